From an optimization exercise on the open Yosys and OpenROAD flow, aimed at small area; shortcuts taken in it are not production practice. At most, simulation tests tie the RTL to the original design; equivalence was not proved. Order is by start time. A run may have started before the one above it ended, and the first run may already hold edits. The series may have gaps, and a smaller design here may also do less where the tests do not look. Function not checked in runs 1, 7, 8, 11 and 12: the RTL went through the layout flow alone. The clock port is modelled as an ideal driver; clocking choices that lean on that would not hold on a real chip. Power is estimated from default activity; no workload was simulated.

`flow/constraint.sdc`:
```
create_clock -name core_clock -period 6.0 [get_ports {bb_clk_in}]
set_input_delay 1.2000 -clock core_clock [delete_from_list [all_inputs] [get_ports {bb_clk_in}]]
set_output_delay 1.2000 -clock core_clock [all_outputs]
set_load 0.01 [all_outputs]
```
`flow/run.sh`:
```
#!/bin/bash
# synth_recipe.tcl (not shown) runs the flow's synth.tcl, then flattens the netlist and writes it again
# the make line also repeats each setting of config.mk as NAME=value (left out here)
make -C /OpenROAD-flow-scripts/flow DESIGN_CONFIG=/design/flow/config.mk WORK_HOME=/design/flow/orfs CLKGATE_MAP_FILE= SYNTH_SCRIPT=/design/flow/synth_recipe.tcl finish
```
`flow/design.v`:
```
module xci2_buf (
    input wire a,
    output wire y
);
assign y = a;    
endmodule
module strobe_generator #(
    parameter STROBE_PERIOD = 3  
) (
    input wire clk,
    input wire rst_l,
    output reg strobe
);
localparam COUNTER_WIDTH = $clog2(STROBE_PERIOD);
reg [COUNTER_WIDTH-1:0] counter;
always @(posedge clk or negedge rst_l) begin
    if (!rst_l) begin
        counter <= 0;
        strobe <= 1'b0;
    end else begin
        if (counter >= STROBE_PERIOD - 1) begin
            counter <= 0;
            strobe <= 1'b1;
        end else begin
            counter <= counter + 1;
            strobe <= 1'b0;
        end
    end
end
endmodule
module codegen #(
	parameter DATA_WIDTH = 8
) (
	input  wire clk,
	input  wire rst_l,
	output reg ready,
	input wire start,
	output wire [DATA_WIDTH-1:0] data
);
reg [DATA_WIDTH-1:0] increment;
always @(posedge clk or negedge rst_l) begin
	if (!rst_l) begin
		increment <= '0;
		ready <= 0;
	end
	else begin
		if (start)
			if (increment < 8'hff) begin
				increment <= increment + 1;
				ready <= 0;
			end
			else	
				ready <= 1;
	end
end
assign data = increment;
endmodule
module psevdo_ram_block (
    input [8:0] DIn,          
    input [7:0] RADDR,        
    input [7:0] WADDR,       
    input RDB,               
    input WRB,                
    input RCLKS,              
    input WCLKS,              
    input DC_in0,             
    input DC_in1,             
    input DC_in2,            
    output wire [8:0] DO1,    
    output wire [8:0] DO2      
);
reg [8:0] memory_block0 [0:255];
reg [8:0] read_data01;
reg [8:0] read_data23;
always @(posedge WCLKS) begin
    if (!WRB) begin
        memory_block0[WADDR] <= DIn;
    end
end
always @(posedge RCLKS) begin
    if (!RDB) begin
		read_data01 <= memory_block0[RADDR];
		read_data23 <= '0;
	end
end
assign DO1 = read_data01;  
assign DO2 = read_data23;
endmodule
module slave_device(
	input  wire 	   clk,
	input  wire 	   rst_l,
	input  wire 	   ram_rd_rq,
	input  wire [15:0] rd_addr,
	output reg  [7:0]  data_o,
	input  wire 	   new_msg,
	output reg 		   ready
);
wire [7:0] data_gen_by_fpga;
wire [7:0] data_inf;
wire [7:0] data_ram;
reg [15:0] data_h;
wire [8:0] DOut1;
reg RDB;
reg [7:0] raddr;
wire        fifo_read_clk; 
wire 	    fifo_write_clk;
wire 	    full1;
wire	    empty1;
wire 	    eqth1;
wire	    geqt1;
wire 	    full2;
wire	    empty2;
wire 	    eqth2;
wire 	    geqth2;
wire RDB_buf, WRB_buf;
codegen #(.DATA_WIDTH(8)) codegen_inst (
	.clk(clk),
	.rst_l(rst_l),
	.data(data_inf),
	.start(1'b1),
	.ready(ready_inf)
);
reg [15:0] rd_addr_reg;
reg [7:0]  data_o_next;
reg        RDB_next;
always @(posedge clk or negedge rst_l) begin : rd_addr_pipeline
    if (!rst_l) begin
        rd_addr_reg <= '0;
        data_o <= '0;
        RDB <= 1;
    end else begin
        rd_addr_reg <= rd_addr;  
        data_o <= data_o_next;   
        RDB <= RDB_next;         
    end
end
reg [7:0] raddr_reg;
always @(posedge clk or negedge rst_l) begin :  rd_addr_pipeline_minus1
    if (!rst_l) 
        raddr_reg <= '0;
    else
        raddr_reg <= rd_addr[7:0] - 1;  
end
always @(posedge clk or negedge rst_l) begin : header_increment
	if (!rst_l) 
		data_h <= '0;
	else
		data_h <= (ram_rd_rq && rd_addr_reg == 0) ? data_h + 1 : data_h;
end
always @(*) begin : package_coding
    case (rd_addr_reg)  
        16'h0: begin
            data_o_next = data_h[15:8];
            RDB_next = 1;
			raddr <= 0;
        end
        16'h1: begin
            data_o_next = data_h[7:0];
            RDB_next = !ram_rd_rq;
			raddr = raddr_reg;
        end
        default: begin
            data_o_next = data_ram;
            RDB_next = !ram_rd_rq;
			raddr = raddr_reg;
        end
    endcase
end
xci2_buf buf3 (
	.a(RDB),
	.y(RDB_buf)
);
xci2_buf buf4a (
	.a(ready_inf),
	.y(WRB_buf)
);
xci2_buf buf7 (
	.a(clk),
	.y(fifo_write_clk)
);
xci2_buf buf8 (
	.a(clk),
	.y(fifo_read_clk)
);
genvar i;
generate
    for (i = 0; i < 8; i = i + 1) begin : data_buf_gen
            xci2_buf buf_inst0 (
                .a(DOut1[i]),       
                .y(data_ram[i])     
            );
    end
endgenerate
	psevdo_ram_block ram0 (
	.DIn({1'b0,data_inf}),
	.RADDR(raddr),
	.WADDR(data_inf),
	.RDB(RDB_buf),
	.WRB(WRB_buf),
	.RCLKS(fifo_read_clk),
	.WCLKS(fifo_write_clk),
	.DC_in0(0),
	.DC_in1(0),
	.DC_in2(0),
	.DO1(DOut1),
	.DO2()
	);
endmodule
module crc16(clk, clk_en, reset, clr, d, data_out);
input clk, clk_en, reset, clr; 
input [7:0] d; 
output [15:0] data_out;
wire [15:0] xor_out; 
reg [15:0] r;
wire [15:0] temr;
assign temr[0] = d[4] ^ d[0];
assign temr[1] = d[5] ^ d[1];
assign temr[2] = d[6] ^ d[2];
assign temr[3] = d[7] ^ d[3];
assign temr[4] = r[12] ^ r[8];
assign temr[5] = r[13] ^ r[9];
assign temr[6] = r[14] ^ r[10];
assign temr[7] = r[15] ^ r[11];
assign temr[8] = d[4] ^ r[12];
assign temr[9] = d[5] ^ r[13];
assign temr[10] = d[6] ^ r[14];
assign temr[11] = d[7] ^ r[15];
assign temr[12] = temr[0] ^ temr[4];
assign temr[13] = temr[1] ^ temr[5];
assign temr[14] = temr[2] ^ temr[6];
assign temr[15] = temr[3] ^ temr[7];
assign xor_out[0] = temr[12];
assign xor_out[1] = temr[13];
assign xor_out[2] = temr[14];
assign xor_out[3] = temr[15];
assign xor_out[4] = temr[8];
assign xor_out[5] = temr[9] ^  temr[12];
assign xor_out[6] = temr[10] ^  temr[13];
assign xor_out[7] = temr[11] ^  temr[14];
assign xor_out[8] = temr[15] ^ r[0];
assign xor_out[9] = temr[8] ^ r[1];
assign xor_out[10] = temr[9] ^ r[2];
assign xor_out[11] = temr[10] ^ r[3];
assign xor_out[12] = temr[11] ^ temr[12] ^ r[4];
assign xor_out[13] = temr[13] ^ r[5];
assign xor_out[14] = temr[14] ^ r[6];
assign xor_out[15] = temr[15] ^ r[7];
always @(posedge clk or negedge reset) 
begin
	if (~reset)  							 
		begin
			r <= 16'h0;
		end
	else if (!clr) 
		r <= 16'hffff;  
	else if (clk_en)
		r <= xor_out;
end
assign data_out = r; 
endmodule
module rs_coder(
CLK,
CLK_EN,
RESET,
WR_DATA, 
WR_EN,
OUT,
CODING,
FULL,
TIME_OUT
);
parameter 	PARITY_BIT = "ON",	 
			STOP_BIT = 1,		 
			WAIT_END = 1,		 
			FIRST_BIT = "MSB";	 
localparam BIT_COUNT = (PARITY_BIT == "ON") ? ((STOP_BIT == 1) ? 10 : 11) : ((STOP_BIT == 1) ? 9 : 10);
input 			CLK; 
input 			CLK_EN;
input 			RESET;
input [7:0]		WR_DATA;
input 			WR_EN;
output			OUT;  
output			CODING;
output			FULL;
output			TIME_OUT;
reg			CODING;
reg	[3:0]	count;
reg			FULL;
reg	[7:0]	reg_data_in;	
reg	[9:0]	shift_data;
wire		parity;
reg			TIME_OUT;	
reg			OUT;
initial  
begin
    if ((PARITY_BIT != "ON") && (PARITY_BIT != "OFF"))  
    begin
        $display("Error: Параметр PARITY_BIT должен быть ON или OFF");
    end
    if ((STOP_BIT != 1) && (STOP_BIT != 2))  
    begin
        $display("Error: Параметр STOP_BIT должен быть 1 или 2");
    end
    if ((PARITY_BIT == "OFF") && (STOP_BIT == 1))  
    	begin
			if ((WAIT_END < 1) || (WAIT_END > 9))
       			$display("Error: Параметр WAIT_END должен быть от 1 до 9");
    	end
	else
		begin
			if ((WAIT_END < 1) || (WAIT_END > 10))
       			$display("Error: Параметр WAIT_END должен быть от 1 до 10");
		end
    if ((FIRST_BIT != "MSB") && (FIRST_BIT != "LSB"))  
    begin
        $display("Error: Параметр FIRST_BIT должен быть MSB или LSB");
    end
end
always @(posedge CLK or negedge RESET)
begin 
	if (~RESET)  							 
		CODING <= 1'b0;
	else 
		if (CLK_EN)
				if (FULL) 	
						CODING <= 1'b1;
				else
				if (TIME_OUT & (count[3:0] == WAIT_END)) 	
						CODING <= 1'b0;		
end		
always @(posedge CLK)
begin 
		if (CLK_EN)
			if (CODING)	
				begin
					if (count[3:0] == BIT_COUNT)
							count[3:0] <= 4'b0;
					else
							count[3:0] <= count[3:0] + 1'b1;
				end
			else
				count[3:0] <= 4'b0;
end		
always @(posedge CLK or negedge RESET)
begin 
	if (~RESET)  							 
		FULL <= 1'b0;
	else 
		if (CLK_EN)
				if ((count[3:0] == 0) & CODING) 	
						FULL <= 1'b0;
				else if (WR_EN & ~TIME_OUT) 	
						FULL <= 1'b1;
end		
always @(posedge CLK)
begin 
		if (CLK_EN & WR_EN & ~FULL)
				reg_data_in[7:0] <= WR_DATA[7:0];
end	
always @(posedge CLK or negedge RESET)
begin 
	if (~RESET)  							 
		shift_data[9:0] <= 10'b1111111111;
	else 
		if (CLK_EN)
			if ((count[3:0] == 0) & FULL & CODING)	
						shift_data[9:0] <= (FIRST_BIT == "MSB") ? 
												({1'b0, 	reg_data_in[7:0], ((PARITY_BIT == "ON") ? (~parity) : 1'b1)})	 
												:
												({1'b0, 	reg_data_in[0], 												 
														reg_data_in[1], 
														reg_data_in[2], 
														reg_data_in[3], 
														reg_data_in[4], 
														reg_data_in[5], 
														reg_data_in[6], 
														reg_data_in[7], 
														((PARITY_BIT == "ON") ? (~parity) : 1'b1)});
			else
						shift_data[9:0] <= {shift_data[8:0], 1'b1};					
end		
assign	parity = ^reg_data_in[7:0];
always @(posedge CLK)
begin 	
	if (CLK_EN)	
		if (CODING)
			begin
				if ((count[3:0] == BIT_COUNT) & ~TIME_OUT)
					begin
						TIME_OUT <= ~(FULL | WR_EN);
					end
				else if ((count[3:0] == WAIT_END) & TIME_OUT)
					begin
						TIME_OUT <= 1'b0;
					end
			end
		else	TIME_OUT <= 1'b0;
end	
always @(posedge CLK or negedge RESET)
begin 
		if (!RESET)
			begin
				OUT <= 1'b1;
			end
		else
			begin
				if (CLK_EN)
					if (CODING)	
						OUT <= shift_data[9];
					else
						OUT <= 1'b1;	
			end	
end		
endmodule
module rs_decoder_4(
CLK, 
CLK_EN, 
RESET, 
IN,
DATA_OUT, 
DECODING, 
RD_EN, 
END_MESSAGE, 
ERROR);
parameter 	PARITY_BIT = "ON",	 
			STOP_BIT = 1,		 
			FIRST_BIT = "MSB",	 
			WAIT_END = 1;  
localparam BIT_NUMBER = (PARITY_BIT == "ON") ? ((STOP_BIT == 1) ? 10 : 11) : ((STOP_BIT == 1) ? 9 : 10);
localparam BIT_NUMBER_NEW_WORD = BIT_NUMBER + WAIT_END;
localparam TAKT_SAMPLE = 0;  
localparam TAKT_CHECK = 1;  
input 			CLK; 
input 			CLK_EN;
input 			RESET;
input			IN;  
output [7:0]	DATA_OUT;
output			DECODING;
output			RD_EN;
output			END_MESSAGE;
output			ERROR;
reg				IN_DFF;
reg				spad_dff;
wire 			spad;
reg	[1:0]	fsm_state;
parameter	FSM_WAITING_NEW_MSG 	= 6'b00,
			FSM_START_BIT_CHECK		= 6'b01,
			FSM_RECEIVING_WORD 		= 6'b10,
			FSM_WAITING_NEW_WORD 	= 6'b11;
reg [7:0]	DATA_OUT;
reg			DECODING;
reg			RD_EN; 
reg			END_MESSAGE; 
reg			ERROR;
reg [1:0]	takt_count;
reg [4:0]	bit_count;
reg			dot;
reg			shift_en;
reg			error_bit;
wire		parity;
initial  
begin
    if ((PARITY_BIT != "ON") && (PARITY_BIT != "OFF"))  
    begin
        $display("Error: Параметр PARITY_BIT должен быть ON или OFF");
    end
    if ((STOP_BIT != 1) && (STOP_BIT != 2))  
    begin
        $display("Error: Параметр STOP_BIT должен быть 1 или 2");
    end
    if ((FIRST_BIT != "MSB") && (FIRST_BIT != "LSB"))  
    begin
        $display("Error: Параметр FIRST_BIT должен быть MSB или LSB");
    end
	if ((WAIT_END < 1) || (WAIT_END > 19))
	begin
       	$display("Error: Параметр WAIT_END должен быть от 1 до 19");
    end
end
always @(posedge CLK)
begin 
	if (CLK_EN)	IN_DFF <= IN;
end		
always @(posedge CLK)
begin 
	if (CLK_EN)	spad_dff <= IN_DFF;
end		
assign spad = ({spad_dff, IN_DFF} == 2'b10);
always @ (posedge CLK or negedge RESET)
begin
	if (~RESET) 
		begin
			fsm_state  <= FSM_WAITING_NEW_MSG;
			DECODING <= 1'b0;
			RD_EN <= 1'b0; 
			END_MESSAGE <= 1'b0; 
			ERROR <= 1'b0;
     	end 
	else if (CLK_EN) begin
       case(fsm_state)
	 FSM_WAITING_NEW_MSG : 
		begin
			takt_count <= 2'b00;
			bit_count <= 5'b00000;
			DECODING <= 1'b0;
			RD_EN <= 1'b0; 
			END_MESSAGE <= 1'b0; 
			ERROR <= 1'b0;
			if (spad)	fsm_state  <= FSM_START_BIT_CHECK;
	 	end
	 FSM_START_BIT_CHECK : 
		begin
			takt_count <= takt_count + 1'b1;
			if (takt_count == TAKT_SAMPLE) 	dot <= IN_DFF;
			if (takt_count == TAKT_CHECK)
				begin
					bit_count <= bit_count + 1'b1;  
					if (error_bit)	
						begin
							if (DECODING)	END_MESSAGE <= 1'b1;
							fsm_state  <= FSM_WAITING_NEW_MSG;
						end
					else			fsm_state  <= FSM_RECEIVING_WORD;
				end			
	 	end
	 FSM_RECEIVING_WORD : 
		begin
			DECODING <= 1'b1;
			takt_count <= takt_count + 1'b1;
			if (takt_count == TAKT_CHECK)	bit_count <= bit_count + 1'b1;  
			if (takt_count == TAKT_SAMPLE) 	dot <= IN_DFF;
			if ((takt_count == TAKT_CHECK) & shift_en)	
				begin
					DATA_OUT[7:0] <= (FIRST_BIT == "MSB") ? ({DATA_OUT[6:0], dot}) : ({dot, DATA_OUT[7:1]});
				end
			if (takt_count == TAKT_CHECK)
				begin
					if (error_bit)
						begin
							ERROR <= 1'b1;
							fsm_state  <= FSM_WAITING_NEW_MSG;
						end
					else if (bit_count == BIT_NUMBER)
						begin
							RD_EN <= 1'b1;
							fsm_state  <= FSM_WAITING_NEW_WORD;
						end
				end
	 	end
	 FSM_WAITING_NEW_WORD :
		begin 
			RD_EN <= 1'b0;
			if (takt_count == TAKT_SAMPLE) dot <= IN_DFF;
			if (spad)
				begin
					takt_count <= 2'b00;
					bit_count <= 5'b00000;
					fsm_state  <= FSM_START_BIT_CHECK;
				end
			else if ((bit_count == BIT_NUMBER_NEW_WORD) && (takt_count == TAKT_CHECK))
				begin
					takt_count <= takt_count + 1'b1;
					if (takt_count == TAKT_CHECK)	bit_count <= bit_count + 1'b1;  
					END_MESSAGE <= 1'b1;
					fsm_state  <= FSM_WAITING_NEW_MSG;
				end
			else
				begin
					takt_count <= takt_count + 1'b1;
					if (takt_count == TAKT_CHECK)	bit_count <= bit_count + 1'b1;  
				end
	 	end	
	default: 				fsm_state  <= FSM_WAITING_NEW_MSG;
       endcase
	end
end
always @(*)
begin
case (bit_count)
	5'd0: 											 
		begin
			shift_en = 1'b0;
			if (dot)		error_bit = 1'b1;
			else			error_bit = 1'b0;
		end
	5'd1, 5'd2, 5'd3, 5'd4, 5'd5, 5'd6, 5'd7, 5'd8:  
		begin
			shift_en = 1'b1;
			error_bit = 1'b0;
		end
	5'd9: 											 
		begin
			shift_en = 1'b0;
			if (dot)		error_bit = (PARITY_BIT == "ON") ? ( parity) : 1'b0;
			else			error_bit = (PARITY_BIT == "ON") ? (~parity) : 1'b1;
		end
	5'd10, 5'd11: 									 
		begin
			shift_en = 1'b0;
			if (dot)		error_bit = 1'b0;
			else			error_bit = 1'b1;
		end		
	default :										 
		begin
			shift_en = 1'b0;
		 	error_bit = 1'b1;	
		end
endcase
end
assign parity = ^DATA_OUT[7:0];
endmodule
module mod_hi_speed_protocol_coder(
CLK, 
RESET,
CLK_EN_RS, 
TX_STR,
TX_FLAG,
TX_BYTE_NUMBER,
TX_RAM_REQ_RD,
TX_RAM_RDY_RD,
TX_RAM_ADDR_OUT,
TX_RAM_DATA_IN,
CODING,
OUT,
test
);
parameter QUARTZ = 24;
parameter [7:0] MARKER_BYTE = 8'hb6;
input 			CLK; 
input 			RESET;
input 			CLK_EN_RS;
input 			TX_STR;
input [7:0] 	TX_FLAG;
input [15:0]	TX_BYTE_NUMBER;
output 			TX_RAM_REQ_RD;
input 			TX_RAM_RDY_RD;
output [15:0]	TX_RAM_ADDR_OUT;
input  [7:0]	TX_RAM_DATA_IN;
output 			CODING;
output 			OUT;
output [31:0] test;
wire		rs_coder_CODING;
wire		rs_coder_FULL;
wire		rs_coder_TIME_OUT;
reg [7:0]	coder_data_in;
wire [15:0]	crc16_coder_data_out;
reg			coder_wr_in_dff;
reg	[3:0]	fsm_state;
parameter	FSM_IDLE 			= 4'd0,
			FSM_TX_MARKER 		= 4'd1,
			FSM_TX_MARKER_END 	= 4'd2,
			FSM_TX_DATA1 		= 4'd3,
			FSM_TX_DATA2 		= 4'd4,
			FSM_TX_DATA_END		= 4'd5,
            FSM_TX_CRC     		= 4'd6,
            FSM_TX_CRC_END    	= 4'd7;
reg			crc_en;
reg	[1:0]	flag_tx_count;
reg	[15:0]	tx_count;
reg	[15:0]	TX_RAM_ADDR_OUT;
reg			CODING;
reg	[7:0]	reg_tx_flag;
reg	[15:0]	reg_tx_byte_number;
reg			coder_wr_in;
reg			TX_RAM_REQ_RD;
reg	[7:0]	reg_data;
rs_coder #(.PARITY_BIT("ON"), .STOP_BIT(1), .WAIT_END(1), .FIRST_BIT("LSB")) rs_coder_inst(
.CLK			(CLK),
.CLK_EN			(CLK_EN_RS),
.RESET			(RESET), 
.WR_DATA		(coder_data_in[7:0]),
.WR_EN			(coder_wr_in),
.OUT			(OUT),
.CODING			(rs_coder_CODING),
.FULL			(rs_coder_FULL),
.TIME_OUT		(rs_coder_TIME_OUT)
);
always @(*) 
begin
	case (flag_tx_count[1:0])
		2'd0	: 	begin  
						case (tx_count[15:0])
							16'd0	: 	coder_data_in[7:0] = MARKER_BYTE[7:0];
							16'd1	: 	coder_data_in[7:0] = reg_tx_flag[7:0];
							16'd2	: 	coder_data_in[7:0] = reg_tx_byte_number[15:8];
							default : 	coder_data_in[7:0] = reg_tx_byte_number[7:0];
						endcase
					end
		2'd1	: 	begin  
						coder_data_in[7:0] = reg_data[7:0];
					end
		default	: 	begin  
						case (tx_count[15:0])
							16'd0	: 	coder_data_in[7:0] = crc16_coder_data_out[15:8];
							default : 	coder_data_in[7:0] = crc16_coder_data_out[7:0];
						endcase
					end
	endcase
end
wire crc_clk_en = CLK_EN_RS & coder_wr_in & crc_en;
crc16 crc16_coder(
.clk		(CLK), 
.clk_en		(crc_clk_en), 
.reset		(RESET),
.clr		(CODING), 
.d			(coder_data_in[7:0]),	 
.data_out	(crc16_coder_data_out[15:0])   
);
assign test[31:0] = {4'b0, CLK, CLK_EN_RS & coder_wr_in & crc_en, RESET, CODING, coder_data_in[7:0], crc16_coder_data_out[15:0]};
always @ (posedge CLK or negedge RESET)
begin
	if (~RESET) 
		begin
			coder_wr_in_dff <= 1'b0;
     	end
	else if (CLK_EN_RS)
		begin
			coder_wr_in_dff <= coder_wr_in;
		end
end
always @ (posedge CLK or negedge RESET)
begin
	if (~RESET) 
		begin
			crc_en <= 1'b0;
			flag_tx_count[1:0] <= 2'd0;
			tx_count[15:0] <= 16'd0;
			TX_RAM_ADDR_OUT[15:0] <= 16'd0;
			CODING <= 1'b0;
			reg_tx_flag[7:0] <= 8'd0;
			reg_tx_byte_number[15:0] <= 16'd0;
			coder_wr_in <= 1'b0;
			TX_RAM_REQ_RD <= 1'b0;
			reg_data[7:0] <= 8'd0;
			fsm_state  <= FSM_IDLE;
     	end
	else begin
       case(fsm_state)
	 FSM_IDLE : 
		begin	
	 		crc_en <= 1'b1;
			flag_tx_count[1:0] <= 2'd0;
			tx_count[15:0] <= 16'd0;
			TX_RAM_ADDR_OUT[15:0] <= 16'd0;
			coder_wr_in <= 1'b0;
			TX_RAM_REQ_RD <= 1'b0;
			reg_data[7:0] <= 8'd0;
			if (TX_STR & ~CODING)
				begin
					CODING <= 1'b1;
					reg_tx_flag[7:0] <= TX_FLAG[7:0];
					reg_tx_byte_number[15:0] <= TX_BYTE_NUMBER[15:0];
					fsm_state  <= FSM_TX_MARKER;
				end
			else
				begin
					CODING <= 1'b0;
				end
	 	end
	 FSM_TX_MARKER :
		begin
			if (CLK_EN_RS)
				begin
					coder_wr_in <= ~coder_wr_in & ~rs_coder_FULL;
					if (coder_wr_in_dff)	tx_count[15:0] <= tx_count[15:0] + 1'b1;
					if (coder_wr_in & (tx_count[15:0] == 16'd3))	
						begin
							fsm_state  <= FSM_TX_MARKER_END;
						end
				end
	 	end
	 FSM_TX_MARKER_END :
		begin
			if (CLK_EN_RS)
				begin
					flag_tx_count[1:0] <= flag_tx_count[1:0] + 1'b1;
					tx_count[15:0] <= 16'h0;
					if (reg_tx_byte_number[15:0] == 16'd0)	fsm_state  <= FSM_TX_DATA_END;
					else									
						begin
							TX_RAM_REQ_RD <= 1'b1;
							fsm_state  <= FSM_TX_DATA1;
						end
				end
	 	end
	 FSM_TX_DATA1 :
		begin
			if (TX_RAM_RDY_RD)
				begin
					TX_RAM_REQ_RD <= 1'b0;
					reg_data[7:0] <= TX_RAM_DATA_IN[7:0];
					tx_count[15:0] <= tx_count[15:0] + 1'b1;
					TX_RAM_ADDR_OUT[15:0] <= TX_RAM_ADDR_OUT[15:0] + 1'b1;
					fsm_state  <= FSM_TX_DATA2;
				end
			else
				begin
					TX_RAM_REQ_RD <= 1'b1;
				end
	 	end
	 FSM_TX_DATA2 :
		begin
			if (CLK_EN_RS)
				begin
					coder_wr_in <= ~coder_wr_in & ~rs_coder_FULL;
					if (coder_wr_in)
						begin
							if (tx_count[15:0] == reg_tx_byte_number[15:0])		fsm_state  <= FSM_TX_DATA_END;
							else									
								begin
									TX_RAM_REQ_RD <= 1'b1;
									fsm_state  <= FSM_TX_DATA1;
								end
						end
				end
	 	end
	 FSM_TX_DATA_END :
		begin
			if (CLK_EN_RS)
				begin
					flag_tx_count[1:0] <= flag_tx_count[1:0] + 1'b1;
					tx_count[15:0] <= 16'd0;
					crc_en <= 1'b0;
					fsm_state  <= FSM_TX_CRC;
				end
	 	end
	 FSM_TX_CRC :
		begin
			if (CLK_EN_RS)
				begin
					coder_wr_in <= ~coder_wr_in & ~rs_coder_FULL;
					if (coder_wr_in_dff)	tx_count[15:0] <= tx_count[15:0] + 1'b1;
					if (coder_wr_in & (tx_count[15:0] == 16'd1))
						begin
							fsm_state  <= FSM_TX_CRC_END;
						end
				end
	 	end
	 FSM_TX_CRC_END :
		begin
			if (CLK_EN_RS)
				begin
					if (~rs_coder_CODING) fsm_state  <= FSM_IDLE;
				end
	 	end		 	
	default : 				fsm_state  <= FSM_IDLE;
       endcase
	end
end
endmodule
module mod_hi_speed_protocol_decoder(
CLK, 
RESET,
CLK_EN_RS, 
IN,
RX_FLAG,
RX_BYTE_NUMBER,
RX_FLAG_BYTE_NUMBER_RD_EN,
RX_RAM_REQ_WR,
RX_RAM_RDY_WR,
RX_RAM_ADDR_OUT,
RX_RAM_DATA_OUT,
DECODING,
RX_END_MESSAGE,
RX_MESSAGE_RIGHT
);
parameter QUARTZ = 24;
parameter [7:0] MARKER_BYTE = 8'ha5;
input 			CLK; 
input 			RESET;
input 			CLK_EN_RS;
input 			IN;
output [7:0]	RX_FLAG;
output [15:0]	RX_BYTE_NUMBER;
output			RX_FLAG_BYTE_NUMBER_RD_EN;
output			RX_RAM_REQ_WR;
input			RX_RAM_RDY_WR;
output [15:0]	RX_RAM_ADDR_OUT;
output [7:0]	RX_RAM_DATA_OUT;
output 			DECODING;
output 			RX_END_MESSAGE;
output 			RX_MESSAGE_RIGHT;
wire [7:0]	rs_decoder_data_out;
wire		rs_decoder_decoding;
wire		rs_decoder_rd_en;
wire		rs_decoder_end_message;
wire		rs_decoder_error;
wire [15:0]	crc16_decoder_data_out;
reg [1:0]	rs_decoder_decoding_dff;
reg			rs_decoder_decoding_front;
reg	[3:0]	fsm_state;
parameter	FSM_IDLE 			= 4'd0,
			FSM_RX_MARKER 		= 4'd1,
			FSM_RX_MARKER_END 	= 4'd2,
			FSM_RX_DATA1 		= 4'd3,
			FSM_RX_DATA2 		= 4'd4,
			FSM_RX_DATA_END		= 4'd5,
            FSM_RX_CRC     		= 4'd6,
            FSM_RX_CRC_END    	= 4'd7;
reg [15:0]	rx_count;
reg			RX_END_MESSAGE;
reg			RX_MESSAGE_RIGHT;
reg [7:0]	RX_FLAG;
reg [15:0]	RX_BYTE_NUMBER;
reg			RX_FLAG_BYTE_NUMBER_RD_EN;
reg			RX_RAM_REQ_WR;
reg [15:0]	RX_RAM_ADDR_OUT;
reg [7:0]	RX_RAM_DATA_OUT;	
reg			DECODING;
reg			crc_en;
reg [15:0]	reg_crc;		
rs_decoder_4 #(.PARITY_BIT("ON"), .STOP_BIT(1), .WAIT_END(1), .FIRST_BIT("LSB")) rs_decoder_4_inst(
.CLK			(CLK),
.CLK_EN			(CLK_EN_RS),
.RESET			(RESET), 
.IN				(IN),
.DATA_OUT		(rs_decoder_data_out[7:0]),
.DECODING		(rs_decoder_decoding),
.RD_EN			(rs_decoder_rd_en),
.END_MESSAGE	(rs_decoder_end_message),
.ERROR			(rs_decoder_error)
);
wire crc_clk_en = CLK_EN_RS & rs_decoder_rd_en & crc_en;
crc16 crc16_decoder(
.clk		(CLK), 
.clk_en		(crc_clk_en), 
.reset		(RESET),
.clr		(DECODING), 
.d			(rs_decoder_data_out[7:0]),		 
.data_out	(crc16_decoder_data_out[15:0])   
);
always @ (posedge CLK or negedge RESET)
begin
	if (~RESET) 
		begin
			rs_decoder_decoding_dff[1:0] <= 2'b0;
			rs_decoder_decoding_front <= 1'b0;
     	end
	else
		begin
			rs_decoder_decoding_dff[1:0] <= {rs_decoder_decoding_dff[0], rs_decoder_decoding};
			rs_decoder_decoding_front <= (rs_decoder_decoding_dff[1:0] == 2'b01);
		end
end
always @ (posedge CLK or negedge RESET)
begin
	if (~RESET) 
		begin
			rx_count[15:0] <= 16'b0;
			RX_END_MESSAGE <= 1'b0;
			RX_MESSAGE_RIGHT <= 1'b0;
			RX_FLAG[7:0] <= 8'b0;
			RX_BYTE_NUMBER[15:0] <= 16'b0;
			RX_FLAG_BYTE_NUMBER_RD_EN <= 1'b0;
			RX_RAM_REQ_WR <= 1'b0;
			RX_RAM_ADDR_OUT[15:0] <= 16'b0;
			RX_RAM_DATA_OUT[7:0] <= 8'b0;	
			reg_crc[15:0] <= 16'b0;
			DECODING <= 1'b0;
			crc_en <= 1'b0;
			fsm_state  <= FSM_IDLE;
     	end
	else begin
       case(fsm_state)
	 FSM_IDLE : 
		begin	
			rx_count[15:0] <= 16'b0;
			RX_END_MESSAGE <= 1'b0;
			RX_MESSAGE_RIGHT <= 1'b0;
			RX_FLAG[7:0] <= 8'b0;
			RX_BYTE_NUMBER[15:0] <= 16'b0;
			RX_FLAG_BYTE_NUMBER_RD_EN <= 1'b0;
			RX_RAM_REQ_WR <= 1'b0;
			RX_RAM_ADDR_OUT[15:0] <= 16'b0;
			RX_RAM_DATA_OUT[7:0] <= 8'b0;								
			reg_crc[15:0] <= 16'b0;
			if (rs_decoder_decoding_front & ~DECODING)
				begin
					DECODING <= 1'b1;
					crc_en <= 1'b1;
					fsm_state  <= FSM_RX_MARKER;
				end
			else
				begin
					DECODING <= 1'b0;
					crc_en <= 1'b0;
				end
	 	end
	 FSM_RX_MARKER :
		begin
			if (CLK_EN_RS)
				begin
					if (rs_decoder_error)
						begin
							RX_END_MESSAGE <= 1'b1;
							RX_MESSAGE_RIGHT <= 1'b0;
							fsm_state  <= FSM_IDLE;
						end
					else if (rs_decoder_end_message)
						begin
							RX_END_MESSAGE <= 1'b1;
							RX_MESSAGE_RIGHT <= 1'b0;
							fsm_state  <= FSM_IDLE;
						end
					else if (rs_decoder_rd_en)
						begin
							rx_count[15:0] <= rx_count[15:0] + 1'b1;
							case (rx_count[15:0])
								16'd0 : begin
											if (rs_decoder_data_out[7:0] != MARKER_BYTE[7:0])
												begin
													RX_END_MESSAGE <= 1'b1;
													RX_MESSAGE_RIGHT <= 1'b0;
													fsm_state  <= FSM_IDLE;
												end
										end
								16'd1 : begin
											RX_FLAG[7:0] <= rs_decoder_data_out[7:0];
										end
								16'd2 : begin
											RX_BYTE_NUMBER[15:8] <= rs_decoder_data_out[7:0];
										end
								16'd3 : begin
											RX_BYTE_NUMBER[7:0] <= rs_decoder_data_out[7:0];
											RX_FLAG_BYTE_NUMBER_RD_EN <= 1'b1;
											fsm_state  <= FSM_RX_MARKER_END;
										end	
								default : ;
							endcase
						end
				end
	 	end
	 FSM_RX_MARKER_END :
		begin
			rx_count[15:0] <= 16'b0;
			RX_FLAG_BYTE_NUMBER_RD_EN <= 1'b0;
			if (RX_BYTE_NUMBER[15:0] == 16'b0)	fsm_state  <= FSM_RX_DATA_END;
			else								fsm_state  <= FSM_RX_DATA1;
	 	end
	 FSM_RX_DATA1 :
		begin
			if (CLK_EN_RS)
				begin
					if (rs_decoder_error)
						begin
							RX_END_MESSAGE <= 1'b1;
							RX_MESSAGE_RIGHT <= 1'b0;
							fsm_state  <= FSM_IDLE;
						end
					else if (rs_decoder_end_message)
						begin
							RX_END_MESSAGE <= 1'b1;
							RX_MESSAGE_RIGHT <= 1'b0;
							fsm_state  <= FSM_IDLE;
						end
					else if (rs_decoder_rd_en)
						begin
							rx_count[15:0] <= rx_count[15:0] + 1'b1;
							RX_RAM_REQ_WR <= 1'b1;
							RX_RAM_DATA_OUT[7:0] <= rs_decoder_data_out[7:0];
							fsm_state  <= FSM_RX_DATA2;
						end
				end
	 	end
	 FSM_RX_DATA2 :
		begin
			if (rs_decoder_rd_en | rs_decoder_end_message)
				begin
					RX_END_MESSAGE <= 1'b1;
					RX_MESSAGE_RIGHT <= 1'b0;
					fsm_state  <= FSM_IDLE;				
				end
			else if (RX_RAM_RDY_WR)
				begin
					RX_RAM_REQ_WR <= 1'b0;
					RX_RAM_ADDR_OUT[15:0] <= RX_RAM_ADDR_OUT[15:0] + 1'b1;
					if (rx_count[15:0] == RX_BYTE_NUMBER[15:0])	fsm_state  <= FSM_RX_DATA_END;
					else										fsm_state  <= FSM_RX_DATA1;
				end
	 	end
	 FSM_RX_DATA_END :
		begin
			rx_count[15:0] <= 16'b0;
			crc_en <= 1'b0;
			fsm_state  <= FSM_RX_CRC;
	 	end
	 FSM_RX_CRC :
		begin
			if (CLK_EN_RS)
				begin
					if (rs_decoder_error)
						begin
							RX_END_MESSAGE <= 1'b1;
							RX_MESSAGE_RIGHT <= 1'b0;
							fsm_state  <= FSM_IDLE;
						end
					else if (rs_decoder_end_message)
						begin
							RX_END_MESSAGE <= 1'b1;
							RX_MESSAGE_RIGHT <= 1'b0;
							fsm_state  <= FSM_IDLE;
						end
					else if (rs_decoder_rd_en)
						begin
							rx_count[15:0] <= rx_count[15:0] + 1'b1;
							case (rx_count[15:0])
								16'd0 : begin
											reg_crc[15:8] <= rs_decoder_data_out[7:0];
										end
								16'd1 : begin
											reg_crc[7:0] <= rs_decoder_data_out[7:0];
											fsm_state  <= FSM_RX_CRC_END;
										end	
								default : ;
							endcase
						end
				end
	 	end
	 FSM_RX_CRC_END :
		begin
			if (reg_crc[15:0] == crc16_decoder_data_out[15:0])
				begin
					RX_END_MESSAGE <= 1'b1;
					RX_MESSAGE_RIGHT <= 1'b1;
					fsm_state  <= FSM_IDLE;
				end
			else
				begin
					RX_END_MESSAGE <= 1'b1;
					RX_MESSAGE_RIGHT <= 1'b0;
					fsm_state  <= FSM_IDLE;
				end
	 	end		 	
	default : 				fsm_state  <= FSM_IDLE;
       endcase
	end
end
endmodule
module mod_hi_speed_protocol_rx(
CLK, 
RESET,
CODING,
DECODING,
BIT_SR,
BIT_BUSY,
CLK_EN_RS_DECODER,
RX_FLAG,
RX_BYTE_NUMBER,
RX_FLAG_BYTE_NUMBER_RD_EN,
RX_RAM_REQ_WR,
RX_RAM_RDY_WR,
RX_RAM_ADDR_OUT,
RX_RAM_DATA_OUT,
RX_END_MESSAGE,
RX_MESSAGE_RIGHT,
RX_END_MESSAGE_LINE,
CLK_EN_RS_CODER,
TX_RAM_REQ_RD,
TX_RAM_RDY_RD,
TX_RAM_ADDR_OUT,
TX_RAM_DATA_IN,
FLAG_DATA_OUT,
COM1,
COM2,
DATA1,
DATA2
);
parameter QUARTZ = 24;
parameter MARKER_BYTE_CODER = 8'ha5;
parameter MARKER_BYTE_DECODER = 8'ha5;
input 			CLK; 
input 			RESET;
output 			CODING;
output 			DECODING;
input 			BIT_SR;  
input 			BIT_BUSY;  
input 			CLK_EN_RS_DECODER;
output  [7:0]	RX_FLAG;
output  [15:0]	RX_BYTE_NUMBER;
output			RX_FLAG_BYTE_NUMBER_RD_EN;
output			RX_RAM_REQ_WR;
input			RX_RAM_RDY_WR;
output [15:0]	RX_RAM_ADDR_OUT;
output [7:0]	RX_RAM_DATA_OUT;
output			RX_END_MESSAGE;
output			RX_MESSAGE_RIGHT;
output			RX_END_MESSAGE_LINE;
input 			CLK_EN_RS_CODER;
output 			TX_RAM_REQ_RD;
input 			TX_RAM_RDY_RD;
output [15:0]	TX_RAM_ADDR_OUT;
input  [7:0]	TX_RAM_DATA_IN;
output 			FLAG_DATA_OUT;
output			DATA1;
output			DATA2;
input 			COM1;
input 			COM2;
reg			r_data1_1takt_en;
reg			r_data2_1takt_en;
reg			r_data1_4takt_en;
reg [3:0]	r_data1_4takt_dff;
reg			r_data2_4takt_en;
reg [3:0]	r_data2_4takt_dff;
wire			mod_hi_speed_protocol_decoder_DECODING;
wire			mod_hi_speed_protocol_coder_CODING;
wire			mod_hi_speed_protocol_coder_OUT;
reg [15:0]		in_TX_BYTE_NUMBER;
reg	[3:0]	fsm_rx_state;
parameter	FSM_RX_IDLE 				= 4'd0,
			FSM_RX_WAIT_FOR_DECODING 	= 4'd1,
			FSM_RX_RX 					= 4'd2;
reg	[4:0]	wait_rx_for_decoding_count;
reg			DECODING;
reg	[3:0]	fsm_tx_state;
parameter	FSM_TX_IDLE 				= 4'd0,
			FSM_TX_WAIT_FOR_DECODING 	= 4'd1,
			FSM_TX_RX 					= 4'd2,
			FSM_TX_PAUSE 				= 4'd3,
			FSM_TX_TX 					= 4'd4,
			FSM_TX_TX1					= 4'd5,
            FSM_TX_END     				= 4'd6;
reg	[4:0]	wait_tx_for_decoding_count;
reg			reg_BIT_SR;
reg			reg_BIT_BUSY;
reg			flag_data_out;
reg			flag_error;
reg			reg_TX_STR;
reg			RX_END_MESSAGE_LINE;
reg			CODING;
always @ (posedge CLK or negedge RESET)
begin
	if (~RESET) 
		begin
			r_data1_1takt_en <= 1'b0;
			r_data2_1takt_en <= 1'b0;
			r_data1_4takt_en <= 1'b0;
			r_data1_4takt_dff[3:0] <= 4'b0;
			r_data2_4takt_en <= 1'b0;
			r_data2_4takt_dff[3:0] <= 4'b0;
     	end 
	else 
		begin 
			r_data1_1takt_en <= COM1;
			r_data2_1takt_en <= COM2;
			r_data1_4takt_en <= r_data1_4takt_dff[3];
			r_data1_4takt_dff[3:0] <= {r_data1_4takt_dff[2:0], COM1};
			r_data2_4takt_en <= r_data2_4takt_dff[3];
			r_data2_4takt_dff[3:0] <= {r_data2_4takt_dff[2:0], COM2};
		end		
end
mod_hi_speed_protocol_decoder #(.MARKER_BYTE(MARKER_BYTE_DECODER)) mod_hi_speed_protocol_decoder_inst(
.CLK						(CLK), 
.RESET						(RESET),
.CLK_EN_RS					(CLK_EN_RS_DECODER), 
.IN							(RX_END_MESSAGE_LINE ? r_data2_4takt_en : r_data1_4takt_en),
.RX_FLAG					(RX_FLAG[7:0]),
.RX_BYTE_NUMBER				(RX_BYTE_NUMBER[15:0]),
.RX_FLAG_BYTE_NUMBER_RD_EN	(RX_FLAG_BYTE_NUMBER_RD_EN),
.RX_RAM_REQ_WR				(RX_RAM_REQ_WR),
.RX_RAM_RDY_WR				(RX_RAM_RDY_WR),
.RX_RAM_ADDR_OUT			(RX_RAM_ADDR_OUT[15:0]),
.RX_RAM_DATA_OUT			(RX_RAM_DATA_OUT[7:0]),
.DECODING					(mod_hi_speed_protocol_decoder_DECODING),
.RX_END_MESSAGE				(RX_END_MESSAGE),
.RX_MESSAGE_RIGHT			(RX_MESSAGE_RIGHT)
);
mod_hi_speed_protocol_coder #(.MARKER_BYTE(MARKER_BYTE_CODER)) mod_hi_speed_protocol_coder_inst(
.CLK					(CLK), 
.RESET					(RESET),
.CLK_EN_RS				(CLK_EN_RS_CODER), 
.TX_STR					(reg_TX_STR),
.TX_FLAG				({3'b0, flag_data_out, 1'b0, BIT_BUSY, BIT_SR, flag_error}),
.TX_BYTE_NUMBER			(in_TX_BYTE_NUMBER[15:0]),
.TX_RAM_REQ_RD			(TX_RAM_REQ_RD),
.TX_RAM_RDY_RD			(TX_RAM_RDY_RD),
.TX_RAM_ADDR_OUT		(TX_RAM_ADDR_OUT[15:0]),
.TX_RAM_DATA_IN			(TX_RAM_DATA_IN[7:0]),
.CODING					(mod_hi_speed_protocol_coder_CODING),
.OUT					(mod_hi_speed_protocol_coder_OUT)
);
always @(*)
begin 
	case (flag_data_out)
		1'b0 : begin  
					in_TX_BYTE_NUMBER[15:0] = 16'h00;
				end
		default : 	begin  
						in_TX_BYTE_NUMBER[15:0] = 16'd2032;  
					end
	endcase
end
always @ (posedge CLK or negedge RESET)
begin
	if (~RESET) 
		begin
			wait_rx_for_decoding_count[4:0] <= 5'b0;
			RX_END_MESSAGE_LINE <= 1'b0;
			DECODING <= 1'b0;
			fsm_rx_state  <= FSM_RX_IDLE;
     	end 
	else begin
       case(fsm_rx_state)
	 FSM_RX_IDLE : 
		begin	
			wait_rx_for_decoding_count[4:0] <= 5'b0;
			if (~DECODING)
				begin
					if (CLK_EN_RS_DECODER)
						begin
							if (r_data1_1takt_en == 1'b0)
								begin
									RX_END_MESSAGE_LINE <= 1'b0;
									DECODING <= 1'b1;
									fsm_rx_state  <= FSM_RX_WAIT_FOR_DECODING;
								end
							else if (r_data2_1takt_en == 1'b0)
								begin
									RX_END_MESSAGE_LINE <= 1'b1;
									DECODING <= 1'b1;
									fsm_rx_state  <= FSM_RX_WAIT_FOR_DECODING;
								end
						end
				end
			else
				begin
					DECODING <= 1'b0;
				end
	 	end
	 FSM_RX_WAIT_FOR_DECODING :
		begin
			if (CLK_EN_RS_DECODER)
				begin
					wait_rx_for_decoding_count[4:0] <= wait_rx_for_decoding_count[4:0] + 1'b1;
					if (mod_hi_speed_protocol_decoder_DECODING)
						begin
							fsm_rx_state  <= FSM_RX_RX;
						end
					else if (wait_rx_for_decoding_count[4:0] == 5'd31)
						begin
							fsm_rx_state  <= FSM_RX_IDLE;
						end
				end
	 	end
	 FSM_RX_RX :
		begin
			if (RX_END_MESSAGE)
				begin
					fsm_rx_state  <= FSM_RX_IDLE;						
				end
	 	end
	default : 				fsm_rx_state  <= FSM_RX_IDLE;
       endcase
	end
end
always @ (posedge CLK or negedge RESET)
begin
	if (~RESET) 
		begin
			wait_tx_for_decoding_count[4:0] <= 5'b0;
			reg_BIT_SR <= 1'b0;
			reg_BIT_BUSY <= 1'b0;
			flag_data_out <= 1'b0;
			flag_error <= 1'b0;
			reg_TX_STR <= 1'b0;
			CODING <= 1'b0;
			fsm_tx_state  <= FSM_TX_IDLE;
     	end 
	else begin
       case(fsm_tx_state)
	 FSM_TX_IDLE : 
		begin	
			wait_tx_for_decoding_count[4:0] <= 5'b0;
			reg_BIT_SR <= 1'b0;
			reg_BIT_BUSY <= 1'b0;
			flag_data_out <= 1'b0;
			flag_error <= 1'b0;
			reg_TX_STR <= 1'b0;
			if (~CODING)
				begin
					if (CLK_EN_RS_DECODER)
						begin
							if (r_data1_1takt_en == 1'b0)
								begin
									fsm_tx_state  <= FSM_TX_WAIT_FOR_DECODING;
								end
							else if (r_data2_1takt_en == 1'b0)
								begin
									fsm_tx_state  <= FSM_TX_WAIT_FOR_DECODING;
								end
						end
				end
			else
				begin
					CODING <= 1'b0;
				end
	 	end
	 FSM_TX_WAIT_FOR_DECODING :
		begin
			if (CLK_EN_RS_DECODER)
				begin
					wait_tx_for_decoding_count[4:0] <= wait_tx_for_decoding_count[4:0] + 1'b1;
					if (mod_hi_speed_protocol_decoder_DECODING)
						begin
							reg_BIT_SR <= BIT_SR;
							reg_BIT_BUSY <= BIT_BUSY;
							fsm_tx_state  <= FSM_TX_RX;
						end
					else if (wait_tx_for_decoding_count[4:0] == 5'd31)
						begin
							fsm_tx_state  <= FSM_TX_IDLE;
						end
				end
	 	end
	 FSM_TX_RX :  
		begin
			if (RX_END_MESSAGE)
				begin
					flag_error <= ~RX_MESSAGE_RIGHT;
					case (RX_FLAG[7:0])
						8'h02 :  
								begin
									CODING <= 1'b1;
									fsm_tx_state  <= FSM_TX_PAUSE;
								end
						8'h03 :  
								begin
									CODING <= 1'b1;
									fsm_tx_state  <= FSM_TX_PAUSE;
								end
						8'h04 :  
								begin
									CODING <= 1'b1;
									flag_data_out <= RX_MESSAGE_RIGHT & reg_BIT_SR & ~reg_BIT_BUSY;   
									fsm_tx_state  <= FSM_TX_PAUSE;
								end
						default :  
								begin
									fsm_tx_state  <= FSM_TX_IDLE;
								end
					endcase
				end
	 	end
	 FSM_TX_PAUSE :
		begin
			fsm_tx_state  <= FSM_TX_TX;
	 	end	 
	 FSM_TX_TX :
		begin
			reg_TX_STR <= 1'b1;
			fsm_tx_state  <= FSM_TX_TX1;
	 	end	
	 FSM_TX_TX1 :
		begin
			reg_TX_STR <= 1'b0;
			if (mod_hi_speed_protocol_coder_CODING) fsm_tx_state <= FSM_TX_END;
	 	end	
	 FSM_TX_END :
		begin
			if (~mod_hi_speed_protocol_coder_CODING) fsm_tx_state <= FSM_TX_IDLE;
	 	end
	default : 				fsm_tx_state  <= FSM_TX_IDLE;
       endcase
	end
end
assign DATA1 = mod_hi_speed_protocol_coder_OUT;
assign DATA2 = mod_hi_speed_protocol_coder_OUT;
assign FLAG_DATA_OUT = flag_data_out;
endmodule
module top (
    input  wire bb_clk_in,
    input  wire rst_h,
    output wire DATA1,
    output wire DATA2,
    input  wire COM1,
    input  wire COM2
);
wire [7:0]  RX_FLAG;
wire [15:0] RX_BYTE_NUMBER;
wire 	   RX_FLAG_BYTE_NUMBER_RD_EN;
wire 		RX_RAM_REQ_WR;
wire 		RX_RAM_RDY_WR = 1'b1;
wire  [15:0]	RX_RAM_ADDR_OUT;
wire  [7:0]	RX_RAM_DATA_OUT;
wire 		RX_END_MESSAGE;
wire 		RX_MESSAGE_RIGHT;
wire 		RX_END_MESSAGE_LINE;
wire         FLAG_DATA_OUT;
wire CODING;
wire DECODING;
wire clk = bb_clk_in;
wire strobe_1mhz;
wire strobe_4mhz;
wire rst_l = !rst_h;
wire rst_s;
wire [15:0] rd_addr;   
wire       ram_rd_rq;
wire       ready;
wire [7:0] data_o;
assign data_mem_out = data_o[0];
strobe_generator #(.STROBE_PERIOD(2)) strobegen_1mhz (
    .clk(clk),
    .rst_l(rst_l),
    .strobe(strobe_1mhz)
);
strobe_generator #(.STROBE_PERIOD(3)) strobegen_4mhz (
    .clk(clk),
    .rst_l(rst_l),
    .strobe(strobe_4mhz)
);
slave_device slave_device_inst (
    .clk(clk),            
    .rst_l(rst_l),        
    .ram_rd_rq(ram_rd_rq),
    .rd_addr(rd_addr),    
    .data_o(data_o)           
);
mod_hi_speed_protocol_rx #(
    .QUARTZ(24),
    .MARKER_BYTE_CODER(8'hb6),
    .MARKER_BYTE_DECODER(8'ha5)
) hi_speed_protocol_rx_inst (
    .CLK(clk),
    .RESET(rst_l),
    .CODING(CODING),
    .DECODING(DECODING),
    .BIT_SR(1'b1),
    .BIT_BUSY(1'b0),
    .CLK_EN_RS_DECODER(strobe_4mhz),
    .RX_FLAG(RX_FLAG),
    .RX_BYTE_NUMBER(RX_BYTE_NUMBER),
    .RX_FLAG_BYTE_NUMBER_RD_EN(RX_FLAG_BYTE_NUMBER_RD_EN),
    .RX_RAM_REQ_WR(RX_RAM_REQ_WR),
    .RX_RAM_RDY_WR(RX_RAM_RDY_WR),
    .RX_RAM_ADDR_OUT(RX_RAM_ADDR_OUT),
    .RX_RAM_DATA_OUT(RX_RAM_DATA_OUT),
    .RX_END_MESSAGE(RX_END_MESSAGE),
    .RX_MESSAGE_RIGHT(RX_MESSAGE_RIGHT),
    .RX_END_MESSAGE_LINE(RX_END_MESSAGE_LINE),
    .CLK_EN_RS_CODER(strobe_1mhz),
    .TX_RAM_REQ_RD(ram_rd_rq),
    .TX_RAM_RDY_RD(1'b1),
    .TX_RAM_ADDR_OUT(rd_addr),
    .TX_RAM_DATA_IN(data_o),
    .FLAG_DATA_OUT(FLAG_DATA_OUT),
    .COM1(COM1),
    .COM2(COM2),
    .DATA1(DATA1),
    .DATA2(DATA2)
);
endmodule
```
`flow/config.mk`:
```
export PLATFORM = sky130hd
export DESIGN_NAME = top
export DESIGN_NICKNAME = top
export VERILOG_FILES = /design/flow/design.v
export SDC_FILE = /design/flow/constraint.sdc
export NUM_CORES = 4
export LEC_CHECK = 0
export CAP_MARGIN = 20
export CORE_MARGIN = 2
export CORE_UTILIZATION = 30
export SLEW_MARGIN = 20
```
==> results of run 1 <==
cells by family after synthesis:
logic type / count (synthesis)
buf+inv: 578
xor+xnor: 135
simple gates: 1424
compound gates: 1507
mux: 624
fa+ha+maj: 39
flops: 2352
cell usage after synthesis, types with 121 or more instances:
cell | instances | area (µm²)
o21ai_0 | 222 | 1110
o221ai_1 | 147 | 1290
a31oi_1 | 121 | 757
inv_1 | 129 | 484
clkbuf_1 | 280 | 1050
edfxtp_1 | 2087 | 62700
o211ai_1 | 147 | 1100
dfrtp_1 | 253 | 6330
mux2_2 | 221 | 2490
mux2i_1 | 315 | 3150
a21oi_1 | 312 | 1560
nand2_1 | 217 | 815
nor2_1 | 786 | 2950
layout make-up:
cell class / count / share of cell area, %
Timing Repair Buffer: 132 / 1.14
Antenna cell: 1 / 0.00227
Sequential cell: 2352 / 62.9
Clock inverter: 157 / 1.38
Inverter: 132 / 0.456
Clock buffer: 290 / 5.65
Tap cell: 4325 / 4.90
Multi-Input combinational cell: 3729 / 23.6
final timing paths:
check / from / endpoint / slack (ns) / cells past startpoint
worst min register to register: hi_speed_protocol_rx_inst.r_data1_4takt_dff[1]$_DFF_PP0_ / hi_speed_protocol_rx_inst.r_data1_4takt_dff[2]$_DFF_PP0_ / 0.35 / 0
worst max-delay path: slave_device_inst.rd_addr_reg[9]$_DFF_PP0_ / slave_device_inst.ram0.read_data01[6]$_DFFE_PN_ / 1.29 / 10
min in group asynchronous: rst_h / asynchronous set/reset pin / 0.93 / 3
worst max register to register: slave_device_inst.rd_addr_reg[9]$_DFF_PP0_ / slave_device_inst.ram0.read_data01[6]$_DFFE_PN_ / 1.29 / 10
worst min-delay path: hi_speed_protocol_rx_inst.r_data1_4takt_dff[1]$_DFF_PP0_ / hi_speed_protocol_rx_inst.r_data1_4takt_dff[2]$_DFF_PP0_ / 0.35 / 0
max in group asynchronous: rst_h / asynchronous set/reset pin / 3.99 / 4
routing by layer:
layer	vias to the layer above	part of all wire (%)	GRT usage, %	wire (µm)
li1	25700	-	-	-
met1	30300	41	21.7	111000
met2	3037	46	25.1	124000
met3	553	9.3	3.25	25400
met4	4	4.0	6.26	10900
met5	-	0.0085	0	23
through the flow:
stage	hold WS [ns]	utilization (%)	cells	worst slack, ns
after floorplan	0.331	-	6659	0.682
final	0.349	34.1	11100	1.29
after CTS	0.352	34.0	11100	1.36
after global placement	0.335	31.7	10700	1.43
after detailed placement	0.340	31.7	10700	1.40
after global routing	0.355	34.1	11100	1.14
==> out/results.txt, run 1 <==
Outcome - complete, no violations
Mapped cell area - 97600 µm²
Congestion Overflow GR - 0
Max Clk Rate - 212 MHz
CTS resizes - 0
CTS tree - done
Slew HR - 16.8%
Number of buffers created by CTS - 238
CP max stage cell - a221oi_1
Slew Viols, Final - 0
Post-synthesis sequential area ratio - 71.0%
Number of global-route vias before repair - 58.2k
Post-route setup TNS - 0 ns
Commonest non-fill, non-tap cell in the layout - edfxtp_1
Most frequent CP cell - a211oi_1
Syn Area/Cell - 14.7 µm²
Setup Viol. Count Final - 0
Critical Path Max Stage Delay - 0.66 ns
Initial antenna violation count - 9
Critical path type - reg -> reg
Later-pin clock latency in the skew report - 0.91 ns
Fillcell total - 30.9k
Total Wirelength - 272000 µm
CP Launch Type - register
Vias per cell - 5.36
Synth Instances - 6659
Core box area - 324000 µm²
FFs w/ async S/R, synth - 11.3%
Max FFs per register - 2048
Synthesis Warnings - 16
Clock skew - 0.0987 ns
Clk pin slew, worst setup/hold paths - 0.07 ns
# Post-CTS Setup Buffers - 0
Hold WC Path Type - reg -> reg
Die Wd - 574 µm
Crit path DAT - 5.34 ns
Num ports - 6
Placed Area - 103000 µm²
Post-Synth Simple-Gate Area - 6.49%
Global-route wire length before repair - 398000 µm
Synth Area in Adders - 0.500%
Area Growth Syn to Fin - 13.0%
Vias - 59.6k
Family with the most delay on the worst path - compound AO/OA/AOI/OAI gates
Final period util - 78.5%
Nets@finish - 6628
DIE AREA - 330000 µm²
Final RePlAce weighted congestion - 0.906
Final Critical Period - 4.71 ns
Final ANT Viol Nets - 0
Chip height - 574 µm
Worst path bufs/invs - 2
CP endpoint kind - register
CTS max path bufs - 3
Avg WL per Cell - 24.5 µm
Main synth FF type - edfxtp_1
Multiplexer share of the synthesized area - 7.81%
Total GRT Usage - 16.0%
Compound-Gate Fraction of Synth Area - 10.4%
Syn Nets - 6702
IO Port Bufs - 5
Max_cap viols - 0
Finished Cell Area - 110000 µm²
Final Hold Viols - 0
Reg area - 69400 µm²
Multi-input gate area - 26000 µm²
CTS Sinks - 2352
Synth Area in XOR/XNOR - 1.34%
HPWL after DPL - 163000 µm
Root buf cell - clkbuf_16
DR pass1 iterations - 7
Largest family of logic cells by synthesized area - compound AO/OA/AOI/OAI gates
Layout cells sized above 1 - 12.6%
H-tree Lvls - 4
Register bit total from synthesis - 2352
DR iter-0 viols - 7538
Row cnt - 209
Post-synth EDFFs - 2087
Hold_buf cts - 0
Worst-margin pin slew - 1.25 ns
Initial core utilization - 30.1%
Distinct cells, synth - 87
Worst-path maximum fanout - 79
Most frequent cells in the layout - 2087 x edfxtp_1, 782 x nor2_1, 315 x mux2i_1, 312 x a21oi_1, 241 x dfrtp_1
RSZ-0062 raised after global routing - no
Drc violations - 0
Worst Path Required - 6.63 ns
Largest net degree at the start of global routing - 189
Crit path cell chain - nor4_1, nand4_1, buf_12, nand3_2, buf_4, o22ai_1, a211oi_1, a211oi_1, a221oi_1, o32ai_1
Power of run 1 is not shown: the default activity estimate is doubtful for this run.
==> inputs of run 2 (changes only) <==
--- a/flow/design.v
+++ b/flow/design.v
@@ -28,64 +28,6 @@
     end
 end
 endmodule
-module codegen #(
-	parameter DATA_WIDTH = 8
-) (
-	input  wire clk,
-	input  wire rst_l,
-	output reg ready,
-	input wire start,
-	output wire [DATA_WIDTH-1:0] data
-);
-reg [DATA_WIDTH-1:0] increment;
-always @(posedge clk or negedge rst_l) begin
-	if (!rst_l) begin
-		increment <= '0;
-		ready <= 0;
-	end
-	else begin
-		if (start)
-			if (increment < 8'hff) begin
-				increment <= increment + 1;
-				ready <= 0;
-			end
-			else	
-				ready <= 1;
-	end
-end
-assign data = increment;
-endmodule
-module psevdo_ram_block (
-    input [8:0] DIn,          
-    input [7:0] RADDR,        
-    input [7:0] WADDR,       
-    input RDB,               
-    input WRB,                
-    input RCLKS,              
-    input WCLKS,              
-    input DC_in0,             
-    input DC_in1,             
-    input DC_in2,            
-    output wire [8:0] DO1,    
-    output wire [8:0] DO2      
-);
-reg [8:0] memory_block0 [0:255];
-reg [8:0] read_data01;
-reg [8:0] read_data23;
-always @(posedge WCLKS) begin
-    if (!WRB) begin
-        memory_block0[WADDR] <= DIn;
-    end
-end
-always @(posedge RCLKS) begin
-    if (!RDB) begin
-		read_data01 <= memory_block0[RADDR];
-		read_data23 <= '0;
-	end
-end
-assign DO1 = read_data01;  
-assign DO2 = read_data23;
-endmodule
 module slave_device(
 	input  wire 	   clk,
 	input  wire 	   rst_l,
@@ -113,13 +55,6 @@
 wire 	    eqth2;
 wire 	    geqth2;
 wire RDB_buf, WRB_buf;
-codegen #(.DATA_WIDTH(8)) codegen_inst (
-	.clk(clk),
-	.rst_l(rst_l),
-	.data(data_inf),
-	.start(1'b1),
-	.ready(ready_inf)
-);
 reg [15:0] rd_addr_reg;
 reg [7:0]  data_o_next;
 reg        RDB_next;
@@ -170,10 +105,6 @@
 	.a(RDB),
 	.y(RDB_buf)
 );
-xci2_buf buf4a (
-	.a(ready_inf),
-	.y(WRB_buf)
-);
 xci2_buf buf7 (
 	.a(clk),
 	.y(fifo_write_clk)
@@ -191,20 +122,12 @@
             );
     end
 endgenerate
-	psevdo_ram_block ram0 (
-	.DIn({1'b0,data_inf}),
-	.RADDR(raddr),
-	.WADDR(data_inf),
-	.RDB(RDB_buf),
-	.WRB(WRB_buf),
-	.RCLKS(fifo_read_clk),
-	.WCLKS(fifo_write_clk),
-	.DC_in0(0),
-	.DC_in1(0),
-	.DC_in2(0),
-	.DO1(DOut1),
-	.DO2()
-	);
+reg [7:0] read_data01;
+always @(posedge clk) begin
+    if (!RDB)
+        read_data01 <= raddr;
+end
+assign DOut1 = {1'b0, read_data01};
 endmodule
 module crc16(clk, clk_en, reset, clr, d, data_out);
 input clk, clk_en, reset, clr; 
@@ -247,12 +170,12 @@
 assign xor_out[15] = temr[15] ^ r[7];
 always @(posedge clk or negedge reset) 
 begin
-	if (~reset)  							 
+	if (~reset)  							
 		begin
 			r <= 16'h0;
 		end
 	else if (!clr) 
-		r <= 16'hffff;  
+		r <= 16'hffff; 
 	else if (clk_en)
 		r <= xor_out;
 end
@@ -295,30 +218,30 @@
 begin
     if ((PARITY_BIT != "ON") && (PARITY_BIT != "OFF"))  
     begin
-        $display("Error: Параметр PARITY_BIT должен быть ON или OFF");
+        $display("Error:  PARITY_BIT   ON  OFF");
     end
     if ((STOP_BIT != 1) && (STOP_BIT != 2))  
     begin
-        $display("Error: Параметр STOP_BIT должен быть 1 или 2");
+        $display("Error:  STOP_BIT   1  2");
     end
     if ((PARITY_BIT == "OFF") && (STOP_BIT == 1))  
     	begin
 			if ((WAIT_END < 1) || (WAIT_END > 9))
-       			$display("Error: Параметр WAIT_END должен быть от 1 до 9");
+       			$display("Error:  WAIT_END    1  9");
     	end
 	else
 		begin
 			if ((WAIT_END < 1) || (WAIT_END > 10))
-       			$display("Error: Параметр WAIT_END должен быть от 1 до 10");
+       			$display("Error:  WAIT_END    1  10");
 		end
     if ((FIRST_BIT != "MSB") && (FIRST_BIT != "LSB"))  
     begin
-        $display("Error: Параметр FIRST_BIT должен быть MSB или LSB");
+        $display("Error:  FIRST_BIT   MSB  LSB");
     end
 end
 always @(posedge CLK or negedge RESET)
 begin 
-	if (~RESET)  							 
+	if (~RESET)  							
 		CODING <= 1'b0;
 	else 
 		if (CLK_EN)
@@ -343,7 +266,7 @@
 end		
 always @(posedge CLK or negedge RESET)
 begin 
-	if (~RESET)  							 
+	if (~RESET)  							
 		FULL <= 1'b0;
 	else 
 		if (CLK_EN)
@@ -359,7 +282,7 @@
 end	
 always @(posedge CLK or negedge RESET)
 begin 
-	if (~RESET)  							 
+	if (~RESET)  							
 		shift_data[9:0] <= 10'b1111111111;
 	else 
 		if (CLK_EN)
@@ -462,19 +385,19 @@
 begin
     if ((PARITY_BIT != "ON") && (PARITY_BIT != "OFF"))  
     begin
-        $display("Error: Параметр PARITY_BIT должен быть ON или OFF");
+        $display("Error:  PARITY_BIT   ON  OFF");
     end
     if ((STOP_BIT != 1) && (STOP_BIT != 2))  
     begin
-        $display("Error: Параметр STOP_BIT должен быть 1 или 2");
+        $display("Error:  STOP_BIT   1  2");
     end
     if ((FIRST_BIT != "MSB") && (FIRST_BIT != "LSB"))  
     begin
-        $display("Error: Параметр FIRST_BIT должен быть MSB или LSB");
+        $display("Error:  FIRST_BIT   MSB  LSB");
     end
 	if ((WAIT_END < 1) || (WAIT_END > 19))
 	begin
-       	$display("Error: Параметр WAIT_END должен быть от 1 до 19");
+       	$display("Error:  WAIT_END    1  19");
     end
 end
 always @(posedge CLK)
@@ -678,7 +601,7 @@
 always @(*) 
 begin
 	case (flag_tx_count[1:0])
-		2'd0	: 	begin  
+		2'd0	: 	begin 
 						case (tx_count[15:0])
 							16'd0	: 	coder_data_in[7:0] = MARKER_BYTE[7:0];
 							16'd1	: 	coder_data_in[7:0] = reg_tx_flag[7:0];
@@ -686,7 +609,7 @@
 							default : 	coder_data_in[7:0] = reg_tx_byte_number[7:0];
 						endcase
 					end
-		2'd1	: 	begin  
+		2'd1	: 	begin 
 						coder_data_in[7:0] = reg_data[7:0];
 					end
 		default	: 	begin  
@@ -1281,10 +1204,10 @@
 always @(*)
 begin 
 	case (flag_data_out)
-		1'b0 : begin  
+		1'b0 : begin 
 					in_TX_BYTE_NUMBER[15:0] = 16'h00;
 				end
-		default : 	begin  
+		default : 	begin 
 						in_TX_BYTE_NUMBER[15:0] = 16'd2032;  
 					end
 	endcase
@@ -1417,17 +1340,17 @@
 				begin
 					flag_error <= ~RX_MESSAGE_RIGHT;
 					case (RX_FLAG[7:0])
-						8'h02 :  
+						8'h02 : 
 								begin
 									CODING <= 1'b1;
 									fsm_tx_state  <= FSM_TX_PAUSE;
 								end
-						8'h03 :  
+						8'h03 : 
 								begin
 									CODING <= 1'b1;
 									fsm_tx_state  <= FSM_TX_PAUSE;
 								end
-						8'h04 :  
+						8'h04 : 
 								begin
 									CODING <= 1'b1;
 									flag_data_out <= RX_MESSAGE_RIGHT & reg_BIT_SR & ~reg_BIT_BUSY;   
==> out/results.txt, run 2 <==
Outcome - complete, no violations
Most common cell in the netlist - dfrtp_1
Layout cells sized above 1 - 10.5%
CTS resizes - 0
RSZ-0062 raised after global routing - no
Final period util - 54.4%
CTS tree - done
Peak supply drop - 169 µV
IO Port Bufs - 5
Finished Layout Cells - 2091
Vias - 10.3k
Dpl cells - 2031
Total Wirelength - 31600 µm
Worst-path maximum fanout - 18
Synth Area in XOR/XNOR - 8.10%
Fillcell total - 4882
Area Growth Syn to Fin - 12.2%
Most frequent cells in the layout - 244 x dfrtp_1, 132 x nand2_1, 111 x nor2_1, 75 x o21ai_0, 67 x xnor2_1
Root buf cell - clkbuf_16
Synth Instances - 1417
Crit path DAT - 3.64 ns
Synth top area share - 41.2%
Later-pin clock latency in the skew report - 0.54 ns
DR pass1 iterations - 5
Number of buffers created by CTS - 34
Initial core utilization - 30.3%
CTS Sinks - 295
Max_cap viols - 0
Largest family of logic cells by synthesized area - simple AND/OR/NAND/NOR gates
R2R cell count - 10
Critical Path Max Stage Delay - 0.78 ns
Family with the most delay on the worst path - simple AND/OR/NAND/NOR gates
Min-delay src - hi_speed_protocol_rx_inst.r_data1_4takt_dff[3]$_DFF_PP0_
Post-synth top area cell - dfrtp_1
Core box area - 48800 µm²
Distinct cells, synth - 88
Initial antenna violation count - 0
Setup Viol. Count Final - 0
Compound-Gate Fraction of Synth Area - 13.2%
Multiplexer share of the synthesized area - 5.66%
Internal - 4160 µW
Max Clk Rate - 307 MHz
Main synth FF type - dfrtp_1
Worst-margin pin slew - 1.04 ns
Clk pin slew, worst setup/hold paths - 0.06 ns
Syn Area/Cell - 10.5 µm²
Total GRT Usage - 12.8%
Synth Area in Adders - 2.96%
PD cells - 368 nW/µm²
Congestion Overflow GR - 0
Hold WC Path Type - reg -> reg
Hold_buf cts - 0
Final Critical Period - 3.26 ns
Num ports - 6
Critical path type - reg -> reg
CP Launch Type - register
Post-route setup TNS - 0 ns
WP depth - 10
CTS max path bufs - 3
Final ANT Viol Nets - 0
Largest net degree at the start of global routing - 149
Post-synthesis sequential area ratio - 51.3%
Sw Pwr - 1960 µW
Global-route wire length before repair - 53400 µm
Post-Synth Simple-Gate Area - 15.6%
HPWL after DPL - 21500 µm
Setup slack, reg-to-reg - 2.74 ns
H-tree Lvls - 2
Mapped cell area - 14800 µm²
Register bit total from synthesis - 295
Top cells by area, synth - dfrtp_1 41%, edfxtp_1 7.9%, xnor2_1 4.0%
DR iter-0 viols - 728
Switching share of power - 32.0%
CP max stage cell - and4_1
DIE AREA - 51200 µm²
Worst path bufs/invs - 1
# Post-CTS Setup Buffers - 0
Post-synth EDFFs - 39
Final RePlAce weighted congestion - 0.847
Seq pwr share - 40.7%
FFs w/ async S/R, synth - 86.8%
Comb pwr share - 24.9%
Vias per cell - 4.94
Number of global-route vias before repair - 10.2k
Row cnt - 81
Drc violations - 0
Syn Nets - 1456
Final Hold Viols - 0
Commonest non-fill, non-tap cell in the layout - dfrtp_1
Clock power frac - 34.4%
Die Wd - 226 µm
Diode count - 0
Slew HR - 30.0%
Avg WL per Cell - 15.1 µm
CP endpoint kind - register
Clock skew - 0.0199 ns
Nets@finish - 1442
Post-synth top cells - 244 x dfrtp_1, 132 x nand2_1, 111 x nor2_1, 75 x o21ai_0, 67 x xnor2_1
Crit path cell chain - inv_1, ha_1, nor4b_2, and4_1, nor2_2, a221oi_1, a2bb2oi_4, xnor2_2, xor2_1, o21ai_1
Worst Path Required - 6.38 ns
Static Leak - 0.00682 µW
Synthesis Warnings - 10
Chip height - 226 µm
Slew Viols, Final - 0
-- run 2: cell types whose count changed after synthesis, moves of 88 or more --
cell / delta
a21oi_1: -251
a31oi_1: -105
buf_2: -99
clkbuf_1: -227
edfxtp_1: -2048
mux2_2: -176
mux2i_1: -283
mux4_2: -88
nor2_1: -675
o211ai_1: -135
o21ai_0: -147
o221ai_1: -146
o22ai_1: -95
-- run 2: worst reg2reg max path, cell delays in order (launching register included) --
cell	delay, ns
dfrtp_1	0.41
inv_1	0.13
ha_1	0.23
nor4b_2	0.30
and4_1	0.78
nor2_2	0.18
a221oi_1	0.42
a2bb2oi_4	0.14
xnor2_2	0.26
xor2_1	0.18
o21ai_1	0.08
-- run 2: through the flow --
stage          setup WS (ns)  cell area [µm²]  power, µW  hold WS [ns]  utilization (%)
2_1_floorplan           1.44            14800       3740         0.331                -
3_3_place_gp            2.81            15500       4000         0.334             31.7
3_5_place_dp            2.64            15500       4050         0.336             31.7
4_1_cts                 2.76            16600       6190         0.352             34.0
5_1_grt                 2.47            16600       6480         0.357             34.0
6_report                2.74            16600       6120         0.348             34.0
-- run 2: final cells by class --
type                            instances  area [µm²]  area share [%]
Inverter                               55         210            1.26
Multi-Input combinational cell       1003        6740            40.6
Timing Repair Buffer                   14         130           0.783
Clock buffer                           49         980            5.90
Tap cell                              664         831            5.00
Clock inverter                         11         135           0.813
Sequential cell                       295        7590            45.7
-- run 2: worst min-delay path by stage --
stage          depth (start not counted)                                                        to
5_1_grt                                0      hi_speed_protocol_rx_inst.r_data1_4takt_en$_DFF_PP0_
6_report                               0      hi_speed_protocol_rx_inst.r_data1_4takt_en$_DFF_PP0_
3_5_place_dp                           0  hi_speed_protocol_rx_inst.r_data1_4takt_dff[3]$_DFF_PP0_
2_1_floorplan                          0  hi_speed_protocol_rx_inst.r_data1_4takt_dff[2]$_DFF_PP0_
3_3_place_gp                           0  hi_speed_protocol_rx_inst.r_data1_4takt_dff[2]$_DFF_PP0_
4_1_cts                                0      hi_speed_protocol_rx_inst.r_data2_4takt_en$_DFF_PP0_
-- run 2: power groups by stage --
stage / Sequential, µW / Combinational, µW / Clock [µW]
finish: 2490 / 1520 / 2110
CTS: 2490 / 1530 / 2160
floorplan: 2390 / 1350 / 0
global route: 2530 / 1700 / 2250
detailed placement: 2530 / 1520 / 0
global placement: 2520 / 1490 / 0
-- run 2: cell families after synthesis --
logic type	count (synthesis)
xor+xnor	132
compound gates	291
flops	295
buf+inv	119
fa+ha+maj	35
mux	78
simple gates	467
-- run 2: metal layers --
metal  vias up  global-route usage (%)  routed length, µm
met3        49                    2.28               1120
li1       5009                       -                  -
met1      5123                    17.5              14900
met2       148                    20.5              14800
met4         0                    3.86                756
met5         -                       0                  0
==> inputs of run 3 (changes only) <==
==> flow/design.v (replaced) <==
module top (
    input  wire bb_clk_in,
    input  wire rst_h,
    output wire DATA1,
    output wire DATA2,
    input  wire COM1,
    input  wire COM2
);
wire clk = bb_clk_in;
function [15:0] crc_upd;
    input [15:0] r;
    input [7:0]  d;
    reg   [15:0] t;
    begin
        t[0]  = d[4] ^ d[0];
        t[1]  = d[5] ^ d[1];
        t[2]  = d[6] ^ d[2];
        t[3]  = d[7] ^ d[3];
        t[4]  = r[12] ^ r[8];
        t[5]  = r[13] ^ r[9];
        t[6]  = r[14] ^ r[10];
        t[7]  = r[15] ^ r[11];
        t[8]  = d[4] ^ r[12];
        t[9]  = d[5] ^ r[13];
        t[10] = d[6] ^ r[14];
        t[11] = d[7] ^ r[15];
        t[12] = t[0] ^ t[4];
        t[13] = t[1] ^ t[5];
        t[14] = t[2] ^ t[6];
        t[15] = t[3] ^ t[7];
        crc_upd[0]  = t[12];
        crc_upd[1]  = t[13];
        crc_upd[2]  = t[14];
        crc_upd[3]  = t[15];
        crc_upd[4]  = t[8];
        crc_upd[5]  = t[9] ^ t[12];
        crc_upd[6]  = t[10] ^ t[13];
        crc_upd[7]  = t[11] ^ t[14];
        crc_upd[8]  = t[15] ^ r[0];
        crc_upd[9]  = t[8] ^ r[1];
        crc_upd[10] = t[9] ^ r[2];
        crc_upd[11] = t[10] ^ r[3];
        crc_upd[12] = t[11] ^ t[12] ^ r[4];
        crc_upd[13] = t[13] ^ r[5];
        crc_upd[14] = t[14] ^ r[6];
        crc_upd[15] = t[15] ^ r[7];
    end
endfunction
reg       q2;
reg [1:0] c3;    
always @(posedge clk or posedge rst_h)
    if (rst_h) begin
        q2 <= 1'b0;
        c3 <= 2'd3;
    end else begin
        q2 <= ~q2;
        c3 <= {c3 == 2'd1, ~(c3[1] ^ c3[0])};
    end
wire s2  = ~q2;
wire s3  = (c3 == 2'd0);
wire smp = (c3 == 2'd1);
reg r1, r2;          
reg a1, a2, b1, b2;  
always @(posedge clk) begin
    r1 <= COM1;
    r2 <= COM2;
    if (smp) begin
        a1 <= COM1;
        a2 <= COM2;
        b1 <= a1;
        b2 <= a2;
    end
end
reg line;    
wire rx_in = line ? b2 : b1;
reg       in_q, in_qq;
reg [1:0] rsd;       
reg       rdec;      
reg       rfail;     
reg [1:0] takt;
reg [3:0] bitc;
reg [7:0] rbyte;
reg       rpar;
wire spad = in_qq & ~in_q;
wire dot  = in_qq;
wire rerr = (bitc == 4'd0)  ? dot :
            (bitc == 4'd9)  ? ~(dot ^ rpar) :
            (bitc == 4'd10) ? ~dot : 1'b0;
wire shift_en = (bitc != 4'd0) && (bitc < 4'd9);
wire rd_en = (rsd == 2'd3) && (takt == 2'd2) && (bitc == 4'd11);
always @(posedge clk or posedge rst_h)
    if (rst_h) begin
        rsd   <= 2'd0;
        rdec  <= 1'b0;
        rfail <= 1'b0;
    end else if (s3) begin
        case (rsd)
        2'd0: begin
            rdec  <= 1'b0;
            rfail <= 1'b0;
            if (spad) rsd <= 2'd1;
        end
        2'd1: if (takt == 2'd1) begin
            if (rerr) begin
                rfail <= rdec;
                rsd   <= 2'd0;
            end else
                rsd <= 2'd2;
        end
        2'd2: begin
            if (takt == 2'd3) rdec <= 1'b1;
            if (takt == 2'd1) begin
                if (rerr) begin
                    rfail <= 1'b1;
                    rsd   <= 2'd0;
                end else if (bitc == 4'd10)
                    rsd <= 2'd3;
            end
        end
        default: begin
            if (spad) rsd <= 2'd1;
            else if (bitc == 4'd11 && takt == 2'd1) begin
                rfail <= 1'b1;
                rsd   <= 2'd0;
            end
        end
        endcase
    end
always @(posedge clk)
    if (s3) begin
        in_q  <= rx_in;
        in_qq <= in_q;
        if (rsd == 2'd0 || (rsd == 2'd3 && spad)) begin
            takt <= 2'd0;
            bitc <= 4'd0;
        end else begin
            takt <= takt + 2'd1;
            if (takt == 2'd1) bitc <= bitc + 4'd1;
        end
        if (rsd == 2'd2 && takt == 2'd1 && shift_en) begin
            rbyte <= {dot, rbyte[7:1]};
            rpar  <= rpar ^ dot;
        end
        if (rsd == 2'd1) rpar <= 1'b0;
    end
localparam D_IDLE = 3'd0, D_HDR = 3'd1, D_BODY = 3'd2, D_CHECK = 3'd3, D_OK = 3'd4, D_BAD = 3'd5;
reg [2:0]  dst;
reg [1:0]  idx;
reg [15:0] rem;
reg [1:0]  cls;      
reg [15:0] rcrc;
wire front   = s3 && (rsd == 2'd2) && (takt == 2'd3) && !rdec;
wire rx_byte = s3 && rd_en;
wire rx_done = (dst == D_OK) || (dst == D_BAD);
wire rx_ok   = (dst == D_OK);
wire rx_busy = (dst != D_IDLE);
always @(posedge clk or posedge rst_h)
    if (rst_h)
        dst <= D_IDLE;
    else case (dst)
        D_IDLE: if (front) dst <= D_HDR;
        D_HDR: if (s3) begin
            if (rfail) dst <= D_BAD;
            else if (rd_en) begin
                if (idx == 2'd0 && rbyte != 8'ha5) dst <= D_BAD;
                else if (idx == 2'd3) dst <= D_BODY;
            end
        end
        D_BODY: if (s3) begin
            if (rfail) dst <= D_BAD;
            else if (rd_en && rem == 16'd0 && idx == 2'd1) dst <= D_CHECK;
        end
        D_CHECK: dst <= (rcrc == 16'd0) ? D_OK : D_BAD;
        default: dst <= D_IDLE;
    endcase
always @(posedge clk)
    if (dst == D_IDLE) begin
        idx  <= 2'd0;
        cls  <= 2'd0;
        rcrc <= 16'hffff;
    end else if ((dst == D_HDR || dst == D_BODY) && rx_byte) begin
        rcrc <= crc_upd(rcrc, rbyte);
        if (dst == D_HDR || rem == 16'd0) idx <= idx + 2'd1;
        if (dst == D_HDR) begin
            if (idx == 2'd1) cls <= {rbyte == 8'h04, rbyte[7:1] == 7'h01};
            if (idx == 2'd2) rem[15:8] <= rbyte;
            if (idx == 2'd3) rem[7:0] <= rbyte;
        end else if (rem != 16'd0)
            rem <= rem - 16'd1;
    end
reg [1:0] rxs;       
reg [4:0] rcnt;
always @(posedge clk or posedge rst_h)
    if (rst_h) begin
        rxs  <= 2'd0;
        line <= 1'b0;
    end else case (rxs)
        2'd0: if (s3 && (!r1 || !r2)) begin
            line <= r1;
            rxs  <= 2'd2;
        end
        2'd1: rxs <= 2'd0;
        2'd2: if (s3) begin
            if (rx_busy) rxs <= 2'd3;
            else if (rcnt == 5'd31) rxs <= 2'd1;
        end
        default: if (rx_done) rxs <= 2'd1;
    endcase
always @(posedge clk)
    if (rxs != 2'd2) rcnt <= 5'd0;
    else if (s3) rcnt <= rcnt + 5'd1;
localparam T_IDLE = 4'd0, T_WAIT = 4'd1, T_RX = 4'd2, T_P1 = 4'd3, T_P2 = 4'd4, T_P3 = 4'd5,
           T_SEND = 4'd6, T_CEND = 4'd7, T_F1 = 4'd8, T_F2 = 4'd9, T_F3 = 4'd10;
reg [3:0]  txs;
reg [4:0]  tcnt;
reg        ferr, fdat;
reg        wr_in;
reg [10:0] M;        
reg [15:0] tcrc;
reg [15:0] pcnt;     
reg        coding, full, out, tmo, acc;
reg [3:0]  count;
wire hdr    = (M[10:4] == 7'h7f);
wire crcreg = (M[10:4] == 7'h7e) && (M[3:1] == 3'b111);
wire crc_hi = fdat ? (M == 11'h7ee) : (M == 11'h7fe);
reg [7:0] tbyte;
always @* begin
    if (hdr) begin
        case (M[2:0])
            3'd3:    tbyte = fdat ? 8'h12 : {7'h01, ferr};
            3'd4:    tbyte = fdat ? 8'h07 : 8'h00;
            3'd5:    tbyte = fdat ? 8'hf0 : 8'h00;
            3'd6:    tbyte = fdat ? pcnt[15:8] : tcrc[15:8];
            3'd7:    tbyte = fdat ? pcnt[7:0]  : tcrc[7:0];
            default: tbyte = 8'hb6;
        endcase
    end else if (crcreg)
        tbyte = M[0] ? tcrc[7:0] : tcrc[15:8];
    else
        tbyte = M[7:0];
end
wire load = s2 && coding && full && (count == 4'd0);
reg  sel;
always @* begin
    case (count)
        4'd0:    sel = 1'b1;
        4'd1:    sel = tmo;
        4'd2:    sel = tbyte[0];
        4'd3:    sel = tbyte[1];
        4'd4:    sel = tbyte[2];
        4'd5:    sel = tbyte[3];
        4'd6:    sel = tbyte[4];
        4'd7:    sel = tbyte[5];
        4'd8:    sel = tbyte[6];
        4'd9:    sel = tbyte[7];
        default: sel = acc;
    endcase
end
always @(posedge clk or posedge rst_h)
    if (rst_h)
        txs <= T_IDLE;
    else case (txs)
        T_IDLE: if (s3 && (!r1 || !r2)) txs <= T_WAIT;
        T_WAIT: if (s3) begin
            if (rx_busy) txs <= T_RX;
            else if (tcnt == 5'd31) txs <= T_IDLE;
        end
        T_RX: if (rx_done) txs <= (cls != 2'd0) ? T_P1 : T_IDLE;
        T_SEND: if (s2 && wr_in && crc_hi) txs <= T_CEND;
        T_CEND: if (s2 && !coding) txs <= T_F1;
        T_F3: txs <= T_IDLE;
        default: txs <= txs + 4'd1;
    endcase
always @(posedge clk) begin
    if (txs != T_WAIT) tcnt <= 5'd0;
    else if (s3) tcnt <= tcnt + 5'd1;
    if (txs == T_RX && rx_done) begin
        ferr <= !rx_ok;
        fdat <= rx_ok && cls[1];
    end
end
always @(posedge clk or posedge rst_h)
    if (rst_h)
        wr_in <= 1'b0;
    else if (txs != T_SEND)
        wr_in <= 1'b0;
    else if (s2)
        wr_in <= !wr_in && !full;
always @(posedge clk)
    if (txs == T_P3) begin
        M    <= 11'h7f9;
        tcrc <= 16'ha80c;    
    end else if (load) begin
        M <= M + 11'd1;
        if (!crc_hi) tcrc <= crc_upd(tcrc, tbyte);
    end
always @(posedge clk or posedge rst_h)
    if (rst_h)
        pcnt <= 16'd0;
    else if (load && fdat && M == 11'h7fe)
        pcnt <= pcnt + 16'd1;
always @(posedge clk or posedge rst_h)
    if (rst_h) begin
        coding <= 1'b0;
        full   <= 1'b0;
        out    <= 1'b1;
    end else if (s2) begin
        if (full) coding <= 1'b1;
        else if (tmo && count == 4'd1) coding <= 1'b0;
        if (count == 4'd0 && coding) full <= 1'b0;
        else if (wr_in && !tmo) full <= 1'b1;
        out <= coding ? sel : 1'b1;
    end
always @(posedge clk)
    if (s2) begin
        count <= !coding ? 4'd0 : (count == 4'd10) ? 4'd0 : count + 4'd1;
        tmo   <= coding && ((count == 4'd10) ? !(full || wr_in) : tmo);
        acc   <= (count < 4'd2) ? 1'b1 : acc ^ sel;
    end
assign DATA1 = out;
assign DATA2 = out;
endmodule
==> out/results.txt, run 3 <==
Dpl cells - 1132
H-tree Lvls - 4
Compound-Gate Fraction of Synth Area - 14.2%
Distinct cells, synth - 82
Syn Area/Cell - 9.65 µm²
Chip height - 167 µm
Clk pin slew, worst setup/hold paths - 0.06 ns
Slew HR - 37.5%
Crit path launch - M[0]$_SDFFE_PN1P_
Largest family of logic cells by synthesized area - simple AND/OR/NAND/NOR gates
Synth Area in Adders - 6.11%
Total Wirelength - 17000 µm
CP Launch Type - register
CP endpoint kind - register
Max Clk Rate - 299 MHz
Post-synth top area cell - edfxtp_1
HPWL after DPL - 12300 µm
Initial core utilization - 30.6%
Worst-margin pin slew - 0.935 ns
Core box area - 26100 µm²
Commonest non-fill, non-tap cell in the layout - nand2_1
Critical path type - reg -> reg
Total GRT Usage - 12.6%
Register bit total from synthesis - 141
Drc violations - 0
Post-Synth Simple-Gate Area - 17.5%
Critical Path Max Stage Delay - 0.68 ns
Outcome - complete, no violations
Worst-path maximum fanout - 13
Crit path DAT - 3.53 ns
Top cells by area, synth - edfxtp_1 17%, dfxtp_1 15%, dfrtp_1 11%
Num ports - 6
CTS tree - done
Row cnt - 59
Nets@finish - 859
Number of buffers created by CTS - 17
Final Hold Viols - 0
Worst path bufs/invs - 1
Congestion Overflow GR - 0
Hold_buf cts - 0
Post-synth EDFFs - 45
Crit path cell chain - inv_1, ha_1, o31ai_1, a211oi_2, a221oi_2, a2bb2oi_1, a31oi_1, or3_4, mux2i_1
Vias per cell - 5.01
Final Critical Period - 3.35 ns
Max_cap viols - 0
Peak supply drop - 248 µV
Largest net degree at the start of global routing - 38
DR iter-0 viols - 432
Layout cells sized above 1 - 7.60%
DR pass1 iterations - 5
R2R cell count - 9
IO Port Bufs - 5
Root buf cell - clkbuf_16
Most frequent cells in the layout - 79 x nand2_1, 69 x nor2_1, 59 x dfxtp_1, 53 x xnor2_1, 50 x a21oi_1
Post-route setup TNS - 0 ns
Synth top area share - 16.9%
Post-synth top cells - 79 x nand2_1, 70 x nor2_1, 59 x dfxtp_1, 53 x xnor2_1, 50 x a21oi_1
RSZ-0062 raised after global routing - no
Most common cell in the netlist - nand2_1
WP depth - 9
Family with the most delay on the worst path - compound AO/OA/AOI/OAI gates
Worst Path Required - 6.18 ns
Synthesis Warnings - 1
# Post-CTS Setup Buffers - 0
Setup Viol. Count Final - 0
Setup slack, reg-to-reg - 2.65 ns
Area Growth Syn to Fin - 11.5%
CTS max path bufs - 2
Main synth FF type - dfxtp_1
Vias - 5828
Mapped cell area - 7980 µm²
Diode count - 0
Initial antenna violation count - 0
Global-route wire length before repair - 28500 µm
Post-synthesis sequential area ratio - 43.4%
Finished Layout Cells - 1164
Synth Area in XOR/XNOR - 10.8%
Syn Nets - 870
Reg2reg end - acc$_SDFFCE_PN1N_
Final RePlAce weighted congestion - 0.921
CTS resizes - 0
Final period util - 55.8%
Synth Instances - 827
CTS Sinks - 141
Number of global-route vias before repair - 5599
Avg WL per Cell - 14.6 µm
PD cells - 316 nW/µm²
Static Leak - 0.00361 µW
FFs w/ async S/R, synth - 26.2%
Clock skew - 0.00684 ns
Multiplexer share of the synthesized area - 4.03%
Die Wd - 167 µm
CP max stage cell - dfxtp_1
Final ANT Viol Nets - 0
CP endpoint - acc$_SDFFCE_PN1N_
Hold WC Path Type - reg -> reg
Later-pin clock latency in the skew report - 0.43 ns
Slew Viols, Final - 0
Worst r2r src - M[0]$_SDFFE_PN1P_
DIE AREA - 27900 µm²
[run 3: power by group]
| group | internal (µW) | leakage, µW | switching (µW) |
|---|---|---|---|
| sequential | 1070 | 0.00144 | 135 |
| combinational | 253 | 0.00189 | 297 |
| clock | 619 | 0.000286 | 439 |
[run 3: how the worst min path moves through the flow]
stage	from	cells after the start	end
5_1_grt	a2$_DFFE_PP_	0	b2$_DFFE_PP_
3_3_place_gp	a1$_DFFE_PP_	0	b1$_DFFE_PP_
3_5_place_dp	a2$_DFFE_PP_	0	b2$_DFFE_PP_
2_1_floorplan	a1$_DFFE_PP_	0	b1$_DFFE_PP_
4_1_cts	a1$_DFFE_PP_	0	b1$_DFFE_PP_
6_report	a1$_DFFE_PP_	0	b1$_DFFE_PP_
[run 3: metal layers]
layer,vias up,global-route usage [%],routed length [µm],share of wire (%)
met5,-,0,0,0
met1,2765,17.1,8300,49
li1,2918,-,-,-
met2,104,19.0,7610,45
met3,41,2.88,633,3.7
met4,0,6.03,492,2.9
[run 3: kinds of logic (layout without fill, tap and decap cells)]
group | Yosys count | count (layout)
adder cells (fa/ha/maj) | 39 | 39
flip-flops | 141 | 141
XOR/XNOR | 92 | 92
multiplexers | 31 | 31
AND/OR/NAND/NOR | 282 | 282
AO/OA/AOI/OAI | 164 | 164
buffers and inverters | 78 | 80
[run 3: area by class of cell]
cell class | count | area, µm²
Inverter | 41 | 154
Fill cell | 2601 | 17200
Clock buffer | 17 | 425
Multi-Input combinational cell | 608 | 4210
Timing Repair Buffer | 7 | 65.1
Sequential cell | 141 | 3460
Tap cell | 335 | 419
Clock inverter | 15 | 161
[run 3: worst reg2reg max path, cell delays in order, from the launching register on]
cell	delay (ns)
dfxtp_1	0.68
inv_1	0.27
ha_1	0.33
o31ai_1	0.48
a211oi_2	0.19
a221oi_2	0.34
a2bb2oi_1	0.20
a31oi_1	0.09
or3_4	0.40
mux2i_1	0.12
[run 3: metrics by stage]
step / utilization [%] / hold slack (ns) / cell area (µm²) / setup WS [ns] / total power (µW)
CTS: 34.1 / 0.420 / 8890 / 2.68 / 2840
global placement: 31.9 / 0.407 / 8300 / 2.82 / 1770
global route: 34.1 / 0.431 / 8900 / 2.43 / 2960
floorplan: - / 0.400 / 7980 / 3.17 / 1650
finish: 34.1 / 0.419 / 8900 / 2.65 / 2820
detailed placement: 31.9 / 0.405 / 8300 / 2.69 / 1780
==> inputs of run 4 (changes only) <==
--- a/flow/design.v
+++ b/flow/design.v
@@ -60,19 +60,18 @@
 wire s3  = (c3 == 2'd0);
 wire smp = (c3 == 2'd1);
 reg r1, r2;          
-reg a1, a2, b1, b2;  
+reg a1, a2;      
+reg rx_in;       
+reg line;        
 always @(posedge clk) begin
     r1 <= COM1;
     r2 <= COM2;
     if (smp) begin
         a1 <= COM1;
         a2 <= COM2;
-        b1 <= a1;
-        b2 <= a2;
+        rx_in <= line ? a2 : a1;
     end
 end
-reg line;    
-wire rx_in = line ? b2 : b1;
 reg       in_q, in_qq;
 reg [1:0] rsd;       
 reg       rdec;      
@@ -102,7 +101,7 @@
         end
         2'd1: if (takt == 2'd1) begin
             if (rerr) begin
-                rfail <= rdec;
+                rfail <= 1'b1;
                 rsd   <= 2'd0;
             end else
                 rsd <= 2'd2;
@@ -149,6 +148,8 @@
 reg [15:0] rem;
 reg [1:0]  cls;      
 reg [15:0] rcrc;
+wire rx_crc_step = s3 && (rsd == 2'd2) && (bitc == 4'd9 || bitc == 4'd10);
+wire rx_crc_bit  = rbyte[{bitc[0], takt[1], ~takt[0]}];
 wire front   = s3 && (rsd == 2'd2) && (takt == 2'd3) && !rdec;
 wire rx_byte = s3 && rd_en;
 wire rx_done = (dst == D_OK) || (dst == D_BAD);
@@ -174,12 +175,15 @@
         default: dst <= D_IDLE;
     endcase
 always @(posedge clk)
+    if (dst == D_IDLE)
+        rcrc <= 16'hffff;
+    else if ((dst == D_HDR || dst == D_BODY) && rx_crc_step)
+        rcrc <= {rcrc[14:0], 1'b0} ^ ((rcrc[15] ^ rx_crc_bit) ? 16'h1021 : 16'h0000);
+always @(posedge clk)
     if (dst == D_IDLE) begin
         idx  <= 2'd0;
         cls  <= 2'd0;
-        rcrc <= 16'hffff;
     end else if ((dst == D_HDR || dst == D_BODY) && rx_byte) begin
-        rcrc <= crc_upd(rcrc, rbyte);
         if (dst == D_HDR || rem == 16'd0) idx <= idx + 2'd1;
         if (dst == D_HDR) begin
             if (idx == 2'd1) cls <= {rbyte == 8'h04, rbyte[7:1] == 7'h01};
@@ -216,13 +220,13 @@
 reg        ferr, fdat;
 reg        wr_in;
 reg [10:0] M;        
-reg [15:0] tcrc;
 reg [15:0] pcnt;     
 reg        coding, full, out, tmo, acc;
 reg [3:0]  count;
 wire hdr    = (M[10:4] == 7'h7f);
 wire crcreg = (M[10:4] == 7'h7e) && (M[3:1] == 3'b111);
 wire crc_hi = fdat ? (M == 11'h7ee) : (M == 11'h7fe);
+wire is_crc = crcreg || (hdr && M[2] && M[1] && !fdat);
 reg [7:0] tbyte;
 always @* begin
     if (hdr) begin
@@ -230,29 +234,47 @@
             3'd3:    tbyte = fdat ? 8'h12 : {7'h01, ferr};
             3'd4:    tbyte = fdat ? 8'h07 : 8'h00;
             3'd5:    tbyte = fdat ? 8'hf0 : 8'h00;
-            3'd6:    tbyte = fdat ? pcnt[15:8] : tcrc[15:8];
-            3'd7:    tbyte = fdat ? pcnt[7:0]  : tcrc[7:0];
+            3'd6:    tbyte = pcnt[15:8];
+            3'd7:    tbyte = pcnt[7:0];
             default: tbyte = 8'hb6;
         endcase
-    end else if (crcreg)
-        tbyte = M[0] ? tcrc[7:0] : tcrc[15:8];
-    else
+    end else
         tbyte = M[7:0];
 end
+wire [2:0] bi = count[2:0] - 3'd2;   
+wire [3:0] cj = {~M[0], bi};
+reg [15:0] gmask;
+reg        kbit, sbit0, sbit1;
+always @* begin
+    case (cj)
+        4'd0: begin gmask = 16'he091; kbit = 1'b0; sbit0 = 1'b0; sbit1 = 1'b0; end
+        4'd1: begin gmask = 16'hc122; kbit = 1'b1; sbit0 = 1'b0; sbit1 = 1'b0; end
+        4'd2: begin gmask = 16'h8245; kbit = 1'b1; sbit0 = 1'b0; sbit1 = 1'b0; end
+        4'd3: begin gmask = 16'h048b; kbit = 1'b1; sbit0 = 1'b1; sbit1 = 1'b1; end
+        4'd4: begin gmask = 16'h0916; kbit = 1'b1; sbit0 = 1'b0; sbit1 = 1'b1; end
+        4'd5: begin gmask = 16'hf2bd; kbit = 1'b1; sbit0 = 1'b1; sbit1 = 1'b0; end
+        4'd6: begin gmask = 16'he57a; kbit = 1'b1; sbit0 = 1'b1; sbit1 = 1'b1; end
+        4'd7: begin gmask = 16'hcaf4; kbit = 1'b0; sbit0 = 1'b1; sbit1 = 1'b1; end
+        4'd8: begin gmask = 16'h95e9; kbit = 1'b1; sbit0 = 1'b0; sbit1 = 1'b1; end
+        4'd9: begin gmask = 16'h2bd3; kbit = 1'b1; sbit0 = 1'b0; sbit1 = 1'b1; end
+        4'd10: begin gmask = 16'h57a6; kbit = 1'b1; sbit0 = 1'b1; sbit1 = 1'b0; end
+        4'd11: begin gmask = 16'haf4c; kbit = 1'b0; sbit0 = 1'b1; sbit1 = 1'b1; end
+        4'd12: begin gmask = 16'hbe09; kbit = 1'b0; sbit0 = 1'b1; sbit1 = 1'b0; end
+        4'd13: begin gmask = 16'h7c12; kbit = 1'b1; sbit0 = 1'b1; sbit1 = 1'b0; end
+        4'd14: begin gmask = 16'hf824; kbit = 1'b0; sbit0 = 1'b0; sbit1 = 1'b0; end
+        4'd15: begin gmask = 16'hf048; kbit = 1'b1; sbit0 = 1'b0; sbit1 = 1'b0; end
+    endcase
+end
+wire crcbit = fdat ? ((^(pcnt & gmask)) ^ kbit) : (ferr ? sbit1 : sbit0);
+wire dbit   = is_crc ? crcbit : tbyte[bi];
 wire load = s2 && coding && full && (count == 4'd0);
 reg  sel;
 always @* begin
     case (count)
         4'd0:    sel = 1'b1;
         4'd1:    sel = tmo;
-        4'd2:    sel = tbyte[0];
-        4'd3:    sel = tbyte[1];
-        4'd4:    sel = tbyte[2];
-        4'd5:    sel = tbyte[3];
-        4'd6:    sel = tbyte[4];
-        4'd7:    sel = tbyte[5];
-        4'd8:    sel = tbyte[6];
-        4'd9:    sel = tbyte[7];
+        4'd2, 4'd3, 4'd4, 4'd5, 4'd6, 4'd7, 4'd8, 4'd9:
+                 sel = dbit;
         default: sel = acc;
     endcase
 end
@@ -287,18 +309,17 @@
     else if (s2)
         wr_in <= !wr_in && !full;
 always @(posedge clk)
-    if (txs == T_P3) begin
-        M    <= 11'h7f9;
-        tcrc <= 16'ha80c;    
-    end else if (load) begin
+    if (txs == T_P3)
+        M <= 11'h7f9;
+    else if (load)
         M <= M + 11'd1;
-        if (!crc_hi) tcrc <= crc_upd(tcrc, tbyte);
-    end
 always @(posedge clk or posedge rst_h)
     if (rst_h)
         pcnt <= 16'd0;
-    else if (load && fdat && M == 11'h7fe)
-        pcnt <= pcnt + 16'd1;
+    else begin
+        if (load && fdat && M == 11'h7fd) pcnt[7:0] <= pcnt[7:0] + 8'd1;
+        if (txs == T_F1 && fdat && pcnt[7:0] == 8'd0) pcnt[15:8] <= pcnt[15:8] + 8'd1;
+    end
 always @(posedge clk or posedge rst_h)
     if (rst_h) begin
         coding <= 1'b0;
==> out/results.txt, run 4 <==
R2R cell count - 12
IO Port Bufs - 5
Post-Route Utilization - 34.4%
HPWL after DPL - 11400 µm
DP Worst Slack - 1.92 ns
Outcome - complete, no violations
Reg area - 3110 µm²
Later-pin clock latency in the skew report - 0.42 ns
Crit path launch - count[1]$_SDFFCE_PP0N_
CP endpoint kind - register
Synth Instances - 781
Register bit total from synthesis - 124
Synth top area share - 18.0%
Final Hold Viols - 0
Slew Viols, Final - 0
Crit path cell chain - ha_1, nand2b_1, nor3b_1, o21ai_1, xnor2_1, xnor2_1, xnor3_1, xnor2_1, a21oi_1, o32ai_2, mux2_4, o31ai_1
Post-route setup TNS - 0 ns
Final ANT Viol Nets - 0
Synthesis Warnings - 1
Layout cells sized above 1 - 7.49%
Root buf cell - clkbuf_16
Total GRT Usage - 12.7%
Total Wirelength - 15900 µm
Core box area - 24200 µm²
PD cells - 310 nW/µm²
CTS max path bufs - 2
Crit path DAT - 4.40 ns
Diode count - 0
Syn Area/Cell - 9.41 µm²
Number of global-route vias before repair - 5419
Critical Path Max Stage Delay - 1.06 ns
FFs w/ async S/R, synth - 29.8%
Number of buffers created by CTS - 17
Vias - 5637
Clk pin slew, worst setup/hold paths - 0.06 ns
Worst-margin pin slew - 0.945 ns
Multi-input gate area - 3960 µm²
Most frequent cells in the layout - 82 x nand2_1, 71 x nor2_1, 54 x a21oi_1, 44 x ha_1, 44 x edfxtp_1
Initial antenna violation count - 0
Worst-path maximum fanout - 32
Num ports - 6
Worst r2r src - count[1]$_SDFFCE_PP0N_
Most frequent CP cell - xnor2_1
H-tree Lvls - 4
Distinct cells, synth - 74
Critical path type - reg -> reg
DR pass1 iterations - 5
Main synth FF type - edfxtp_1
RSZ-0062 raised after global routing - no
Final period util - 69.2%
Max_cap viols - 0
Final RePlAce weighted congestion - 0.950
Worst Path Required - 6.25 ns
Row cnt - 57
CP Launch Type - register
Setup slack, reg-to-reg - 1.85 ns
Post-synth top cells - 82 x nand2_1, 71 x nor2_1, 54 x a21oi_1, 44 x edfxtp_1, 44 x ha_1
Syn Nets - 829
Clock skew - 0.0142 ns
CTS tree - done
Largest net degree at the start of global routing - 38
Avg WL per Cell - 14.3 µm
Post-synth top area cell - edfxtp_1
CP max stage cell - ha_1
Final Critical Period - 4.15 ns
Post-synthesis sequential area ratio - 42.3%
Fillcell total - 2478
Worst setup margin - 1.85 ns
Hold_buf cts - 0
CTS resizes - 0
Top cells by area, synth - edfxtp_1 18%, dfxtp_1 12%, dfrtp_1 12%
Slew HR - 37.0%
CP endpoint - acc$_SDFFCE_PN1N_
Max Clk Rate - 241 MHz
Global-route wire length before repair - 26800 µm
Area Growth Syn to Fin - 13.2%
Reg2reg end - acc$_SDFFCE_PN1N_
Die Wd - 161 µm
Mapped cell area - 7350 µm²
DR iter-0 viols - 482
Setup Viol. Count Final - 0
Nets@finish - 823
Hold WC Path Type - reg -> reg
Chip height - 161 µm
Drc violations - 0
# Post-CTS Setup Buffers - 0
Congestion Overflow GR - 0
Static Leak - 0.00317 µW
Peak supply drop - 252 µV
Vias per cell - 5.07
Commonest non-fill, non-tap cell in the layout - nand2_1
DIE AREA - 25800 µm²
Most common cell in the netlist - nand2_1
CTS Sinks - 124
Post-synth EDFFs - 44
Initial core utilization - 30.4%
==> run 4: changes by cell type in the layout (fill, tap and decap cells not counted), sizes merged, moves of 5 or more <==
cell,before,now
xor2,34,24
xnor2,57,40
nand2b,6,13
o21ai,26,44
o211ai,14,3
nand3,33,19
inv,48,36
dfxtp,59,43
mux2,9,4
nor2b,7,14
o22ai,6,0
ha,39,44
==> run 4: kinds of logic after synthesis <==
family	after synthesis	synth area share [%]
xor+xnor	65	8.04
simple gates	285	19.0
buf+inv	69	3.95
flops	124	42.3
compound gates	164	14.3
fa+ha+maj	44	7.49
mux	30	4.89
==> run 4: worst max-delay path, delay by kind of cell, from the launching register on <==
kind	cells	cell delay (ns)
AOI/OAI and AO/OA	4	0.60
xor gates and xnor gates	4	0.93
adders and majority gates	1	1.06
DFF	1	0.70
muxes	1	0.33
and+or+nand+nor	2	0.37
==> run 4: worst min path at each step <==
| stage | start | endpoint | slack [ns] | depth (start not counted) |
|---|---|---|---|---|
| 3_5_place_dp | rx_in$_DFFE_PP_ | in_q$_DFFE_PP_ | 0.43 | 0 |
| 3_3_place_gp | rx_in$_DFFE_PP_ | in_q$_DFFE_PP_ | 0.43 | 0 |
| 6_report | rx_in$_DFFE_PP_ | in_q$_DFFE_PP_ | 0.45 | 0 |
| 5_1_grt | rx_in$_DFFE_PP_ | in_q$_DFFE_PP_ | 0.44 | 0 |
| 4_1_cts | rx_in$_DFFE_PP_ | in_q$_DFFE_PP_ | 0.44 | 0 |
| 2_1_floorplan | rx_in$_DFFE_PP_ | in_q$_DFFE_PP_ | 0.40 | 0 |
==> run 4: per-layer routing <==
metal  global-route usage [%]  part of all wire [%]  up-vias
li1                         -                     -     2776
met1                     17.3                    48     2707
met2                     20.1                    46      129
met3                     2.43                   4.5       25
met4                     5.12                   2.0        0
met5                        0                     0        -
==> run 4: through the flow <==
stage | power (µW) | hold slack, ns | cell area, µm² | cells
3_5_place_dp | 1510 | 0.427 | 7680 | 1080
5_1_grt | 2720 | 0.444 | 8320 | 1112
3_3_place_gp | 1500 | 0.432 | 7680 | 1080
2_1_floorplan | 1390 | 0.400 | 7350 | 781
4_1_cts | 2600 | 0.441 | 8310 | 1112
6_report | 2580 | 0.451 | 8320 | 1112
==> run 4: power breakdown <==
part | switching, µW | leakage (µW) | internal [µW] | total (µW)
clock | 367 | 0.000302 | 718 | 1080
sequential | 87.8 | 0.00125 | 937 | 1020
combinational | 291 | 0.00162 | 182 | 472
==> run 4: cell type report <==
class,count,share of cell area [%]
multi-input cells,588,47.7
flip-flops and latches,124,37.4
clock buffers,21,5.55
well taps,324,4.87
clock inverters,11,2.02
inverters,36,1.62
repair buffers,8,0.872
==> inputs of run 5 (changes only) <==
--- a/flow/config.mk
+++ b/flow/config.mk
@@ -8,4 +8,5 @@
 export CAP_MARGIN = 20
 export CORE_MARGIN = 2
 export CORE_UTILIZATION = 30
+export CTS_BUF_LIST = sky130_fd_sc_hd__clkbuf_8
 export SLEW_MARGIN = 20
==> out/results.txt, run 5 <==
Outcome - complete, no violations
Synth Instances - 781
Most frequent cells in the layout - 82 x nand2_1, 71 x nor2_1, 54 x a21oi_1, 44 x ha_1, 44 x edfxtp_1
Clock skew - 0.0154 ns
Final Hold Viols - 0
IO Port Bufs - 5
Slew HR - 37.4%
Multi-input gate area - 3960 µm²
Post-synth top area cell - edfxtp_1
Most frequent CP cell - xnor2_1
Critical Path Max Stage Delay - 1.06 ns
Core box area - 24200 µm²
CTS tree - done
Final ANT Viol Nets - 0
Synth top area share - 18.0%
Final period util - 69.4%
Final RePlAce weighted congestion - 0.950
Worst setup margin - 1.84 ns
Worst Path Required - 6.27 ns
Post-synth top cells - 82 x nand2_1, 71 x nor2_1, 54 x a21oi_1, 44 x edfxtp_1, 44 x ha_1
Vias - 5604
Congestion Overflow GR - 0
FFs w/ async S/R, synth - 29.8%
Commonest non-fill, non-tap cell in the layout - nand2_1
Area Growth Syn to Fin - 10.7%
Peak supply drop - 187 µV
Die Wd - 161 µm
Number of buffers created by CTS - 17
Worst path bufs/invs - 0
Hold_buf cts - 0
Max Clk Rate - 240 MHz
Mapped cell area - 7350 µm²
HPWL after DPL - 11400 µm
Total Wirelength - 16000 µm
Synthesis Warnings - 1
Critical path type - reg -> reg
Row cnt - 57
Vias per cell - 5.04
DR iter-0 viols - 408
Num ports - 6
Worst-path maximum fanout - 32
Setup Viol. Count Final - 0
Chip height - 161 µm
Top cells by area, synth - edfxtp_1 18%, dfxtp_1 12%, dfrtp_1 12%
Post-synth EDFFs - 44
Layout cells sized above 1 - 7.49%
Distinct cells, synth - 74
Most common cell in the netlist - nand2_1
Root buf cell - clkbuf_8
Syn Area/Cell - 9.41 µm²
Crit path cell chain - ha_1, nand2b_1, nor3b_1, o21ai_1, xnor2_1, xnor2_1, xnor3_1, xnor2_1, a21oi_1, o32ai_2, mux2_4, o31ai_1
Initial core utilization - 30.4%
CP endpoint kind - register
Slew Viols, Final - 0
DIE AREA - 25800 µm²
Crit path DAT - 4.43 ns
Final Critical Period - 4.16 ns
Global-route wire length before repair - 26800 µm
Static Leak - 0.00310 µW
Nets@finish - 823
Later-pin clock latency in the skew report - 0.44 ns
# Post-CTS Setup Buffers - 0
H-tree Lvls - 4
Post-synthesis sequential area ratio - 42.3%
DR pass1 iterations - 6
Total GRT Usage - 12.7%
Reg area - 3110 µm²
CTS resizes - 0
CTS max path bufs - 2
Number of global-route vias before repair - 5420
Largest net degree at the start of global routing - 38
CP max stage cell - ha_1
Syn Nets - 829
Worst-margin pin slew - 0.939 ns
Avg WL per Cell - 14.3 µm
DP Worst Slack - 1.92 ns
PD cells - 285 nW/µm²
Diode count - 0
Max_cap viols - 0
Drc violations - 0
Family with the most delay on the worst path - adder cells
Initial antenna violation count - 0
Clk pin slew, worst setup/hold paths - 0.08 ns
Hold WC Path Type - reg -> reg
RSZ-0062 raised after global routing - no
CP Launch Type - register
Fillcell total - 2499
Register bit total from synthesis - 124
Main synth FF type - edfxtp_1
CTS Sinks - 124
Post-route setup TNS - 0 ns
## run 5: cell count changes in the layout (fill, tap and decap cells not counted), sizes merged
cell and delta:
clkbuf -4, inv +3, bufinv +1
## run 5: metrics by stage
stage | std cells | cell area [µm²] | hold WS (ns) | util (%) | power, µW
after floorplan | 781 | 7350 | 0.400 | - | 1390
after global placement | 1080 | 7680 | 0.432 | 31.8 | 1500
after detailed placement | 1080 | 7680 | 0.427 | 31.8 | 1510
after CTS | 1112 | 8120 | 0.445 | 33.6 | 2340
after global routing | 1112 | 8130 | 0.449 | 33.6 | 2450
final | 1112 | 8130 | 0.453 | 33.6 | 2320
## run 5: layout make-up
type / count / area share (%)
Inverter: 36 / 1.66
Multi-Input combinational cell: 588 / 48.7
Sequential cell: 124 / 38.3
Timing Repair Buffer: 8 / 0.892
Clock buffer: 17 / 2.88
Tap cell: 324 / 4.99
Clock inverter: 15 / 2.57
## run 5: cells by family (layout without fill, tap and decap cells)
group,count (synthesis),in the layout,share of synthesized area (%)
multiplexers,30,30,4.89
buffers and inverters,69,76,3.95
AND/OR/NAND/NOR,285,285,19.0
flip-flops,124,124,42.3
adder cells (fa/ha/maj),44,44,7.49
XOR/XNOR,65,65,8.04
AO/OA/AOI/OAI,164,164,14.3
## run 5: worst reg2reg max path: cells and delay by family, from the launching register on
family | cells | cell delay (ns)
compound gates | 4 | 0.59
xor+xnor | 4 | 0.93
fa+ha+maj | 1 | 1.06
flops | 1 | 0.70
mux | 1 | 0.33
simple gates | 2 | 0.39
## run 5: layer usage
layer | track usage, % | up-vias | wire (µm)
met2 | 20.1 | 110 | 7350
li1 | - | 2781 | -
met5 | 0 | - | 0
met4 | 4.38 | 0 | 280
met1 | 17.2 | 2688 | 7680
met3 | 2.74 | 25 | 641
## run 5: path summary, 6_finish.rpt
check / slack, ns / from / cells past startpoint / to
worst max register to register: 1.84 / count[1]$_SDFFCE_PP0N_ / 12 / acc$_SDFFCE_PN1N_
worst max-delay path: 1.84 / count[1]$_SDFFCE_PP0N_ / 12 / acc$_SDFFCE_PN1N_
worst min-delay path: 0.45 / rx_in$_DFFE_PP_ / 0 / in_q$_DFFE_PP_
max in group asynchronous: 4.46 / rst_h / 3 / c3[1]$_DFF_PP1_
min in group asynchronous: 1.18 / rst_h / 3 / q2$_DFF_PP0_
worst min register to register: 0.45 / rx_in$_DFFE_PP_ / 0 / in_q$_DFFE_PP_
## run 5: where the power goes
part | internal (µW) | total [µW] | switching (µW) | leakage [µW]
Combinational | 182 | 474 | 292 | 0.00162
Sequential | 935 | 1020 | 87.9 | 0.00125
Clock | 488 | 819 | 330 | 0.000229
==> inputs of run 6 (changes only) <==
--- a/flow/config.mk
+++ b/flow/config.mk
@@ -9,4 +9,6 @@
 export CORE_MARGIN = 2
 export CORE_UTILIZATION = 30
 export CTS_BUF_LIST = sky130_fd_sc_hd__clkbuf_8
+export CTS_CLUSTER_DIAMETER = 100
+export CTS_CLUSTER_SIZE = 30
 export SLEW_MARGIN = 20
==> out/results.txt, run 6 <==
Outcome - complete, no violations
Final Hold Viols - 0
Most frequent cells in the layout - 82 x nand2_1, 71 x nor2_1, 54 x a21oi_1, 44 x ha_1, 44 x edfxtp_1
Synth Area in Adders - 7.49%
# Post-CTS Setup Buffers - 0
Top cells by area, synth - edfxtp_1 18%, dfxtp_1 12%, dfrtp_1 12%
Total GRT Usage - 12.7%
Setup Viol. Count Final - 0
Initial core utilization - 30.4%
Max_cap viols - 0
Total Wirelength - 16000 µm
CTS resizes - 0
Final Critical Period - 4.16 ns
Vias - 5604
Largest family of logic cells by synthesized area - simple AND/OR/NAND/NOR gates
Multiplexer share of the synthesized area - 4.89%
Syn Area/Cell - 9.41 µm²
R2R cell count - 12
PD cells - 285 nW/µm²
Peak supply drop - 187 µV
DR pass1 iterations - 6
Post-synthesis sequential area ratio - 42.3%
CTS tree - done
Clk pin slew, worst setup/hold paths - 0.08 ns
Distinct cells, synth - 74
Largest net degree at the start of global routing - 38
Worst-path maximum fanout - 32
Synth top area share - 18.0%
H-tree Lvls - 4
Post-synth EDFFs - 44
Row cnt - 57
Root buf cell - clkbuf_8
Post-Route Utilization - 33.6%
Core box area - 24200 µm²
Hold_buf cts - 0
CTS Sinks - 124
Min-delay src - rx_in$_DFFE_PP_
Critical path type - reg -> reg
Worst-margin pin slew - 0.939 ns
Drc violations - 0
CTS max path bufs - 2
Final period util - 69.4%
Num ports - 6
Dpl cells - 1080
Number of global-route vias before repair - 5420
Chip height - 161 µm
HPWL after DPL - 11400 µm
Post-route setup TNS - 0 ns
Register bit total from synthesis - 124
Post-synth top cells - 82 x nand2_1, 71 x nor2_1, 54 x a21oi_1, 44 x edfxtp_1, 44 x ha_1
Die Wd - 161 µm
Setup slack, reg-to-reg - 1.84 ns
RSZ-0062 raised after global routing - no
Initial antenna violation count - 0
Synthesis Warnings - 1
Final ANT Viol Nets - 0
Diode count - 0
Final RePlAce weighted congestion - 0.950
DIE AREA - 25800 µm²
Post-Synth Simple-Gate Area - 19.0%
Commonest non-fill, non-tap cell in the layout - nand2_1
Mapped cell area - 7350 µm²
Post-synth top area cell - edfxtp_1
DR iter-0 viols - 408
Avg WL per Cell - 14.3 µm
Later-pin clock latency in the skew report - 0.44 ns
Worst r2r src - count[1]$_SDFFCE_PP0N_
Crit path DAT - 4.43 ns
Static Leak - 0.00310 µW
Global-route wire length before repair - 26800 µm
Worst Path Required - 6.27 ns
IO Port Bufs - 5
Synth Instances - 781
Most common cell in the netlist - nand2_1
Max Clk Rate - 240 MHz
CP Launch Type - register
Hold depth - 0
CP endpoint kind - register
FFs w/ async S/R, synth - 29.8%
Vias per cell - 5.04
Finished Layout Cells - 1112
Reg2reg end - acc$_SDFFCE_PN1N_
Slew HR - 37.4%
Congestion Overflow GR - 0
Number of buffers created by CTS - 17
Synth Area in XOR/XNOR - 8.04%
Nets@finish - 823
Hold WC Path Type - reg -> reg
Main synth FF type - edfxtp_1
Slew Viols, Final - 0
Syn Nets - 829
Layout cells sized above 1 - 7.49%
Area Growth Syn to Fin - 10.7%
Compound-Gate Fraction of Synth Area - 14.3%
Hold Path End - in_q$_DFFE_PP_
Clock skew - 0.0154 ns
==> run 6: cell counts after synthesis <==
No cell type changed its count.
==> run 6: cell type report <==
| cell class | count | area (µm²) |
|---|---|---|
| Clock inverter | 15 | 209 |
| Tap cell | 324 | 405 |
| Clock buffer | 17 | 234 |
| Fill cell | 2499 | 16000 |
| Multi-Input combinational cell | 588 | 3960 |
| Inverter | 36 | 135 |
| Timing Repair Buffer | 8 | 72.6 |
| Sequential cell | 124 | 3110 |
==> run 6: routing by layer <==
layer | part of all wire, % | global-route usage, %
met4 | 1.8 | 4.38
met5 | 0 | 0
met1 | 48 | 17.2
met3 | 4.0 | 2.74
met2 | 46 | 20.1
==> run 6: cell families (layout without fill, tap and decap cells) <==
kind of cell | after synthesis | count (layout)
adder cells (fa/ha/maj) | 44 | 44
XOR/XNOR | 65 | 65
multiplexers | 30 | 30
AO/OA/AOI/OAI | 164 | 164
AND/OR/NAND/NOR | 285 | 285
flip-flops | 124 | 124
buffers and inverters | 69 | 76
==> run 6: worst max-delay path by stage <==
stage	start	end	slack, ns	cells past startpoint
2_1_floorplan	count[1]$_SDFFCE_PP0N_	acc$_SDFFCE_PN1N_	2.65	14
3_3_place_gp	count[1]$_SDFFCE_PP0N_	acc$_SDFFCE_PN1N_	2.05	12
3_5_place_dp	count[1]$_SDFFCE_PP0N_	acc$_SDFFCE_PN1N_	1.92	12
4_1_cts	count[1]$_SDFFCE_PP0N_	acc$_SDFFCE_PN1N_	1.91	12
5_1_grt	count[1]$_SDFFCE_PP0N_	acc$_SDFFCE_PN1N_	1.61	12
6_report	count[1]$_SDFFCE_PP0N_	acc$_SDFFCE_PN1N_	1.84	12
==> run 6: critical path: stages (launching register included) <==
cell and delay [ns]:
edfxtp_1 0.70, ha_1 1.06, nand2b_1 0.19, nor3b_1 0.19
o21ai_1 0.20, xnor2_1 0.16, xnor2_1 0.14, xnor3_1 0.42
xnor2_1 0.21, a21oi_1 0.13, o32ai_2 0.20, mux2_4 0.33
o31ai_1 0.06
==> run 6: stage by stage <==
stage | total power (µW) | hold slack, ns | worst slack, ns | area, µm²
after detailed placement | 1510 | 0.427 | 1.92 | 7680
after global routing | 2450 | 0.449 | 1.61 | 8130
final | 2320 | 0.453 | 1.84 | 8130
after CTS | 2340 | 0.445 | 1.91 | 8120
after global placement | 1500 | 0.432 | 2.05 | 7680
after floorplan | 1390 | 0.400 | 2.65 | 7350
==> run 6: power breakdown <==
group	internal (µW)	switching, µW	total [µW]
sequential	935	87.9	1020
combinational	182	292	474
clock	488	330	819
total	1610	711	2320
==> inputs of run 7 (changes only) <==
--- a/flow/design.v
+++ b/flow/design.v
@@ -7,58 +7,19 @@
     input  wire COM2
 );
 wire clk = bb_clk_in;
-function [15:0] crc_upd;
-    input [15:0] r;
-    input [7:0]  d;
-    reg   [15:0] t;
-    begin
-        t[0]  = d[4] ^ d[0];
-        t[1]  = d[5] ^ d[1];
-        t[2]  = d[6] ^ d[2];
-        t[3]  = d[7] ^ d[3];
-        t[4]  = r[12] ^ r[8];
-        t[5]  = r[13] ^ r[9];
-        t[6]  = r[14] ^ r[10];
-        t[7]  = r[15] ^ r[11];
-        t[8]  = d[4] ^ r[12];
-        t[9]  = d[5] ^ r[13];
-        t[10] = d[6] ^ r[14];
-        t[11] = d[7] ^ r[15];
-        t[12] = t[0] ^ t[4];
-        t[13] = t[1] ^ t[5];
-        t[14] = t[2] ^ t[6];
-        t[15] = t[3] ^ t[7];
-        crc_upd[0]  = t[12];
-        crc_upd[1]  = t[13];
-        crc_upd[2]  = t[14];
-        crc_upd[3]  = t[15];
-        crc_upd[4]  = t[8];
-        crc_upd[5]  = t[9] ^ t[12];
-        crc_upd[6]  = t[10] ^ t[13];
-        crc_upd[7]  = t[11] ^ t[14];
-        crc_upd[8]  = t[15] ^ r[0];
-        crc_upd[9]  = t[8] ^ r[1];
-        crc_upd[10] = t[9] ^ r[2];
-        crc_upd[11] = t[10] ^ r[3];
-        crc_upd[12] = t[11] ^ t[12] ^ r[4];
-        crc_upd[13] = t[13] ^ r[5];
-        crc_upd[14] = t[14] ^ r[6];
-        crc_upd[15] = t[15] ^ r[7];
-    end
-endfunction
 reg       q2;
 reg [1:0] c3;    
 always @(posedge clk or posedge rst_h)
     if (rst_h) begin
         q2 <= 1'b0;
-        c3 <= 2'd3;
+        c3 <= 2'd0;
     end else begin
         q2 <= ~q2;
-        c3 <= {c3 == 2'd1, ~(c3[1] ^ c3[0])};
+        c3 <= {c3 != 2'd2, c3[1] ^ c3[0]};
     end
 wire s2  = ~q2;
-wire s3  = (c3 == 2'd0);
-wire smp = (c3 == 2'd1);
+wire s3  = (c3 == 2'd3);
+wire smp = (c3 == 2'd2);
 reg r1, r2;          
 reg a1, a2;      
 reg rx_in;       
==> flow/flow/run.sh (new file) <==
#!/bin/bash
# Standard layout; clock tree with small leaf buffers and no dummy loads.
export CTS_ARGS="-sink_clustering_enable -repair_clock_nets -dont_use_dummy_load -root_buf sky130_fd_sc_hd__clkbuf_8 -buf_list sky130_fd_sc_hd__clkbuf_4"
bash standard.sh > standard.log 2>&1
==> flow/standard.sh (new file) <==
#!/bin/bash
# synth_recipe.tcl (not shown) runs the flow's synth.tcl, then flattens the netlist and writes it again
# the make line also repeats each setting of config.mk as NAME=value (left out here)
make -C /OpenROAD-flow-scripts/flow DESIGN_CONFIG=/design/flow/config.mk WORK_HOME=/design/flow/orfs CLKGATE_MAP_FILE= SYNTH_SCRIPT=/design/flow/synth_recipe.tcl "${@:-finish}"
--- a/flow/config.mk
+++ b/flow/config.mk
@@ -8,7 +8,4 @@
 export CAP_MARGIN = 20
 export CORE_MARGIN = 2
 export CORE_UTILIZATION = 30
-export CTS_BUF_LIST = sky130_fd_sc_hd__clkbuf_8
-export CTS_CLUSTER_DIAMETER = 100
-export CTS_CLUSTER_SIZE = 30
 export SLEW_MARGIN = 20
removed: flow/run.sh
==> out/results.txt, run 7 <==
Later-pin clock latency in the skew report - 0.40 ns
Total GRT Usage - 12.2%
Worst-margin pin slew - 0.945 ns
Initial core utilization - 30.7%
DP Worst Slack - 1.84 ns
Largest family of logic cells by synthesized area - simple AND/OR/NAND/NOR gates
Most frequent cells in the layout - 96 x nand2_1, 81 x nor2_1, 47 x a21oi_1, 44 x ha_1, 44 x edfxtp_1
Slew HR - 36.4%
Clk pin slew, worst setup/hold paths - 0.10 ns
Post-synth top area cell - edfxtp_1
Num ports - 6
Post-Route Utilization - 32.8%
FFs w/ async S/R, synth - 29.8%
H-tree Lvls - 4
Synthesis Warnings - 1
Crit path cell chain - ha_1, inv_2, or3_4, o211ai_2, xnor3_1, xnor2_1, xnor3_1, xor2_1, o311a_1, mux2_4, o21ai_2
Drc violations - 0
DIE AREA - 25400 µm²
Max Clk Rate - 237 MHz
Most common cell in the netlist - nand2_1
Synth Instances - 786
Final period util - 70.3%
Worst setup margin - 1.78 ns
Chip height - 159 µm
R2R cell count - 11
Static Leak - 0.00298 µW
Crit path DAT - 4.46 ns
Commonest non-fill, non-tap cell in the layout - nand2_1
Vias - 5516
Peak supply drop - 151 µV
DR iter-0 viols - 243
Total Wirelength - 15300 µm
Hold WC Path Type - reg -> reg
Nets@finish - 832
Core box area - 23600 µm²
Register bit total from synthesis - 124
Post-Synth Simple-Gate Area - 19.6%
Avg WL per Cell - 13.9 µm
Global-route wire length before repair - 25800 µm
PnR Total Power - 1840 µW
Slew Viols, Final - 0
Multiplexer share of the synthesized area - 2.85%
CTS tree - done
Number of buffers created by CTS - 17
HPWL after DPL - 11000 µm
Syn Nets - 834
Clock skew - 0.0394 ns
Max_cap viols - 0
Final RePlAce weighted congestion - 0.867
Final Critical Period - 4.22 ns
Post-synth EDFFs - 44
Final ANT Viol Nets - 0
RSZ-0062 raised after global routing - no
Area Growth Syn to Fin - 6.89%
Worst Path Required - 6.24 ns
Mapped cell area - 7250 µm²
Synth top area share - 18.2%
Distinct cells, synth - 70
CP max stage cell - ha_1
Critical Path Max Stage Delay - 1.02 ns
Worst-path maximum fanout - 33
Synth Area in Adders - 7.59%
Finished Layout Cells - 1101
Post-synthesis sequential area ratio - 42.9%
Main synth FF type - edfxtp_1
Diode count - 0
CTS max path bufs - 2
Critical path type - reg -> reg
Initial antenna violation count - 0
Reg area - 3110 µm²
CTS resizes - 0
Outcome - complete, no violations
Hold_buf cts - 0
Most frequent CP cell - xnor3_1
CP Launch Type - register
Multi-input gate area - 3860 µm²
Syn Area/Cell - 9.22 µm²
Final Hold Viols - 0
Synth Area in XOR/XNOR - 8.42%
IO Port Bufs - 5
Die Wd - 159 µm
Compound-Gate Fraction of Synth Area - 14.7%
CP endpoint kind - register
Congestion Overflow GR - 0
Setup Viol. Count Final - 0
PD cells - 237 nW/µm²
CTS Sinks - 124
Layout cells sized above 1 - 4.99%
Fillcell total - 2469
Dpl cells - 1084
Row cnt - 56
Post-route setup TNS - 0 ns
Largest net degree at the start of global routing - 38
Post-synth top cells - 96 x nand2_1, 81 x nor2_1, 47 x a21oi_1, 44 x edfxtp_1, 44 x ha_1
Top cells by area, synth - edfxtp_1 18%, dfrtp_1 12%, dfxtp_1 12%
# Post-CTS Setup Buffers - 0
Hold depth - 0
Vias per cell - 5.01
Root buf cell - clkbuf_8
Number of global-route vias before repair - 5283
DR pass1 iterations - 5
-- run 7: cell type report --
cell class | count | share of cell area (%)
multi-input combinational | 591 | 49.8
inverter | 39 | 1.92
clock buffer | 17 | 1.73
sequential | 124 | 40.1
timing repair buffer | 11 | 1.23
tap | 319 | 5.15
-- run 7: final timing paths --
path                            slack (ns)                   end                   start
max in group asynchronous             4.38  pcnt[10]$_DFFE_PP0P_                   rst_h
worst min-delay path                  0.45        in_q$_DFFE_PP_         rx_in$_DFFE_PN_
worst max register to register        1.78     acc$_SDFFCE_PN1N_  count[1]$_SDFFCE_PP0N_
worst min register to register        0.45        in_q$_DFFE_PP_         rx_in$_DFFE_PN_
min in group asynchronous             1.22    txs[2]$_DFFE_PP0P_                   rst_h
worst max-delay path                  1.78     acc$_SDFFCE_PN1N_  count[1]$_SDFFCE_PP0N_
-- run 7: per-layer routing --
layer	wire, µm	vias up	GRT usage, %
met4	261	0	3.84
li1	-	2790	-
met3	578	20	2.97
met2	7130	96	19.6
met5	0	-	0
met1	7320	2610	16.1
-- run 7: power by group --
part / switching (µW) / leakage [µW] / internal [µW]
registers: 86.7 / 0.00125 / 920
clock network: 250 / 0.0000808 / 139
logic: 252 / 0.00165 / 193
total: 588 / 0.00298 / 1250
-- run 7: kinds of logic after synthesis --
family,count (synthesis)
flops,124
simple gates,302
compound gates,164
fa+ha+maj,44
xor+xnor,65
buf+inv,71
mux,16
-- run 7: critical path: cells and delay by family (launching register included) --
kind	cells	cell delay [ns]
xor gates and xnor gates	4	1.03
AOI/OAI and AO/OA	3	0.51
DFF	1	0.64
buffers and inverters	1	0.18
and+or+nand+nor	1	0.37
muxes	1	0.31
adders and majority gates	1	1.02
-- run 7: metrics by stage --
step	hold slack, ns	cell area, µm²
floorplan	0.400	7250
global route	0.455	7750
finish	0.446	7750
CTS	0.454	7750
detailed placement	0.429	7610
global placement	0.433	7610
==> inputs of run 8 (changes only) <==
==> flow/flow/run.sh (replaced) <==
#!/bin/bash
# Standard layout; clock tree with small buffers and no dummy loads.
export CTS_ARGS="-sink_clustering_enable -repair_clock_nets -dont_use_dummy_load -buf_list sky130_fd_sc_hd__clkbuf_4"
bash standard.sh > standard.log 2>&1
--- a/flow/config.mk
+++ b/flow/config.mk
@@ -7,5 +7,5 @@
 export LEC_CHECK = 0
 export CAP_MARGIN = 20
 export CORE_MARGIN = 2
-export CORE_UTILIZATION = 30
+export CORE_UTILIZATION = 60
 export SLEW_MARGIN = 20
==> out/results.txt, run 8 <==
Avg WL per Cell - 16.7 µm
Slew Viols, Final - 0
CTS max path bufs - 2
Post-route setup TNS - 0 ns
Final Critical Period - 4.25 ns
Metal-1 WL - 7450 µm
Switching share of power - 32.2%
Drc violations - 0
Top cells by area, synth - edfxtp_1 18%, dfrtp_1 12%, dfxtp_1 12%
Main synth FF type - edfxtp_1
Initial antenna violation count - 0
Sw Pwr - 589 µW
Clock skew - 0.0361 ns
Num ports - 6
CP Launch Type - register
Max_cap viols - 0
Largest net degree at the start of global routing - 38
DP Worst Slack - 1.81 ns
Final Hold Viols - 0
HPWL after DPL - 11100 µm
Initial core utilization - 60.9%
Post-synth EDFFs - 44
Hold WC Path Type - reg -> reg
Most common cell in the netlist - nand2_1
Crit path DAT - 4.63 ns
Crit path cell chain - ha_1, inv_2, or3_4, o211ai_2, xnor3_1, xnor2_1, xnor3_1, xor2_1, o311a_1, mux2_4, o21ai_2
Slew HR - 37.4%
Root buf cell - clkbuf_4
DR iter-0 viols - 507
# Post-CTS Setup Buffers - 0
Distinct cells, synth - 70
Syn Nets - 834
Hold_buf cts - 0
CP max stage cell - ha_1
Vias per cell - 6.05
Total Wirelength - 15500 µm
CTS tree - done
DR pass1 iterations - 5
Most frequent CP cell - xnor3_1
Core box area - 11900 µm²
Final ANT Viol Nets - 0
Worst setup margin - 1.75 ns
Clock power frac - 21.3%
Register bit total from synthesis - 124
Internal - 1240 µW
Synthesis Warnings - 1
Number of global-route vias before repair - 5463
Commonest non-fill, non-tap cell in the layout - nand2_1
Clk pin slew, worst setup/hold paths - 0.10 ns
Mapped cell area - 7250 µm²
Diode count - 0
Area Growth Syn to Fin - 3.85%
Vias - 5618
Setup Viol. Count Final - 0
Post-synth top area cell - edfxtp_1
Most frequent cells in the layout - 96 x nand2_1, 81 x nor2_1, 47 x a21oi_1, 44 x ha_1, 44 x edfxtp_1
Static Leak - 0.00298 µW
Synth Instances - 786
Outcome - complete, no violations
DIE AREA - 13000 µm²
DR top layer - met4
Critical path type - reg -> reg
Worst-path maximum fanout - 33
Met3 wire len - 768 µm
Seq pwr share - 54.0%
Nets@finish - 831
CTS resizes - 0
Comb pwr share - 24.7%
Total GRT Usage - 25.1%
Die Wd - 114 µm
Worst Path Required - 6.37 ns
Number of buffers created by CTS - 17
CTS Sinks - 124
PD cells - 243 nW/µm²
Later-pin clock latency in the skew report - 0.53 ns
Synth top area share - 18.2%
Peak supply drop - 207 µV
IO Port Bufs - 5
Worst-margin pin slew - 0.940 ns
Syn Area/Cell - 9.22 µm²
Post-synthesis sequential area ratio - 42.9%
H-tree Lvls - 4
Max Clk Rate - 235 MHz
Final period util - 70.9%
Critical Path Max Stage Delay - 1.03 ns
Chip height - 114 µm
RSZ-0062 raised after global routing - no
FFs w/ async S/R, synth - 29.8%
Post-synth top cells - 96 x nand2_1, 81 x nor2_1, 47 x a21oi_1, 44 x edfxtp_1, 44 x ha_1
Row cnt - 40
Global-route wire length before repair - 26100 µm
Layout cells sized above 1 - 4.87%
WL met2 - 7000 µm
CP endpoint kind - register
Congestion Overflow GR - 0
Final RePlAce weighted congestion - 0.884
==> run 8: cell count changes in the layout (fill, tap and decap cells not counted) <==
cell and delta:
buf_4 -1, clkbuf_8 -1, nor4_2 -1, nor4_4 +1, clkbuf_4 +1
==> run 8: path summary, 6_finish.rpt <==
path / startpoint / cells past startpoint / to / slack (ns)
max in group asynchronous: rst_h / 3 / out$_DFFE_PP1N_ / 4.50
worst min-delay path: rx_in$_DFFE_PN_ / 0 / in_q$_DFFE_PP_ / 0.44
worst min register to register: rx_in$_DFFE_PN_ / 0 / in_q$_DFFE_PP_ / 0.44
worst max register to register: count[1]$_SDFFCE_PP0N_ / 11 / acc$_SDFFCE_PN1N_ / 1.75
worst max-delay path: count[1]$_SDFFCE_PP0N_ / 11 / acc$_SDFFCE_PN1N_ / 1.75
min in group asynchronous: rst_h / 3 / rsd[0]$_DFFE_PP0P_ / 1.09
==> run 8: cell families after synthesis <==
group / share of synthesized area (%)
xor+xnor: 8.42
simple gates: 19.6
fa+ha+maj: 7.59
buf+inv: 3.92
flops: 42.9
compound gates: 14.7
mux: 2.85
==> run 8: layout make-up <==
class	instances	area [µm²]
clock buffer	17	128
fill	1016	4380
sequential	124	3110
multi-input combinational	591	3870
tap	147	184
inverter	39	149
timing repair buffer	10	87.6
==> run 8: metal layers <==
metal,up-vias,global-route usage (%)
met3,26,6.27
met1,2685,35.1
li1,2783,-
met2,124,38.5
met5,-,0
met4,0,8.21
==> run 8: worst max-delay path: cells and delay by family, from the launching register on <==
kind | cells | cell delay, ns
xor gates and xnor gates | 4 | 1.04
and+or+nand+nor | 1 | 0.37
muxes | 1 | 0.31
AOI/OAI and AO/OA | 3 | 0.52
DFF | 1 | 0.66
adders and majority gates | 1 | 1.03
buffers and inverters | 1 | 0.17
==> run 8: per-stage QoR <==
| stage | utilization (%) | instances | area, µm² | total power (µW) | hold slack [ns] |
|---|---|---|---|---|---|
| after floorplan | - | 786 | 7250 | 1360 | 0.400 |
| after CTS | 63.1 | 928 | 7520 | 1840 | 0.447 |
| after detailed placement | 62.1 | 911 | 7390 | 1450 | 0.422 |
| after global placement | 62.1 | 911 | 7390 | 1440 | 0.407 |
| after global routing | 63.2 | 928 | 7530 | 1940 | 0.465 |
| final | 63.2 | 928 | 7530 | 1830 | 0.445 |
==> run 8: power groups by stage <==
| stage | Sequential [µW] | Clock [µW] | Combinational, µW |
|---|---|---|---|
| 2_1_floorplan | 981 | 0 | 379 |
| 3_3_place_gp | 1000 | 0 | 442 |
| 3_5_place_dp | 1010 | 0 | 447 |
| 4_1_cts | 987 | 402 | 450 |
| 5_1_grt | 996 | 430 | 513 |
| 6_report | 989 | 389 | 452 |
==> inputs of run 9 (changes only) <==
--- a/flow/design.v
+++ b/flow/design.v
@@ -36,12 +36,12 @@
 reg       in_q, in_qq;
 reg [1:0] rsd;       
 reg       rdec;      
-reg       rfail;     
 reg [1:0] takt;
 reg [3:0] bitc;
 reg [7:0] rbyte;
 reg       rpar;
 wire spad = in_qq & ~in_q;
+wire rfail = (rsd == 2'd0) && (takt == 2'd2);
 wire dot  = in_qq;
 wire rerr = (bitc == 4'd0)  ? dot :
             (bitc == 4'd9)  ? ~(dot ^ rpar) :
@@ -52,37 +52,27 @@
     if (rst_h) begin
         rsd   <= 2'd0;
         rdec  <= 1'b0;
-        rfail <= 1'b0;
     end else if (s3) begin
         case (rsd)
         2'd0: begin
             rdec  <= 1'b0;
-            rfail <= 1'b0;
             if (spad) rsd <= 2'd1;
         end
         2'd1: if (takt == 2'd1) begin
-            if (rerr) begin
-                rfail <= 1'b1;
-                rsd   <= 2'd0;
-            end else
-                rsd <= 2'd2;
+            if (rerr) rsd <= 2'd0;
+            else      rsd <= 2'd2;
         end
         2'd2: begin
             if (takt == 2'd3) rdec <= 1'b1;
             if (takt == 2'd1) begin
-                if (rerr) begin
-                    rfail <= 1'b1;
-                    rsd   <= 2'd0;
-                end else if (bitc == 4'd10)
+                if (rerr) rsd <= 2'd0;
+                else if (bitc == 4'd10)
                     rsd <= 2'd3;
             end
         end
         default: begin
             if (spad) rsd <= 2'd1;
-            else if (bitc == 4'd11 && takt == 2'd1) begin
-                rfail <= 1'b1;
-                rsd   <= 2'd0;
-            end
+            else if (bitc == 4'd11 && takt == 2'd1) rsd <= 2'd0;
         end
         endcase
     end
@@ -175,14 +165,14 @@
     if (rxs != 2'd2) rcnt <= 5'd0;
     else if (s3) rcnt <= rcnt + 5'd1;
 localparam T_IDLE = 4'd0, T_WAIT = 4'd1, T_RX = 4'd2, T_P1 = 4'd3, T_P2 = 4'd4, T_P3 = 4'd5,
-           T_SEND = 4'd6, T_CEND = 4'd7, T_F1 = 4'd8, T_F2 = 4'd9, T_F3 = 4'd10;
+           T_S0 = 4'd6, T_S1 = 4'd7, T_S2 = 4'd8, T_SEND = 4'd9, T_CEND = 4'd10,
+           T_F1 = 4'd11, T_F2 = 4'd12, T_F3 = 4'd13;
 reg [3:0]  txs;
 reg [4:0]  tcnt;
 reg        ferr, fdat;
-reg        wr_in;
 reg [10:0] M;        
 reg [15:0] pcnt;     
-reg        coding, full, out, tmo, acc;
+reg        coding, out, tmo, acc;
 reg [3:0]  count;
 wire hdr    = (M[10:4] == 7'h7f);
 wire crcreg = (M[10:4] == 7'h7e) && (M[3:1] == 3'b111);
@@ -228,7 +218,8 @@
 end
 wire crcbit = fdat ? ((^(pcnt & gmask)) ^ kbit) : (ferr ? sbit1 : sbit0);
 wire dbit   = is_crc ? crcbit : tbyte[bi];
-wire load = s2 && coding && full && (count == 4'd0);
+wire last = is_crc && M[0];    
+wire load = s2 && coding && !last && (count == 4'd0);
 reg  sel;
 always @* begin
     case (count)
@@ -249,7 +240,8 @@
             else if (tcnt == 5'd31) txs <= T_IDLE;
         end
         T_RX: if (rx_done) txs <= (cls != 2'd0) ? T_P1 : T_IDLE;
-        T_SEND: if (s2 && wr_in && crc_hi) txs <= T_CEND;
+        T_S0, T_S1, T_S2: if (s2) txs <= txs + 4'd1;
+        T_SEND: if (s2 && coding && count == 4'd2 && crc_hi) txs <= T_CEND;
         T_CEND: if (s2 && !coding) txs <= T_F1;
         T_F3: txs <= T_IDLE;
         default: txs <= txs + 4'd1;
@@ -262,13 +254,6 @@
         fdat <= rx_ok && cls[1];
     end
 end
-always @(posedge clk or posedge rst_h)
-    if (rst_h)
-        wr_in <= 1'b0;
-    else if (txs != T_SEND)
-        wr_in <= 1'b0;
-    else if (s2)
-        wr_in <= !wr_in && !full;
 always @(posedge clk)
     if (txs == T_P3)
         M <= 11'h7f9;
@@ -284,19 +269,16 @@
 always @(posedge clk or posedge rst_h)
     if (rst_h) begin
         coding <= 1'b0;
-        full   <= 1'b0;
         out    <= 1'b1;
     end else if (s2) begin
-        if (full) coding <= 1'b1;
+        if (txs == T_S2) coding <= 1'b1;
         else if (tmo && count == 4'd1) coding <= 1'b0;
-        if (count == 4'd0 && coding) full <= 1'b0;
-        else if (wr_in && !tmo) full <= 1'b1;
         out <= coding ? sel : 1'b1;
     end
 always @(posedge clk)
     if (s2) begin
         count <= !coding ? 4'd0 : (count == 4'd10) ? 4'd0 : count + 4'd1;
-        tmo   <= coding && ((count == 4'd10) ? !(full || wr_in) : tmo);
+        tmo   <= coding && ((count == 4'd10) ? last : tmo);
         acc   <= (count < 4'd2) ? 1'b1 : acc ^ sel;
     end
 assign DATA1 = out;
==> flow/flow/run.sh (replaced) <==
#!/bin/bash
# Standard layout; clock tree with small leaf buffers and no dummy loads.
export CTS_ARGS="-sink_clustering_enable -repair_clock_nets -dont_use_dummy_load -root_buf sky130_fd_sc_hd__clkbuf_8 -buf_list sky130_fd_sc_hd__clkbuf_4"
bash standard.sh > standard.log 2>&1
--- a/flow/config.mk
+++ b/flow/config.mk
@@ -7,5 +7,5 @@
 export LEC_CHECK = 0
 export CAP_MARGIN = 20
 export CORE_MARGIN = 2
-export CORE_UTILIZATION = 60
+export CORE_UTILIZATION = 30
 export SLEW_MARGIN = 20
==> out/results.txt, run 9 <==
Outcome - complete, no violations
Worst-margin pin slew - 0.955 ns
Syn Nets - 844
R2R cell count - 13
Final Critical Period - 4.05 ns
Mapped cell area - 7210 µm²
H-tree Lvls - 4
Layout cells sized above 1 - 4.48%
Max Clk Rate - 247 MHz
Initial core utilization - 30.6%
Worst Path Required - 6.13 ns
Clk pin slew, worst setup/hold paths - 0.09 ns
# Post-CTS Setup Buffers - 0
Finished Layout Cells - 1101
IO Port Bufs - 5
Post-synth top cells - 91 x nand2_1, 71 x nor2_1, 56 x a21oi_1, 45 x ha_1, 44 x edfxtp_1
Setup slack, reg-to-reg - 1.95 ns
Post-Route Utilization - 32.5%
Clock power frac - 18.1%
Largest net degree at the start of global routing - 35
Worst-path maximum fanout - 34
Worst path bufs/invs - 0
Reg2reg end - acc$_SDFFCE_PN1N_
Slew HR - 36.4%
Sw Pwr - 782 µW
Seq pwr share - 48.5%
Slew Viols, Final - 0
PD cells - 279 nW/µm²
Clock skew - 0.0427 ns
CTS tree - done
Total GRT Usage - 12.2%
DR pass1 iterations - 5
Hold Path End - in_q$_DFFE_PP_
Commonest non-fill, non-tap cell in the layout - nand2_1
Nets@finish - 833
FFs w/ async S/R, synth - 28.1%
CP Launch Type - register
Hold_buf cts - 0
Num ports - 6
Final ANT Viol Nets - 0
Dpl cells - 1084
CTS resizes - 0
Most frequent cells in the layout - 91 x nand2_1, 71 x nor2_1, 56 x a21oi_1, 45 x ha_1, 44 x edfxtp_1
CTS Sinks - 121
Register bit total from synthesis - 121
Main synth FF type - edfxtp_1
CP endpoint kind - register
Setup Viol. Count Final - 0
Comb pwr share - 33.4%
DIE AREA - 25300 µm²
Later-pin clock latency in the skew report - 0.41 ns
Core box area - 23500 µm²
CTS max path bufs - 2
Hold depth - 0
Avg WL per Cell - 13.5 µm
Synth Instances - 795
Hold WC Path Type - reg -> reg
Synth top area share - 18.3%
Internal - 1360 µW
Crit path DAT - 4.18 ns
CP max stage cell - ha_1
Crit path cell chain - ha_1, nor2b_1, nor3_1, a311o_1, xnor2_2, xnor2_1, xnor3_1, xnor2_1, a21oi_1, o21ai_2, a21oi_2, xnor2_1, o2bb2ai_1
Vias - 5509
Max_cap viols - 0
Final Hold Viols - 0
Syn Area/Cell - 9.07 µm²
Final RePlAce weighted congestion - 0.884
Vias per cell - 5.00
Switching share of power - 36.5%
Total Wirelength - 14900 µm
Area Growth Syn to Fin - 6.27%
Number of global-route vias before repair - 5209
Post-route setup TNS - 0 ns
Critical path type - reg -> reg
Final period util - 67.5%
Post-synthesis sequential area ratio - 42.1%
Critical Path Max Stage Delay - 1.04 ns
Peak supply drop - 128 µV
Initial antenna violation count - 0
Root buf cell - clkbuf_8
Distinct cells, synth - 64
Die Wd - 159 µm
Static Leak - 0.00292 µW
Global-route wire length before repair - 25500 µm
Row cnt - 56
Drc violations - 0
DR iter-0 viols - 400
Most common cell in the netlist - nand2_1
Top cells by area, synth - edfxtp_1 18%, dfxtp_1 12%, dfrtp_1 11%
RSZ-0062 raised after global routing - no
Diode count - 0
Worst r2r src - count[1]$_SDFFCE_PP0N_
Congestion Overflow GR - 0
Chip height - 159 µm
Most frequent CP cell - xnor2_1
HPWL after DPL - 10900 µm
Post-synth top area cell - edfxtp_1
Min-delay src - rx_in$_DFFE_PN_
Number of buffers created by CTS - 17
Post-synth EDFFs - 44
Family with the most delay on the worst path - adder cells
Synthesis Warnings - 1
run 9: metrics by stage:
stage | area [µm²] | setup slack, ns | power [µW] | hold WS (ns)
4_1_cts | 7660 | 1.97 | 2160 | 0.444
5_1_grt | 7660 | 1.65 | 2310 | 0.446
3_5_place_dp | 7530 | 1.98 | 1770 | 0.409
2_1_floorplan | 7210 | 2.94 | 1610 | 0.400
3_3_place_gp | 7530 | 2.03 | 1760 | 0.408
6_report | 7660 | 1.95 | 2140 | 0.436
run 9: power by group through the flow:
stage / clock network (µW) / logic, µW / registers [µW]
after global placement: 0 / 706 / 1050
final: 387 / 714 / 1040
after detailed placement: 0 / 711 / 1050
after floorplan: 0 / 614 / 1000
after CTS: 411 / 713 / 1040
after global routing: 442 / 807 / 1060
run 9: cell type report:
type	count	area, µm²
Fill cell	2491	15900
Sequential cell	121	3030
Clock buffer	17	134
Inverter	39	146
Tap cell	319	399
Multi-Input combinational cell	596	3870
Timing Repair Buffer	9	80.1
run 9: how the worst max path moves through the flow:
| stage | from | end | slack (ns) | depth (start not counted) |
|---|---|---|---|---|
| 2_1_floorplan | count[0]$_SDFFCE_PP0N_ | acc$_SDFFCE_PN1N_ | 2.94 | 15 |
| 3_3_place_gp | count[1]$_SDFFCE_PP0N_ | acc$_SDFFCE_PN1N_ | 2.03 | 13 |
| 3_5_place_dp | count[1]$_SDFFCE_PP0N_ | acc$_SDFFCE_PN1N_ | 1.98 | 13 |
| 4_1_cts | count[1]$_SDFFCE_PP0N_ | acc$_SDFFCE_PN1N_ | 1.97 | 13 |
| 5_1_grt | count[1]$_SDFFCE_PP0N_ | acc$_SDFFCE_PN1N_ | 1.65 | 13 |
| 6_report | count[1]$_SDFFCE_PP0N_ | acc$_SDFFCE_PN1N_ | 1.95 | 13 |
run 9: layer usage:
metal | routed length, µm | GRT usage [%] | vias up
li1 | - | - | 2785
met1 | 7340 | 16.8 | 2613
met2 | 6780 | 19.1 | 99
met3 | 608 | 2.84 | 12
met4 | 172 | 3.51 | 0
met5 | 0 | 0 | -
run 9: cells by family after synthesis:
logic type      share of synthesized area [%]
mux                                      3.09
flops                                    42.1
xor+xnor                                 7.93
simple gates                             21.2
fa+ha+maj                                7.81
buf+inv                                  4.36
compound gates                           13.5
==> inputs of run 10 (changes only) <==
==> flow/run.sh (new file) <==
#!/bin/bash
# synth_recipe.tcl (not shown) runs the flow's synth.tcl, then flattens the netlist and writes it again
# the make line also repeats each setting of config.mk as NAME=value (left out here)
make -C /OpenROAD-flow-scripts/flow DESIGN_CONFIG=/design/flow/config.mk WORK_HOME=/design/flow/orfs CLKGATE_MAP_FILE= SYNTH_SCRIPT=/design/flow/synth_recipe.tcl finish
--- a/flow/config.mk
+++ b/flow/config.mk
@@ -8,4 +8,5 @@
 export CAP_MARGIN = 20
 export CORE_MARGIN = 2
 export CORE_UTILIZATION = 30
+export CTS_BUF_LIST = sky130_fd_sc_hd__clkbuf_8
 export SLEW_MARGIN = 20
removed: flow/flow/run.sh
removed: flow/standard.sh
==> out/results.txt, run 10 <==
Outcome - complete, no violations
Syn Area/Cell - 9.07 µm²
Max_cap viols - 0
Post-synth EDFFs - 44
Core box area - 23500 µm²
Total Wirelength - 15100 µm
Hold_buf cts - 0
Mapped cell area - 7210 µm²
Static Leak - 0.00306 µW
Register bit total from synthesis - 121
Final Hold Viols - 0
CTS resizes - 0
Crit path DAT - 4.25 ns
Vias - 5541
DR pass1 iterations - 5
CP endpoint kind - register
Crit path cell chain - ha_1, nor2b_1, nor3_1, a311o_1, xnor2_2, xnor2_1, xnor3_1, xnor2_1, a21oi_1, o21ai_2, a21oi_2, xnor2_1, o2bb2ai_1
Critical path type - reg -> reg
Final ANT Viol Nets - 0
Chip height - 159 µm
Hold WC Path Type - reg -> reg
Initial antenna violation count - 0
Max Clk Rate - 246 MHz
Number of global-route vias before repair - 5251
Later-pin clock latency in the skew report - 0.45 ns
PnR Total Power - 2560 µW
Setup Viol. Count Final - 0
Clk pin slew, worst setup/hold paths - 0.07 ns
Nets@finish - 833
PD cells - 321 nW/µm²
Most common cell in the netlist - nand2_1
Most frequent CP cell - xnor2_1
H-tree Lvls - 4
Min-delay src - rx_in$_DFFE_PN_
Synthesis Warnings - 1
CP max stage cell - ha_1
DR iter-0 viols - 337
Post-synthesis sequential area ratio - 42.1%
Largest net degree at the start of global routing - 35
Distinct cells, synth - 64
Post-route setup TNS - 0 ns
RSZ-0062 raised after global routing - no
Final RePlAce weighted congestion - 0.884
Final period util - 67.7%
Die Wd - 159 µm
CTS Sinks - 121
Global-route wire length before repair - 25700 µm
Post-synth top cells - 91 x nand2_1, 71 x nor2_1, 56 x a21oi_1, 45 x ha_1, 44 x edfxtp_1
Reg2reg end - acc$_SDFFCE_PN1N_
Commonest non-fill, non-tap cell in the layout - nand2_1
Main synth FF type - edfxtp_1
Fillcell total - 2456
CTS max path bufs - 2
Congestion Overflow GR - 0
IO Port Bufs - 5
Number of buffers created by CTS - 17
DIE AREA - 25300 µm²
HPWL after DPL - 10900 µm
Top cells by area, synth - edfxtp_1 18%, dfxtp_1 12%, dfrtp_1 11%
Final Critical Period - 4.06 ns
Initial core utilization - 30.6%
Root buf cell - clkbuf_8
Post-synth top area cell - edfxtp_1
Num ports - 6
Most frequent cells in the layout - 91 x nand2_1, 71 x nor2_1, 56 x a21oi_1, 45 x ha_1, 44 x edfxtp_1
CP Launch Type - register
Hold Path End - in_q$_DFFE_PP_
Area Growth Syn to Fin - 10.4%
Avg WL per Cell - 13.5 µm
Peak supply drop - 149 µV
Setup slack, reg-to-reg - 1.94 ns
Row cnt - 56
Worst-margin pin slew - 0.955 ns
Hold depth - 0
Slew Viols, Final - 0
Diode count - 0
Critical Path Max Stage Delay - 1.04 ns
Synth top area share - 18.3%
Drc violations - 0
Worst Path Required - 6.18 ns
Worst-path maximum fanout - 34
Slew HR - 36.4%
Worst r2r src - count[1]$_SDFFCE_PP0N_
CTS tree - done
Total GRT Usage - 12.4%
Syn Nets - 844
R2R cell count - 13
Layout cells sized above 1 - 5.90%
# Post-CTS Setup Buffers - 0
Synth Instances - 795
Vias per cell - 4.97
FFs w/ async S/R, synth - 28.1%
Clock skew - 0.0122 ns
run 10: routing by layer:
layer | vias to the layer above | share of wire, % | GRT usage [%]
li1 | 2797 | - | -
met1 | 2646 | 50 | 16.9
met2 | 78 | 45 | 19.2
met3 | 20 | 3.6 | 2.92
met4 | 0 | 1.5 | 4.26
met5 | - | 0 | 0
run 10: kinds of logic (layout without fill, tap and decap cells):
group	count (synthesis)	after routing	synth area share [%]
adders and majority gates	45	45	7.81
DFF	121	121	42.1
buffers and inverters	78	80	4.36
and+or+nand+nor	315	315	21.2
muxes	17	17	3.09
AOI/OAI and AO/OA	157	157	13.5
xor gates and xnor gates	62	62	7.93
run 10: report_power, final:
part / switching, µW / internal (µW) / leakage, µW / total, µW
registers: 116 / 924 / 0.00121 / 1040
clock network: 331 / 472 / 0.000227 / 802
logic: 419 / 295 / 0.00163 / 715
total: 866 / 1690 / 0.00306 / 2560
run 10: worst max-delay path by stage:
stage / start / end / cells past startpoint
2_1_floorplan: count[0]$_SDFFCE_PP0N_ / acc$_SDFFCE_PN1N_ / 15
3_5_place_dp: count[1]$_SDFFCE_PP0N_ / acc$_SDFFCE_PN1N_ / 13
5_1_grt: count[1]$_SDFFCE_PP0N_ / acc$_SDFFCE_PN1N_ / 13
4_1_cts: count[1]$_SDFFCE_PP0N_ / acc$_SDFFCE_PN1N_ / 13
3_3_place_gp: count[1]$_SDFFCE_PP0N_ / acc$_SDFFCE_PN1N_ / 13
6_report: count[1]$_SDFFCE_PP0N_ / acc$_SDFFCE_PN1N_ / 13
run 10: area by class of cell:
class,instances,area (µm²),area share (%)
Tap cell,319,399,5.01
Sequential cell,121,3030,38.1
Multi-Input combinational cell,596,3870,48.6
Timing Repair Buffer,9,80.1,1.01
Inverter,39,146,1.84
Clock inverter,13,174,2.18
Clock buffer,19,262,3.28
run 10: metrics by stage:
step                      setup slack [ns]  cell area (µm²)  utilization (%)  hold slack [ns]  std cells
after CTS                             1.97             7960             33.8            0.425       1116
after floorplan                       2.94             7210                -            0.400        795
after global placement                2.03             7530             32.0            0.408       1084
final                                 1.94             7960             33.8            0.420       1116
after detailed placement              1.98             7530             32.0            0.409       1084
after global routing                  1.65             7960             33.8            0.431       1116
run 10: worst max-delay path: cells and delay by family, from the launching register on:
family | cells | cell delay (ns)
fa+ha+maj | 1 | 1.04
xor+xnor | 5 | 0.98
compound gates | 5 | 0.87
simple gates | 2 | 0.27
flops | 1 | 0.63
==> inputs of run 11 (changes only) <==
--- a/flow/design.v
+++ b/flow/design.v
@@ -96,12 +96,16 @@
 localparam D_IDLE = 3'd0, D_HDR = 3'd1, D_BODY = 3'd2, D_CHECK = 3'd3, D_OK = 3'd4, D_BAD = 3'd5;
 reg [2:0]  dst;
 reg [1:0]  idx;
-reg [15:0] rem;
+reg [15:0] rem;      
+reg        rdecr;    
+reg        rbor;     
 reg [1:0]  cls;      
 reg [15:0] rcrc;
 wire rx_crc_step = s3 && (rsd == 2'd2) && (bitc == 4'd9 || bitc == 4'd10);
 wire rx_crc_bit  = rbyte[{bitc[0], takt[1], ~takt[0]}];
 wire front   = s3 && (rsd == 2'd2) && (takt == 2'd3) && !rdec;
+wire rem_load = s3 && (rsd == 2'd2) && (takt == 2'd1) && shift_en && (dst == D_HDR) && idx[1];
+wire rem_step = s3 && (rsd == 2'd2) && rdecr && (bitc != 4'd0) && (bitc < 4'd5);
 wire rx_byte = s3 && rd_en;
 wire rx_done = (dst == D_OK) || (dst == D_BAD);
 wire rx_ok   = (dst == D_OK);
@@ -120,7 +124,7 @@
         end
         D_BODY: if (s3) begin
             if (rfail) dst <= D_BAD;
-            else if (rd_en && rem == 16'd0 && idx == 2'd1) dst <= D_CHECK;
+            else if (rd_en && !rdecr && idx == 2'd1) dst <= D_CHECK;
         end
         D_CHECK: dst <= (rcrc == 16'd0) ? D_OK : D_BAD;
         default: dst <= D_IDLE;
@@ -135,14 +139,22 @@
         idx  <= 2'd0;
         cls  <= 2'd0;
     end else if ((dst == D_HDR || dst == D_BODY) && rx_byte) begin
-        if (dst == D_HDR || rem == 16'd0) idx <= idx + 2'd1;
-        if (dst == D_HDR) begin
-            if (idx == 2'd1) cls <= {rbyte == 8'h04, rbyte[7:1] == 7'h01};
-            if (idx == 2'd2) rem[15:8] <= rbyte;
-            if (idx == 2'd3) rem[7:0] <= rbyte;
-        end else if (rem != 16'd0)
-            rem <= rem - 16'd1;
-    end
+        if (dst == D_HDR || !rdecr) idx <= idx + 2'd1;
+        if (dst == D_HDR && idx == 2'd1) cls <= {rbyte == 8'h04, rbyte[7:1] == 7'h01};
+    end
+always @(posedge clk) begin
+    if (s3 && rsd == 2'd1) begin
+        rdecr <= (dst == D_BODY) && (rem != 16'd0);
+        rbor  <= 1'b1;
+    end else if (rem_step)
+        rbor <= rbor & ~rem[8];
+    if (rem_load || rem_step) begin
+        rem[14:8] <= rem[15:9];
+        rem[6:0]  <= rem[7:1];
+        rem[7]    <= rem[8] ^ (rem_step & rbor);
+        rem[15]   <= rem_load ? dot : rem[0];
+    end
+end
 reg [1:0] rxs;       
 reg [4:0] rcnt;
 always @(posedge clk or posedge rst_h)
==> flow/flow/run.sh (new file) <==
#!/bin/bash
# Standard layout, except: clock tree with small buffers and no dummy loads,
# and the smallest buffer on each port.
export CTS_ARGS="-sink_clustering_enable -repair_clock_nets -dont_use_dummy_load -root_buf sky130_fd_sc_hd__clkbuf_8 -buf_list sky130_fd_sc_hd__clkbuf_4"
export BUFFER_PORTS_ARGS="-buffer_cell sky130_fd_sc_hd__buf_1"
bash standard.sh > standard.log 2>&1
==> flow/standard.sh (new file) <==
#!/bin/bash
# synth_recipe.tcl (not shown) runs the flow's synth.tcl, then flattens the netlist and writes it again
# the make line also repeats each setting of config.mk as NAME=value (left out here)
make -C /OpenROAD-flow-scripts/flow DESIGN_CONFIG=/design/flow/config.mk WORK_HOME=/design/flow/orfs CLKGATE_MAP_FILE= SYNTH_SCRIPT=/design/flow/synth_recipe.tcl "${@:-finish}"
--- a/flow/config.mk
+++ b/flow/config.mk
@@ -8,5 +8,4 @@
 export CAP_MARGIN = 20
 export CORE_MARGIN = 2
 export CORE_UTILIZATION = 30
-export CTS_BUF_LIST = sky130_fd_sc_hd__clkbuf_8
 export SLEW_MARGIN = 20
removed: flow/run.sh
==> out/results.txt, run 11 <==
Reg area - 3080 µm²
CP Launch Type - register
Distinct cells, synth - 74
Die Wd - 157 µm
Largest net degree at the start of global routing - 39
Critical path type - reg -> reg
DIE AREA - 24600 µm²
Syn Area/Cell - 9.91 µm²
Finished Cell Area - 7400 µm²
Final Hold Viols - 0
# Post-CTS Setup Buffers - 0
Number of buffers created by CTS - 17
DR pass1 iterations - 5
Synthesis Warnings - 1
Placed Area - 7270 µm²
Outcome - complete, no violations
Final ANT Viol Nets - 0
Worst-margin pin slew - 0.951 ns
Hold_buf cts - 0
Crit path DAT - 4.01 ns
IO Port Bufs - 5
Post-synth EDFFs - 45
CTS tree - done
Mapped cell area - 7020 µm²
Initial core utilization - 30.8%
Max Clk Rate - 265 MHz
Post-synth top cells - 79 x nand2_1, 62 x nor2_1, 45 x edfxtp_1, 44 x dfxtp_1, 43 x ha_1
Clock skew - 0.0358 ns
Hold WC Path Type - reg -> reg
Avg WL per Cell - 14.1 µm
H-tree Lvls - 4
Final period util - 62.8%
CTS max path bufs - 2
Drc violations - 0
Worst Path Required - 6.24 ns
Area Growth Syn to Fin - 5.55%
Core box area - 22800 µm²
Vias - 5100
Initial antenna violation count - 0
HPWL after DPL - 10100 µm
Final RePlAce weighted congestion - 0.867
Top cells by area, synth - edfxtp_1 19%, dfxtp_1 13%, dfrtp_1 12%
CP endpoint kind - register
Most frequent cells in the layout - 79 x nand2_1, 62 x nor2_1, 45 x edfxtp_1, 44 x dfxtp_1, 42 x ha_1
PD cells - 284 nW/µm²
Vias per cell - 5.03
Chip height - 157 µm
Synth top area share - 19.3%
Layout cells sized above 1 - 6.42%
FFs w/ async S/R, synth - 27.6%
Setup Viol. Count Final - 0
DR iter-0 viols - 421
Max_cap viols - 0
Num ports - 6
Nets@finish - 750
CTS Sinks - 123
Slew Viols, Final - 0
Slew HR - 36.0%
Post-synth top area cell - edfxtp_1
Synth Instances - 708
Multi-input gate area - 3620 µm²
Commonest non-fill, non-tap cell in the layout - nand2_1
Main synth FF type - edfxtp_1
Diode count - 0
Later-pin clock latency in the skew report - 0.42 ns
Register bit total from synthesis - 123
Congestion Overflow GR - 0
Root buf cell - clkbuf_8
Most common cell in the netlist - nand2_1
Row cnt - 55
Global-route wire length before repair - 24200 µm
Post-synthesis sequential area ratio - 44.0%
Number of global-route vias before repair - 4746
Total GRT Usage - 12.3%
Static Leak - 0.00283 µW
Peak supply drop - 158 µV
CTS resizes - 0
Post-route setup TNS - 0 ns
Syn Nets - 755
Clk pin slew, worst setup/hold paths - 0.13 ns
RSZ-0062 raised after global routing - no
Fillcell total - 2372
Total Wirelength - 14300 µm
Worst-path maximum fanout - 20
Final Critical Period - 3.77 ns
run 11: changes by cell type after synthesis, moves of 10 or more:
cell / before / now
a21oi_1: 56 / 26
nand3_1: 32 / 17
clkbuf_1: 28 / 15
mux2i_1: 11 / 23
nand2_1: 91 / 79
nor3_1: 22 / 10
o21ai_0: 38 / 26
a211oi_1: 1 / 11
run 11: routing by layer:
metal / part of all wire, % / track usage (%)
met5: 0 / 0
met1: 50 / 17.6
met3: 4.0 / 2.64
met2: 44 / 18.5
met4: 1.7 / 4.19
run 11: final cells by class:
cell class | count | area share, %
multi-input cells | 518 | 48.9
clock buffers | 17 | 1.81
flip-flops and latches | 123 | 41.7
well taps | 313 | 5.29
repair buffers | 9 | 0.659
inverters | 34 | 1.72
run 11: logic make-up after synthesis:
kind of cell | count (synthesis) | share of synthesized area, %
compound gates | 134 | 13.5
xor+xnor | 55 | 7.06
fa+ha+maj | 43 | 7.67
buf+inv | 67 | 4.49
flops | 123 | 44.0
mux | 32 | 5.53
simple gates | 254 | 17.8
run 11: per-stage QoR:
step	hold slack, ns	std cells	total power, µW	utilization [%]	setup slack (ns)
after detailed placement	0.409	997	1720	31.9	1.92
after CTS	0.441	1014	2120	32.5	1.92
after global placement	0.403	997	1710	31.9	2.07
after floorplan	0.400	708	1600	-	2.94
after global routing	0.442	1014	2250	32.5	1.87
final	0.440	1014	2100	32.5	2.23
run 11: report_power, final:
| part | internal (µW) | switching (µW) |
|---|---|---|
| combinational | 271 | 369 |
| sequential | 943 | 121 |
| clock | 139 | 258 |
| total | 1350 | 749 |
run 11: critical path, stage by stage, from the launching register on:
cell and delay, ns:
edfxtp_1 0.83, inv_1 0.26, ha_1 0.46, nor2b_1 0.18, and2_1 0.19, o21ai_1 0.15, xor2_1 0.16, xnor3_1 0.42
xnor2_1 0.15, xnor2_1 0.26, a31oi_4 0.13, o21a_1 0.23, o31ai_2 0.17
run 11: path summary, 6_finish.rpt:
check                                             from                   to  slack [ns]  cells past startpoint
max in group asynchronous                        rst_h  pcnt[7]$_DFFE_PP0P_        4.75                      3
worst min register to register       rem[12]$_DFFE_PP_    rem[11]$_DFFE_PP_        0.44                      0
worst min-delay path                 rem[12]$_DFFE_PP_    rem[11]$_DFFE_PP_        0.44                      0
worst max register to register  count[1]$_SDFFCE_PP0N_    acc$_SDFFCE_PN1N_        2.23                     12
min in group asynchronous                        rst_h      c3[1]$_DFF_PP0_        0.86                      3
worst max-delay path            count[1]$_SDFFCE_PP0N_    acc$_SDFFCE_PN1N_        2.23                     12
==> inputs of run 12 (changes only) <==
--- a/flow/config.mk
+++ b/flow/config.mk
@@ -5,7 +5,7 @@
 export SDC_FILE = /design/flow/constraint.sdc
 export NUM_CORES = 4
 export LEC_CHECK = 0
-export CAP_MARGIN = 20
+export CAP_MARGIN = 0
 export CORE_MARGIN = 2
 export CORE_UTILIZATION = 30
-export SLEW_MARGIN = 20
+export SLEW_MARGIN = 0
==> out/results.txt, run 12 <==
Mapped cell area - 7020 µm²
DIE AREA - 24600 µm²
Vias per cell - 4.99
Final ANT Viol Nets - 0
Chip height - 157 µm
Most common cell in the netlist - nand2_1
DR iter-0 viols - 384
Layout cells sized above 1 - 6.28%
Worst-path maximum fanout - 38
Fillcell total - 2371
Finished Cell Area - 7400 µm²
CTS resizes - 0
Final Hold Viols - 0
PD cells - 284 nW/µm²
# Post-CTS Setup Buffers - 0
Multi-input gate area - 3620 µm²
Hold_buf cts - 0
CTS Sinks - 123
Initial antenna violation count - 0
Congestion Overflow GR - 0
RSZ-0062 raised after global routing - no
Die Wd - 157 µm
Worst path bufs/invs - 0
Setup Viol. Count Final - 0
Synth top area share - 19.3%
Final Critical Period - 4.09 ns
Register bit total from synthesis - 123
Syn Area/Cell - 9.91 µm²
Syn Nets - 755
Worst-margin pin slew - 1.09 ns
Avg WL per Cell - 14.1 µm
Post-synthesis sequential area ratio - 44.0%
Total Wirelength - 14300 µm
Core box area - 22800 µm²
Total GRT Usage - 12.3%
FFs w/ async S/R, synth - 27.6%
Commonest non-fill, non-tap cell in the layout - nand2_1
Peak supply drop - 160 µV
Num ports - 6
Diode count - 0
Post-route setup TNS - 0 ns
Nets@finish - 750
Largest net degree at the start of global routing - 39
Drc violations - 0
Vias - 5057
Synth Instances - 708
Worst Path Required - 6.24 ns
Root buf cell - clkbuf_8
DR pass1 iterations - 5
CP max stage cell - ha_1
CTS tree - done
Max_cap viols - 0
Post-synth top area cell - edfxtp_1
Number of global-route vias before repair - 4746
Clock skew - 0.0358 ns
Post-synth top cells - 79 x nand2_1, 62 x nor2_1, 45 x edfxtp_1, 44 x dfxtp_1, 43 x ha_1
Crit path cell chain - ha_1, nand2_1, o211ai_1, o311ai_2, xor2_1, xnor3_1, xnor2_1, xnor2_1, a31oi_4, o21a_1, o31ai_2
Placed Area - 7270 µm²
Synthesis Warnings - 1
Static Leak - 0.00284 µW
Final RePlAce weighted congestion - 0.867
CP endpoint kind - register
Area Growth Syn to Fin - 5.51%
Later-pin clock latency in the skew report - 0.42 ns
CP Launch Type - register
Top cells by area, synth - edfxtp_1 19%, dfxtp_1 13%, dfrtp_1 12%
Initial core utilization - 30.8%
Global-route wire length before repair - 24200 µm
Crit path DAT - 4.32 ns
Row cnt - 55
Most frequent CP cell - xnor2_1
Slew Viols, Final - 0
Critical Path Max Stage Delay - 1.16 ns
Clk pin slew, worst setup/hold paths - 0.10 ns
Slew HR - 27.6%
CTS max path bufs - 2
H-tree Lvls - 4
Most frequent cells in the layout - 79 x nand2_1, 62 x nor2_1, 45 x edfxtp_1, 44 x dfxtp_1, 43 x ha_1
Max Clk Rate - 245 MHz
Main synth FF type - edfxtp_1
Family with the most delay on the worst path - adder cells
Final period util - 68.1%
Number of buffers created by CTS - 17
Outcome - complete, no violations
Post-synth EDFFs - 45
IO Port Bufs - 5
Critical path type - reg -> reg
Reg area - 3080 µm²
Distinct cells, synth - 74
Hold WC Path Type - reg -> reg
HPWL after DPL - 10100 µm
[run 12: cell type report]
class                   count  area share (%)
multi-input cells         518            48.9
flip-flops and latches    123            41.7
well taps                 313            5.29
clock buffers              17            1.81
inverters                  34            1.72
repair buffers              9           0.659
[run 12: path summary, 6_finish.rpt]
path                            cells past startpoint                   start            endpoint  slack, ns
max in group asynchronous                           3                   rst_h  coding$_DFFE_PP0P_       4.75
worst min register to register                      0         rx_in$_DFFE_PN_      in_q$_DFFE_PP_       0.44
worst min-delay path                                0         rx_in$_DFFE_PN_      in_q$_DFFE_PP_       0.44
min in group asynchronous                           3                   rst_h     c3[1]$_DFF_PP0_       0.87
worst max register to register                     11  count[1]$_SDFFCE_PP0N_   acc$_SDFFCE_PN1N_       1.91
worst max-delay path                               11  count[1]$_SDFFCE_PP0N_   acc$_SDFFCE_PN1N_       1.91
[run 12: metrics by stage]
stage | power, µW | hold slack (ns) | worst slack [ns] | cells | utilization [%]
final | 2100 | 0.440 | 1.91 | 1014 | 32.5
after global routing | 2250 | 0.442 | 1.51 | 1014 | 32.5
after CTS | 2120 | 0.441 | 1.92 | 1014 | 32.5
after detailed placement | 1720 | 0.409 | 1.92 | 997 | 31.9
after global placement | 1710 | 0.403 | 2.07 | 997 | 31.9
after floorplan | 1600 | 0.400 | 2.94 | 708 | -
[run 12: cells by family (layout without fill, tap and decap cells)]
group,count (synthesis),in the layout,share of synthesized area [%]
XOR/XNOR,55,55,7.06
multiplexers,32,32,5.53
adder cells (fa/ha/maj),43,43,7.67
AO/OA/AOI/OAI,134,134,13.5
buffers and inverters,67,60,4.49
flip-flops,123,123,44.0
AND/OR/NAND/NOR,254,254,17.8
[run 12: layer usage]
| layer | wire (µm) | share of wire, % | global-route usage [%] | up-vias |
|---|---|---|---|---|
| met5 | 0 | 0 | 0 | - |
| met4 | 230 | 1.6 | 4.19 | 0 |
| met3 | 483 | 3.4 | 2.64 | 16 |
| met2 | 6290 | 44 | 18.5 | 97 |
| met1 | 7280 | 51 | 17.6 | 2425 |
| li1 | - | - | - | 2519 |
[run 12: where the power goes]
part / total (µW) / internal, µW / switching (µW)
clock: 396 / 139 / 258
combinational: 639 / 271 / 369
sequential: 1060 / 943 / 121
==> inputs of run 13 (changes only) <==
--- a/flow/design.v
+++ b/flow/design.v
@@ -34,64 +34,54 @@
     end
 end
 reg       in_q, in_qq;
-reg [1:0] rsd;       
+reg       ract;      
 reg       rdec;      
 reg [1:0] takt;
-reg [3:0] bitc;
+reg [3:0] bitc;      
 reg [7:0] rbyte;
 reg       rpar;
+wire rs_start = ract && (bitc == 4'd0);
+wire rs_wnw   = ract && (bitc == 4'd11);
+wire rs_recv  = ract && !rs_start && !rs_wnw;
 wire spad = in_qq & ~in_q;
-wire rfail = (rsd == 2'd0) && (takt == 2'd2);
+wire rfail = !ract && (takt == 2'd2);
 wire dot  = in_qq;
 wire rerr = (bitc == 4'd0)  ? dot :
             (bitc == 4'd9)  ? ~(dot ^ rpar) :
             (bitc == 4'd10) ? ~dot : 1'b0;
 wire shift_en = (bitc != 4'd0) && (bitc < 4'd9);
-wire rd_en = (rsd == 2'd3) && (takt == 2'd2) && (bitc == 4'd11);
-always @(posedge clk or posedge rst_h)
-    if (rst_h) begin
-        rsd   <= 2'd0;
+wire rd_en = rs_wnw && (takt == 2'd2);
+always @(posedge clk or posedge rst_h)
+    if (rst_h) begin
+        ract  <= 1'b0;
         rdec  <= 1'b0;
     end else if (s3) begin
-        case (rsd)
-        2'd0: begin
-            rdec  <= 1'b0;
-            if (spad) rsd <= 2'd1;
-        end
-        2'd1: if (takt == 2'd1) begin
-            if (rerr) rsd <= 2'd0;
-            else      rsd <= 2'd2;
-        end
-        2'd2: begin
-            if (takt == 2'd3) rdec <= 1'b1;
-            if (takt == 2'd1) begin
-                if (rerr) rsd <= 2'd0;
-                else if (bitc == 4'd10)
-                    rsd <= 2'd3;
-            end
-        end
-        default: begin
-            if (spad) rsd <= 2'd1;
-            else if (bitc == 4'd11 && takt == 2'd1) rsd <= 2'd0;
-        end
-        endcase
+        if (!ract) begin
+            rdec <= 1'b0;
+            if (spad) ract <= 1'b1;
+        end else if (rs_wnw) begin
+            if (!spad && takt == 2'd1) ract <= 1'b0;
+        end else begin
+            if (rs_recv && takt == 2'd3) rdec <= 1'b1;
+            if (takt == 2'd1 && rerr) ract <= 1'b0;
+        end
     end
 always @(posedge clk)
     if (s3) begin
         in_q  <= rx_in;
         in_qq <= in_q;
-        if (rsd == 2'd0 || (rsd == 2'd3 && spad)) begin
+        if (!ract || (rs_wnw && spad)) begin
             takt <= 2'd0;
             bitc <= 4'd0;
         end else begin
             takt <= takt + 2'd1;
             if (takt == 2'd1) bitc <= bitc + 4'd1;
         end
-        if (rsd == 2'd2 && takt == 2'd1 && shift_en) begin
+        if (rs_recv && takt == 2'd1 && shift_en) begin
             rbyte <= {dot, rbyte[7:1]};
             rpar  <= rpar ^ dot;
         end
-        if (rsd == 2'd1) rpar <= 1'b0;
+        if (rs_start) rpar <= 1'b0;
     end
 localparam D_IDLE = 3'd0, D_HDR = 3'd1, D_BODY = 3'd2, D_CHECK = 3'd3, D_OK = 3'd4, D_BAD = 3'd5;
 reg [2:0]  dst;
@@ -101,11 +91,11 @@
 reg        rbor;     
 reg [1:0]  cls;      
 reg [15:0] rcrc;
-wire rx_crc_step = s3 && (rsd == 2'd2) && (bitc == 4'd9 || bitc == 4'd10);
+wire rx_crc_step = s3 && rs_recv && (bitc == 4'd9 || bitc == 4'd10);
 wire rx_crc_bit  = rbyte[{bitc[0], takt[1], ~takt[0]}];
-wire front   = s3 && (rsd == 2'd2) && (takt == 2'd3) && !rdec;
-wire rem_load = s3 && (rsd == 2'd2) && (takt == 2'd1) && shift_en && (dst == D_HDR) && idx[1];
-wire rem_step = s3 && (rsd == 2'd2) && rdecr && (bitc != 4'd0) && (bitc < 4'd5);
+wire front   = s3 && rs_recv && (takt == 2'd3) && !rdec;
+wire rem_load = s3 && rs_recv && (takt == 2'd1) && shift_en && (dst == D_HDR) && idx[1];
+wire rem_step = s3 && ract && rdecr && (bitc != 4'd0) && (bitc < 4'd5);
 wire rx_byte = s3 && rd_en;
 wire rx_done = (dst == D_OK) || (dst == D_BAD);
 wire rx_ok   = (dst == D_OK);
@@ -143,7 +133,7 @@
         if (dst == D_HDR && idx == 2'd1) cls <= {rbyte == 8'h04, rbyte[7:1] == 7'h01};
     end
 always @(posedge clk) begin
-    if (s3 && rsd == 2'd1) begin
+    if (s3 && rs_start) begin
         rdecr <= (dst == D_BODY) && (rem != 16'd0);
         rbor  <= 1'b1;
     end else if (rem_step)
==> flow/flow/run.sh (replaced) <==
#!/bin/bash
# Standard layout, except: clock tree with small buffers and no dummy loads
# (leaf buffers that drive many flip-flops are then upsized, see
# post_cts.tcl), and the smallest buffer on each port.
export CTS_ARGS="-sink_clustering_enable -repair_clock_nets -dont_use_dummy_load -root_buf sky130_fd_sc_hd__clkbuf_8 -buf_list sky130_fd_sc_hd__clkbuf_4"
export BUFFER_PORTS_ARGS="-buffer_cell sky130_fd_sc_hd__buf_1"
export POST_CTS_TCL="$(pwd)/flow/post_cts.tcl"
bash standard.sh > standard.log 2>&1
==> flow/flow/post_cts.tcl (new file) <==
set block [ord::get_db_block]
set n 0
foreach inst [$block getInsts] {
  if {[[$inst getMaster] getName] != "sky130_fd_sc_hd__clkbuf_4"} { continue }
  set net [[$inst findITerm X] getNet]
  if {$net == "NULL"} { continue }
  set fo [expr {[llength [$net getITerms]] - 1}]
  if {$fo > 8} {
    replace_cell [get_cells [$inst getName]] sky130_fd_sc_hd__clkbuf_8
    incr n
  }
}
puts "post_cts: upsized $n clock buffers"
detailed_placement
check_placement -verbose
estimate_parasitics -placement
--- a/flow/config.mk
+++ b/flow/config.mk
@@ -5,7 +5,7 @@
 export SDC_FILE = /design/flow/constraint.sdc
 export NUM_CORES = 4
 export LEC_CHECK = 0
-export CAP_MARGIN = 0
+export CAP_MARGIN = 20
 export CORE_MARGIN = 2
 export CORE_UTILIZATION = 30
-export SLEW_MARGIN = 0
+export SLEW_MARGIN = 20
==> out/results.txt, run 13 <==
CP max stage cell - ha_1
Num ports - 6
Worst-margin pin slew - 1.01 ns
Crit path cell chain - ha_1, inv_1, a21oi_1, o21ai_1, xor2_1, xnor3_1, xnor2_1, xnor2_1, a31oi_1, a2bb2oi_1, o32ai_1
Post-synth EDFFs - 45
Critical path type - reg -> reg
Synth Instances - 719
Global-route wire length before repair - 24100 µm
Syn Area/Cell - 9.60 µm²
Hold depth - 0
Reg2reg end - acc$_SDFFCE_PN1N_
Main synth FF type - edfxtp_1
Distinct cells, synth - 74
Top cells by area, synth - edfxtp_1 20%, dfxtp_1 13%, dfrtp_1 12%
Post-Route Utilization - 32.2%
Most frequent cells in the layout - 72 x nand2_1, 61 x nor2_1, 45 x edfxtp_1, 44 x dfxtp_1, 38 x ha_1
Congestion Overflow GR - 0
Post-synth top cells - 72 x nand2_1, 61 x nor2_1, 45 x edfxtp_1, 44 x dfxtp_1, 38 x ha_1
Finished Layout Cells - 992
Multiplexer share of the synthesized area - 4.33%
Synth Area in XOR/XNOR - 6.79%
CP Launch Type - register
Diode count - 0
Final Critical Period - 3.91 ns
CTS Sinks - 122
Finished Cell Area - 7290 µm²
Register bit total from synthesis - 122
Chip height - 156 µm
HPWL after DPL - 10200 µm
Most common cell in the netlist - nand2_1
Critical Path Max Stage Delay - 0.98 ns
Final period util - 65.1%
Row cnt - 55
Static Leak - 0.00276 µW
DR pass1 iterations - 4
Placed Area - 7120 µm²
Slew Viols, Final - 0
Worst r2r src - count[1]$_SDFFCE_PP0N_
Max Clk Rate - 256 MHz
Max_cap viols - 0
Hold Path End - rem[2]$_DFFE_PP_
Number of global-route vias before repair - 4819
CP endpoint kind - register
Post-Synth Simple-Gate Area - 19.2%
Final Hold Viols - 0
Area Growth Syn to Fin - 5.64%
Worst Path Required - 6.15 ns
Most frequent CP cell - xnor2_1
Slew HR - 32.3%
RSZ-0062 raised after global routing - no
Clk pin slew, worst setup/hold paths - 0.09 ns
Commonest non-fill, non-tap cell in the layout - nand2_1
Clock skew - 0.0343 ns
Compound-Gate Fraction of Synth Area - 14.2%
Drc violations - 0
Synthesis Warnings - 1
Nets@finish - 751
Final ANT Viol Nets - 0
DIE AREA - 24200 µm²
Core box area - 22600 µm²
Final RePlAce weighted congestion - 0.836
Total GRT Usage - 12.4%
Min-delay src - rem[3]$_DFFE_PP_
Outcome - complete, no violations
DR iter-0 viols - 435
Post-synthesis sequential area ratio - 44.3%
Hold WC Path Type - reg -> reg
Vias - 5119
PnR Total Power - 2190 µW
Largest net degree at the start of global routing - 35
Peak supply drop - 200 µV
Dpl cells - 975
Avg WL per Cell - 14.6 µm
Vias per cell - 5.16
Initial antenna violation count - 0
Worst-path maximum fanout - 30
Synth top area share - 19.6%
Initial core utilization - 30.5%
CTS tree - done
PD cells - 301 nW/µm²
Post-synth top area cell - edfxtp_1
Later-pin clock latency in the skew report - 0.43 ns
Largest family of logic cells by synthesized area - simple AND/OR/NAND/NOR gates
Syn Nets - 761
Synth Area in Adders - 6.89%
Layout cells sized above 1 - 5.80%
IO Port Bufs - 5
R2R cell count - 11
Mapped cell area - 6910 µm²
Die Wd - 156 µm
Setup Viol. Count Final - 0
Post-route setup TNS - 0 ns
Crit path DAT - 4.05 ns
Total Wirelength - 14500 µm
FFs w/ async S/R, synth - 27.0%
Setup slack, reg-to-reg - 2.09 ns
-- run 13: changes by cell type after synthesis, sizes merged, moves of 5 or more --
cell / delta
a21oi: +10
ha: -5
xor2: -5
nand2: -7
nor3: +6
o21ai: +9
nand3: +7
-- run 13: how the worst max path moves through the flow --
stage | cells past startpoint | to | startpoint | slack [ns]
2_1_floorplan | 12 | acc$_SDFFCE_PN1N_ | count[1]$_SDFFCE_PP0N_ | 2.86
3_3_place_gp | 11 | acc$_SDFFCE_PN1N_ | count[1]$_SDFFCE_PP0N_ | 2.21
3_5_place_dp | 11 | acc$_SDFFCE_PN1N_ | count[1]$_SDFFCE_PP0N_ | 2.16
5_1_grt | 11 | acc$_SDFFCE_PN1N_ | count[1]$_SDFFCE_PP0N_ | 1.76
6_report | 11 | acc$_SDFFCE_PN1N_ | count[1]$_SDFFCE_PP0N_ | 2.09
-- run 13: through the flow --
| stage | worst slack, ns | hold WS (ns) |
|---|---|---|
| floorplan | 2.86 | 0.400 |
| global placement | 2.21 | 0.416 |
| detailed placement | 2.16 | 0.414 |
| global route | 1.76 | 0.463 |
| finish | 2.09 | 0.430 |
-- run 13: logic make-up (layout without fill, tap and decap cells) --
| logic type | Yosys count | in the layout |
|---|---|---|
| multiplexers | 27 | 27 |
| buffers and inverters | 68 | 56 |
| AND/OR/NAND/NOR | 263 | 263 |
| flip-flops | 122 | 122 |
| XOR/XNOR | 52 | 52 |
| AO/OA/AOI/OAI | 149 | 149 |
| adder cells (fa/ha/maj) | 38 | 38 |
-- run 13: area by class of cell --
cell class	instances	area [µm²]
Inverter	31	116
Tap cell	285	357
Fill cell	2290	15300
Clock buffer	17	171
Multi-Input combinational cell	529	3550
Timing Repair Buffer	8	41.3
Sequential cell	122	3060
-- run 13: critical path: cells and delay by family, from the launching register on --
kind                       cells  cell delay (ns)
adders and majority gates      1             0.98
xor gates and xnor gates       4             0.88
AOI/OAI and AO/OA              5             0.84
DFF                            1             0.64
buffers and inverters          1             0.31
-- run 13: report_power, final --
part | switching [µW] | internal (µW)
Sequential | 128 | 939
Combinational | 404 | 272
Clock | 270 | 180
-- run 13: metal layers --
metal	share of wire (%)	wire length (µm)	global-route usage, %	vias to the layer above
met4	2.1	301	4.54	0
met5	0	0	0	-
met3	3.1	443	2.64	25
li1	-	-	-	2546
met1	49	7140	17.0	2460
met2	46	6610	19.3	88
==> inputs of run 14 (changes only) <==
==> flow/flow/run.sh (replaced) <==
#!/bin/bash
# Standard layout, except: clock tree with small buffers and no dummy loads,
# and the smallest buffer on each port.
export CTS_ARGS="-sink_clustering_enable -repair_clock_nets -dont_use_dummy_load -buf_list {sky130_fd_sc_hd__clkbuf_4 sky130_fd_sc_hd__clkbuf_8}"
export BUFFER_PORTS_ARGS="-buffer_cell sky130_fd_sc_hd__buf_1"
bash standard.sh > standard.log 2>&1
removed: flow/flow/post_cts.tcl
==> out/results.txt, run 14 <==
Final hold slack - 0.438 ns
Number of global-route vias before repair - 4791
Avg WL per Cell - 14.7 µm
Static Leak - 0.00279 µW
Post-synth EDFFs - 45
Synth Instances - 719
Multi-input gate area - 3550 µm²
Worst-margin pin slew - 1.00 ns
Diode count - 0
Largest family of logic cells by synthesized area - simple AND/OR/NAND/NOR gates
CTS max path bufs - 2
CP endpoint kind - register
Syn Area/Cell - 9.60 µm²
Total GRT Usage - 12.3%
Reg area - 3060 µm²
Crit path cell chain - ha_1, inv_1, a21oi_1, o21ai_1, xor2_1, xnor3_1, xnor2_1, xnor2_1, a31oi_1, a2bb2oi_1, o32ai_1
Initial core utilization - 30.5%
Seq pwr share - 47.0%
Synth Area in XOR/XNOR - 6.79%
Distinct cells, synth - 74
Post-synthesis sequential area ratio - 44.3%
Worst path bufs/invs - 1
CP Launch Type - register
Post-route setup TNS - 0 ns
Final period util - 65.3%
Post-Synth Simple-Gate Area - 19.2%
Most frequent CP cell - xnor2_1
Root buf cell - clkbuf_8
Final RePlAce weighted congestion - 0.836
Row cnt - 55
H-tree Lvls - 4
Drc violations - 0
DIE AREA - 24200 µm²
Setup Viol. Count Final - 0
Nets@finish - 751
FFs w/ async S/R, synth - 27.0%
Setup slack, reg-to-reg - 2.08 ns
Most common cell in the netlist - nand2_1
Top cells by area, synth - edfxtp_1 20%, dfxtp_1 13%, dfrtp_1 12%
Initial antenna violation count - 0
DR pass1 iterations - 5
Slew Viols, Final - 0
CP max stage cell - ha_1
DR iter-0 viols - 515
Global-route wire length before repair - 24000 µm
Final Hold Viols - 0
Compound-Gate Fraction of Synth Area - 14.2%
Syn Nets - 761
Clock skew - 0.0361 ns
Largest net degree at the start of global routing - 35
# Post-CTS Setup Buffers - 0
Final Critical Period - 3.92 ns
CTS Sinks - 122
PD cells - 309 nW/µm²
Register bit total from synthesis - 122
Die Wd - 156 µm
Switching share of power - 35.7%
Worst setup margin - 2.08 ns
Area Growth Syn to Fin - 6.54%
Sw Pwr - 812 µW
PnR Total Power - 2270 µW
Worst Path Required - 6.17 ns
Comb pwr share - 29.8%
Core box area - 22600 µm²
Mapped cell area - 6910 µm²
RSZ-0062 raised after global routing - no
Post-synth top cells - 72 x nand2_1, 61 x nor2_1, 45 x edfxtp_1, 44 x dfxtp_1, 38 x ha_1
Final ANT Viol Nets - 0
HPWL after DPL - 10200 µm
DP Worst Slack - 2.16 ns
Hold WC Path Type - reg -> reg
Layout cells sized above 1 - 5.80%
Clock power frac - 23.2%
Later-pin clock latency in the skew report - 0.44 ns
Total Wirelength - 14600 µm
IO Port Bufs - 5
Max Clk Rate - 255 MHz
Family with the most delay on the worst path - adder cells
Num ports - 6
Synthesis Warnings - 1
Worst-path maximum fanout - 30
Synth top area share - 19.6%
Outcome - complete, no violations
Internal - 1460 µW
Post-synth top area cell - edfxtp_1
Crit path DAT - 4.09 ns
Main synth FF type - edfxtp_1
Chip height - 156 µm
Clk pin slew, worst setup/hold paths - 0.07 ns
Fillcell total - 2284
Slew HR - 33.1%
Most frequent cells in the layout - 72 x nand2_1, 61 x nor2_1, 45 x edfxtp_1, 44 x dfxtp_1, 38 x ha_1
Commonest non-fill, non-tap cell in the layout - nand2_1
Max_cap viols - 0
CTS tree - done
Vias per cell - 5.21
Critical Path Max Stage Delay - 0.97 ns
Multiplexer share of the synthesized area - 4.33%
Hold_buf cts - 0
Vias - 5165
Congestion Overflow GR - 0
Critical path type - reg -> reg
Number of buffers created by CTS - 17
Finished Layout Cells - 992
Dpl cells - 975
CTS resizes - 0
Peak supply drop - 203 µV
Synth Area in Adders - 6.89%
==> run 14: kinds of logic after synthesis <==
logic type / Yosys count
fa+ha+maj: 38
compound gates: 149
flops: 122
simple gates: 263
buf+inv: 68
xor+xnor: 52
mux: 27
==> run 14: power by group through the flow <==
stage                     logic, µW  registers [µW]  clock network (µW)
after floorplan                 584            1020                   0
after global placement          662            1080                   0
after detailed placement        667            1080                   0
after CTS                       671            1060                 551
after global routing            756            1080                 577
final                           677            1070                 527
==> run 14: area by class of cell <==
type | count | area share [%]
inverters | 31 | 1.58
flip-flops and latches | 122 | 41.6
repair buffers | 8 | 0.561
multi-input cells | 529 | 48.2
clock buffers | 17 | 3.18
well taps | 285 | 4.85
==> run 14: path summary, 6_finish.rpt <==
kind | start | to | cells after the start
worst min register to register | rx_in$_DFFE_PN_ | in_q$_DFFE_PP_ | 0
worst max register to register | count[1]$_SDFFCE_PP0N_ | acc$_SDFFCE_PN1N_ | 11
worst max-delay path | count[1]$_SDFFCE_PP0N_ | acc$_SDFFCE_PN1N_ | 11
worst min-delay path | rx_in$_DFFE_PN_ | in_q$_DFFE_PP_ | 0
max in group asynchronous | rst_h | rxs[1]$_DFFE_PP0P_ | 3
min in group asynchronous | rst_h | coding$_DFFE_PP0P_ | 3
==> run 14: per-layer routing <==
| metal | GRT usage, % | wire [µm] | up-vias |
|---|---|---|---|
| met4 | 3.84 | 195 | 0 |
| met3 | 2.78 | 622 | 15 |
| met2 | 19.3 | 6710 | 122 |
| li1 | - | - | 2545 |
| met5 | 0 | 0 | - |
| met1 | 16.9 | 7090 | 2483 |
==> run 14: stage by stage <==
| step | util [%] | instance area (µm²) |
|---|---|---|
| global placement | 31.5 | 7120 |
| global route | 32.5 | 7360 |
| CTS | 32.5 | 7360 |
| finish | 32.5 | 7360 |
| floorplan | - | 6910 |
| detailed placement | 31.5 | 7120 |
==> inputs of run 15 (changes only) <==
--- a/flow/design.v
+++ b/flow/design.v
@@ -170,7 +170,6 @@
            T_S0 = 4'd6, T_S1 = 4'd7, T_S2 = 4'd8, T_SEND = 4'd9, T_CEND = 4'd10,
            T_F1 = 4'd11, T_F2 = 4'd12, T_F3 = 4'd13;
 reg [3:0]  txs;
-reg [4:0]  tcnt;
 reg        ferr, fdat;
 reg [10:0] M;        
 reg [15:0] pcnt;     
@@ -239,7 +238,7 @@
         T_IDLE: if (s3 && (!r1 || !r2)) txs <= T_WAIT;
         T_WAIT: if (s3) begin
             if (rx_busy) txs <= T_RX;
-            else if (tcnt == 5'd31) txs <= T_IDLE;
+            else if (M[4:0] == 5'd31) txs <= T_IDLE;
         end
         T_RX: if (rx_done) txs <= (cls != 2'd0) ? T_P1 : T_IDLE;
         T_S0, T_S1, T_S2: if (s2) txs <= txs + 4'd1;
@@ -249,8 +248,6 @@
         default: txs <= txs + 4'd1;
     endcase
 always @(posedge clk) begin
-    if (txs != T_WAIT) tcnt <= 5'd0;
-    else if (s3) tcnt <= tcnt + 5'd1;
     if (txs == T_RX && rx_done) begin
         ferr <= !rx_ok;
         fdat <= rx_ok && cls[1];
@@ -259,7 +256,9 @@
 always @(posedge clk)
     if (txs == T_P3)
         M <= 11'h7f9;
-    else if (load)
+    else if (txs == T_IDLE)
+        M <= 11'd0;
+    else if (load || (txs == T_WAIT && s3))
         M <= M + 11'd1;
 always @(posedge clk or posedge rst_h)
     if (rst_h)
==> flow/flow/run.sh (replaced) <==
#!/bin/bash
# Standard layout, except: clock tree with small buffers and no dummy loads
# (leaf buffers that drive many flip-flops are then upsized, see
# post_cts.tcl), and the smallest buffer on each port.
export CTS_ARGS="-sink_clustering_enable -repair_clock_nets -dont_use_dummy_load -root_buf sky130_fd_sc_hd__clkbuf_8 -buf_list sky130_fd_sc_hd__clkbuf_4"
export BUFFER_PORTS_ARGS="-buffer_cell sky130_fd_sc_hd__buf_1"
export POST_CTS_TCL="$(pwd)/flow/post_cts.tcl"
bash standard.sh > standard.log 2>&1
==> flow/flow/post_cts.tcl (new file) <==
set block [ord::get_db_block]
set n 0
foreach inst [$block getInsts] {
  if {[[$inst getMaster] getName] != "sky130_fd_sc_hd__clkbuf_4"} { continue }
  set net [[$inst findITerm X] getNet]
  if {$net == "NULL"} { continue }
  set fo [expr {[llength [$net getITerms]] - 1}]
  if {$fo > 8} {
    replace_cell [get_cells [$inst getName]] sky130_fd_sc_hd__clkbuf_8
    incr n
  }
}
puts "post_cts: upsized $n clock buffers"
detailed_placement
check_placement -verbose
estimate_parasitics -placement
==> out/results.txt, run 15 <==
Outcome - complete, no violations
CTS Sinks - 117
Multi-input gate area - 3480 µm²
Clock skew - 0.0275 ns
Hold WC Path Type - reg -> reg
Final Critical Period - 4.10 ns
Number of global-route vias before repair - 4711
Largest net degree at the start of global routing - 34
Reg area - 2960 µm²
Register bit total from synthesis - 117
Synth Instances - 694
Setup Viol. Count Final - 0
Mapped cell area - 6720 µm²
Crit path cell chain - ha_1, inv_2, mux4_2, nand2_1, xnor2_1, xnor3_1, xnor2_1, xor2_1, o211ai_2, nor3b_1, a211o_1
HPWL after DPL - 10000 µm
Most frequent CP cell - xnor2_1
PD cells - 303 nW/µm²
Finished Cell Area - 7120 µm²
CTS tree - done
Initial core utilization - 30.7%
Seq pwr share - 47.8%
Initial antenna violation count - 0
PnR Total Power - 2150 µW
Core box area - 21900 µm²
Vias - 4964
Die Wd - 154 µm
Nets@finish - 727
Post-Route Utilization - 32.5%
Num ports - 6
DIE AREA - 23600 µm²
Vias per cell - 5.15
Row cnt - 54
DR iter-0 viols - 327
Synthesis Warnings - 1
Later-pin clock latency in the skew report - 0.41 ns
Comb pwr share - 32.8%
Family with the most delay on the worst path - adder cells
DP Worst Slack - 1.94 ns
Drc violations - 0
Final ANT Viol Nets - 0
Most frequent cells in the layout - 70 x nand2_1, 62 x nor2_1, 45 x edfxtp_1, 39 x dfxtp_1, 37 x ha_1
Final RePlAce weighted congestion - 0.851
Syn Area/Cell - 9.68 µm²
Top cells by area, synth - edfxtp_1 20%, dfrtp_1 12%, dfxtp_1 12%
CP max stage cell - ha_1
Most common cell in the netlist - nand2_1
Crit path DAT - 4.25 ns
Post-synth EDFFs - 45
Chip height - 154 µm
Post-synthesis sequential area ratio - 44.1%
Synth top area share - 20.1%
Worst Path Required - 6.16 ns
Final Hold Viols - 0
DR pass1 iterations - 5
Internal - 1360 µW
Placed Area - 6950 µm²
Area Growth Syn to Fin - 6.02%
Final period util - 68.3%
Slew HR - 38.3%
Worst path bufs/invs - 1
Total GRT Usage - 12.3%
IO Port Bufs - 5
Critical Path Max Stage Delay - 1.03 ns
Peak supply drop - 137 µV
CP Launch Type - register
Switching share of power - 36.7%
Distinct cells, synth - 69
Slew Viols, Final - 0
Total Wirelength - 14100 µm
Post-route setup TNS - 0 ns
Global-route wire length before repair - 23700 µm
Worst-margin pin slew - 0.926 ns
Clk pin slew, worst setup/hold paths - 0.07 ns
Layout cells sized above 1 - 5.99%
Worst-path maximum fanout - 32
Sw Pwr - 791 µW
RSZ-0062 raised after global routing - no
Critical path type - reg -> reg
Worst setup margin - 1.90 ns
Post-synth top area cell - edfxtp_1
Post-synth top cells - 70 x nand2_1, 62 x nor2_1, 45 x edfxtp_1, 39 x dfxtp_1, 37 x ha_1
Max Clk Rate - 244 MHz
Static Leak - 0.00271 µW
Max_cap viols - 0
Avg WL per Cell - 14.6 µm
Clock power frac - 19.4%
FFs w/ async S/R, synth - 28.2%
CP endpoint kind - register
Diode count - 0
Congestion Overflow GR - 0
Syn Nets - 735
Commonest non-fill, non-tap cell in the layout - nand2_1
Fillcell total - 2278
Main synth FF type - edfxtp_1
-- run 15: final timing paths --
kind,to,depth (start not counted),from,slack [ns]
setup reg to reg,acc$_SDFFCE_PN1N_,11,count[1]$_SDFFCE_PP0N_,1.90
max in group asynchronous,out$_DFFE_PP1N_,3,rst_h,4.76
hold / removal,in_q$_DFFE_PP_,0,rx_in$_DFFE_PN_,0.43
hold reg to reg,in_q$_DFFE_PP_,0,rx_in$_DFFE_PN_,0.43
min in group asynchronous,pcnt[4]$_DFFE_PP0P_,3,rst_h,0.87
setup / recovery,acc$_SDFFCE_PN1N_,11,count[1]$_SDFFCE_PP0N_,1.90
-- run 15: area by class of cell --
class	instances	share of cell area [%]
Multi-Input combinational cell	508	48.9
Clock buffer	17	2.23
Inverter	34	1.79
Tap cell	280	4.92
Timing Repair Buffer	8	0.580
Sequential cell	117	41.6
-- run 15: routing by layer --
| layer | vias to the layer above | GRT usage (%) | wire [µm] | share of wire, % |
|---|---|---|---|---|
| li1 | 2478 | - | - | - |
| met1 | 2372 | 17.0 | 7020 | 50 |
| met2 | 97 | 19.0 | 6330 | 45 |
| met3 | 17 | 2.51 | 558 | 4.0 |
| met4 | 0 | 4.46 | 206 | 1.5 |
| met5 | - | 0 | 0 | 0 |
-- run 15: kinds of logic after synthesis --
logic type,synth area share (%)
AOI/OAI and AO/OA,14.3
xor gates and xnor gates,6.80
adders and majority gates,6.89
buffers and inverters,4.34
DFF,44.1
muxes,5.12
and+or+nand+nor,18.5
-- run 15: worst register-to-register path: stages (launching register included) --
cell      delay [ns]
edfxtp_1        0.67
ha_1            1.03
inv_2           0.24
mux4_2          0.49
nand2_1         0.09
xnor2_1         0.14
xnor3_1         0.27
xnor2_1         0.16
xor2_1          0.19
o211ai_2        0.22
nor3b_1         0.08
a211o_1         0.27
-- run 15: power groups by stage --
stage / sequential [µW] / clock [µW] / combinational [µW]
after floorplan: 977 / 0 / 627
after global placement: 1040 / 0 / 699
after detailed placement: 1050 / 0 / 701
after global routing: 1040 / 466 / 790
final: 1030 / 418 / 706
-- run 15: per-stage QoR --
stage	hold slack, ns	instances
finish	0.426	964
global route	0.432	964
detailed placement	0.409	947
global placement	0.404	947
floorplan	0.400	694
==> inputs of run 16 (changes only) <==
--- a/flow/design.v
+++ b/flow/design.v
@@ -173,7 +173,8 @@
 reg        ferr, fdat;
 reg [10:0] M;        
 reg [15:0] pcnt;     
-reg        coding, out, tmo, acc;
+reg        coding, out;
+reg        pt;       
 reg [3:0]  count;
 wire hdr    = (M[10:4] == 7'h7f);
 wire crcreg = (M[10:4] == 7'h7e) && (M[3:1] == 3'b111);
@@ -225,10 +226,10 @@
 always @* begin
     case (count)
         4'd0:    sel = 1'b1;
-        4'd1:    sel = tmo;
+        4'd1:    sel = pt;
         4'd2, 4'd3, 4'd4, 4'd5, 4'd6, 4'd7, 4'd8, 4'd9:
                  sel = dbit;
-        default: sel = acc;
+        default: sel = pt;
     endcase
 end
 always @(posedge clk or posedge rst_h)
@@ -273,14 +274,20 @@
         out    <= 1'b1;
     end else if (s2) begin
         if (txs == T_S2) coding <= 1'b1;
-        else if (tmo && count == 4'd1) coding <= 1'b0;
+        else if (pt && count == 4'd1) coding <= 1'b0;
         out <= coding ? sel : 1'b1;
     end
 always @(posedge clk)
     if (s2) begin
         count <= !coding ? 4'd0 : (count == 4'd10) ? 4'd0 : count + 4'd1;
-        tmo   <= coding && ((count == 4'd10) ? last : tmo);
-        acc   <= (count < 4'd2) ? 1'b1 : acc ^ sel;
+        if (!coding)
+            pt <= 1'b0;
+        else if (count == 4'd10)
+            pt <= last;
+        else if (count == 4'd2)
+            pt <= ~sel;
+        else if (count > 4'd2)
+            pt <= pt ^ sel;
     end
 assign DATA1 = out;
 assign DATA2 = out;
==> out/results.txt, run 16 <==
Outcome - complete, no violations
Worst Path Required - 6.16 ns
Vias - 4951
Fillcell total - 2273
Register bit total from synthesis - 116
Num ports - 6
Syn Area/Cell - 9.55 µm²
DR iter-0 viols - 374
Post-route setup TNS - 0 ns
Static Leak - 0.00256 µW
Final period util - 68.6%
Row cnt - 54
Nets@finish - 731
PnR Total Power - 1890 µW
Clk pin slew, worst setup/hold paths - 0.09 ns
Core box area - 21800 µm²
Syn Nets - 741
Setup Viol. Count Final - 0
Avg WL per Cell - 14.6 µm
R2R cell count - 12
Critical path type - reg -> reg
DIE AREA - 23500 µm²
CTS Sinks - 116
Post-synth top area cell - edfxtp_1
Later-pin clock latency in the skew report - 0.40 ns
Area Growth Syn to Fin - 5.50%
Most common cell in the netlist - nand2_1
Final Critical Period - 4.12 ns
Peak supply drop - 194 µV
Initial core utilization - 30.6%
Final RePlAce weighted congestion - 0.829
Slew HR - 37.3%
CP endpoint kind - register
Hold WC Path Type - reg -> reg
Congestion Overflow GR - 0
Chip height - 153 µm
Crit path DAT - 4.27 ns
Met1 Track Usage GR - 17.1%
Worst-margin pin slew - 0.932 ns
Clock skew - 0.0231 ns
PD cells - 268 nW/µm²
Top cells by area, synth - edfxtp_1 20%, dfrtp_1 12%, dfxtp_1 12%
Final ANT Viol Nets - 0
CP Launch Type - register
Main synth FF type - edfxtp_1
Largest net degree at the start of global routing - 38
Vias per cell - 5.11
Post-synthesis sequential area ratio - 43.8%
Drc violations - 0
HPWL after DPL - 9970 µm
Mapped cell area - 6690 µm²
Initial antenna violation count - 0
Synthesis Warnings - 1
Post-synth top cells - 67 x nand2_1, 65 x nor2_1, 44 x edfxtp_1, 39 x dfxtp_1, 39 x o21ai_0
Number of global-route vias before repair - 4775
Post-synth EDFFs - 44
CTS tree - done
Max_cap viols - 0
FFs w/ async S/R, synth - 28.4%
Total GRT Usage - 12.4%
Diode count - 0
Layout cells sized above 1 - 5.81%
Final Hold Viols - 0
Synth top area share - 19.8%
IO Port Bufs - 5
Distinct cells, synth - 67
Worst-path maximum fanout - 37
Commonest non-fill, non-tap cell in the layout - nand2_1
Max Clk Rate - 243 MHz
Total Wirelength - 14100 µm
Hold depth - 0
Most frequent cells in the layout - 67 x nand2_1, 65 x nor2_1, 44 x edfxtp_1, 39 x dfxtp_1, 39 x o21ai_0
GRT Max-Usage Layer - met2
GR Layer Usage met2 - 19.3%
Global-route wire length before repair - 23900 µm
Slew Viols, Final - 0
Grt met3 use - 3.23%
DR pass1 iterations - 7
Die Wd - 153 µm
Synth Instances - 700
RSZ-0062 raised after global routing - no
[run 16: cell families after synthesis]
logic type | after synthesis | share of synthesized area, %
AND/OR/NAND/NOR | 257 | 19.0
AO/OA/AOI/OAI | 135 | 12.8
flip-flops | 116 | 43.8
buffers and inverters | 69 | 4.57
XOR/XNOR | 52 | 7.13
adder cells (fa/ha/maj) | 37 | 6.92
multiplexers | 34 | 5.74
[run 16: final cells by class]
cell class                      count  area [µm²]  share of cell area, %
Sequential cell                   116        2930                   41.5
Multi-Input combinational cell    515        3450                   49.0
Clock buffer                       17         159                   2.25
Inverter                           32         120                   1.70
Tap cell                          280         350                   4.97
Timing Repair Buffer                8        41.3                  0.585
[run 16: worst max-delay path, stage by stage, from the launching register on]
cell,delay [ns]
edfxtp_1,0.66
ha_2,0.87
nor2_1,0.14
nor4b_1,0.31
a31oi_1,0.09
xnor2_1,0.17
xnor2_1,0.21
xnor3_1,0.35
xnor2_1,0.18
a21oi_1,0.09
nor2_1,0.17
mux2_1,0.35
o311a_1,0.29
[run 16: per-stage QoR]
stage	hold WS (ns)	cell area (µm²)	util [%]	worst slack (ns)	std cells
2_1_floorplan	0.400	6690	-	2.49	700
3_3_place_gp	0.405	6890	31.6	1.70	951
3_5_place_dp	0.410	6890	31.6	1.61	951
5_1_grt	0.444	7050	32.3	1.53	968
6_report	0.423	7050	32.3	1.88	968
[run 16: report_power, final]
part	internal, µW	switching (µW)
clock network	167	246
registers	881	100
logic	202	295
[run 16: final timing paths]
path | from | to | slack, ns
setup / recovery | count[1]$_SDFFCE_PP0N_ | pt$_SDFFCE_PN0P_ | 1.88
max in group asynchronous | rst_h | rxs[0]$_DFFE_PP0P_ | 4.76
setup reg to reg | count[1]$_SDFFCE_PP0N_ | pt$_SDFFCE_PN0P_ | 1.88
min in group asynchronous | rst_h | pcnt[6]$_DFFE_PP0P_ | 0.88
hold reg to reg | rx_in$_DFFE_PN_ | in_q$_DFFE_PP_ | 0.42
hold / removal | rx_in$_DFFE_PN_ | in_q$_DFFE_PP_ | 0.42
[run 16: metal layers]
metal	part of all wire, %	vias up
met5	0	-
met4	0.79	0
met3	4.0	8
met2	45	90
met1	50	2380
li1	-	2473
==> inputs of run 17 (changes only) <==
==> flow/flow/run.sh (replaced) <==
#!/bin/bash
# Standard layout, except: clock tree with small buffers and no dummy loads
# (leaf buffers that drive many flip-flops are then upsized, see
# post_cts.tcl), and the smallest buffer on each port.
export CTS_ARGS="-sink_clustering_enable -repair_clock_nets -dont_use_dummy_load -sink_clustering_size 30 -sink_clustering_max_diameter 400 -root_buf sky130_fd_sc_hd__clkbuf_8 -buf_list sky130_fd_sc_hd__clkbuf_4"
export BUFFER_PORTS_ARGS="-buffer_cell sky130_fd_sc_hd__buf_1"
export POST_CTS_TCL="$(pwd)/flow/post_cts.tcl"
bash standard.sh > standard.log 2>&1
==> out/results.txt, run 17 <==
Outcome - complete, no violations
Nets@finish - 731
DIE AREA - 23500 µm²
Post-synth top cells - 67 x nand2_1, 65 x nor2_1, 44 x edfxtp_1, 39 x dfxtp_1, 39 x o21ai_0
Most common cell in the netlist - nand2_1
Later-pin clock latency in the skew report - 0.40 ns
Post-Synth Simple-Gate Area - 19.0%
Die Wd - 153 µm
Synth top area share - 19.8%
Final RePlAce weighted congestion - 0.829
Sw Pwr - 642 µW
Final hold slack - 0.423 ns
CP Launch Type - register
Largest net degree at the start of global routing - 38
Worst r2r src - count[1]$_SDFFCE_PP0N_
Multiplexer share of the synthesized area - 5.74%
Core box area - 21800 µm²
Num ports - 6
Reg2reg end - pt$_SDFFCE_PN0P_
Global-route wire length before repair - 23900 µm
Drc violations - 0
Internal - 1250 µW
PnR Total Power - 1890 µW
IO Port Bufs - 5
Area Growth Syn to Fin - 5.50%
Row cnt - 54
Synth Area in XOR/XNOR - 7.13%
Post-synth EDFFs - 44
Initial core utilization - 30.6%
Top cells by area, synth - edfxtp_1 20%, dfrtp_1 12%, dfxtp_1 12%
Peak supply drop - 194 µV
Final ANT Viol Nets - 0
HPWL after DPL - 9970 µm
Placed Area - 6890 µm²
Crit path DAT - 4.27 ns
Largest family of logic cells by synthesized area - simple AND/OR/NAND/NOR gates
Setup Viol. Count Final - 0
Reg area - 2930 µm²
Critical path type - reg -> reg
Most frequent CP cell - xnor2_1
Hold Path End - in_q$_DFFE_PP_
Final Critical Period - 4.12 ns
Number of global-route vias before repair - 4775
Vias - 4951
Comb pwr share - 26.3%
DR pass1 iterations - 7
Total GRT Usage - 12.4%
Static Leak - 0.00256 µW
Slew Viols, Final - 0
PD cells - 268 nW/µm²
Finished Cell Area - 7050 µm²
CP endpoint kind - register
Critical Path Max Stage Delay - 0.87 ns
Mapped cell area - 6690 µm²
Setup slack, reg-to-reg - 1.88 ns
Switching share of power - 33.9%
Slew HR - 37.3%
Compound-Gate Fraction of Synth Area - 12.8%
Min-delay src - rx_in$_DFFE_PN_
Avg WL per Cell - 14.6 µm
Max Clk Rate - 243 MHz
DR iter-0 viols - 374
Congestion Overflow GR - 0
Clock skew - 0.0231 ns
Vias per cell - 5.11
Worst Path Required - 6.16 ns
R2R cell count - 12
Multi-input gate area - 3450 µm²
Syn Nets - 741
Post-route setup TNS - 0 ns
Most frequent cells in the layout - 67 x nand2_1, 65 x nor2_1, 44 x edfxtp_1, 39 x dfxtp_1, 39 x o21ai_0
Worst-path maximum fanout - 37
CTS Sinks - 116
Register bit total from synthesis - 116
Main synth FF type - edfxtp_1
CTS tree - done
Crit path cell chain - ha_2, nor2_1, nor4b_1, a31oi_1, xnor2_1, xnor2_1, xnor3_1, xnor2_1, a21oi_1, nor2_1, mux2_1, o311a_1
Seq pwr share - 51.9%
Synth Instances - 700
Worst-margin pin slew - 0.932 ns
Initial antenna violation count - 0
RSZ-0062 raised after global routing - no
Syn Area/Cell - 9.55 µm²
Distinct cells, synth - 67
FFs w/ async S/R, synth - 28.4%
Fillcell total - 2273
Post-synth top area cell - edfxtp_1
Clock power frac - 21.8%
Max_cap viols - 0
Total Wirelength - 14100 µm
Diode count - 0
Commonest non-fill, non-tap cell in the layout - nand2_1
Hold WC Path Type - reg -> reg
Hold depth - 0
Final period util - 68.6%
CP max stage cell - ha_2
Synth Area in Adders - 6.92%
Chip height - 153 µm
Layout cells sized above 1 - 5.81%
Clk pin slew, worst setup/hold paths - 0.09 ns
Post-synthesis sequential area ratio - 43.8%
Final Hold Viols - 0
Synthesis Warnings - 1
==> run 17: metrics by stage <==
stage | std cells | util (%) | worst slack, ns
global route | 968 | 32.3 | 1.53
detailed placement | 951 | 31.6 | 1.61
global placement | 951 | 31.6 | 1.70
floorplan | 700 | - | 2.49
finish | 968 | 32.3 | 1.88
==> run 17: power groups by stage <==
stage	Combinational [µW]	Clock [µW]	Sequential, µW
2_1_floorplan	439	0	950
3_3_place_gp	488	0	996
3_5_place_dp	495	0	997
5_1_grt	570	465	994
6_report	498	413	981
==> run 17: worst max-delay path by stage <==
stage | start | to | slack, ns | depth (start not counted)
6_report | count[1]$_SDFFCE_PP0N_ | pt$_SDFFCE_PN0P_ | 1.88 | 12
2_1_floorplan | count[0]$_SDFFCE_PP0N_ | pt$_SDFFCE_PN0P_ | 2.49 | 14
3_3_place_gp | count[1]$_SDFFCE_PP0N_ | pt$_SDFFCE_PN0P_ | 1.70 | 12
3_5_place_dp | count[1]$_SDFFCE_PP0N_ | pt$_SDFFCE_PN0P_ | 1.61 | 11
5_1_grt | count[1]$_SDFFCE_PP0N_ | pt$_SDFFCE_PN0P_ | 1.53 | 12
==> run 17: cells by family after synthesis <==
logic type               count (synthesis)
multiplexers                            34
adder cells (fa/ha/maj)                 37
buffers and inverters                   69
AO/OA/AOI/OAI                          135
AND/OR/NAND/NOR                        257
flip-flops                             116
XOR/XNOR                                52
==> run 17: cell type report <==
cell class                 count  area share [%]
tap                          280            4.97
timing repair buffer           8           0.585
multi-input combinational    515            49.0
inverter                      32            1.70
sequential                   116            41.5
clock buffer                  17            2.25
==> run 17: critical path: cells and delay by family (launching register included) <==
family	cells	cell delay (ns)
XOR/XNOR	4	0.91
adder cells (fa/ha/maj)	1	0.87
flip-flops	1	0.66
multiplexers	1	0.35
AND/OR/NAND/NOR	3	0.62
AO/OA/AOI/OAI	3	0.47
==> run 17: metal layers <==
metal | GRT usage [%] | wire length, µm | vias to the layer above
met3 | 3.23 | 565 | 8
li1 | - | - | 2473
met5 | 0 | 0 | -
met1 | 17.1 | 7020 | 2380
met4 | 3.26 | 112 | 0
met2 | 19.3 | 6400 | 90
==> inputs of run 18 (changes only) <==
--- a/flow/design.v
+++ b/flow/design.v
@@ -167,15 +167,16 @@
     if (rxs != 2'd2) rcnt <= 5'd0;
     else if (s3) rcnt <= rcnt + 5'd1;
 localparam T_IDLE = 4'd0, T_WAIT = 4'd1, T_RX = 4'd2, T_P1 = 4'd3, T_P2 = 4'd4, T_P3 = 4'd5,
-           T_S0 = 4'd6, T_S1 = 4'd7, T_S2 = 4'd8, T_SEND = 4'd9, T_CEND = 4'd10,
-           T_F1 = 4'd11, T_F2 = 4'd12, T_F3 = 4'd13;
+           T_S0 = 4'd6, T_S1 = 4'd7, T_S2 = 4'd8, T_SEND = 4'd9, T_CEND = 4'd10, T_CEND2 = 4'd11,
+           T_F1 = 4'd12, T_F2 = 4'd13, T_F3 = 4'd14;
 reg [3:0]  txs;
 reg        ferr, fdat;
 reg [10:0] M;        
 reg [15:0] pcnt;     
-reg        coding, out;
+reg        out;
 reg        pt;       
 reg [3:0]  count;
+wire coding = (txs == T_SEND) || (txs == T_CEND);
 wire hdr    = (M[10:4] == 7'h7f);
 wire crcreg = (M[10:4] == 7'h7e) && (M[3:1] == 3'b111);
 wire crc_hi = fdat ? (M == 11'h7ee) : (M == 11'h7fe);
@@ -244,7 +245,8 @@
         T_RX: if (rx_done) txs <= (cls != 2'd0) ? T_P1 : T_IDLE;
         T_S0, T_S1, T_S2: if (s2) txs <= txs + 4'd1;
         T_SEND: if (s2 && coding && count == 4'd2 && crc_hi) txs <= T_CEND;
-        T_CEND: if (s2 && !coding) txs <= T_F1;
+        T_CEND: if (s2 && pt && count == 4'd1) txs <= T_CEND2;
+        T_CEND2: if (s2) txs <= T_F1;
         T_F3: txs <= T_IDLE;
         default: txs <= txs + 4'd1;
     endcase
@@ -270,11 +272,8 @@
     end
 always @(posedge clk or posedge rst_h)
     if (rst_h) begin
-        coding <= 1'b0;
         out    <= 1'b1;
     end else if (s2) begin
-        if (txs == T_S2) coding <= 1'b1;
-        else if (pt && count == 4'd1) coding <= 1'b0;
         out <= coding ? sel : 1'b1;
     end
 always @(posedge clk)
==> flow/flow/run.sh (replaced) <==
#!/bin/bash
# Standard layout, except: clock tree with small buffers and no dummy loads
# (leaf buffers that drive many flip-flops are then upsized, see
# post_cts.tcl), and the smallest buffer on each port.
export CTS_ARGS="-sink_clustering_enable -repair_clock_nets -dont_use_dummy_load -root_buf sky130_fd_sc_hd__clkbuf_8 -buf_list sky130_fd_sc_hd__clkbuf_4"
export BUFFER_PORTS_ARGS="-buffer_cell sky130_fd_sc_hd__buf_1"
export POST_CTS_TCL="$(pwd)/flow/post_cts.tcl"
bash standard.sh > standard.log 2>&1
==> out/results.txt, run 18 <==
DIE AREA - 23700 µm²
Core box area - 22000 µm²
Final period util - 73.7%
Final RePlAce weighted congestion - 0.863
CP endpoint kind - register
Drc violations - 0
CTS tree - done
DR pass1 iterations - 5
IO Port Bufs - 5
Fillcell total - 2242
Initial core utilization - 30.7%
Setup slack, reg-to-reg - 1.58 ns
Die Wd - 154 µm
Post-route setup TNS - 0 ns
Crit path DAT - 4.59 ns
Most common cell in the netlist - nor2_1
Layout cells sized above 1 - 5.60%
Peak supply drop - 185 µV
DP Worst Slack - 1.65 ns
Vias - 5077
Congestion Overflow GR - 0
Diode count - 0
Syn Area/Cell - 9.53 µm²
Most frequent CP cell - xnor3_1
Commonest non-fill, non-tap cell in the layout - nor2_1
Distinct cells, synth - 70
Post-synth top cells - 62 x nor2_1, 60 x nand2_1, 44 x edfxtp_1, 39 x dfxtp_1, 38 x o21ai_0
Row cnt - 54
Top cells by area, synth - edfxtp_1 20%, dfxtp_1 12%, dfrtp_1 12%
Clk pin slew, worst setup/hold paths - 0.09 ns
Final Critical Period - 4.42 ns
Synth top area share - 19.6%
Worst-margin pin slew - 1.02 ns
Synth Area in Adders - 6.87%
Chip height - 154 µm
Synthesis Warnings - 1
PD cells - 243 nW/µm²
CP max stage cell - ha_1
Nets@finish - 739
Syn Nets - 748
Initial antenna violation count - 0
Most frequent cells in the layout - 62 x nor2_1, 60 x nand2_1, 44 x edfxtp_1, 39 x dfxtp_1, 38 x o21ai_0
Worst Path Required - 6.17 ns
HPWL after DPL - 10100 µm
Register bit total from synthesis - 115
RSZ-0062 raised after global routing - no
CP Launch Type - register
Dpl cells - 959
Family with the most delay on the worst path - XOR/XNOR gates
Finished Layout Cells - 976
Post-synth EDFFs - 44
Global-route wire length before repair - 24200 µm
Post-synth top area cell - edfxtp_1
Max Clk Rate - 226 MHz
DR iter-0 viols - 306
Final Hold Viols - 0
CTS Sinks - 115
Crit path cell chain - ha_1, inv_2, o311a_1, o32ai_2, xnor3_1, xnor3_1, xnor3_1, or3_1, and3_1
Area Growth Syn to Fin - 6.09%
Worst-path maximum fanout - 34
Setup Viol. Count Final - 0
Slew HR - 31.9%
FFs w/ async S/R, synth - 27.8%
Final ANT Viol Nets - 0
Post-Synth Simple-Gate Area - 19.9%
Synth Instances - 707
Largest net degree at the start of global routing - 37
Clock skew - 0.0316 ns
Outcome - complete, no violations
Vias per cell - 5.20
Compound-Gate Fraction of Synth Area - 13.9%
Critical path type - reg -> reg
Multiplexer share of the synthesized area - 4.96%
Slew Viols, Final - 0
Hold WC Path Type - reg -> reg
Mapped cell area - 6740 µm²
Critical Path Max Stage Delay - 1.01 ns
Worst setup margin - 1.58 ns
Num ports - 6
Static Leak - 0.00271 µW
Worst path bufs/invs - 1
Total Wirelength - 14300 µm
Avg WL per Cell - 14.7 µm
Largest family of logic cells by synthesized area - simple AND/OR/NAND/NOR gates
Number of global-route vias before repair - 4769
Post-synthesis sequential area ratio - 43.1%
Later-pin clock latency in the skew report - 0.43 ns
Total GRT Usage - 12.5%
Max_cap viols - 0
Synth Area in XOR/XNOR - 7.06%
Main synth FF type - edfxtp_1
run 18: cell types whose count changed after synthesis, moves of 6 or more:
cell	previous run	this run
o21ai_1	9	1
nand2_1	67	60
nand2b_1	14	20
xor2_1	15	8
nor2b_1	9	17
run 18: cell type report:
class | instances | area, µm² | share of cell area (%)
inverter | 34 | 128 | 1.79
clock buffer | 17 | 165 | 2.31
tap | 280 | 350 | 4.90
multi-input combinational | 521 | 3550 | 49.7
sequential | 115 | 2900 | 40.6
timing repair buffer | 9 | 48.8 | 0.683
run 18: worst paths after layout:
check	startpoint	endpoint	cells after the start
setup / recovery	count[1]$_SDFFCE_PP0N_	pt$_SDFFCE_PP0P_	9
hold / removal	rem[4]$_DFFE_PP_	rem[3]$_DFFE_PP_	0
setup reg to reg	count[1]$_SDFFCE_PP0N_	pt$_SDFFCE_PP0P_	9
hold reg to reg	rem[4]$_DFFE_PP_	rem[3]$_DFFE_PP_	0
max in group asynchronous	rst_h	out$_DFFE_PP1N_	3
min in group asynchronous	rst_h	pcnt[14]$_DFFE_PP0P_	3
run 18: worst reg2reg max path: cells and delay by family (launching register included):
kind	cells	cell delay, ns
XOR/XNOR	3	1.08
adder cells (fa/ha/maj)	1	1.01
flip-flops	1	0.70
AO/OA/AOI/OAI	2	0.58
AND/OR/NAND/NOR	2	0.53
buffers and inverters	1	0.27
run 18: report_power, final:
group / total [µW] / switching, µW / internal, µW
logic: 378 / 222 / 156
clock network: 422 / 249 / 173
registers: 940 / 79.0 / 861
run 18: cells by family after synthesis:
group	count (synthesis)
muxes	28
buffers and inverters	71
and+or+nand+nor	267
xor gates and xnor gates	48
adders and majority gates	37
DFF	115
AOI/OAI and AO/OA	141
run 18: per-layer routing:
layer / global-route usage, % / wire length, µm / up-vias
met5: 0 / 0 / -
met3: 2.79 / 555 / 29
met4: 4.81 / 290 / 0
li1: - / - / 2522
met1: 17.6 / 7140 / 2406
met2: 18.7 / 6350 / 120
run 18: per-stage QoR:
stage / hold slack, ns / utilization (%) / instance area, µm² / total power (µW)
final: 0.441 / 32.6 / 7150 / 1740
after global routing: 0.449 / 32.6 / 7150 / 1850
after detailed placement: 0.435 / 31.8 / 6980 / 1330
after global placement: 0.431 / 31.8 / 6980 / 1330
after floorplan: 0.400 / - / 6740 / 1240
==> inputs of run 19 (changes only) <==
--- a/flow/design.v
+++ b/flow/design.v
@@ -85,17 +85,15 @@
     end
 localparam D_IDLE = 3'd0, D_HDR = 3'd1, D_BODY = 3'd2, D_CHECK = 3'd3, D_OK = 3'd4, D_BAD = 3'd5;
 reg [2:0]  dst;
-reg [1:0]  idx;
+reg [1:0]  idx;      
 reg [15:0] rem;      
-reg        rdecr;    
-reg        rbor;     
 reg [1:0]  cls;      
 reg [15:0] rcrc;
 wire rx_crc_step = s3 && rs_recv && (bitc == 4'd9 || bitc == 4'd10);
 wire rx_crc_bit  = rbyte[{bitc[0], takt[1], ~takt[0]}];
 wire front   = s3 && rs_recv && (takt == 2'd3) && !rdec;
 wire rem_load = s3 && rs_recv && (takt == 2'd1) && shift_en && (dst == D_HDR) && idx[1];
-wire rem_step = s3 && ract && rdecr && (bitc != 4'd0) && (bitc < 4'd5);
+wire rem_step = s3 && ract && (dst == D_BODY) && idx[1] && (bitc != 4'd0) && (bitc < 4'd5);
 wire rx_byte = s3 && rd_en;
 wire rx_done = (dst == D_OK) || (dst == D_BAD);
 wire rx_ok   = (dst == D_OK);
@@ -114,7 +112,7 @@
         end
         D_BODY: if (s3) begin
             if (rfail) dst <= D_BAD;
-            else if (rd_en && !rdecr && idx == 2'd1) dst <= D_CHECK;
+            else if (rd_en && idx == 2'd1) dst <= D_CHECK;
         end
         D_CHECK: dst <= (rcrc == 16'd0) ? D_OK : D_BAD;
         default: dst <= D_IDLE;
@@ -129,19 +127,18 @@
         idx  <= 2'd0;
         cls  <= 2'd0;
     end else if ((dst == D_HDR || dst == D_BODY) && rx_byte) begin
-        if (dst == D_HDR || !rdecr) idx <= idx + 2'd1;
+        if (dst == D_HDR || !idx[1]) idx <= idx + 2'd1;
         if (dst == D_HDR && idx == 2'd1) cls <= {rbyte == 8'h04, rbyte[7:1] == 7'h01};
-    end
+    end else if (dst == D_BODY && s3 && rs_start) begin
+        idx[1] <= (rem != 16'd0);
+        if (rem != 16'd0) idx[0] <= 1'b1;
+    end else if (rem_step)
+        idx[0] <= idx[0] & ~rem[8];
 always @(posedge clk) begin
-    if (s3 && rs_start) begin
-        rdecr <= (dst == D_BODY) && (rem != 16'd0);
-        rbor  <= 1'b1;
-    end else if (rem_step)
-        rbor <= rbor & ~rem[8];
     if (rem_load || rem_step) begin
         rem[14:8] <= rem[15:9];
         rem[6:0]  <= rem[7:1];
-        rem[7]    <= rem[8] ^ (rem_step & rbor);
+        rem[7]    <= rem[8] ^ (rem_step & idx[0]);
         rem[15]   <= rem_load ? dot : rem[0];
     end
 end
==> out/results.txt, run 19 <==
Outcome - complete, no violations
Crit path DAT - 4.29 ns
Most frequent cells in the layout - 73 x nand2_1, 61 x nor2_1, 43 x edfxtp_1, 38 x dfxtp_1, 38 x o21ai_0
Chip height - 152 µm
Vias - 4926
Initial antenna violation count - 0
Largest net degree at the start of global routing - 35
Worst-path maximum fanout - 29
Final ANT Viol Nets - 0
Final RePlAce weighted congestion - 0.889
Worst path bufs/invs - 0
Family with the most delay on the worst path - adder cells
Worst-margin pin slew - 0.894 ns
HPWL after DPL - 9740 µm
Global-route wire length before repair - 23400 µm
WP depth - 12
Vias per cell - 5.13
Later-pin clock latency in the skew report - 0.42 ns
Max_cap viols - 0
Final period util - 69.0%
Register bit total from synthesis - 113
Hold WC Path Type - reg -> reg
Layout cells sized above 1 - 6.62%
Critical path type - reg -> reg
PD cells - 289 nW/µm²
Finished Layout Cells - 960
Main synth FF type - edfxtp_1
Slew Viols, Final - 0
Dpl cells - 943
CP endpoint kind - register
Static Leak - 0.00251 µW
Diode count - 0
DR iter-0 viols - 444
Critical Path Max Stage Delay - 1.02 ns
Distinct cells, synth - 69
Number of global-route vias before repair - 4683
Clk pin slew, worst setup/hold paths - 0.10 ns
DIE AREA - 23100 µm²
Drc violations - 0
Post-synthesis sequential area ratio - 43.4%
Crit path cell chain - ha_1, nand2b_1, and3_1, o21ai_1, xnor2_1, xnor3_1, xnor2_1, xor2_1, o21ai_2, and3_1, a311oi_1, o21ai_1
Clock skew - 0.0433 ns
Nets@finish - 723
Setup Viol. Count Final - 0
DR pass1 iterations - 5
Most common cell in the netlist - nand2_1
CP max stage cell - ha_1
Post-synth EDFFs - 43
Total GRT Usage - 12.3%
Synth Instances - 689
Final Hold Viols - 0
Top cells by area, synth - edfxtp_1 20%, dfrtp_1 12%, dfxtp_1 12%
Slew HR - 40.4%
Synth top area share - 19.6%
Row cnt - 54
Avg WL per Cell - 14.4 µm
FFs w/ async S/R, synth - 28.3%
Final Critical Period - 4.14 ns
CP Launch Type - register
Syn Area/Cell - 9.54 µm²
Area Growth Syn to Fin - 6.13%
Initial core utilization - 30.3%
Worst Path Required - 6.15 ns
Total Wirelength - 13800 µm
Hold depth - 0
Congestion Overflow GR - 0
Post-synth top area cell - edfxtp_1
R2R cell count - 12
IO Port Bufs - 5
Num ports - 6
Synthesis Warnings - 1
Mapped cell area - 6570 µm²
Syn Nets - 730
Die Wd - 152 µm
CTS tree - done
Max Clk Rate - 241 MHz
Peak supply drop - 158 µV
Post-synth top cells - 73 x nand2_1, 61 x nor2_1, 43 x edfxtp_1, 38 x dfxtp_1, 38 x o21ai_0
CTS Sinks - 113
Commonest non-fill, non-tap cell in the layout - nand2_1
Post-route setup TNS - 0 ns
RSZ-0062 raised after global routing - no
Core box area - 21700 µm²
==> run 19: cell types whose count changed in the layout (fill, tap and decap cells not counted), sizes merged, moves of 7 or more <==
| cell | delta |
|---|---|
| nor2b | -11 |
| nand2 | +13 |
| nand2b | -8 |
| a31oi | -7 |
| xor2 | +7 |
| o21ai | +9 |
==> run 19: logic make-up (layout without fill, tap and decap cells) <==
| group | after synthesis | in the layout | share of synthesized area [%] |
|---|---|---|---|
| AO/OA/AOI/OAI | 147 | 147 | 14.3 |
| buffers and inverters | 72 | 63 | 4.55 |
| XOR/XNOR | 49 | 49 | 7.27 |
| multiplexers | 32 | 32 | 5.94 |
| AND/OR/NAND/NOR | 239 | 239 | 17.5 |
| flip-flops | 113 | 113 | 43.4 |
| adder cells (fa/ha/maj) | 37 | 37 | 7.04 |
==> run 19: final cells by class <==
cell class | instances | area [µm²]
fillers | 2204 | 14700
repair buffers | 10 | 56.3
flip-flops and latches | 113 | 2850
well taps | 280 | 350
multi-input cells | 504 | 3430
inverters | 36 | 138
clock buffers | 17 | 153
==> run 19: power breakdown <==
group	switching, µW	leakage [µW]	internal (µW)	total [µW]
combinational	379	0.00134	264	643
sequential	104	0.00108	865	969
clock	245	0.0000886	159	404
==> run 19: per-stage QoR <==
step	hold WS, ns	area [µm²]	setup WS (ns)	utilization [%]	total power [µW]
after floorplan	0.400	6570	2.94	-	1490
after global placement	0.403	6820	2.00	31.5	1620
after detailed placement	0.407	6820	1.90	31.5	1630
after global routing	0.374	6980	1.60	32.2	2170
final	0.371	6980	1.86	32.2	2020
==> run 19: final timing paths <==
kind                                          to                    from  slack (ns)
worst max register to register  pt$_SDFFCE_PP0P_  count[1]$_SDFFCE_PP0N_        1.86
worst min register to register    in_q$_DFFE_PP_         rx_in$_DFFE_PN_        0.37
worst max-delay path            pt$_SDFFCE_PP0P_  count[1]$_SDFFCE_PP0N_        1.86
min in group asynchronous       ract$_DFFE_PP0P_                   rst_h        0.86
worst min-delay path              in_q$_DFFE_PP_         rx_in$_DFFE_PN_        0.37
max in group asynchronous       line$_DFFE_PP0P_                   rst_h        4.76
==> run 19: layer usage <==
layer / part of all wire (%) / routed length, µm / vias to the layer above / track usage, %
met2: 44 / 6140 / 88 / 18.4
met4: 1.6 / 224 / 0 / 4.18
li1: - / - / 2443 / -
met3: 3.9 / 545 / 19 / 3.51
met5: 0 / 0 / - / 0
met1: 50 / 6910 / 2376 / 17.1
==> inputs of run 20 (changes only) <==
==> flow/flow/run.sh (replaced) <==
#!/bin/bash
# Standard layout, except: clock tree with small buffers and no dummy loads
# (leaf buffers that drive many flip-flops are then upsized, see
# post_cts.tcl), and the smallest buffer on each port.
export CTS_ARGS="-repair_clock_nets -dont_use_dummy_load -root_buf sky130_fd_sc_hd__clkbuf_8 -buf_list sky130_fd_sc_hd__clkbuf_4"
export BUFFER_PORTS_ARGS="-buffer_cell sky130_fd_sc_hd__buf_1"
export POST_CTS_TCL="$(pwd)/flow/post_cts.tcl"
bash standard.sh > standard.log 2>&1
==> out/results.txt, run 20 <==
Synthesis Warnings - 1
Static Leak - 0.00251 µW
Largest net degree at the start of global routing - 35
Met3 wire len - 545 µm
Sw Pwr - 727 µW
PD cells - 289 nW/µm²
Crit path launch - count[1]$_SDFFCE_PP0N_
Vias per cell - 5.13
FFs w/ async S/R, synth - 28.3%
Top cells by area, synth - edfxtp_1 20%, dfrtp_1 12%, dfxtp_1 12%
Mapped cell area - 6570 µm²
CTS tree - done
Initial core utilization - 30.3%
Clk pin slew, worst setup/hold paths - 0.10 ns
Final RePlAce weighted congestion - 0.889
Post-synth EDFFs - 43
Post-synthesis sequential area ratio - 43.4%
Worst path bufs/invs - 0
Final ANT Viol Nets - 0
Register bit total from synthesis - 113
Avg WL per Cell - 14.4 µm
Synth top area share - 19.6%
Synth Instances - 689
Max Clk Rate - 241 MHz
Total GRT Usage - 12.3%
Switching share of power - 36.1%
Worst-margin pin slew - 0.894 ns
Congestion Overflow GR - 0
Syn Area/Cell - 9.54 µm²
Num ports - 6
Hold WC Path Type - reg -> reg
IO Port Bufs - 5
DR iter-0 viols - 444
Total Wirelength - 13800 µm
Outcome - complete, no violations
Nets@finish - 723
Layout cells sized above 1 - 6.62%
Global-route wire length before repair - 23400 µm
Vias - 4926
Crit path cell chain - ha_1, nand2b_1, and3_1, o21ai_1, xnor2_1, xnor3_1, xnor2_1, xor2_1, o21ai_2, and3_1, a311oi_1, o21ai_1
Post-synth top area cell - edfxtp_1
Chip height - 152 µm
Placed Area - 6820 µm²
Seq pwr share - 48.0%
DR top layer - met4
Later-pin clock latency in the skew report - 0.42 ns
Peak supply drop - 158 µV
Final Hold Viols - 0
Internal - 1290 µW
Row cnt - 54
Worst-path maximum fanout - 29
Slew HR - 40.4%
CP Launch Type - register
PnR Total Power - 2020 µW
Post-synth top cells - 73 x nand2_1, 61 x nor2_1, 43 x edfxtp_1, 38 x dfxtp_1, 38 x o21ai_0
Clock power frac - 20.1%
Post-route setup TNS - 0 ns
Drc violations - 0
Critical Path Max Stage Delay - 1.02 ns
Most frequent cells in the layout - 73 x nand2_1, 61 x nor2_1, 43 x edfxtp_1, 38 x dfxtp_1, 38 x o21ai_0
Critical path type - reg -> reg
Syn Nets - 730
CP endpoint kind - register
Family with the most delay on the worst path - adder cells
Commonest non-fill, non-tap cell in the layout - nand2_1
Number of global-route vias before repair - 4683
HPWL after DPL - 9740 µm
Finished Layout Cells - 960
Metal-1 WL - 6910 µm
Most common cell in the netlist - nand2_1
CTS Sinks - 113
Final Critical Period - 4.14 ns
Die Wd - 152 µm
Worst Path Required - 6.15 ns
DR pass1 iterations - 5
DIE AREA - 23100 µm²
Finished Cell Area - 6980 µm²
Fillcell total - 2204
Main synth FF type - edfxtp_1
Clock skew - 0.0433 ns
Diode count - 0
Comb pwr share - 31.9%
Dpl cells - 943
Slew Viols, Final - 0
WL met2 - 6140 µm
RSZ-0062 raised after global routing - no
Initial antenna violation count - 0
Min-delay src - rx_in$_DFFE_PN_
Final period util - 69.0%
Area Growth Syn to Fin - 6.13%
Final hold slack - 0.371 ns
Core box area - 21700 µm²
Distinct cells, synth - 69
Max_cap viols - 0
Setup Viol. Count Final - 0
CP max stage cell - ha_1
Worst r2r src - count[1]$_SDFFCE_PP0N_
Crit path DAT - 4.29 ns
[run 20: final timing paths]
path,to,slack [ns],cells after the start
setup / recovery,pt$_SDFFCE_PP0P_,1.86,12
hold / removal,in_q$_DFFE_PP_,0.37,0
setup reg to reg,pt$_SDFFCE_PP0P_,1.86,12
hold reg to reg,in_q$_DFFE_PP_,0.37,0
max in group asynchronous,line$_DFFE_PP0P_,4.76,3
min in group asynchronous,ract$_DFFE_PP0P_,0.86,3
[run 20: area by class of cell]
cell class | count | area, µm² | area share [%]
Multi-Input combinational cell | 504 | 3430 | 49.1
Tap cell | 280 | 350 | 5.02
Timing Repair Buffer | 10 | 56.3 | 0.807
Sequential cell | 113 | 2850 | 40.9
Inverter | 36 | 138 | 1.97
Clock buffer | 17 | 153 | 2.19
[run 20: cell families after synthesis]
group	share of synthesized area [%]
adders and majority gates	7.04
buffers and inverters	4.55
xor gates and xnor gates	7.27
DFF	43.4
muxes	5.94
and+or+nand+nor	17.5
AOI/OAI and AO/OA	14.3
[run 20: metrics by stage]
stage	worst slack (ns)	util, %
after floorplan	2.94	-
after global placement	2.00	31.5
after detailed placement	1.90	31.5
after global routing	1.60	32.2
final	1.86	32.2
[run 20: power groups by stage]
stage / Combinational (µW) / Clock (µW) / Sequential (µW)
finish: 643 / 404 / 969
detailed placement: 642 / 0 / 985
floorplan: 553 / 0 / 934
global route: 729 / 457 / 983
global placement: 636 / 0 / 981
[run 20: routing by layer]
layer,GRT usage [%],vias up
li1,-,2443
met1,17.1,2376
met2,18.4,88
met3,3.51,19
met4,4.18,0
met5,0,-
[run 20: worst register-to-register path, cell delays in order (launching register included)]
cell and delay, ns:
edfxtp_1 0.69, ha_1 1.02, nand2b_1 0.26, and3_1 0.25
o21ai_1 0.14, xnor2_1 0.13, xnor3_1 0.42, xnor2_1 0.19
xor2_1 0.24, o21ai_2 0.10, and3_1 0.15, a311oi_1 0.22
o21ai_1 0.08
==> inputs of run 21 (changes only) <==
==> flow/flow/run.sh (replaced) <==
#!/bin/bash
# Standard layout, except: clock tree with small buffers and no dummy loads
# (leaf buffers that drive many flip-flops are then upsized, see
# post_cts.tcl), and the smallest buffer on each port.
export CTS_ARGS="-sink_clustering_enable -repair_clock_nets -dont_use_dummy_load -sink_clustering_levels 1 -root_buf sky130_fd_sc_hd__clkbuf_8 -buf_list sky130_fd_sc_hd__clkbuf_4"
export BUFFER_PORTS_ARGS="-buffer_cell sky130_fd_sc_hd__buf_1"
export POST_CTS_TCL="$(pwd)/flow/post_cts.tcl"
bash standard.sh > standard.log 2>&1
==> out/results.txt, run 21 <==
Register bit total from synthesis - 113
Worst-path maximum fanout - 29
Post-route setup TNS - 0 ns
Sw Pwr - 727 µW
Commonest non-fill, non-tap cell in the layout - nand2_1
Main synth FF type - edfxtp_1
PD cells - 289 nW/µm²
Crit path cell chain - ha_1, nand2b_1, and3_1, o21ai_1, xnor2_1, xnor3_1, xnor2_1, xor2_1, o21ai_2, and3_1, a311oi_1, o21ai_1
Critical Path Max Stage Delay - 1.02 ns
Most frequent cells in the layout - 73 x nand2_1, 61 x nor2_1, 43 x edfxtp_1, 38 x dfxtp_1, 38 x o21ai_0
Internal - 1290 µW
Drc violations - 0
Final ANT Viol Nets - 0
Number of global-route vias before repair - 4683
Worst setup margin - 1.86 ns
Post-synth top area cell - edfxtp_1
Initial core utilization - 30.3%
Critical path type - reg -> reg
Final period util - 69.0%
Largest net degree at the start of global routing - 35
Final Hold Viols - 0
Final Critical Period - 4.14 ns
DP Worst Slack - 1.90 ns
HPWL after DPL - 9740 µm
Distinct cells, synth - 69
Area Growth Syn to Fin - 6.13%
Initial antenna violation count - 0
DIE AREA - 23100 µm²
CTS Sinks - 113
Clock power frac - 20.1%
Peak supply drop - 158 µV
Diode count - 0
Congestion Overflow GR - 0
CTS tree - done
Row cnt - 54
Vias per cell - 5.13
Vias - 4926
Worst Path Required - 6.15 ns
Post-Route Utilization - 32.2%
Mapped cell area - 6570 µm²
Slew HR - 40.4%
Post-synthesis sequential area ratio - 43.4%
Post-synth EDFFs - 43
FFs w/ async S/R, synth - 28.3%
Chip height - 152 µm
Synth Instances - 689
Nets@finish - 723
Final RePlAce weighted congestion - 0.889
Setup Viol. Count Final - 0
Top cells by area, synth - edfxtp_1 20%, dfrtp_1 12%, dfxtp_1 12%
Total Wirelength - 13800 µm
IO Port Bufs - 5
Synthesis Warnings - 1
Num ports - 6
DR pass1 iterations - 5
Seq pwr share - 48.0%
Hold WC Path Type - reg -> reg
Most common cell in the netlist - nand2_1
Avg WL per Cell - 14.4 µm
Family with the most delay on the worst path - adder cells
RSZ-0062 raised after global routing - no
Later-pin clock latency in the skew report - 0.42 ns
CP Launch Type - register
Worst-margin pin slew - 0.894 ns
CP max stage cell - ha_1
Layout cells sized above 1 - 6.62%
Max Clk Rate - 241 MHz
Static Leak - 0.00251 µW
CP endpoint kind - register
Syn Nets - 730
Switching share of power - 36.1%
DR iter-0 viols - 444
Total GRT Usage - 12.3%
Post-synth top cells - 73 x nand2_1, 61 x nor2_1, 43 x edfxtp_1, 38 x dfxtp_1, 38 x o21ai_0
Crit path DAT - 4.29 ns
Slew Viols, Final - 0
Global-route wire length before repair - 23400 µm
Max_cap viols - 0
Worst path bufs/invs - 0
Comb pwr share - 31.9%
Die Wd - 152 µm
Outcome - complete, no violations
Clock skew - 0.0433 ns
Core box area - 21700 µm²
Synth top area share - 19.6%
Syn Area/Cell - 9.54 µm²
Clk pin slew, worst setup/hold paths - 0.10 ns
run 21: cell counts after synthesis:
No cell type changed its count.
run 21: cell families (layout without fill, tap and decap cells):
family,count (synthesis),in the layout,share of synthesized area (%)
multiplexers,32,32,5.94
flip-flops,113,113,43.4
buffers and inverters,72,63,4.55
AO/OA/AOI/OAI,147,147,14.3
XOR/XNOR,49,49,7.27
adder cells (fa/ha/maj),37,37,7.04
AND/OR/NAND/NOR,239,239,17.5
run 21: layout make-up:
| cell class | count | area (µm²) |
|---|---|---|
| Fill cell | 2204 | 14700 |
| Sequential cell | 113 | 2850 |
| Clock buffer | 17 | 153 |
| Multi-Input combinational cell | 504 | 3430 |
| Inverter | 36 | 138 |
| Timing Repair Buffer | 10 | 56.3 |
| Tap cell | 280 | 350 |
run 21: per-layer routing:
layer	vias to the layer above	wire length, µm	GRT usage [%]
li1	2443	-	-
met1	2376	6910	17.1
met2	88	6140	18.4
met3	19	545	3.51
met4	0	224	4.18
met5	-	0	0
run 21: power groups by stage:
stage	registers [µW]	clock network (µW)	logic, µW
detailed placement	985	0	642
finish	969	404	643
global placement	981	0	636
global route	983	457	729
floorplan	934	0	553
run 21: final timing paths:
kind	start	end	slack (ns)	cells past startpoint
setup / recovery	count[1]$_SDFFCE_PP0N_	pt$_SDFFCE_PP0P_	1.86	12
hold / removal	rx_in$_DFFE_PN_	in_q$_DFFE_PP_	0.37	0
setup reg to reg	count[1]$_SDFFCE_PP0N_	pt$_SDFFCE_PP0P_	1.86	12
hold reg to reg	rx_in$_DFFE_PN_	in_q$_DFFE_PP_	0.37	0
max in group asynchronous	rst_h	line$_DFFE_PP0P_	4.76	3
min in group asynchronous	rst_h	ract$_DFFE_PP0P_	0.86	3
run 21: through the flow:
| step | instance area (µm²) | total power, µW | hold slack (ns) | std cells |
|---|---|---|---|---|
| after global placement | 6820 | 1620 | 0.403 | 943 |
| after global routing | 6980 | 2170 | 0.374 | 960 |
| after floorplan | 6570 | 1490 | 0.400 | 689 |
| after detailed placement | 6820 | 1630 | 0.407 | 943 |
| final | 6980 | 2020 | 0.371 | 960 |
run 21: worst reg2reg max path: cells and delay by family (launching register included):
family                   cells  cell delay, ns
XOR/XNOR                     4            0.98
AO/OA/AOI/OAI                4            0.54
flip-flops                   1            0.69
adder cells (fa/ha/maj)      1            1.02
AND/OR/NAND/NOR              3            0.66

## afterwards: timing with drivers on the ports
The results above use ideal ports. As a check the final layouts listed here were re-extracted and re-timed, cells and wires unchanged. Step 1 (the two cells are an assumption about what drives the block):
set clk [get_ports {bb_clk_in}]
set_driving_cell -lib_cell sky130_fd_sc_hd__clkbuf_16 $clk
set_driving_cell -lib_cell sky130_fd_sc_hd__buf_2 [delete_from_list [all_inputs] $clk]
Step 2 moves the port delays by t, midway between the first and last clock arrival at a register: inputs arrive t later, outputs are due t later. That takes back most of the time a late clock gives input paths. Slacks: no drivers / after step 1 / after step 2; pairs: no drivers / after step 1.
run	t (ns)	slack for setup (ns)	clock arrival spread, ns	worst register clock-pin slew, ns	worst data-port slew with drivers (ns)
run 1	0.969	1.291 / 1.291 / 1.291	0.099 / 0.098	0.07 / 0.07	0.04
run 2	0.583	2.738 / 2.738 / 2.666	0.022 / 0.022	0.07 / 0.07	0.03
run 3	0.478	2.655 / 2.655 / 2.655	0.009 / 0.008	0.07 / 0.07	0.04
run 4	0.459	1.849 / 1.849 / 1.849	0.015 / 0.015	0.06 / 0.06	0.03
run 5	0.471	1.839 / 1.839 / 1.839	0.021 / 0.020	0.08 / 0.08	0.03
run 6	0.471	1.839 / 1.839 / 1.839	0.021 / 0.020	0.08 / 0.08	0.03
run 7	0.420	1.784 / 1.784 / 1.784	0.043 / 0.043	0.12 / 0.12	0.03
run 8	0.543	1.746 / 1.746 / 1.746	0.036 / 0.036	0.11 / 0.11	0.03
run 9	0.431	1.948 / 1.948 / 1.948	0.044 / 0.043	0.12 / 0.12	0.03
run 10	0.480	1.937 / 1.937 / 1.937	0.015 / 0.015	0.08 / 0.08	0.03
run 11	0.439	2.232 / 2.232 / 2.232	0.053 / 0.052	0.13 / 0.13	0.03
run 12	0.437	1.913 / 1.913 / 1.913	0.053 / 0.052	0.13 / 0.13	0.03
run 13	0.451	2.093 / 2.093 / 2.093	0.034 / 0.034	0.09 / 0.09	0.03
run 14	0.466	2.080 / 2.080 / 2.080	0.036 / 0.037	0.08 / 0.08	0.03
run 15	0.438	1.904 / 1.904 / 1.904	0.028 / 0.027	0.09 / 0.09	0.03
run 16	0.422	1.884 / 1.884 / 1.884	0.023 / 0.023	0.09 / 0.09	0.04
run 17	0.422	1.884 / 1.884 / 1.884	0.023 / 0.023	0.09 / 0.09	0.04
run 18	0.440	1.575 / 1.575 / 1.575	0.032 / 0.032	0.09 / 0.09	0.04
run 19	0.438	1.859 / 1.859 / 1.859	0.043 / 0.043	0.10 / 0.10	0.04
run 20	0.438	1.859 / 1.859 / 1.859	0.043 / 0.043	0.10 / 0.10	0.04
run 21	0.438	1.859 / 1.859 / 1.859	0.043 / 0.043	0.10 / 0.10	0.04
After both steps setup and hold are still met in every run listed. The setup slack of run 2, which loses most, moves by 0.000 ns with the drivers and by -0.072 ns with both steps.
